Background: an optimization exercise with open tools, aiming at small area and a short achievable clock period. Do not read the settings as production practice. At most, simulation tests tie the RTL to the original design; equivalence was not proved. The runs stand in the order in which they began. Some may have run side by side, so a run need not build on the results above it, and the first need not be the original design. Some runs may be left out. An edit can pass the tests and still lose a function that they never use. The RTL of runs 2 to 8, 10, 15, 18 and 21 was laid out without a check of its function. Power and IR drop assume default switching activity.

==> flow/design.v <==
module MAC_opt #(
    parameter DATA_WIDTH = 8,
    parameter ACC_WIDTH  = 24
)
(
    input                      clk,
    input                      control,
    input                      reset,
    input  [ACC_WIDTH-1:0]     acc_in,
    input  [DATA_WIDTH-1:0]    data_in,
    input  [DATA_WIDTH-1:0]    wt_path_in,
    output reg [ACC_WIDTH-1:0] acc_out,
    output [DATA_WIDTH-1:0]    data_out,
    output [DATA_WIDTH-1:0]    wt_path_out
);
    assign data_out    = data_in;
    assign wt_path_out = wt_path_in;
    always @(posedge clk) begin
        if (reset)
            acc_out <= {ACC_WIDTH{1'b0}};
        else if (control)
            acc_out <= acc_in + (data_in * wt_path_in);
        else
            acc_out <= acc_in;
    end
endmodule
`timescale 1ns/1ps
module TPU_optimized #(
    parameter DEPTH     = 4,
    parameter BIT_WIDTH = 8,
    parameter ACC_WIDTH = 24
)
(
    input clk,
    input control, 
    input [(BIT_WIDTH*DEPTH)-1:0] data_arr,
    input [(BIT_WIDTH*DEPTH)-1:0] wt_arr,
    output reg [(ACC_WIDTH*DEPTH)-1:0] acc_out
);
    wire [BIT_WIDTH-1:0] data_out [0:DEPTH-1][0:DEPTH-1];
    wire [BIT_WIDTH-1:0] wt_out   [0:DEPTH-1][0:DEPTH-1];
    wire [ACC_WIDTH-1:0] acc_temp [0:DEPTH-1][0:DEPTH-1];
    genvar j;
    generate
        for (j = 0; j < DEPTH; j = j + 1) begin : top_row
            if(j == 0) begin : cell_0_0
                MAC_opt #(BIT_WIDTH, ACC_WIDTH) mac_inst (
                    .clk(clk),
                    .control(control),
                    .reset(1'b0),
                    .acc_in({ACC_WIDTH{1'b0}}),
                    .data_in(data_arr[0*BIT_WIDTH +: BIT_WIDTH]),
                    .wt_path_in(wt_arr[0*BIT_WIDTH +: BIT_WIDTH]),
                    .acc_out(acc_temp[0][0]),
                    .data_out(data_out[0][0]),
                    .wt_path_out(wt_out[0][0])
                );
            end else begin : cell_0_j
                MAC_opt #(BIT_WIDTH, ACC_WIDTH) mac_inst (
                    .clk(clk),
                    .control(control),
                    .reset(1'b0),
                    .acc_in({ACC_WIDTH{1'b0}}),
                    .data_in(data_out[0][j-1]),
                    .wt_path_in(wt_arr[j*BIT_WIDTH +: BIT_WIDTH]),
                    .acc_out(acc_temp[0][j]),
                    .data_out(data_out[0][j]),
                    .wt_path_out(wt_out[0][j])
                );
            end
        end
    endgenerate
    genvar i, k;
    generate
        for (i = 1; i < DEPTH; i = i + 1) begin : other_rows
            for (k = 0; k < DEPTH; k = k + 1) begin : col_gen
                if(k == 0) begin : cell_i_0
                    MAC_opt #(BIT_WIDTH, ACC_WIDTH) mac_inst (
                        .clk(clk),
                        .control(control),
                        .reset(1'b0),
                        .acc_in(acc_temp[i-1][0]),
                        .data_in(data_arr[i*BIT_WIDTH +: BIT_WIDTH]),
                        .wt_path_in(wt_out[i-1][0]),
                        .acc_out(acc_temp[i][0]),
                        .data_out(data_out[i][0]),
                        .wt_path_out(wt_out[i][0])
                    );
                end else begin : cell_i_k
                    MAC_opt #(BIT_WIDTH, ACC_WIDTH) mac_inst (
                        .clk(clk),
                        .control(control),
                        .reset(1'b0),
                        .acc_in(acc_temp[i-1][k]),
                        .data_in(data_out[i][k-1]),
                        .wt_path_in(wt_out[i-1][k]),
                        .acc_out(acc_temp[i][k]),
                        .data_out(data_out[i][k]),
                        .wt_path_out(wt_out[i][k])
                    );
                end
            end
        end
    endgenerate
    genvar col;
    generate
        for(col = 0; col < DEPTH; col = col + 1) begin : output_gen
            always @(posedge clk) begin
                acc_out[col*ACC_WIDTH +: ACC_WIDTH] <= acc_temp[DEPTH-1][col];
            end
        end
    endgenerate
endmodule 
==> flow/run.sh <==
#!/bin/bash
# synth_recipe.tcl (not shown) runs the flow's synth.tcl, then flattens the netlist and writes it again
# the make line also repeats each setting of config.mk as NAME=value (left out here)
make -C /OpenROAD-flow-scripts/flow DESIGN_CONFIG=/design/flow/config.mk WORK_HOME=/design/flow/orfs CLKGATE_MAP_FILE= SYNTH_SCRIPT=/design/flow/synth_recipe.tcl finish
==> flow/config.mk <==
export PLATFORM = sky130hd
export DESIGN_NAME = TPU_optimized
export DESIGN_NICKNAME = TPU_optimized
export VERILOG_FILES = /design/flow/design.v
export SDC_FILE = /design/flow/constraint.sdc
export NUM_CORES = 4
export LEC_CHECK = 0
export CAP_MARGIN = 20
export CORE_MARGIN = 2
export CORE_UTILIZATION = 40
export SLEW_MARGIN = 20
==> flow/constraint.sdc <==
create_clock -name core_clock -period 7.5 [get_ports {clk}]
set_input_delay 1.5000 -clock core_clock [delete_from_list [all_inputs] [get_ports {clk}]]
set_output_delay 1.5000 -clock core_clock [all_outputs]
set_load 0.01 [all_outputs]
==> impl_metrics.yaml, run 1 <==
clock_tree:
  cts.path.max_buffers: 3
  cts_tree: "yes"
  htree_levels: 2
  post_cts_buffers: 0
  insertion_delay_ps: 600
  post_cts_resized: 0
  hold_buffers: 0
  clock_sinks: 356
  numCtsBuffers: 45
  cts_root_buf: "clkbuf_16"
  clk_pin_slew_worst_paths_ps: 60
global_routing:
  grt_pass1_vias: 40600
  grt.overflow.total: 0
  antenna_found_initial: 8
  grt_pass1_wl_um: 210000
  track_usage_pct: 19.0
  grt_max_degree: 180
die:
  ioPinCount: 162
  die_x_um: 366
  core_area_sq_um: 130000
  die_h_um: 366
  dieArea_sq_um: 134000
  row_count: 132
  initial_core_util_pct: 40.4
placed_design:
  routabilityCongestion: 0.859
  place_ws_ps: -30.6
  place_area_sq_um: 57300
  place.port_buffers: 141
  dpl.hpwl_um: 99800
synthesis:
  ys_ff_latch: 356
  synth_edf_count: 0
  ys_types: 91
  synth_seq_area_share_pct: 13.6
  netlist_top_cells_count: "inv_1, and2_1, ha_1"
  yosysMostFrequentCell: "inv_1"
  synth-warning-count: 2
  synth.avg_cell_area_sq_um: 8.77
  yosys-top-cells-area: "fa_1, ha_1, dfxtp_1, and2_1, inv_1"
  syn_inst: 5970
  synth_area_leader_cell: "fa_1"
  ys.flop_type: "dfxtp_1"
  synth_area_sq_um: 52400
  async_flop_share_pct: 0
  yosysTopAreaCellShare_pct: 22.5
timing:
  slew_viol_final: 0
  fmaxAchievable_mhz: 144
  whs_ps: 323
  finalHoldViolCount: 0
  fin_crit_sh_pct: 92.5
  min_period_ps: 6930
  slew-limit-headroom_pct: 41.1
  rsz0062_at_grt: "no"
  setup_viol: 0
  finClkSkew_ps: 17.5
  finalWorstSetupSlack_ps: 565
  tightest_slew_ps: 883
  finalSetupTns_ps: 0
route:
  via_per_inst: 5.02
  route.detailed.drc: 0
  wl_per_cell_um: 16.0
  routed_wl_um: 126000
  drtPass1Iterations: 5
  ant_nets: 0
  vias: 39700
  drtIter0Drc: 2005
finish:
  final_cell_area_sq_um: 59000
  syn2layout_area_growth_pct: 12.5
  diodes: 0
  drive_above_1_share_pct: 7.70
  final_nets: 7557
power_and_ir_drop:
  p_per_area_nw_per_um2: 406
  vdd_ir_drop_max_v: 0.000243
  leakage_uw: 0.0292
worst_hold_path:
  hp-class: "register to register"
job:
  maxCapViolCount: 0
worst_setup_path:
  setup.worst_path.start_class: "input port"
  startpoint: "wt_arr[26]"
  cpLargestDelayFamily: "adder cells"
  cp.required_ps: 8020
  worstSetupPathType: "input port to register"
  crit_fanout: 17
  cp_slowest_cell: "clkdlybuf4s50_1"
  path_depth: 23
  path_buf_inv: 6
  slowest_delay_ps: 680
  end_kind: "register"
  reg2regPathDepth: 8
  worstPathArrival_ps: 7460
  rrSetupSlack_ps: 4530
  path_cells: "clkdlybuf4s50_1 > buf_4 > nand2_1 > fa_1 > fa_1 > inv_1 > fa_1 > inv_1 > fa_1 > inv_1 > ha_1 > inv_1 > o21a_1 > nor3_1 > a21oi_1 > xnor2_1 > ha_1 > a21oi_1 > a21oi_1 > o22ai_1 > o21ai_1 > o211ai_1 > xnor2_1"
status:
  outcome: "finished clean"
==> worst min path at each step <==
stage	startpoint	endpoint	slack (ps)	cells after the start
2_1_floorplan	register	acc_out[0]	310	0
3_5_place_dp	register	acc_out[73]	310	0
5_1_grt	register	acc_out[56]	330	0
6_report	register	acc_out[76]	320	0
4_1_cts	register	acc_out[76]	320	0
3_3_place_gp	register	acc_out[18]	310	0
==> state kept, by name (all words and copies together) (netlist names) <==
| register | cells |
|---|---|
| acc_out | 76 |
| other_rows.col_gen.cell_i_k.mac_inst.acc_out | 162 |
| top_row.cell_0_j.mac_inst.acc_out | 48 |
| top_row.cell_0_0.mac_inst.acc_out | 16 |
| other_rows.col_gen.cell_i_0.mac_inst.acc_out | 54 |
==> power by group <==
group          total (uW)  switching (uW)  internal [uW]
Clock                2480             933           1540
Combinational       18200            9630           8580
Sequential           3260             494           2770
==> kinds of logic after synthesis <==
kind of cell	Yosys count	share of synthesized area [%]
other	1	0.00716
buffers and inverters	1206	8.83
muxes	137	2.95
and+or+nand+nor	1780	17.9
adders and majority gates	1360	40.9
AOI/OAI and AO/OA	819	10.6
DFF	356	13.6
xor gates and xnor gates	311	5.20
==> cell type report <==
class,instances,area (sq um)
Clock buffer,59,1310
Clock inverter,23,373
Fill cell,12600,70900
Inverter,942,3540
Multi-Input combinational cell,4427,40700
Sequential cell,356,7130
Tap cell,1742,2180
Timing Repair Buffer,359,3720
==> cells in the final DEF (no fill, tap or decap), drive strengths merged, types with 10 or more instances in the layout <==
cell type      instances
nand3                 65
a21o                  87
ha                   772
o21ai                134
nand2b                21
nor4b                 11
o31ai                 26
nor2b                 24
and2                 783
a31oi                 28
buf                  219
clkdlybuf4s50        140
nor2                 239
fa                   588
inv                  947
nor4                  13
clkbuf                59
a211oi                30
a211o                 10
xor2                  92
xnor2                219
a21oi                246
nand4                 23
o41ai                 16
o211ai                31
a2111oi               29
and3                  25
or3                   20
o21a                  36
dfxtp                356
mux2                 132
nor3                 105
o21bai                52
nand2                411
conb                  20
==> per-layer routing <==
layer | track usage (%) | wire length, um
met5 | 0 | 70
met4 | 4.20 | 2600
met3 | 2.33 | 6220
met2 | 30.6 | 55600
met1 | 27.1 | 61800
==> metrics by stage <==
stage,util [%],total power [uW],instances
after floorplan,-,17000,5989
after global placement,44.1,21100,7826
after detailed placement,44.1,21300,7826
after CTS,45.4,24000,7908
after global routing,45.4,26600,7908
final,45.4,23900,7908
==> run 2, diff against run 1 <==
==> flow/design.v (replaced) <==
module MAC_opt #(
    parameter IN_WIDTH  = 16,
    parameter OUT_WIDTH = 17
)
(
    input  [11:0]          sel,
    input  [7:0]           w1,
    input  [9:0]           w3,
    input  [IN_WIDTH-1:0]  acc_in,
    output [OUT_WIDTH-1:0] acc_out
);
    wire [9:0] m1 = {2'b00, w1};
    wire [9:0] m2 = {1'b0, w1, 1'b0};
    wire [9:0] pp [0:3];
    genvar j;
    generate
        for (j = 0; j < 4; j = j + 1) begin : digit
            assign pp[j] = ({10{sel[3*j]}}   & m1) |
                           ({10{sel[3*j+1]}} & m2) |
                           ({10{sel[3*j+2]}} & w3);
        end
    endgenerate
    assign acc_out = acc_in + pp[0] + (pp[1] << 2) + (pp[2] << 4) + (pp[3] << 6);
endmodule
`timescale 1ns/1ps
module TPU_optimized #(
    parameter DEPTH     = 4,
    parameter BIT_WIDTH = 8,
    parameter ACC_WIDTH = 24
)
(
    input clk,
    input control,
    input [(BIT_WIDTH*DEPTH)-1:0] data_arr,
    input [(BIT_WIDTH*DEPTH)-1:0] wt_arr,
    output [(ACC_WIDTH*DEPTH)-1:0] acc_out
);
    reg [11:0] sel_r [0:3];
    reg [7:0]  w1_r  [0:3];
    reg [9:0]  w3_r  [0:3];
    genvar i, j, k;
    generate
        for (i = 0; i < 4; i = i + 1) begin : row_in
            wire [7:0] d = data_arr[8*i +: 8];
            wire [11:0] sel_d;
            for (j = 0; j < 4; j = j + 1) begin : dig
                wire [1:0] b = d[2*j +: 2];
                assign sel_d[3*j]   = control &  b[0] & ~b[1];
                assign sel_d[3*j+1] = control & ~b[0] &  b[1];
                assign sel_d[3*j+2] = control &  b[0] &  b[1];
            end
            always @(posedge clk) sel_r[i] <= sel_d;
        end
        for (k = 0; k < 4; k = k + 1) begin : col_in
            wire [7:0] w = wt_arr[8*k +: 8];
            always @(posedge clk) begin
                w1_r[k] <= w;
                w3_r[k] <= {2'b00, w} + {1'b0, w, 1'b0};
            end
        end
    endgenerate
    generate
        for (k = 0; k < 4; k = k + 1) begin : col
            reg  [15:0] s1;
            reg  [16:0] s2;
            reg  [17:0] s3;
            reg  [17:0] o;
            wire [15:0] n1;
            wire [16:0] n2;
            wire [17:0] n3, no;
            MAC_opt #(1, 16)  m0 (.sel(sel_r[0]), .w1(w1_r[k]), .w3(w3_r[k]), .acc_in(1'b0), .acc_out(n1));
            MAC_opt #(16, 17) m1 (.sel(sel_r[1]), .w1(w1_r[k]), .w3(w3_r[k]), .acc_in(s1),   .acc_out(n2));
            MAC_opt #(17, 18) m2 (.sel(sel_r[2]), .w1(w1_r[k]), .w3(w3_r[k]), .acc_in(s2),   .acc_out(n3));
            MAC_opt #(18, 18) m3 (.sel(sel_r[3]), .w1(w1_r[k]), .w3(w3_r[k]), .acc_in(s3),   .acc_out(no));
            always @(posedge clk) begin
                s1 <= n1;
                s2 <= n2;
                s3 <= n3;
                o  <= no;
            end
            assign acc_out[ACC_WIDTH*k +: ACC_WIDTH] = {{(ACC_WIDTH-18){1'b0}}, o};
        end
    endgenerate
endmodule
--- a/flow/config.mk
+++ b/flow/config.mk
@@ -5,6 +5,7 @@
 export SDC_FILE = /design/flow/constraint.sdc
 export NUM_CORES = 4
 export LEC_CHECK = 0
+export ABC_CLOCK_PERIOD_IN_PS = 2500
 export CAP_MARGIN = 20
 export CORE_MARGIN = 2
 export CORE_UTILIZATION = 40
==> run 2 against run 1 <==
Effect of this change:
- still clean on timing, DRC and antenna
- global-route usage increased by 1.6 points
- die area is 26% lower
- synthesized cell count decreased by 30%
- sequential cell count rose by 36
- setup slack better by 1900 ps
- final cell count down 30%
- power decreased by 38%
- clock-buffer cell count grew 8
- register-to-register slack worse by 2000 ps
- largest cell class unchanged
==> impl_metrics.yaml, run 2 <==
status:
  outcome: "finished clean"
global_routing:
  grt.overflow.total: 0
  track_usage_pct: 20.6
  grt_max_degree: 49
  grt_pass1_wl_um: 168000
  grt_pass1_vias: 31000
  antenna_found_initial: 1
clock_tree:
  cts_tree: "yes"
  post_cts_buffers: 0
  numCtsBuffers: 47
  insertion_delay_ps: 620
  hold_buffers: 0
  clk_pin_slew_worst_paths_ps: 60
  htree_levels: 2
  clock_sinks: 392
  cts_root_buf: "clkbuf_16"
  cts.path.max_buffers: 3
  post_cts_resized: 0
synthesis:
  yosys-top-cells-area: "dfxtp_1, fa_1, ha_1, a222oi_1, inv_1"
  yosysTopAreaCellShare_pct: 20.2
  ys_types: 63
  synth_edf_count: 0
  synth_area_sq_um: 38800
  async_flop_share_pct: 0
  synth_area_leader_cell: "dfxtp_1"
  synth-warning-count: 11
  ys_ff_latch: 392
  syn_inst: 4208
  synth.avg_cell_area_sq_um: 9.22
  synth_seq_area_share_pct: 20.2
  yosysMostFrequentCell: "inv_1"
  ys.flop_type: "dfxtp_1"
  netlist_top_cells_count: "inv_1, ha_1, a222oi_1"
route:
  ant_nets: 0
  via_per_inst: 5.66
  wl_per_cell_um: 18.9
  drtPass1Iterations: 12
  vias: 31100
  route.detailed.drc: 0
  routed_wl_um: 104000
  drtIter0Drc: 5090
finish:
  fillCellCount: 9420
  diodes: 0
  reg_top3: "col.o (72), col.s3 (72), col.s2 (68)"
  syn2layout_area_growth_pct: 10.4
  ff_latch_area_sq_um: 7850
  final_common_cell: "inv_1"
  drive_above_1_share_pct: 4.57
  multi_input_area_sq_um: 26800
  final_cell_mix: "inv_1, ha_1, a222oi_1"
  final_nets: 5139
  final_cell_count_no_fill: 5501
power_and_ir_drop:
  leakage_uw: 0.0222
  vdd_ir_drop_max_v: 0.000180
  p_per_area_nw_per_um2: 345
worst_setup_path:
  worstSetupPathType: "register to register"
  timing.rr.start: "sel_r[0][0]"
  crit_fanout: 17
  end_kind: "register"
  reg2regPathDepth: 17
  worstPathArrival_ps: 5550
  startpoint: "sel_r[0][0]"
  setup.worst_path.start_class: "register"
  cp.required_ps: 8050
timing:
  finalSetupTns_ps: 0
  finClkSkew_ps: 26.7
  fmaxAchievable_mhz: 200
  slew_viol_final: 0
  slew-limit-headroom_pct: 24.8
  min_period_ps: 5010
  setup_viol: 0
  tightest_slew_ps: 1130
  fin_crit_sh_pct: 66.7
  rsz0062_at_grt: "no"
  finalHoldViolCount: 0
placed_design:
  place.port_buffers: 137
  routabilityCongestion: 0.858
  dp_cells: 5416
  dpl.hpwl_um: 74900
worst_hold_path:
  holdCritStartpoint: "col[2].s1[0]"
  hp-class: "register to register"
  whs_path_depth: 1
die:
  die_x_um: 315
  die_h_um: 315
  dieArea_sq_um: 99500
  core_area_sq_um: 96400
  ioPinCount: 162
  row_count: 114
  initial_core_util_pct: 40.2
job:
  maxCapViolCount: 0
run 2: cell types whose count changed after synthesis, sizes merged, moves of 54 or more:
cell    before  now
a222oi       0  448
inv        942  767
and2       783   35
xnor2      219  162
nor2       239  178
a21oi      246  153
fa         588  348
clkbuf     225  279
mux2       132    0
ha         772  536
nand2      411  132
run 2: power breakdown:
group | internal, uW | leakage (uW) | total [uW] | switching (uW)
combinational | 4090 | 0.0182 | 9180 | 5090
sequential | 2860 | 0.00328 | 3280 | 412
clock | 1340 | 0.000762 | 2300 | 961
total | 8290 | 0.0222 | 14800 | 6460
run 2: layout make-up:
class	instances	share of cell area (%)
Multi-Input combinational cell	2743	62.7
Sequential cell	392	18.3
Inverter	767	6.72
Timing Repair Buffer	238	4.97
Tap cell	1276	3.73
Clock buffer	67	3.20
Clock inverter	18	0.391
run 2: stage by stage:
| step | hold WS (ps) | cell area (sq um) | util [%] | total power [uW] | setup WS [ps] |
|---|---|---|---|---|---|
| 2_1_floorplan | 432 | 38900 | - | 10100 | 2990 |
| 3_5_place_dp | 452 | 41300 | 42.8 | 12400 | 2520 |
| 6_report | 466 | 42800 | 44.4 | 14800 | 2490 |
| 3_3_place_gp | 447 | 41300 | 42.8 | 12300 | 2550 |
| 5_1_grt | 477 | 42800 | 44.4 | 16300 | 2130 |
| 4_1_cts | 453 | 42800 | 44.4 | 14800 | 2520 |
run 2: per-layer routing:
layer	up-vias	GRT usage, %	wire [um]
met5	-	0	13
met1	14800	28.3	46200
met3	132	3.09	8820
met4	2	5.51	2040
li1	14900	-	-
met2	1304	33.9	46900
run 2: worst paths after layout:
check	to	slack, ps
worst max-delay path	col[0].s1[15]	2490
worst min-delay path	col[2].s2[0]	470
worst max register to register	col[0].s1[15]	2490
worst min register to register	col[2].s2[0]	470
run 2: cell families after synthesis:
logic type	share of synthesized area [%]
fa+ha+maj	35.2
flops	20.2
buf+inv	10.8
simple gates	7.04
other cells	0.00966
xor+xnor	5.15
compound gates	21.5
run 2: worst max-delay path: stages (launching register included):
cell	delay, ps
dfxtp_1	470
buf_4	290
a222oi_1	320
inv_1	80
ha_1	220
fa_1	470
a21o_1	180
a21oi_1	200
o21ai_0	160
o41ai_1	440
xor2_1	230
fa_1	440
ha_1	330
o21a_1	120
o31a_1	110
or4_1	430
a2111o_1	380
o211ai_1	90
==> run 3, diff against run 2 <==
--- a/flow/config.mk
+++ b/flow/config.mk
@@ -5,7 +5,6 @@
 export SDC_FILE = /design/flow/constraint.sdc
 export NUM_CORES = 4
 export LEC_CHECK = 0
-export ABC_CLOCK_PERIOD_IN_PS = 2500
 export CAP_MARGIN = 20
 export CORE_MARGIN = 2
 export CORE_UTILIZATION = 40
==> run 3 against run 2 <==
Effect of this change:
- still clean
- clock-buffer cell count unchanged
- wire length unchanged
- area after synthesis unchanged
- largest power group unchanged
==> impl_metrics.yaml, run 3 <==
status:
  outcome: "finished clean"
job:
  maxCapViolCount: 0
synthesis:
  synth_xor_area_share_pct: 5.15
  yosys-top-cells-area: "dfxtp_1, fa_1, ha_1, a222oi_1, inv_1"
  synth_area_sq_um: 38800
  synth-warning-count: 11
  synth_top_family_by_area: "adder cells"
  synthAdderAreaFrac_pct: 35.2
  synth_edf_count: 0
  synth-simple-area-share_pct: 7.04
  ys_ff_latch: 392
  yosysMostFrequentCell: "inv_1"
  ys_types: 63
  synth_seq_area_share_pct: 20.2
  syn_inst: 4208
  muxShareOfSynthArea_pct: 0
  ys.flop_type: "dfxtp_1"
  synth_area_leader_cell: "dfxtp_1"
  netlist_top_cells_count: "inv_1, ha_1, a222oi_1"
  synth_compound_area_share_pct: 21.5
  synth.avg_cell_area_sq_um: 9.22
  yosysTopAreaCellShare_pct: 20.2
  async_flop_share_pct: 0
finish:
  reg_top3: "col.o (72), col.s3 (72), col.s2 (68)"
  final_cell_count_no_fill: 5501
  drive_above_1_share_pct: 4.57
  fillCellCount: 9420
  diodes: 0
  syn2layout_area_growth_pct: 10.4
  final_cell_area_sq_um: 42800
  ff_latch_area_sq_um: 7850
  final_nets: 5139
  final_common_cell: "inv_1"
  final_cell_mix: "inv_1, ha_1, a222oi_1"
  multi_input_area_sq_um: 26800
  finish.utilization_pct: 44.4
clock_tree:
  post_cts_resized: 0
  cts.path.max_buffers: 3
  post_cts_buffers: 0
  numCtsBuffers: 47
  cts_root_buf: "clkbuf_16"
  cts_tree: "yes"
  hold_buffers: 0
  htree_levels: 2
  insertion_delay_ps: 620
  clock_sinks: 392
  clk_pin_slew_worst_paths_ps: 60
die:
  ioPinCount: 162
  die_x_um: 315
  row_count: 114
  initial_core_util_pct: 40.2
  dieArea_sq_um: 99500
  die_h_um: 315
  core_area_sq_um: 96400
power_and_ir_drop:
  p_int_uw: 8290
  vdd_ir_drop_max_v: 0.000180
  pwr-share-clk_pct: 15.6
  switchingPower_uw: 6460
  leakage_uw: 0.0222
  swShare_pct: 43.8
  p_per_area_nw_per_um2: 345
  pwr-share-comb_pct: 62.2
  p_seq_share_pct: 22.2
global_routing:
  track_usage_pct: 20.6
  grt_pass1_vias: 31000
  grt_pass1_wl_um: 168000
  grt.overflow.total: 0
  antenna_found_initial: 1
  grt_max_degree: 49
placed_design:
  routabilityCongestion: 0.858
  dpl.hpwl_um: 74900
  dp_cells: 5416
  place_area_sq_um: 41300
  place.port_buffers: 137
timing:
  slew-limit-headroom_pct: 24.8
  fmaxAchievable_mhz: 200
  fin_crit_sh_pct: 66.7
  rsz0062_at_grt: "no"
  slew_viol_final: 0
  setup_viol: 0
  tightest_slew_ps: 1130
  finClkSkew_ps: 26.7
  whs_ps: 466
  finalHoldViolCount: 0
  finalSetupTns_ps: 0
  min_period_ps: 5010
route:
  routed_wl_um: 104000
  wl_met2_um: 46900
  wl_per_cell_um: 18.9
  wl_met1_um: 46200
  vias: 31100
  wl_met3_um: 8820
  drtPass1Iterations: 12
  top_layer: "met5"
  route.detailed.drc: 0
  ant_nets: 0
  via_per_inst: 5.66
  drtIter0Drc: 5090
worst_setup_path:
  startpoint: "sel_r[0][0]"
  setup.worst_path.start_class: "register"
  timing.rr.start: "sel_r[0][0]"
  crit_fanout: 17
  end_kind: "register"
  cp.required_ps: 8050
  rrSetupSlack_ps: 2490
  worstPathArrival_ps: 5550
  worstSetupPathType: "register to register"
worst_hold_path:
  hp-class: "register to register"
  holdCritStartpoint: "col[2].s1[0]"
## run 3: cell counts after synthesis
Identical to the previous run, type by type.
## run 3: worst paths after layout
path | to | depth (start not counted)
max | col[0].s1[15] | 17
min | col[2].s2[0] | 1
max reg2reg | col[0].s1[15] | 17
min reg2reg | col[2].s2[0] | 1
## run 3: cells by family after synthesis
group,after synthesis
other cells,1
compound gates,1035
xor+xnor,228
buf+inv,1096
fa+ha+maj,884
flops,392
simple gates,572
## run 3: power by group through the flow
stage / combinational [uW] / sequential [uW] / clock (uW)
6_report: 9180 / 3280 / 2300
5_1_grt: 10500 / 3340 / 2440
4_1_cts: 9200 / 3280 / 2360
3_5_place_dp: 9080 / 3320 / 0
3_3_place_gp: 9020 / 3310 / 0
2_1_floorplan: 6860 / 3270 / 0
## run 3: cell type report
cell class	instances	share of cell area [%]
flip-flops and latches	392	18.3
well taps	1276	3.73
clock buffers	67	3.20
repair buffers	238	4.97
inverters	767	6.72
multi-input cells	2743	62.7
clock inverters	18	0.391
## run 3: critical path: stages, from the launching register on
cell,delay (ps)
dfxtp_1,470
buf_4,290
a222oi_1,320
inv_1,80
ha_1,220
fa_1,470
a21o_1,180
a21oi_1,200
o21ai_0,160
o41ai_1,440
xor2_1,230
fa_1,440
ha_1,330
o21a_1,120
o31a_1,110
or4_1,430
a2111o_1,380
o211ai_1,90
## run 3: metrics by stage
step           setup slack [ps]  power [uW]
6_report                   2490       14800
5_1_grt                    2130       16300
4_1_cts                    2520       14800
2_1_floorplan              2990       10100
3_3_place_gp               2550       12300
3_5_place_dp               2520       12400
## run 3: layer usage
| metal | vias up | global-route usage (%) |
|---|---|---|
| met2 | 1304 | 33.9 |
| li1 | 14900 | - |
| met5 | - | 0 |
| met4 | 2 | 5.51 |
| met1 | 14800 | 28.3 |
| met3 | 132 | 3.09 |
==> run 4: too many edits to list; what changed since run 3 <==
flow/design.v: 84 -> 2349 lines; modules unchanged: 0
  TPU_optimized: edited, 59 -> 2348 lines, shown in part
  removed: MAC_opt
==> module TPU_optimized as of run 4, first 62 of 2348 lines <==
module TPU_optimized #(
    parameter DEPTH     = 4,
    parameter BIT_WIDTH = 8,
    parameter ACC_WIDTH = 24
)
(
    input clk,
    input control,
    input [(BIT_WIDTH*DEPTH)-1:0] data_arr,
    input [(BIT_WIDTH*DEPTH)-1:0] wt_arr,
    output [(ACC_WIDTH*DEPTH)-1:0] acc_out
);
    reg [11:0] sel0;
    reg [11:0] sel1;
    reg [11:0] sel2;
    reg [7:0] wr0;
    reg [9:0] w3r0;
    reg [7:0] wr1;
    reg [9:0] w3r1;
    reg [7:0] wr2;
    reg [9:0] w3r2;
    reg [7:0] wr3;
    reg [9:0] w3r3;
    reg [15:0] p3_0_0;
    reg [15:0] p3_0_1;
    reg [15:0] p3_1_0;
    reg [15:0] p3_1_1;
    reg [15:0] p3_2_0;
    reg [15:0] p3_2_1;
    reg [15:0] p3_3_0;
    reg [15:0] p3_3_1;
    reg [15:0] s1_0_0;
    reg [15:0] s1_0_1;
    reg [16:0] s2_0_0;
    reg [16:0] s2_0_1;
    reg [17:0] s3_0_0;
    reg [17:0] s3_0_1;
    reg [17:0] o0;
    reg [15:0] s1_1_0;
    reg [15:0] s1_1_1;
    reg [16:0] s2_1_0;
    reg [16:0] s2_1_1;
    reg [17:0] s3_1_0;
    reg [17:0] s3_1_1;
    reg [17:0] o1;
    reg [15:0] s1_2_0;
    reg [15:0] s1_2_1;
    reg [16:0] s2_2_0;
    reg [16:0] s2_2_1;
    reg [17:0] s3_2_0;
    reg [17:0] s3_2_1;
    reg [17:0] o2;
    reg [15:0] s1_3_0;
    reg [15:0] s1_3_1;
    reg [16:0] s2_3_0;
    reg [16:0] s2_3_1;
    reg [17:0] s3_3_0;
    reg [17:0] s3_3_1;
    reg [17:0] o3;
    wire [7:0] d0 = data_arr[7:0];
    wire [11:0] sel0_d = {control & d0[6] & d0[7], control & ~d0[6] & d0[7], control & d0[6] & ~d0[7], control & d0[4] & d0[5], control & ~d0[4] & d0[5], control & d0[4] & ~d0[5], control & d0[2] & d0[3], control & ~d0[2] & d0[3], control & d0[2] & ~d0[3], control & d0[0] & d0[1], control & ~d0[0] & d0[1], control & d0[0] & ~d0[1]};
    wire [7:0] d1 = data_arr[15:8];
==> run 4 against run 3 <==
Effect of this change:
- wire length rose by 12%
- non-clock buffer count fell by 39
- sequential cell count rose by 288
- power rose by 16%
- maximum frequency rose by 11%
==> impl_metrics.yaml, run 4 <==
status:
  outcome: "finished clean"
route:
  drtIter0Drc: 4204
  wl_per_cell_um: 20.4
  via_per_inst: 5.26
  route.detailed.drc: 0
  vias: 30000
  drtPass1Iterations: 17
  ant_nets: 0
  routed_wl_um: 116000
finish:
  diodes: 0
  ff_latch_area_sq_um: 13600
  syn2layout_area_growth_pct: 12.0
  final_nets: 5135
  final_cell_mix: "inv_1, dfxtp_1, fa_1"
  drive_above_1_share_pct: 4.91
  multi_input_area_sq_um: 24300
  fillCellCount: 10200
  final_cell_count_no_fill: 5700
  final_common_cell: "inv_1"
power_and_ir_drop:
  p_seq_share_pct: 29.9
  p_per_area_nw_per_um2: 352
  switchingPower_uw: 6680
  pwr-share-comb_pct: 46.5
  pwr-share-clk_pct: 23.6
  leakage_uw: 0.0235
  p_int_uw: 10400
  swShare_pct: 39.2
  vdd_ir_drop_max_v: 0.000256
synthesis:
  synth_edf_count: 0
  synth_area_leader_cell: "dfxtp_1"
  netlist_top_cells_count: "inv_1, dfxtp_1, fa_1"
  ys.flop_type: "dfxtp_1"
  syn_inst: 4229
  synth-warning-count: 1
  yosysTopAreaCellShare_pct: 31.5
  yosysMostFrequentCell: "inv_1"
  ys_ff_latch: 680
  synth.avg_cell_area_sq_um: 10.2
  yosys-top-cells-area: "dfxtp_1, fa_1, inv_1, a222oi_1, ha_1"
  synth_area_sq_um: 43200
  async_flop_share_pct: 0
  synth_seq_area_share_pct: 31.5
  ys_types: 62
die:
  row_count: 120
  initial_core_util_pct: 40.3
  die_x_um: 333
  dieArea_sq_um: 111000
  die_h_um: 333
  ioPinCount: 162
  core_area_sq_um: 107000
worst_setup_path:
  cp.required_ps: 8030
  worstSetupPathType: "input port to register"
  setup.worst_path.start_class: "input port"
  worstPathArrival_ps: 5050
  end_kind: "register"
  crit_fanout: 15
global_routing:
  track_usage_pct: 21.2
  grt.overflow.total: 0
  grt_pass1_wl_um: 184000
  grt_pass1_vias: 31300
  grt_max_degree: 83
  antenna_found_initial: 5
timing:
  finalSetupTns_ps: 0
  fmaxAchievable_mhz: 221
  rsz0062_at_grt: "no"
  slew-limit-headroom_pct: 20.2
  slew_viol_final: 0
  fin_crit_sh_pct: 60.2
  finalHoldViolCount: 0
  min_period_ps: 4520
  finClkSkew_ps: 28.5
  tightest_slew_ps: 1200
  setup_viol: 0
clock_tree:
  numCtsBuffers: 80
  clock_sinks: 680
  cts.path.max_buffers: 3
  htree_levels: 3
  post_cts_resized: 0
  post_cts_buffers: 0
  clk_pin_slew_worst_paths_ps: 60
  insertion_delay_ps: 650
  hold_buffers: 0
  cts_tree: "yes"
  cts_root_buf: "clkbuf_16"
placed_design:
  routabilityCongestion: 0.807
  dp_cells: 5562
  dpl.hpwl_um: 76200
  place.port_buffers: 137
worst_hold_path:
  hp-class: "register to register"
job:
  maxCapViolCount: 0
run 4: cell type report:
type	instances	share of cell area [%]
flip-flops and latches	680	28.1
repair buffers	199	3.79
well taps	1403	3.63
inverters	1131	8.77
clock buffers	102	4.64
multi-input cells	2149	50.1
clock inverters	36	0.910
run 4: worst paths after layout:
| kind | slack [ps] | from | to | depth (start not counted) |
|---|---|---|---|---|
| max | 2980 | data_arr[24] | p3_1_1[8] | 8 |
| min | 330 | s1_0_0[0] | s2_0_0[0] | 0 |
| max reg2reg | 3600 | p3_0_0[2] | o0[16] | 12 |
| min reg2reg | 330 | s1_0_0[0] | s2_0_0[0] | 0 |
run 4: critical path: stages:
cell and delay (ps):
clkdlybuf4s50_1 990, and2_1 460, fa_1 470, fa_1 460, fa_1 540, inv_1 50
fa_1 530, nor2b_1 40
run 4: power by group through the flow:
stage / clock [uW] / sequential, uW / combinational, uW
detailed placement: 0 / 5170 / 7970
global route: 4270 / 5180 / 9090
finish: 4020 / 5100 / 7930
CTS: 4130 / 5090 / 8020
floorplan: 0 / 4970 / 5670
global placement: 0 / 5160 / 7860
run 4: metal layers:
metal / global-route usage (%) / wire, um / up-vias
li1: - / - / 13400
met1: 29.8 / 50300 / 15000
met2: 32.8 / 51900 / 1395
met3: 4.03 / 11100 / 178
met4: 6.62 / 2830 / 10
met5: 0 / 56 / -
run 4: through the flow:
| stage | worst slack (ps) | util [%] | instance area, sq um | power, uW | hold WS (ps) |
|---|---|---|---|---|---|
| after floorplan | 3480 | - | 43300 | 10600 | 310 |
| after global placement | 2360 | 42.7 | 45700 | 13000 | 311 |
| after detailed placement | 2340 | 42.7 | 45700 | 13100 | 313 |
| after CTS | 3030 | 45.2 | 48400 | 17300 | 325 |
| after global routing | 2880 | 45.2 | 48400 | 18500 | 331 |
| final | 2980 | 45.2 | 48400 | 17100 | 325 |
run 4: cells by family after synthesis:
kind of cell             Yosys count  synth area share (%)
other                              1               0.00867
multiplexers                       2                0.0463
XOR/XNOR                          78                  1.58
adder cells (fa/ha/maj)          828                  34.4
AO/OA/AOI/OAI                    582                  11.7
buffers and inverters           1423                  12.6
flip-flops                       680                  31.5
AND/OR/NAND/NOR                  635                  8.18
--- run 5: outline of the changes from run 4 ---
flow/design.v: 2349 -> 2361 lines; modules unchanged: 0
  TPU_optimized: edited, 2348 -> 2360 lines, shown in part
==> module TPU_optimized, changes in run 5, first 44 of 4209 lines <==
@@ -23,12 +23,16 @@
     reg [9:0] w3r3;
     reg [15:0] p3_0_0;
     reg [15:0] p3_0_1;
+    reg [15:0] p3_0_2;
     reg [15:0] p3_1_0;
     reg [15:0] p3_1_1;
+    reg [15:0] p3_1_2;
     reg [15:0] p3_2_0;
     reg [15:0] p3_2_1;
+    reg [15:0] p3_2_2;
     reg [15:0] p3_3_0;
     reg [15:0] p3_3_1;
+    reg [15:0] p3_3_2;
     reg [15:0] s1_0_0;
     reg [15:0] s1_0_1;
     reg [16:0] s2_0_0;
@@ -204,2096 +208,2100 @@
     wire fc122 = (pp61 & fc100) | (pp61 & fs103) | (fc100 & fs103);
     wire fs123 = pp48 ^ pp55 ^ pp62;
     wire fc124 = (pp48 & pp55) | (pp48 & pp62) | (pp55 & pp62);
-    wire hs125 = pp10 ^ pp17;
-    wire hc126 = pp10 & pp17;
-    wire fs127 = pp25 ^ pp4 ^ hs105;
-    wire fc128 = (pp25 & pp4) | (pp25 & hs105) | (pp4 & hs105);
-    wire fs129 = hc106 ^ hs77 ^ fs107;
-    wire fc130 = (hc106 & hs77) | (hc106 & fs107) | (hs77 & fs107);
-    wire fs131 = fc108 ^ fs79 ^ fs109;
-    wire fc132 = (fc108 & fs79) | (fc108 & fs109) | (fs79 & fs109);
-    wire fs133 = fc110 ^ fs85 ^ fs111;
-    wire fc134 = (fc110 & fs85) | (fc110 & fs111) | (fs85 & fs111);
-    wire fs135 = fc112 ^ fs89 ^ fs113;
-    wire fc136 = (fc112 & fs89) | (fc112 & fs113) | (fs89 & fs113);
-    wire fs137 = fs93 ^ fc114 ^ fs115;
-    wire fc138 = (fs93 & fc114) | (fs93 & fs115) | (fc114 & fs115);
-    wire fs139 = fs97 ^ fc116 ^ fs117;
-    wire fc140 = (fs97 & fc116) | (fs97 & fs117) | (fc116 & fs117);
-    wire fs141 = fs101 ^ fc118 ^ fs119;
-    wire fc142 = (fs101 & fc118) | (fs101 & fs119) | (fc118 & fs119);
-    wire fs143 = fc102 ^ fs121 ^ fc120;
-    wire fc144 = (fc102 & fs121) | (fc102 & fc120) | (fs121 & fc120);
-    wire fs145 = fc104 ^ fs123 ^ fc122;
-    wire fc146 = (fc104 & fs123) | (fc104 & fc122) | (fs123 & fc122);
-    wire fs147 = pp56 ^ pp63 ^ fc124;
==> run 5 against run 4 <==
Effect of this change:
- clock skew up 6.8 ps
- clock power increased by 4%
- critical path depth increased by 4
- sequential cell count rose by 44
- register-to-register slack improved by 160 ps
- worst hold slack about the same
- combinational power increased by 0.6%
- area after synthesis rose by 3.0%
- setup slack better by 780 ps
- first-iteration DRC count fell by 14%
- critical path type is now register to register
- largest cell class unchanged
==> impl_metrics.yaml, run 5 <==
synthesis:
  synth-warning-count: 1
  async_flop_share_pct: 0
  synth_area_leader_cell: "dfxtp_1"
  synth_seq_area_share_pct: 32.5
  ys_types: 66
  yosysMostFrequentCell: "inv_1"
  ys_ff_latch: 724
  syn_inst: 4318
  synth_area_sq_um: 44500
  synth_edf_count: 0
  yosysTopAreaCellShare_pct: 32.5
  ys.flop_type: "dfxtp_1"
  synth.avg_cell_area_sq_um: 10.3
  netlist_top_cells_count: "inv_1, dfxtp_1, fa_1"
  yosys-top-cells-area: "dfxtp_1, fa_1, inv_1, a222oi_1, ha_1"
placed_design:
  dp_cells: 5725
  place.port_buffers: 137
  place_ws_ps: 3210
  dpl.hpwl_um: 74600
  routabilityCongestion: 0.790
timing:
  tightest_slew_ps: 1190
  rsz0062_at_grt: "no"
  fmaxAchievable_mhz: 267
  finalWorstSetupSlack_ps: 3760
  finalSetupTns_ps: 0
  finalHoldViolCount: 0
  min_period_ps: 3740
  fin_crit_sh_pct: 49.9
  slew-limit-headroom_pct: 20.4
  setup_viol: 0
  slew_viol_final: 0
  finClkSkew_ps: 35.3
clock_tree:
  post_cts_resized: 0
  cts_root_buf: "clkbuf_16"
  cts.path.max_buffers: 3
  cts_tree: "yes"
  hold_buffers: 0
  clk_pin_slew_worst_paths_ps: 60
  numCtsBuffers: 81
  post_cts_buffers: 0
  htree_levels: 3
  clock_sinks: 724
  insertion_delay_ps: 660
global_routing:
  grt.overflow.total: 0
  antenna_found_initial: 11
  use_met2_pct: 35.1
  grt_max_degree: 108
  grt_pass1_vias: 32500
  grtUsageMet1_pct: 26.2
  grt_pass1_wl_um: 184000
  track_usage_pct: 20.8
  met3_usage_pct: 3.85
  top_usage_layer: "met2"
route:
  routed_wl_um: 117000
  drtIter0Drc: 3606
  ant_nets: 0
  wl_per_cell_um: 19.9
  via_per_inst: 5.18
  route.detailed.drc: 0
  drtPass1Iterations: 13
  vias: 30400
finish:
  drive_above_1_share_pct: 4.75
  fillCellCount: 10400
  syn2layout_area_growth_pct: 11.9
  finish.utilization_pct: 45.1
  final_nets: 5214
  final_common_cell: "inv_1"
  final_cell_mix: "inv_1, dfxtp_1, fa_1"
  final_cell_count_no_fill: 5873
worst_hold_path:
  hp-class: "register to register"
  holdCritStartpoint: "s1_0_0[0]"
  hold_end: "s2_0_0[0]"
  whs_path_depth: 0
worst_setup_path:
  slowest_delay_ps: 500
  timing.rr.start: "p3_1_0[5]"
  rrSetupSlack_ps: 3760
  cp.required_ps: 8020
  cp_slowest_cell: "fa_1"
  worstPathArrival_ps: 4260
  crit_fanout: 6
  worstSetupPathType: "register to register"
  r2r-end: "o1[17]"
  path_cells: "inv_1 > fa_1 > fa_1 > inv_1 > fa_1 > ha_1 > a2111oi_0 > a21oi_1 > o2111a_1 > a31oi_1 > mux2i_1 > o211ai_1"
  reg2regPathDepth: 12
  setup.worst_path.start_class: "register"
  crit_top_cell: "fa_1"
  end_kind: "register"
job:
  maxCapViolCount: 0
status:
  outcome: "finished clean"
die:
  ioPinCount: 162
  die_x_um: 338
  core_area_sq_um: 111000
  initial_core_util_pct: 40.3
  die_h_um: 338
  row_count: 122
  dieArea_sq_um: 114000
power_and_ir_drop:
  p_per_area_nw_per_um2: 350
  leakage_uw: 0.0243
  vdd_ir_drop_max_v: 0.000231
  power_uw: 17500
==> run 5: changes by cell type in the layout (fill, tap and decap cells not counted), moves of 13 or more <==
cell,before,now
inv_1,1131,1113
nor2_1,53,72
and3_1,39,61
and2_1,210,291
a21o_1,33,46
nand2_1,128,70
nor2b_1,129,110
dfxtp_1,674,714
==> run 5: worst max path at each step <==
stage,start,endpoint,slack (ps)
floorplan,data_arr[27],p3_1_2[9],4010
global placement,wt_arr[15],p3_1_2[9],3250
detailed placement,wt_arr[22],p3_2_2[9],3210
CTS,p3_1_0[5],o1[17],3760
global route,p3_1_0[5],o1[17],3500
finish,p3_1_0[5],o1[17],3760
==> run 5: layout make-up <==
cell class                 count  area [sq um]  share of cell area (%)
tap                         1488          1860                    3.73
inverter                    1113          4180                    8.38
clock buffer                 116          2390                    4.80
multi-input combinational   2210         24800                    49.7
antenna                        3          7.51                  0.0151
timing repair buffer         190          1750                    3.50
sequential                   724         14500                    29.1
clock inverter                29           399                   0.801
==> run 5: per-stage QoR <==
step | area (sq um) | hold slack (ps)
6_report | 49900 | 325
5_1_grt | 49900 | 332
4_1_cts | 49900 | 327
3_5_place_dp | 47100 | 314
3_3_place_gp | 47100 | 312
2_1_floorplan | 44600 | 310
==> run 5: routing by layer <==
layer | part of all wire, % | vias up
met5 | 0.062 | -
met1 | 40 | 15200
met4 | 3.2 | 12
li1 | - | 13700
met2 | 48 | 1246
met3 | 8.3 | 210
==> run 5: cells by family after synthesis <==
family          Yosys count  share of synthesized area, %
buf+inv                1407                          12.1
fa+ha+maj               828                          33.4
flops                   724                          32.5
simple gates            667                          8.61
compound gates          612                          11.9
xor+xnor                 77                          1.51
mux                       2                        0.0449
other cells               1                       0.00842
==> run 5: report_power, final <==
part           switching [uW]  total (uW)  internal (uW)
Combinational            4560        7980           3420
Sequential                484        5290           4810
Clock                    1650        4180           2520
==> run 5: critical path, delay by kind of cell (launching register included) <==
| family | cells | cell delay [ps] |
|---|---|---|
| fa+ha+maj | 4 | 1820 |
| compound gates | 5 | 1180 |
| mux | 1 | 220 |
| buf+inv | 2 | 110 |
| flops | 1 | 300 |
==> run 6, diff against run 5 <==
--- a/flow/config.mk
+++ b/flow/config.mk
@@ -8,4 +8,5 @@
 export CAP_MARGIN = 20
 export CORE_MARGIN = 2
 export CORE_UTILIZATION = 40
+export SETUP_SLACK_MARGIN = 4.3
 export SLEW_MARGIN = 20
==> run 6 against run 5 <==
Effect of this change:
- still clean
- first-iteration DRC count rose by 3.5%
- area after synthesis did not move
- clock power rose by 4%
- die area did not move
- register-to-register slack improved by 320 ps
- final cell count rose by 1.1%
- wire length rose by 2.6%
- worst hold slack got worse by 12 ps
- via count rose by 1.7%
- utilization rose by 1.7 points
- critical path type unchanged
- largest cell class unchanged
==> impl_metrics.yaml, run 6 <==
global_routing:
  track_usage_pct: 21.2
  grt_pass1_wl_um: 188000
  grt_pass1_vias: 32900
  grt.overflow.total: 0
  grt_max_degree: 112
  antenna_found_initial: 15
worst_setup_path:
  cp.required_ps: 8070
  rrSetupSlack_ps: 4080
  cpLargestDelayFamily: "adder cells"
  setup.worst_path.start_class: "register"
  timing.rr.start: "p3_3_0[6]"
  startpoint: "p3_3_0[6]"
  end_kind: "register"
  path_depth: 12
  path_cells: "inv_2 > fa_2 > fa_1 > inv_2 > fa_1 > ha_4 > a211oi_4 > o211ai_2 > a311oi_4 > o31ai_4 > or4b_1 > nand3_1"
  worstPathArrival_ps: 3990
  r2r-end: "o3[14]"
  reg2regPathDepth: 12
  crit_end: "o3[14]"
  cp_slowest_cell: "fa_1"
  worstSetupPathType: "register to register"
  crit_fanout: 3
  slowest_delay_ps: 510
  path_buf_inv: 2
die:
  die_h_um: 338
  ioPinCount: 162
  die_x_um: 338
  initial_core_util_pct: 40.3
  core_area_sq_um: 111000
  dieArea_sq_um: 114000
  row_count: 122
synthesis:
  synth_area_sq_um: 44500
  ys_types: 66
  netlist_top_cells_count: "inv_1, dfxtp_1, fa_1"
  yosys-top-cells-area: "dfxtp_1, fa_1, inv_1, a222oi_1, ha_1"
  yosysTopAreaCellShare_pct: 32.5
  synth_area_leader_cell: "dfxtp_1"
  synth_edf_count: 0
  synth-warning-count: 1
  syn_inst: 4318
  synth.avg_cell_area_sq_um: 10.3
  yosysMostFrequentCell: "inv_1"
  ys.flop_type: "dfxtp_1"
  ys_ff_latch: 724
  async_flop_share_pct: 0
  synth_seq_area_share_pct: 32.5
timing:
  finalWorstSetupSlack_ps: 4080
  setup_viol: 0
  fin_crit_sh_pct: 45.6
  slew-limit-headroom_pct: 23.2
  fmaxAchievable_mhz: 292
  finalHoldViolCount: 0
  rsz0062_at_grt: "yes"
  finClkSkew_ps: 32.9
  finalSetupTns_ps: 0
  tightest_slew_ps: 1150
  min_period_ps: 3420
  slew_viol_final: 0
worst_hold_path:
  hp-class: "register to register"
finish:
  final_common_cell: "inv_1"
  finish.utilization_pct: 46.9
  final_nets: 5270
  drive_above_1_share_pct: 11.6
  final_cell_mix: "inv_1, dfxtp_1, fa_1"
  syn2layout_area_growth_pct: 16.3
  final_cell_count_no_fill: 5939
route:
  ant_nets: 0
  wl_per_cell_um: 20.1
  via_per_inst: 5.21
  vias: 30900
  drtPass1Iterations: 12
  drtIter0Drc: 3732
  routed_wl_um: 120000
  route.detailed.drc: 0
clock_tree:
  cts_tree: "yes"
  htree_levels: 3
  insertion_delay_ps: 650
  clock_sinks: 724
  numCtsBuffers: 82
  clk_pin_slew_worst_paths_ps: 70
  cts.path.max_buffers: 3
  cts_root_buf: "clkbuf_16"
placed_design:
  dp_cells: 5731
  dpl.hpwl_um: 74700
  place_ws_ps: 2810
  routabilityCongestion: 0.800
  place.port_buffers: 137
status:
  outcome: "finished clean"
power_and_ir_drop:
  p_per_area_nw_per_um2: 393
  power_uw: 20400
  vdd_ir_drop_max_v: 0.000286
  leakage_uw: 0.0249
job:
  maxCapViolCount: 0
run 6: cells by family (layout without fill, tap and decap cells):
kind of cell               count (synthesis)  in the layout  synth area share, %
xor gates and xnor gates                  77             77                 1.51
DFF                                      724            724                 32.5
AOI/OAI and AO/OA                        612            612                 11.9
other                                      1             33              0.00842
adders and majority gates                828            828                 33.4
and+or+nand+nor                          667            667                 8.61
buffers and inverters                   1407           1508                 12.1
muxes                                      2              2               0.0449
run 6: worst register-to-register path: stages, from the launching register on:
cell and delay, ps:
dfxtp_2 320, inv_2 40, fa_2 390, fa_1 500, inv_2 40, fa_1 510, ha_4 220, a211oi_4 190
o211ai_2 150, a311oi_4 290, o31ai_4 120, or4b_1 460, nand3_1 110
run 6: per-layer routing:
layer	up-vias	part of all wire, %	global-route usage, %
li1	13900	-	-
met1	15500	39	26.2
met2	1307	49	36.5
met3	265	8.5	4.17
met4	20	3.4	8.27
met5	-	0.096	0.170
run 6: worst min-delay path by stage:
stage | to | startpoint | cells after the start
2_1_floorplan | s2_0_0[0] | s1_0_0[0] | 0
3_3_place_gp | s2_3_0[0] | s1_3_0[0] | 0
3_5_place_dp | s2_2_0[0] | s1_2_0[0] | 0
4_1_cts | s2_3_0[0] | s1_3_0[0] | 0
5_1_grt | s2_3_0[0] | s1_3_0[0] | 0
6_report | s2_3_0[0] | s1_3_0[0] | 0
run 6: repair_timing:
item / in CTS / in global routing
buffers inserted: 30 / 18
hold buffers: 0 / 0
pin swaps: 65 / 100
cloned: 1 / 0
setup endpoints to repair: 99 / 55
gates resized for setup: 163 / 146
run 6: layout make-up:
cell class	count	area (sq um)
antenna	9	22.5
clock buffer	114	2460
tap	1488	1860
timing repair buffer	245	2230
clock inverter	36	462
fill	10300	58700
multi-input combinational	2210	26000
sequential	724	14500
inverter	1113	4180
run 6: where the power goes:
group          total (uW)  internal (uW)  switching, uW
logic               10800           5160           5610
clock network        4330           2630           1690
registers            5280           4810            475
total               20400          12600           7780
run 6: metrics by stage:
stage          hold slack (ps)  instance area, sq um
3_3_place_gp               311                 47300
2_1_floorplan              310                 44900
6_report                   314                 51800
4_1_cts                    319                 51100
5_1_grt                    329                 51800
3_5_place_dp               312                 47300
==> run 7, diff against run 6 <==
--- a/flow/config.mk
+++ b/flow/config.mk
@@ -8,5 +8,6 @@
 export CAP_MARGIN = 20
 export CORE_MARGIN = 2
 export CORE_UTILIZATION = 40
-export SETUP_SLACK_MARGIN = 4.3
+export CTS_BUF_LIST = sky130_fd_sc_hd__clkbuf_4 sky130_fd_sc_hd__clkbuf_8
+export SETUP_SLACK_MARGIN = 3.9
 export SLEW_MARGIN = 20
==> run 7 against run 6 <==
Effect of this change:
- final cell count rose by 0.27%
- synthesized cell count did not move
- critical path depth did not move
- setup slack got worse by 120 ps
- sequential power barely moved
- still clean
- critical path type unchanged
==> impl_metrics.yaml, run 7 <==
placed_design:
  place.port_buffers: 137
  dp_cells: 5725
  routabilityCongestion: 0.790
  dpl.hpwl_um: 74600
timing:
  rsz0062_at_grt: "yes"
  slew-limit-headroom_pct: 22.5
  slew_viol_final: 0
  finalSetupTns_ps: 0
  tightest_slew_ps: 1160
  fin_crit_sh_pct: 47.2
  finalHoldViolCount: 0
  setup_viol: 0
  min_period_ps: 3540
  fmaxAchievable_mhz: 283
  finClkSkew_ps: 31.2
die:
  die_x_um: 338
  dieArea_sq_um: 114000
  row_count: 122
  core_area_sq_um: 111000
  initial_core_util_pct: 40.3
  ioPinCount: 162
  die_h_um: 338
clock_tree:
  htree_levels: 3
  clock_sinks: 724
  cts_tree: "yes"
  numCtsBuffers: 121
  cts_root_buf: "clkbuf_8"
  cts.path.max_buffers: 3
  insertion_delay_ps: 780
  clk_pin_slew_worst_paths_ps: 70
  hold_buffers: 0
global_routing:
  grt.overflow.total: 0
  track_usage_pct: 20.9
  grt_pass1_vias: 32900
  grt_max_degree: 108
  antenna_found_initial: 14
  grt_pass1_wl_um: 185000
synthesis:
  synth.avg_cell_area_sq_um: 10.3
  synth_area_leader_cell: "dfxtp_1"
  synth-warning-count: 1
  yosys-top-cells-area: "dfxtp_1, fa_1, inv_1, a222oi_1, ha_1"
  netlist_top_cells_count: "inv_1, dfxtp_1, fa_1"
  yosysMostFrequentCell: "inv_1"
  ys_types: 66
  synth_edf_count: 0
  ys_ff_latch: 724
  syn_inst: 4318
  synth_area_sq_um: 44500
  yosysTopAreaCellShare_pct: 32.5
  synth_seq_area_share_pct: 32.5
  async_flop_share_pct: 0
  ys.flop_type: "dfxtp_1"
finish:
  drive_above_1_share_pct: 7.44
  final_cell_count_no_fill: 5955
  final_common_cell: "inv_1"
  final_cell_mix: "inv_1, dfxtp_1, fa_1"
  final_nets: 5257
  syn2layout_area_growth_pct: 12.1
route:
  drtPass1Iterations: 17
  wl_per_cell_um: 19.8
  via_per_inst: 5.18
  routed_wl_um: 118000
  ant_nets: 0
  route.detailed.drc: 0
  vias: 30800
  drtIter0Drc: 3769
worst_hold_path:
  hp-class: "register to register"
worst_setup_path:
  setup.worst_path.start_class: "register"
  path_cells: "inv_1 > fa_1 > fa_1 > inv_1 > fa_1 > ha_2 > o21a_1 > o21ai_0 > a2bb2oi_2 > a31o_2 > a211oi_1 > xnor2_1"
  crit_fanout: 6
  end_kind: "register"
  worstPathArrival_ps: 4220
  cp.required_ps: 8180
  path_buf_inv: 2
  worstSetupPathType: "register to register"
  slowest_delay_ps: 550
  crit_top_cell: "fa_1"
  cp_slowest_cell: "fa_1"
  cpLargestDelayFamily: "adder cells"
power_and_ir_drop:
  swShare_pct: 39.4
  p_int_uw: 10600
  pwr-share-clk_pct: 21.9
  pwr-share-comb_pct: 47.8
  p_per_area_nw_per_um2: 349
  vdd_ir_drop_max_v: 0.000233
  switchingPower_uw: 6870
  leakage_uw: 0.0244
  p_seq_share_pct: 30.4
status:
  outcome: "finished clean"
job:
  maxCapViolCount: 0
run 7: changes by cell type in the layout (fill, tap and decap cells not counted), sizes merged:
cell           before  now
buf               110   61
bufbuf              1    0
clkinvlp            5    2
diode               9    6
clkinv             18   24
clkdlybuf4s50      98  132
dlygate4sd2        24    0
clkbuf            118  189
bufinv             10    3
dlymetal6s2s        8    0
run 7: cell families after synthesis:
kind of cell             Yosys count  share of synthesized area (%)
buffers and inverters           1407                           12.1
other                              1                        0.00842
XOR/XNOR                          77                           1.51
adder cells (fa/ha/maj)          828                           33.4
AND/OR/NAND/NOR                  667                           8.61
multiplexers                       2                         0.0449
AO/OA/AOI/OAI                    612                           11.9
flip-flops                       724                           32.5
run 7: worst paths after layout:
| check | startpoint | to | slack, ps | cells after the start |
|---|---|---|---|---|
| setup / recovery | p3_2_0[4] | o2[15] | 3960 | 12 |
| hold reg to reg | s1_3_0[0] | s2_3_0[0] | 310 | 0 |
| hold / removal | s1_3_0[0] | s2_3_0[0] | 310 | 0 |
| setup reg to reg | p3_2_0[4] | o2[15] | 3960 | 12 |
run 7: through the flow:
step / utilization (%) / instance area, sq um / total power (uW) / hold WS [ps] / setup WS (ps)
final: 45.2 / 49900 / 17400 / 314 / 3960
after global routing: 45.2 / 49900 / 19000 / 326 / 3840
after detailed placement: 42.6 / 47100 / 13500 / 314 / 3210
after floorplan: - / 44600 / 11100 / 310 / 4010
after CTS: 45.0 / 49800 / 17400 / 313 / 3900
after global placement: 42.6 / 47100 / 13300 / 312 / 3250
run 7: repair_timing:
item                       CTS  global route
setup endpoints to repair    7            13
gates resized for setup     10            27
setup buffers                0             3
pin swaps                    2            10
run 7: metal layers:
metal  vias up  share of wire [%]  GRT usage (%)
li1      13900                  -              -
met1     15400                 40           26.2
met2      1286                 48           35.3
met3       248                8.5           4.19
met4        14                3.1           8.02
met5         -              0.068              0
run 7: final cells by class:
class                      count  area, sq um
clock buffer                 189         2410
sequential                   724        14500
fill                       10500        60600
inverter                    1113         4180
tap                         1488         1860
antenna                        6         15.0
multi-input combinational   2210        24900
timing repair buffer         193         1770
clock inverter                32          254
run 7: power by group through the flow:
stage / sequential, uW / combinational [uW] / clock [uW]
after global routing: 5360 / 9530 / 4100
after global placement: 5370 / 7960 / 0
after floorplan: 5190 / 5900 / 0
after detailed placement: 5370 / 8080 / 0
after CTS: 5290 / 8200 / 3930
final: 5290 / 8330 / 3820
run 7: worst register-to-register path, delay by kind of cell (launching register included):
| kind | cells | cell delay, ps |
|---|---|---|
| DFF | 1 | 310 |
| adders and majority gates | 4 | 1790 |
| buffers and inverters | 2 | 100 |
| AOI/OAI and AO/OA | 5 | 1090 |
| xor gates and xnor gates | 1 | 160 |
==> run 8, diff against run 7 <==
==> flow/design.v: back to that of run 4 <==
==> run 8 against run 7 <==
Effect of this change:
- still clean on timing, DRC and antenna
- area after synthesis down 2.9%
- sequential power decreased by 4.0%
- non-clock buffer count up 11
- critical path depth increased by 1
- first-iteration DRC count grew 4.1%
- via count decreased by 1.5%
- critical endpoint is now o0[17]
==> impl_metrics.yaml, run 8 <==
global_routing:
  antenna_found_initial: 12
  grt_max_degree: 92
  track_usage_pct: 21.1
  grt_pass1_vias: 32200
  grt.overflow.total: 0
  grt_pass1_wl_um: 184000
power_and_ir_drop:
  swShare_pct: 39.8
  vdd_ir_drop_max_v: 0.000260
  p_per_area_nw_per_um2: 352
  leakage_uw: 0.0239
  pwr-share-clk_pct: 22.8
  pwr-share-comb_pct: 47.7
  switchingPower_uw: 6850
  p_int_uw: 10300
  p_seq_share_pct: 29.5
clock_tree:
  cts_tree: "yes"
  clock_sinks: 680
  cts_root_buf: "clkbuf_8"
  hold_buffers: 0
  htree_levels: 3
  clk_pin_slew_worst_paths_ps: 70
  numCtsBuffers: 119
  insertion_delay_ps: 780
  cts.path.max_buffers: 3
worst_setup_path:
  path_cells: "inv_1 > fa_2 > fa_1 > inv_1 > ha_2 > o21ai_2 > o21ai_2 > a21oi_4 > buf_6 > a2bb2oi_4 > a21oi_4 > or4_1 > and3_1"
  cp_slowest_cell: "fa_2"
  crit_fanout: 4
  worstSetupPathType: "register to register"
  cp.required_ps: 8160
  end_kind: "register"
  slowest_delay_ps: 620
  worstPathArrival_ps: 4230
  path_buf_inv: 3
  setup.worst_path.start_class: "register"
  cpLargestDelayFamily: "adder cells"
synthesis:
  synth-warning-count: 1
  ys_ff_latch: 680
  synth_area_leader_cell: "dfxtp_1"
  synth_edf_count: 0
  synth_area_sq_um: 43200
  yosysMostFrequentCell: "inv_1"
  synth_seq_area_share_pct: 31.5
  async_flop_share_pct: 0
  yosys-top-cells-area: "dfxtp_1, fa_1, inv_1, a222oi_1, ha_1"
  synth.avg_cell_area_sq_um: 10.2
  ys.flop_type: "dfxtp_1"
  ys_types: 62
  syn_inst: 4229
  netlist_top_cells_count: "inv_1, dfxtp_1, fa_1"
  yosysTopAreaCellShare_pct: 31.5
worst_hold_path:
  hp-class: "register to register"
status:
  outcome: "finished clean"
finish:
  final_nets: 5179
  final_common_cell: "inv_1"
  drive_above_1_share_pct: 8.31
  fillCellCount: 10200
  final_cell_mix: "inv_1, dfxtp_1, fa_1"
  syn2layout_area_growth_pct: 13.1
die:
  ioPinCount: 162
  row_count: 120
  dieArea_sq_um: 111000
  die_x_um: 333
  core_area_sq_um: 107000
  initial_core_util_pct: 40.3
  die_h_um: 333
placed_design:
  routabilityCongestion: 0.810
  dpl.hpwl_um: 74700
  place.port_buffers: 137
timing:
  slew_viol_final: 0
  tightest_slew_ps: 1140
  fin_crit_sh_pct: 47.5
  setup_viol: 0
  whs_ps: 320
  finalSetupTns_ps: 0
  rsz0062_at_grt: "yes"
  fmaxAchievable_mhz: 281
  finClkSkew_ps: 42.9
  slew-limit-headroom_pct: 23.6
  finalHoldViolCount: 0
  min_period_ps: 3560
route:
  route.detailed.drc: 0
  vias: 30300
  drtIter0Drc: 3922
  routed_wl_um: 118000
  drtPass1Iterations: 17
  wl_met2_um: 54200
  wl_per_cell_um: 20.4
  wl_met1_um: 48500
  via_per_inst: 5.24
  wl_met3_um: 11300
  ant_nets: 0
  top_layer: "met5"
job:
  maxCapViolCount: 0
run 8: cell types whose count changed in the layout (fill, tap and decap cells not counted), sizes merged, moves of 22 or more:
cell,change
and3,-22
nand2,+58
and2,-81
clkdlybuf4s50,-28
dfxtp,-44
run 8: cells by family after synthesis:
group,after synthesis,share of synthesized area (%)
multiplexers,2,0.0463
other,1,0.00867
buffers and inverters,1423,12.6
AND/OR/NAND/NOR,635,8.18
XOR/XNOR,78,1.58
adder cells (fa/ha/maj),828,34.4
AO/OA/AOI/OAI,582,11.7
flip-flops,680,31.5
run 8: path summary, 6_finish.rpt:
path / depth (start not counted) / startpoint / slack, ps / to
hold / removal: 0 / s1_0_0[0] / 320 / s2_0_0[0]
setup reg to reg: 13 / s3_0_0[2] / 3940 / o0[17]
hold reg to reg: 0 / s1_0_0[0] / 320 / s2_0_0[0]
setup / recovery: 13 / s3_0_0[2] / 3940 / o0[17]
run 8: worst register-to-register path: cells and delay by family (launching register included):
family | cells | cell delay, ps
AOI/OAI and AO/OA | 5 | 860
adders and majority gates | 3 | 1370
buffers and inverters | 3 | 300
DFF | 1 | 310
and+or+nand+nor | 2 | 630
run 8: timing repair:
action,4_1_cts,5_1_grt
gates cloned,0,4
gates resized for setup,41,49
buffers inserted,1,2
pin swaps,1,10
setup endpoints to repair,52,48
run 8: cell type report:
type	instances	area (sq um)	area share, %
multi-input cells	2149	24500	50.0
flip-flops and latches	680	13600	27.8
inverters	1131	4250	8.68
clock buffers	178	2310	4.71
repair buffers	204	2030	4.15
well taps	1403	1760	3.59
clock inverters	40	467	0.954
diodes	3	7.51	0.0153
run 8: power by group through the flow:
stage	Combinational (uW)	Clock (uW)	Sequential, uW
after floorplan	5680	0	4970
after global placement	7930	0	5150
after detailed placement	8040	0	5150
after CTS	8130	4030	5070
after global routing	9430	4200	5150
final	8200	3930	5080
run 8: routing by layer:
metal  vias up  track usage, %
met5         -               0
met4        16            7.96
met3       240            4.44
met2      1444            34.2
met1     15100            27.8
li1      13500               -
run 8: stage by stage:
step                      instances  instance area [sq um]  power [uW]  setup WS, ps  utilization (%)
after CTS                      5779                  48700       17200          3900             45.4
after floorplan                4252                  43500       10600          3760                -
after global routing           5786                  48900       18800          3880             45.6
final                          5788                  48900       17200          3940             45.6
after global placement         5560                  45800       13100          2820             42.7
after detailed placement       5560                  45800       13200          2760             42.7
==> run 9: too many edits to list; what changed since run 8 <==
flow/design.v: 2349 -> 2361 lines; modules unchanged: 0
  TPU_optimized: edited, 2348 -> 2360 lines, shown in part
==> module TPU_optimized, changes in run 9, first 44 of 4234 lines <==
@@ -23,12 +23,16 @@
     reg [9:0] w3r3;
     reg [15:0] p3_0_0;
     reg [15:0] p3_0_1;
+    reg [15:0] p3_0_2;
     reg [15:0] p3_1_0;
     reg [15:0] p3_1_1;
+    reg [15:0] p3_1_2;
     reg [15:0] p3_2_0;
     reg [15:0] p3_2_1;
+    reg [15:0] p3_2_2;
     reg [15:0] p3_3_0;
     reg [15:0] p3_3_1;
+    reg [15:0] p3_3_2;
     reg [15:0] s1_0_0;
     reg [15:0] s1_0_1;
     reg [16:0] s2_0_0;
@@ -64,20 +68,20 @@
     wire [7:0] d2 = data_arr[23:16];
     wire [11:0] sel2_d = {control & d2[6] & d2[7], control & ~d2[6] & d2[7], control & d2[6] & ~d2[7], control & d2[4] & d2[5], control & ~d2[4] & d2[5], control & d2[4] & ~d2[5], control & d2[2] & d2[3], control & ~d2[2] & d2[3], control & d2[2] & ~d2[3], control & d2[0] & d2[1], control & ~d2[0] & d2[1], control & d2[0] & ~d2[1]};
     wire [7:0] w0 = wt_arr[7:0];
-    wire [9:0] w3_0 = {2'b00, w0} + {1'b0, w0, 1'b0};
     wire [7:0] wr0_d = w0;
+    wire [9:0] w3_0 = {2'b00, w0} + {1'b0, w0, 1'b0};
     wire [9:0] w3r0_d = w3_0;
     wire [7:0] w1 = wt_arr[15:8];
-    wire [9:0] w3_1 = {2'b00, w1} + {1'b0, w1, 1'b0};
     wire [7:0] wr1_d = w1;
+    wire [9:0] w3_1 = {2'b00, w1} + {1'b0, w1, 1'b0};
     wire [9:0] w3r1_d = w3_1;
     wire [7:0] w2 = wt_arr[23:16];
-    wire [9:0] w3_2 = {2'b00, w2} + {1'b0, w2, 1'b0};
     wire [7:0] wr2_d = w2;
+    wire [9:0] w3_2 = {2'b00, w2} + {1'b0, w2, 1'b0};
     wire [9:0] w3r2_d = w3_2;
     wire [7:0] w3 = wt_arr[31:24];
-    wire [9:0] w3_3 = {2'b00, w3} + {1'b0, w3, 1'b0};
     wire [7:0] wr3_d = w3;
+    wire [9:0] w3_3 = {2'b00, w3} + {1'b0, w3, 1'b0};
     wire [9:0] w3r3_d = w3_3;
     wire [7:0] d3g = data_arr[31:24];
     wire pp1 = d3g[0] & w0[0];
@@ -204,2096 +208,2100 @@
     wire fc122 = (pp61 & fc100) | (pp61 & fs103) | (fc100 & fs103);
--- a/flow/config.mk
+++ b/flow/config.mk
@@ -8,6 +8,5 @@
 export CAP_MARGIN = 20
 export CORE_MARGIN = 2
 export CORE_UTILIZATION = 40
-export CTS_BUF_LIST = sky130_fd_sc_hd__clkbuf_4 sky130_fd_sc_hd__clkbuf_8
-export SETUP_SLACK_MARGIN = 3.9
+export SETUP_SLACK_MARGIN = 4.3
 export SLEW_MARGIN = 20
==> run 9 against run 8 <==
Effect of this change:
- maximum frequency rose by 4.2%
- still clean on timing, DRC and antenna
- largest cell class unchanged
- clock skew shrank 9.9 ps
- largest power group unchanged
- wire length increased by 1.4%
- first-iteration DRC count is 4.8% lower
- area after synthesis is 3.0% higher
- final cell count grew 2.6%
- critical endpoint is now o3[14]
- die area grew 3.0%
- global-route usage rose by 0.10 points
- non-clock buffer count up 41
- register-to-register slack improved by 140 ps
- sequential power up 4%
==> impl_metrics.yaml, run 9 <==
finish:
  syn2layout_area_growth_pct: 16.3
  final_cell_mix: "inv_1, dfxtp_1, fa_1"
  drive_above_1_share_pct: 11.6
  finish.utilization_pct: 46.9
  final_common_cell: "inv_1"
  final_nets: 5270
  fillCellCount: 10300
synthesis:
  ys.flop_type: "dfxtp_1"
  ys_ff_latch: 724
  synth_area_sq_um: 44500
  syn_inst: 4318
  synth_compound_area_share_pct: 11.9
  synth.avg_cell_area_sq_um: 10.3
  yosysTopAreaCellShare_pct: 32.5
  synth_top_family_by_area: "adder cells"
  synth_edf_count: 0
  muxShareOfSynthArea_pct: 0.0449
  yosysMostFrequentCell: "inv_1"
  yosys-top-cells-area: "dfxtp_1, fa_1, inv_1, a222oi_1, ha_1"
  synth-warning-count: 1
  synthAdderAreaFrac_pct: 33.4
  ys_types: 66
  synth_xor_area_share_pct: 1.51
  async_flop_share_pct: 0
  netlist_top_cells_count: "inv_1, dfxtp_1, fa_1"
  synth_area_leader_cell: "dfxtp_1"
  synth_seq_area_share_pct: 32.5
  synth-simple-area-share_pct: 8.61
worst_setup_path:
  startpoint: "p3_3_0[6]"
  slowest_delay_ps: 510
  r2r-end: "o3[14]"
  path_cells: "inv_2 > fa_2 > fa_1 > inv_2 > fa_1 > ha_4 > a211oi_4 > o211ai_2 > a311oi_4 > o31ai_4 > or4b_1 > nand3_1"
  cp_slowest_cell: "fa_1"
  setup.worst_path.start_class: "register"
  cp.required_ps: 8070
  crit_fanout: 3
  reg2regPathDepth: 12
  end_kind: "register"
  worstSetupPathType: "register to register"
  timing.rr.start: "p3_3_0[6]"
  crit_end: "o3[14]"
  rrSetupSlack_ps: 4080
  worstPathArrival_ps: 3990
worst_hold_path:
  hp-class: "register to register"
  whs_path_depth: 0
  holdCritStartpoint: "s1_3_0[0]"
placed_design:
  place.port_buffers: 137
  dpl.hpwl_um: 74700
  routabilityCongestion: 0.800
  place_ws_ps: 2810
timing:
  fmaxAchievable_mhz: 292
  finalWorstSetupSlack_ps: 4080
  finalHoldViolCount: 0
  slew_viol_final: 0
  slew-limit-headroom_pct: 23.2
  finalSetupTns_ps: 0
  min_period_ps: 3420
  setup_viol: 0
  tightest_slew_ps: 1150
  rsz0062_at_grt: "yes"
  finClkSkew_ps: 32.9
  fin_crit_sh_pct: 45.6
clock_tree:
  cts_tree: "yes"
  insertion_delay_ps: 650
  cts.path.max_buffers: 3
  numCtsBuffers: 82
  hold_buffers: 0
  cts_root_buf: "clkbuf_16"
  clk_pin_slew_worst_paths_ps: 70
  clock_sinks: 724
  htree_levels: 3
global_routing:
  track_usage_pct: 21.2
  grt_pass1_wl_um: 188000
  grt_max_degree: 112
  grt.overflow.total: 0
  antenna_found_initial: 15
  grt_pass1_vias: 32900
power_and_ir_drop:
  p_int_uw: 12600
  vdd_ir_drop_max_v: 0.000286
  pwr-share-comb_pct: 52.8
  leakage_uw: 0.0249
  switchingPower_uw: 7780
  swShare_pct: 38.2
  pwr-share-clk_pct: 21.2
  p_seq_share_pct: 25.9
  p_per_area_nw_per_um2: 393
die:
  ioPinCount: 162
  core_area_sq_um: 111000
  dieArea_sq_um: 114000
  die_h_um: 338
  die_x_um: 338
  row_count: 122
  initial_core_util_pct: 40.3
route:
  route.detailed.drc: 0
  wl_per_cell_um: 20.1
  routed_wl_um: 120000
  drtPass1Iterations: 12
  via_per_inst: 5.21
  ant_nets: 0
  drtIter0Drc: 3732
  vias: 30900
status:
  outcome: "finished clean"
job:
  maxCapViolCount: 0
-- run 9: cell types whose count changed after synthesis, moves of 10 or more --
cell / change
o21ai_0: +10
and3_1: +22
a211oi_1: +10
nor2_1: +19
dfxtp_1: +44
and2_1: +81
nor2b_1: -19
inv_1: -18
a21o_1: +13
nand2_1: -58
-- run 9: final cells by class --
cell class / count / area, sq um / share of cell area, %
tap: 1488 / 1860 / 3.60
multi-input combinational: 2210 / 26000 / 50.3
clock inverter: 36 / 462 / 0.892
clock buffer: 114 / 2460 / 4.74
antenna: 9 / 22.5 / 0.0435
sequential: 724 / 14500 / 28.0
inverter: 1113 / 4180 / 8.07
timing repair buffer: 245 / 2230 / 4.32
-- run 9: power by group through the flow --
stage	Sequential (uW)	Combinational [uW]	Clock, uW
finish	5280	10800	4330
floorplan	5190	6100	0
global placement	5350	8190	0
CTS	5280	9740	4420
detailed placement	5360	8290	0
global route	5350	12100	4580
-- run 9: metrics by stage --
step	hold slack (ps)	power [uW]	std cells	cell area, sq um
after floorplan	310	11300	4341	44900
after global placement	311	13500	5731	47300
after detailed placement	312	13700	5731	47300
after CTS	319	19400	5912	51100
after global routing	329	22000	5932	51800
final	314	20400	5939	51800
-- run 9: metal layers --
layer,global-route usage (%),up-vias,part of all wire (%)
li1,-,13900,-
met1,26.2,15500,39
met2,36.5,1307,49
met3,4.17,265,8.5
met4,8.27,20,3.4
met5,0.170,-,0.096
-- run 9: how the worst min path moves through the flow --
stage / endpoint / slack, ps
finish: s2_3_0[0] / 310
global route: s2_3_0[0] / 330
CTS: s2_3_0[0] / 320
detailed placement: s2_2_0[0] / 310
global placement: s2_3_0[0] / 310
floorplan: s2_0_0[0] / 310
-- run 9: worst max-delay path: cells and delay by family (launching register included) --
| family | cells | cell delay, ps |
|---|---|---|
| and+or+nand+nor | 2 | 570 |
| buffers and inverters | 2 | 80 |
| AOI/OAI and AO/OA | 4 | 750 |
| DFF | 1 | 320 |
| adders and majority gates | 4 | 1620 |
-- run 9: timing repair --
item                       CTS  global route
gates cloned                 1             0
setup buffers               30            18
setup endpoints to repair   99            55
gates resized for setup    163           146
pin swaps                   65           100
-- run 9: logic make-up (layout without fill, tap and decap cells) --
group,count (synthesis),after routing
adders and majority gates,828,828
buffers and inverters,1407,1508
and+or+nand+nor,667,667
DFF,724,724
xor gates and xnor gates,77,77
muxes,2,2
other,1,33
AOI/OAI and AO/OA,612,612
--- run 10: outline of the changes from run 9 ---
flow/design.v: 2361 -> 2312 lines; modules unchanged: 0
  TPU_optimized: edited, 2360 -> 2311 lines, shown in part
==> module TPU_optimized, changes in run 10, first 69 of 4255 lines <==
@@ -21,41 +21,38 @@
     reg [9:0] w3r2;
     reg [7:0] wr3;
     reg [9:0] w3r3;
+    reg [11:0] sel0d;
+    reg [7:0] wrd0;
+    reg [9:0] w3rd0;
+    reg [7:0] wrd1;
+    reg [9:0] w3rd1;
+    reg [7:0] wrd2;
+    reg [9:0] w3rd2;
+    reg [7:0] wrd3;
+    reg [9:0] w3rd3;
     reg [15:0] p3_0_0;
     reg [15:0] p3_0_1;
-    reg [15:0] p3_0_2;
     reg [15:0] p3_1_0;
     reg [15:0] p3_1_1;
-    reg [15:0] p3_1_2;
     reg [15:0] p3_2_0;
     reg [15:0] p3_2_1;
-    reg [15:0] p3_2_2;
     reg [15:0] p3_3_0;
     reg [15:0] p3_3_1;
-    reg [15:0] p3_3_2;
-    reg [15:0] s1_0_0;
-    reg [15:0] s1_0_1;
     reg [16:0] s2_0_0;
     reg [16:0] s2_0_1;
     reg [17:0] s3_0_0;
     reg [17:0] s3_0_1;
     reg [17:0] o0;
-    reg [15:0] s1_1_0;
-    reg [15:0] s1_1_1;
     reg [16:0] s2_1_0;
     reg [16:0] s2_1_1;
     reg [17:0] s3_1_0;
     reg [17:0] s3_1_1;
     reg [17:0] o1;
-    reg [15:0] s1_2_0;
-    reg [15:0] s1_2_1;
     reg [16:0] s2_2_0;
     reg [16:0] s2_2_1;
     reg [17:0] s3_2_0;
     reg [17:0] s3_2_1;
     reg [17:0] o2;
-    reg [15:0] s1_3_0;
-    reg [15:0] s1_3_1;
     reg [16:0] s2_3_0;
     reg [16:0] s2_3_1;
     reg [17:0] s3_3_0;
@@ -83,6 +80,15 @@
     wire [7:0] wr3_d = w3;
     wire [9:0] w3_3 = {2'b00, w3} + {1'b0, w3, 1'b0};
     wire [9:0] w3r3_d = w3_3;
+    wire [11:0] sel0d_d = sel0;
+    wire [7:0] wrd0_d = wr0;
+    wire [9:0] w3rd0_d = w3r0;
+    wire [7:0] wrd1_d = wr1;
+    wire [9:0] w3rd1_d = w3r1;
+    wire [7:0] wrd2_d = wr2;
+    wire [9:0] w3rd2_d = w3r2;
+    wire [7:0] wrd3_d = wr3;
+    wire [9:0] w3rd3_d = w3r3;
     wire [7:0] d3g = data_arr[31:24];
     wire pp1 = d3g[0] & w0[0];
     wire pp2 = d3g[0] & w0[1];
@@ -208,2100 +214,2048 @@
     wire fc122 = (pp61 & fc100) | (pp61 & fs103) | (fc100 & fs103);
--- a/flow/config.mk
+++ b/flow/config.mk
@@ -8,5 +8,6 @@
 export CAP_MARGIN = 20
 export CORE_MARGIN = 2
 export CORE_UTILIZATION = 40
-export SETUP_SLACK_MARGIN = 4.3
+export CTS_BUF_LIST = sky130_fd_sc_hd__clkbuf_4 sky130_fd_sc_hd__clkbuf_8
+export SETUP_SLACK_MARGIN = 3.9
 export SLEW_MARGIN = 20
==> run 10 against run 9 <==
Effect of this change:
- still clean on timing, DRC and antenna
- power shrank 18%
- wire length shrank 2.6%
- clock power shrank 11%
- maximum frequency shrank 3.2%
- final area shrank 7.6%
- sequential share of layout area shrank 1.1 points
- register-to-register slack lost 80 ps
- largest power group unchanged
==> impl_metrics.yaml, run 10 <==
status:
  outcome: "finished clean"
timing:
  finClkSkew_ps: 44.9
  tightest_slew_ps: 1080
  slew-limit-headroom_pct: 27.5
  rsz0062_at_grt: "no"
  finalHoldViolCount: 0
  finalSetupTns_ps: 0
  fin_crit_sh_pct: 47.1
  min_period_ps: 3530
  slew_viol_final: 0
  setup_viol: 0
  finalWorstSetupSlack_ps: 3970
  fmaxAchievable_mhz: 283
die:
  die_x_um: 330
  ioPinCount: 162
  die_h_um: 330
  core_area_sq_um: 105000
  row_count: 119
  dieArea_sq_um: 109000
  initial_core_util_pct: 40.3
power_and_ir_drop:
  pwr-share-comb_pct: 48.1
  p_int_uw: 10100
  p_per_area_nw_per_um2: 351
  power_uw: 16800
  switchingPower_uw: 6670
  pwr-share-clk_pct: 23.0
  leakage_uw: 0.0234
  vdd_ir_drop_max_v: 0.000242
  p_seq_share_pct: 28.9
  swShare_pct: 39.8
worst_hold_path:
  hold_end: "sel0d[9]"
  holdCritStartpoint: "sel0[9]"
  hp-class: "register to register"
  whs_path_depth: 0
global_routing:
  track_usage_pct: 21.5
  antenna_found_initial: 9
  grt_pass1_vias: 32000
  grt_pass1_wl_um: 181000
  grt.overflow.total: 0
  grt_max_degree: 95
placed_design:
  routabilityCongestion: 0.868
  place.port_buffers: 137
  place_area_sq_um: 44900
  place_ws_ps: 2660
  dp_cells: 5513
  dpl.hpwl_um: 76700
route:
  vias: 30300
  drtPass1Iterations: 14
  drtIter0Drc: 4527
  routed_wl_um: 116000
  ant_nets: 0
  via_per_inst: 5.28
  wl_per_cell_um: 20.3
  route.detailed.drc: 0
synthesis:
  netlist_top_cells_count: "inv_1, dfxtp_1, fa_1"
  ys.flop_type: "dfxtp_1"
  yosys-top-cells-area: "dfxtp_1, fa_1, inv_1, a222oi_1, ha_1"
  yosysMostFrequentCell: "inv_1"
  synth.avg_cell_area_sq_um: 10.1
  yosysTopAreaCellShare_pct: 30.4
  synth_area_sq_um: 42400
  syn_inst: 4201
  synth_area_leader_cell: "dfxtp_1"
  async_flop_share_pct: 0
  ys_types: 61
  synth-warning-count: 1
  synth_seq_area_share_pct: 30.4
  synth_edf_count: 0
  ys_ff_latch: 644
worst_setup_path:
  reg2regPathDepth: 8
  slowest_delay_ps: 490
  r2r-end: "s2_0_1[11]"
  end_kind: "register"
  path_cells: "dlymetal6s2s_1 > buf_12 > and2_1 > fa_1 > fa_2 > fa_1 > inv_1 > fa_1 > nor2b_1"
  cp.required_ps: 8140
  rrSetupSlack_ps: 4000
  worstPathArrival_ps: 4170
  timing.rr.start: "sel1[9]"
  cp_slowest_cell: "fa_1"
  crit_fanout: 16
  crit_top_cell: "fa_1"
  worstSetupPathType: "input port to register"
  setup.worst_path.start_class: "input port"
finish:
  final_cell_mix: "inv_1, dfxtp_1, fa_1"
  multi_input_area_sq_um: 24300
  final_common_cell: "inv_1"
  final_cell_area_sq_um: 47800
  final_nets: 5115
  final_cell_count_no_fill: 5733
  syn2layout_area_growth_pct: 12.9
  drive_above_1_share_pct: 7.65
  fillCellCount: 10000
  ff_latch_area_sq_um: 12900
clock_tree:
  cts_tree: "yes"
  numCtsBuffers: 113
  hold_buffers: 0
  post_cts_buffers: 0
  insertion_delay_ps: 770
  cts_root_buf: "clkbuf_8"
  clk_pin_slew_worst_paths_ps: 60
  htree_levels: 3
  cts.path.max_buffers: 3
  clock_sinks: 644
job:
  maxCapViolCount: 0
## run 10: changes by cell type after synthesis, sizes merged, moves of 6 or more
cell    change
nand2      +78
buf        +27
and3       -27
a21o        -6
nor2        -6
ha         -20
inv        +10
and2       -94
a21oi      +10
nor2b      +28
dfxtp      -80
clkbuf     -34
xnor2      +10
## run 10: cell families (layout without fill, tap and decap cells)
logic type	after synthesis	after routing	synth area share [%]
compound gates	614	614	12.4
xor+xnor	82	82	1.69
fa+ha+maj	808	808	34.5
buf+inv	1410	1526	12.7
flops	644	644	30.4
mux	1	1	0.0266
other cells	1	26	0.00885
simple gates	641	641	8.26
## run 10: power by group through the flow
stage | clock, uW | sequential, uW | combinational [uW]
floorplan | 0 | 4740 | 5790
global placement | 0 | 4910 | 7940
detailed placement | 0 | 4920 | 8030
CTS | 3970 | 4840 | 8110
global route | 4120 | 4920 | 9230
finish | 3860 | 4840 | 8070
## run 10: how the worst max path moves through the flow
stage,from,endpoint,slack [ps],depth (start not counted)
after floorplan,wt_arr[15],p3_1_1[8],3760,8
after global placement,data_arr[29],p3_0_1[8],2730,11
after detailed placement,data_arr[29],p3_0_1[8],2660,11
after CTS,wt_arr[2],p3_0_1[8],3840,10
after global routing,sel1[9],s2_0_1[11],3910,8
final,data_arr[26],p3_1_1[8],3970,9
## run 10: repair_timing
item / CTS / global route
gates cloned: 1 / 3
pin swaps: 0 / 1
gates resized for setup: 39 / 41
setup endpoints to repair: 65 / 38
## run 10: stage by stage
stage / hold WS [ps] / utilization, %
3_3_place_gp: 311 / 42.7
5_1_grt: 328 / 45.5
4_1_cts: 321 / 45.4
3_5_place_dp: 312 / 42.7
6_report: 322 / 45.5
2_1_floorplan: 310 / -
## run 10: cell type report
class	count	share of cell area [%]
repair buffers	189	4.03
multi-input cells	2170	50.8
flip-flops and latches	644	27.0
clock inverters	47	1.26
diodes	2	0.0105
inverters	1123	8.81
clock buffers	167	4.44
well taps	1391	3.64
## run 10: critical path, delay by kind of cell
family | cells | cell delay (ps)
fa+ha+maj | 4 | 1760
buf+inv | 3 | 680
simple gates | 2 | 210
## run 10: per-layer routing
metal / vias to the layer above / track usage (%) / wire (um)
li1: 13400 / - / -
met1: 15100 / 27.3 / 45500
met2: 1449 / 35.8 / 55400
met3: 230 / 4.44 / 10800
met4: 10 / 8.46 / 4800
met5: - / 0 / 72
--- run 11: outline of the changes from run 10 ---
flow/design.v: 2312 -> 2792 lines; modules unchanged: 0
  TPU_optimized: edited, 2311 -> 2791 lines, shown in part
==> module TPU_optimized, changes in run 11, first 31 of 2838 lines <==
@@ -1080,1183 +1080,1663 @@
     wire hc976 = s3_0_0[16] & s3_0_1[16];
     wire [17:0] o0_a = {s3_0_0[17], hs975, fc972, fc970, fc968, fc966, fc964, fc962, fc960, fc958, fc956, fc954, fc952, fc950, fc948, fc946, hc944, s3_0_1[0]};
     wire [17:0] o0_b = {hc976, fc974, fs973, fs971, fs969, fs967, fs965, fs963, fs961, fs959, fs957, fs955, fs953, fs951, fs949, fs947, fs945, hs943};
-    wire [17:0] o0_d = o0_a + o0_b;
+    wire [17:0] o0_d_p = o0_a ^ o0_b;
+    wire [17:0] o0_d_g = o0_a & o0_b;
+    wire o0_d_G977 = o0_d_g[1] | (o0_d_p[1] & o0_d_g[0]);
+    wire o0_d_P978 = o0_d_p[1] & o0_d_p[0];
+    wire o0_d_G979 = o0_d_g[2] | (o0_d_p[2] & o0_d_g[1]);
+    wire o0_d_P980 = o0_d_p[2] & o0_d_p[1];
+    wire o0_d_G981 = o0_d_g[3] | (o0_d_p[3] & o0_d_g[2]);
+    wire o0_d_P982 = o0_d_p[3] & o0_d_p[2];
+    wire o0_d_G983 = o0_d_g[4] | (o0_d_p[4] & o0_d_g[3]);
+    wire o0_d_P984 = o0_d_p[4] & o0_d_p[3];
+    wire o0_d_G985 = o0_d_g[5] | (o0_d_p[5] & o0_d_g[4]);
+    wire o0_d_P986 = o0_d_p[5] & o0_d_p[4];
+    wire o0_d_G987 = o0_d_g[6] | (o0_d_p[6] & o0_d_g[5]);
+    wire o0_d_P988 = o0_d_p[6] & o0_d_p[5];
+    wire o0_d_G989 = o0_d_g[7] | (o0_d_p[7] & o0_d_g[6]);
+    wire o0_d_P990 = o0_d_p[7] & o0_d_p[6];
+    wire o0_d_G991 = o0_d_g[8] | (o0_d_p[8] & o0_d_g[7]);
+    wire o0_d_P992 = o0_d_p[8] & o0_d_p[7];
+    wire o0_d_G993 = o0_d_g[9] | (o0_d_p[9] & o0_d_g[8]);
+    wire o0_d_P994 = o0_d_p[9] & o0_d_p[8];
+    wire o0_d_G995 = o0_d_g[10] | (o0_d_p[10] & o0_d_g[9]);
+    wire o0_d_P996 = o0_d_p[10] & o0_d_p[9];
+    wire o0_d_G997 = o0_d_g[11] | (o0_d_p[11] & o0_d_g[10]);
+    wire o0_d_P998 = o0_d_p[11] & o0_d_p[10];
+    wire o0_d_G999 = o0_d_g[12] | (o0_d_p[12] & o0_d_g[11]);
+    wire o0_d_P1000 = o0_d_p[12] & o0_d_p[11];
==> run 11 against run 10 <==
Effect of this change:
- final cell count is 6.5% lower
- clock power barely moved
- die area fell by 3.0%
==> impl_metrics.yaml, run 11 <==
synthesis:
  synth-simple-area-share_pct: 8.38
  synth_seq_area_share_pct: 31.4
  synth_area_sq_um: 41100
  syn_inst: 3858
  synth_top_family_by_area: "adder cells"
  synth_area_leader_cell: "dfxtp_1"
  synth-warning-count: 1
  synth.avg_cell_area_sq_um: 10.7
  synth_edf_count: 0
  synth_compound_area_share_pct: 12.6
  yosysMostFrequentCell: "inv_1"
  yosysTopAreaCellShare_pct: 31.4
  muxShareOfSynthArea_pct: 0.0761
  yosys-top-cells-area: "dfxtp_1, fa_1, a222oi_1, inv_1, ha_1"
  async_flop_share_pct: 0
  synthAdderAreaFrac_pct: 35.6
  ys.flop_type: "dfxtp_1"
  netlist_top_cells_count: "inv_1, dfxtp_1, fa_1"
  ys_ff_latch: 644
  synth_xor_area_share_pct: 1.73
  ys_types: 68
route:
  wl_per_cell_um: 21.0
  vias: 29000
  ant_nets: 0
  drtPass1Iterations: 17
  via_per_inst: 5.41
  route.detailed.drc: 0
  drtIter0Drc: 4446
  routed_wl_um: 113000
clock_tree:
  cts.path.max_buffers: 3
  cts_tree: "yes"
  insertion_delay_ps: 770
  htree_levels: 3
  cts_root_buf: "clkbuf_8"
  clk_pin_slew_worst_paths_ps: 60
  clock_sinks: 644
  numCtsBuffers: 114
job:
  maxCapViolCount: 0
finish:
  final_common_cell: "inv_1"
  final_cell_mix: "inv_1, dfxtp_1, fa_1"
  final_nets: 4765
  syn2layout_area_growth_pct: 13.1
  drive_above_1_share_pct: 7.95
placed_design:
  routabilityCongestion: 0.856
  dpl.hpwl_um: 71500
  place.port_buffers: 137
timing:
  setup_viol: 0
  min_period_ps: 3550
  whs_ps: 321
  slew_viol_final: 0
  finalHoldViolCount: 0
  fmaxAchievable_mhz: 282
  finalSetupTns_ps: 0
  rsz0062_at_grt: "yes"
  finClkSkew_ps: 41.5
  slew-limit-headroom_pct: 31.0
  fin_crit_sh_pct: 47.3
  tightest_slew_ps: 1030
die:
  core_area_sq_um: 102000
  dieArea_sq_um: 105000
  initial_core_util_pct: 40.3
  ioPinCount: 162
  die_x_um: 325
  row_count: 117
  die_h_um: 325
worst_setup_path:
  path_cells: "clkdlybuf4s50_1 > nand2_1 > fa_1 > inv_1 > fa_1 > inv_1 > fa_1 > nor2b_1"
  worstPathArrival_ps: 4190
  worstSetupPathType: "input port to register"
  timing.rr.start: "sel1[6]"
  reg2regPathDepth: 6
  end_kind: "register"
  cp.required_ps: 8140
  r2r-end: "s2_3_1[9]"
  startpoint: "wt_arr[25]"
  crit_fanout: 12
  crit_top_cell: "fa_1"
  slowest_delay_ps: 830
  cp_slowest_cell: "clkdlybuf4s50_1"
  rrSetupSlack_ps: 4020
  setup.worst_path.start_class: "input port"
worst_hold_path:
  holdCritStartpoint: "sel0[9]"
  whs_path_depth: 0
  hold_end: "sel0d[9]"
  hp-class: "register to register"
global_routing:
  grt_pass1_vias: 30400
  grt_pass1_wl_um: 173000
  track_usage_pct: 20.9
  grt.overflow.total: 0
  antenna_found_initial: 10
  grt_max_degree: 95
power_and_ir_drop:
  vdd_ir_drop_max_v: 0.000234
  power_uw: 16000
  leakage_uw: 0.0225
  p_per_area_nw_per_um2: 345
status:
  outcome: "finished clean"
## run 11: cell count changes after synthesis, moves of 5 or more
| cell | change |
|---|---|
| inv_1 | -314 |
| a21oi_1 | -15 |
| nand2_1 | -11 |
| o21bai_1 | +8 |
| xnor2_1 | -7 |
| clkbuf_1 | +6 |
| xor2_1 | +6 |
| buf_1 | -5 |
| nor2_1 | -5 |
## run 11: area by class of cell
cell class | count | area, sq um
Inverter | 809 | 3040
Multi-Input combinational cell | 2141 | 24200
Fill cell | 9618 | 55400
Sequential cell | 644 | 12900
Clock inverter | 41 | 554
Clock buffer | 170 | 2190
Antenna cell | 8 | 20.0
Timing Repair Buffer | 181 | 1870
Tap cell | 1368 | 1710
## run 11: metal layers
metal	part of all wire (%)	global-route usage, %
met2	46	33.6
met4	3.6	9.01
met1	41	27.3
met5	0.065	0
met3	9.1	4.36
## run 11: worst max path at each step
stage	endpoint	slack, ps	depth (start not counted)
6_report	p3_3_1[7]	3950	8
5_1_grt	p3_3_1[10]	3900	9
4_1_cts	p3_1_1[8]	3900	9
3_5_place_dp	p3_3_1[10]	2840	10
3_3_place_gp	p3_0_1[8]	2870	9
2_1_floorplan	p3_0_1[8]	3760	8
## run 11: logic make-up after synthesis
family	after synthesis
other	1
AOI/OAI and AO/OA	598
and+or+nand+nor	627
muxes	3
buffers and inverters	1096
xor gates and xnor gates	81
adders and majority gates	808
DFF	644
## run 11: what timing repair did
action,4_1_cts,5_1_grt
pin swaps,0,1
resized for setup,35,30
hold buffers,0,0
setup endpoints to repair,34,30
setup buffers,0,0
gates cloned,2,3
## run 11: per-stage QoR
| step | cells | utilization, % | cell area (sq um) | worst slack, ps |
|---|---|---|---|---|
| after floorplan | 3881 | - | 41500 | 3760 |
| final | 5362 | 45.6 | 46500 | 3950 |
| after CTS | 5351 | 45.5 | 46300 | 3900 |
| after global routing | 5355 | 45.6 | 46500 | 3900 |
| after global placement | 5138 | 42.7 | 43500 | 2870 |
| after detailed placement | 5138 | 42.7 | 43500 | 2840 |
## run 11: power by group
part / internal [uW] / total (uW) / switching (uW)
sequential: 4360 / 5000 / 640
combinational: 3210 / 7130 / 3930
clock: 2320 / 3890 / 1570
total: 9890 / 16000 / 6130
## run 11: worst max-delay path: cells and delay by family
kind                     cells  cell delay (ps)
adder cells (fa/ha/maj)      3             1550
buffers and inverters        3              940
AND/OR/NAND/NOR              2              190
==> run 12, diff against run 11 <==
==> flow/flow/run.sh (new file) <==
#!/bin/bash
# Layout flow: the standard ORFS flow (standard.sh, unchanged synthesis), with
# the port buffers that placement inserts on every input and output made
# sky130_fd_sc_hd__buf_4 instead of the resizer's default delay-buffer choice.
# Each tool's full output stays in orfs/logs/; make's own output goes to
# flow_make.log in the work folder.
set -euo pipefail
export BUFFER_PORTS_ARGS="-buffer_cell sky130_fd_sc_hd__buf_4"
bash standard.sh > flow_make.log 2>&1
==> flow/standard.sh (new file) <==
#!/bin/bash
# synth_recipe.tcl (not shown) runs the flow's synth.tcl, then flattens the netlist and writes it again
# the make line also repeats each setting of config.mk as NAME=value (left out here)
make -C /OpenROAD-flow-scripts/flow DESIGN_CONFIG=/design/flow/config.mk WORK_HOME=/design/flow/orfs CLKGATE_MAP_FILE= SYNTH_SCRIPT=/design/flow/synth_recipe.tcl "${@:-finish}"
--- a/flow/config.mk
+++ b/flow/config.mk
@@ -8,6 +8,7 @@
 export CAP_MARGIN = 20
 export CORE_MARGIN = 2
 export CORE_UTILIZATION = 40
-export CTS_BUF_LIST = sky130_fd_sc_hd__clkbuf_4 sky130_fd_sc_hd__clkbuf_8
-export SETUP_SLACK_MARGIN = 3.9
+export CTS_CLUSTER_DIAMETER = 100
+export CTS_CLUSTER_SIZE = 30
+export SETUP_SLACK_MARGIN = 4.1
 export SLEW_MARGIN = 20
removed: flow/run.sh
==> run 12 against run 11 <==
Effect of this change:
- utilization fell by 1.9 points
- via count shrank 3.4%
- worst hold slack better by 14 ps
- first-iteration DRC count is 1.8% higher
- sequential power is essentially flat
- critical endpoint is now p3_1_1[10]
==> impl_metrics.yaml, run 12 <==
timing:
  finalHoldViolCount: 0
  fmaxAchievable_mhz: 300
  slew-limit-headroom_pct: 35.9
  finalSetupTns_ps: 0
  slew_viol_final: 0
  rsz0062_at_grt: "yes"
  fin_crit_sh_pct: 44.4
  finalWorstSetupSlack_ps: 4170
  setup_viol: 0
  whs_ps: 335
  tightest_slew_ps: 957
  min_period_ps: 3330
  finClkSkew_ps: 36.9
global_routing:
  grt_max_degree: 95
  top_usage_layer: "met2"
  use_met2_pct: 33.7
  grtUsageMet1_pct: 27.1
  antenna_found_initial: 2
  grt_pass1_wl_um: 170000
  grt.overflow.total: 0
  met3_usage_pct: 3.30
  track_usage_pct: 20.3
  grt_pass1_vias: 29600
synthesis:
  netlist_top_cells_count: "inv_1, dfxtp_1, fa_1"
  yosysMostFrequentCell: "inv_1"
  async_flop_share_pct: 0
  yosys-top-cells-area: "dfxtp_1, fa_1, a222oi_1, inv_1, ha_1"
  synth_area_leader_cell: "dfxtp_1"
  ys.flop_type: "dfxtp_1"
  synth.avg_cell_area_sq_um: 10.7
  yosysTopAreaCellShare_pct: 31.4
  ys_types: 68
  syn_inst: 3858
  synth_edf_count: 0
  synth-warning-count: 1
  synth_area_sq_um: 41100
  synth_seq_area_share_pct: 31.4
  ys_ff_latch: 644
clock_tree:
  cts_root_buf: "clkbuf_16"
  clk_pin_slew_worst_paths_ps: 110
  cts.path.max_buffers: 3
  numCtsBuffers: 31
  clock_sinks: 644
  insertion_delay_ps: 660
  cts_tree: "yes"
  htree_levels: 1
finish:
  syn2layout_area_growth_pct: 8.33
  finish.utilization_pct: 43.7
  final_nets: 4677
  final_common_cell: "inv_1"
  drive_above_1_share_pct: 8.76
  final_cell_mix: "inv_1, dfxtp_1, fa_1"
  final_cell_area_sq_um: 44500
worst_setup_path:
  end_kind: "register"
  cpLargestDelayFamily: "adder cells"
  worstPathArrival_ps: 3870
  slowest_delay_ps: 530
  cp.required_ps: 8040
  crit_top_cell: "fa_2"
  path_buf_inv: 3
  path_cells: "buf_8 > nand2_1 > fa_1 > inv_1 > fa_2 > inv_2 > fa_2 > fa_2 > nor2b_1"
  worstSetupPathType: "input port to register"
  cp_slowest_cell: "fa_2"
  setup.worst_path.start_class: "input port"
  crit_fanout: 32
power_and_ir_drop:
  p_seq_share_pct: 34.8
  vdd_ir_drop_max_v: 0.000201
  pwr-share-clk_pct: 15.2
  leakage_uw: 0.0215
  swShare_pct: 41.1
  p_int_uw: 8420
  switchingPower_uw: 5880
  p_per_area_nw_per_um2: 321
  pwr-share-comb_pct: 50.0
route:
  via_per_inst: 5.39
  routed_wl_um: 108000
  ant_nets: 0
  wl_per_cell_um: 20.7
  route.detailed.drc: 0
  drtIter0Drc: 4528
  vias: 28000
  drtPass1Iterations: 13
placed_design:
  place_ws_ps: 3300
  place_area_sq_um: 43200
  place.port_buffers: 137
  dpl.hpwl_um: 71900
  routabilityCongestion: 0.844
worst_hold_path:
  hp-class: "register to register"
die:
  row_count: 117
  initial_core_util_pct: 40.3
  die_x_um: 325
  ioPinCount: 162
  dieArea_sq_um: 105000
  core_area_sq_um: 102000
  die_h_um: 325
job:
  maxCapViolCount: 0
status:
  outcome: "finished clean"
==> run 12: cell types whose count changed in the layout (fill, tap and decap cells not counted), moves of 9 or more <==
cell,previous run,this run
dfxtp_1,635,626
clkdlybuf4s50_1,102,0
clkbuf_4,25,0
bufinv_16,13,2
clkbuf_8,146,3
inv_2,8,18
dlygate4sd2_1,14,0
fa_2,12,25
fa_1,588,575
inv_1,801,791
clkbuf_16,3,31
clkinv_2,23,0
dlymetal6s2s_1,13,0
buf_4,35,164
==> run 12: what timing repair did <==
| action | CTS | global route |
|---|---|---|
| setup buffers | 1 | 0 |
| pin swaps | 1 | 7 |
| endpoints found under the setup margin | 32 | 43 |
| gates resized for setup | 6 | 43 |
| hold buffers | 0 | 0 |
==> run 12: cell families (layout without fill, tap and decap cells) <==
group                    after synthesis  count (layout)  synth area share, %
multiplexers                           3               3               0.0761
other                                  1              28              0.00913
buffers and inverters               1096            1038                 10.2
flip-flops                           644             644                 31.4
XOR/XNOR                              81              81                 1.73
adder cells (fa/ha/maj)              808             808                 35.6
AND/OR/NAND/NOR                      627             627                 8.38
AO/OA/AOI/OAI                        598             598                 12.6
==> run 12: cell type report <==
class / count / area, sq um
multi-input combinational: 2141 / 24400
tap: 1368 / 1710
timing repair buffer: 176 / 1380
clock buffer: 36 / 815
fill: 9792 / 57400
clock inverter: 17 / 273
antenna: 4 / 10.0
sequential: 644 / 12900
inverter: 809 / 3040
==> run 12: path summary, 6_finish.rpt <==
| kind | end | slack, ps | from | cells after the start |
|---|---|---|---|---|
| worst min register to register | sel0d[7] | 330 | sel0[7] | 0 |
| worst max-delay path | p3_1_1[10] | 4170 | data_arr[27] | 9 |
| worst min-delay path | sel0d[7] | 330 | sel0[7] | 0 |
| worst max register to register | s2_3_1[7] | 4180 | wr3[2] | 8 |
==> run 12: power by group through the flow <==
| stage | logic [uW] | clock network [uW] | registers, uW |
|---|---|---|---|
| 2_1_floorplan | 5230 | 0 | 4820 |
| 3_3_place_gp | 7020 | 0 | 5070 |
| 3_5_place_dp | 7110 | 0 | 5070 |
| 4_1_cts | 7170 | 2250 | 4980 |
| 5_1_grt | 8220 | 2360 | 5060 |
| 6_report | 7160 | 2170 | 4980 |
==> run 12: layer usage <==
layer / part of all wire (%) / vias up
li1: - / 12400
met1: 42 / 14200
met2: 48 / 1207
met3: 8.0 / 133
met4: 2.7 / 4
met5: 0.023 / -
==> run 12: stage by stage <==
step | instances | total power, uW
2_1_floorplan | 3881 | 10100
3_3_place_gp | 5137 | 12100
3_5_place_dp | 5137 | 12200
4_1_cts | 5191 | 14400
5_1_grt | 5191 | 15600
6_report | 5195 | 14300
==> run 12: worst reg2reg max path, cell delays in order, from the launching register on <==
cell and delay, ps:
dfxtp_1 900, a222oi_1 310, fa_1 580, inv_1 60, fa_1 410, inv_1 90, fa_1 380, inv_1 100
fa_1 380
==> run 13, diff against run 12 <==
--- a/flow/config.mk
+++ b/flow/config.mk
@@ -8,7 +8,5 @@
 export CAP_MARGIN = 20
 export CORE_MARGIN = 2
 export CORE_UTILIZATION = 40
-export CTS_CLUSTER_DIAMETER = 100
-export CTS_CLUSTER_SIZE = 30
 export SETUP_SLACK_MARGIN = 4.1
 export SLEW_MARGIN = 20
==> run 13 against run 12 <==
Effect of this change:
- still clean
- combinational power hardly changed
- sequential power hardly changed
- sequential share of layout area is 0.98 points lower
- utilization is 1.5 points higher
- setup slack worse by 6.3 ps
- sequential cell count stayed put
- register-to-register slack worse by 20 ps
- power is 12% higher
- synthesized cell count stayed put
- critical endpoint is now s2_3_1[9]
- largest cell class unchanged
- highest routed layer unchanged
==> impl_metrics.yaml, run 13 <==
synthesis:
  syn_inst: 3858
  synth_edf_count: 0
  async_flop_share_pct: 0
  yosysMostFrequentCell: "inv_1"
  yosys-top-cells-area: "dfxtp_1, fa_1, a222oi_1, inv_1, ha_1"
  synth_area_leader_cell: "dfxtp_1"
  synth-warning-count: 1
  netlist_top_cells_count: "inv_1, dfxtp_1, fa_1"
  synth_seq_area_share_pct: 31.4
  synth_area_sq_um: 41100
  ys_ff_latch: 644
  ys_types: 68
  ys.flop_type: "dfxtp_1"
  yosysTopAreaCellShare_pct: 31.4
  synth.avg_cell_area_sq_um: 10.7
route:
  ant_nets: 0
  route.detailed.drc: 0
  wl_per_cell_um: 20.6
  vias: 28400
  routed_wl_um: 109000
  drtIter0Drc: 4489
  via_per_inst: 5.37
  drtPass1Iterations: 17
die:
  core_area_sq_um: 102000
  ioPinCount: 162
  dieArea_sq_um: 105000
  die_h_um: 325
  die_x_um: 325
  row_count: 117
  initial_core_util_pct: 40.3
timing:
  slew_viol_final: 0
  slew-limit-headroom_pct: 37.8
  setup_viol: 0
  min_period_ps: 3340
  tightest_slew_ps: 933
  fin_crit_sh_pct: 44.5
  rsz0062_at_grt: "yes"
  finalSetupTns_ps: 0
  finalHoldViolCount: 0
  finClkSkew_ps: 30.5
  finalWorstSetupSlack_ps: 4160
  fmaxAchievable_mhz: 300
finish:
  finish.utilization_pct: 45.2
  final_common_cell: "inv_1"
  final_nets: 4722
  final_cell_count_no_fill: 5280
  final_cell_mix: "inv_1, dfxtp_1, fa_1"
  syn2layout_area_growth_pct: 12.1
  drive_above_1_share_pct: 10.5
  fillCellCount: 9652
worst_setup_path:
  setup.worst_path.start_class: "register"
  startpoint: "wr3[4]"
  cp.required_ps: 8020
  worstPathArrival_ps: 3850
  worstSetupPathType: "register to register"
  path_cells: "a222oi_1 > fa_1 > fa_1 > fa_1 > inv_1 > fa_1"
  crit_top_cell: "fa_1"
  slowest_delay_ps: 850
  path_depth: 6
  crit_fanout: 17
  reg2regPathDepth: 6
  end_kind: "register"
  timing.rr.start: "wr3[4]"
  cp_slowest_cell: "dfxtp_1"
  path_buf_inv: 1
  cpLargestDelayFamily: "adder cells"
global_routing:
  grt_pass1_vias: 30100
  antenna_found_initial: 2
  grt.overflow.total: 0
  track_usage_pct: 20.7
  grt_pass1_wl_um: 172000
  grt_max_degree: 95
power_and_ir_drop:
  vdd_ir_drop_max_v: 0.000195
  p_per_area_nw_per_um2: 348
  leakage_uw: 0.0223
placed_design:
  place.port_buffers: 137
  place_ws_ps: 3300
  routabilityCongestion: 0.844
  dpl.hpwl_um: 71900
  dp_cells: 5137
job:
  maxCapViolCount: 0
worst_hold_path:
  hp-class: "register to register"
  whs_path_depth: 0
  holdCritStartpoint: "sel0[4]"
clock_tree:
  clk_pin_slew_worst_paths_ps: 60
  cts_root_buf: "clkbuf_16"
  htree_levels: 3
  clock_sinks: 644
  numCtsBuffers: 76
  cts_tree: "yes"
  insertion_delay_ps: 640
  cts.path.max_buffers: 3
status:
  outcome: "finished clean"
==> run 13: cell counts after synthesis <==
Identical to the previous run, type by type.
==> run 13: path summary, 6_finish.rpt <==
path               endpoint  slack (ps)
setup / recovery  s2_3_1[9]        4160
hold / removal     sel0d[4]         330
setup reg to reg  s2_3_1[9]        4160
hold reg to reg    sel0d[4]         330
==> run 13: logic make-up after synthesis <==
logic type | after synthesis | share of synthesized area, %
buf+inv | 1096 | 10.2
fa+ha+maj | 808 | 35.6
flops | 644 | 31.4
simple gates | 627 | 8.38
compound gates | 598 | 12.6
xor+xnor | 81 | 1.73
mux | 3 | 0.0761
other cells | 1 | 0.00913
==> run 13: through the flow <==
stage	instance area (sq um)	hold WS, ps	power [uW]
2_1_floorplan	41600	310	10100
3_3_place_gp	43200	312	12100
3_5_place_dp	43200	312	12200
4_1_cts	45900	327	16100
5_1_grt	46000	332	17400
6_report	46100	326	16000
==> run 13: per-layer routing <==
layer	share of wire (%)	global-route usage [%]	up-vias
met5	0.0073	0	-
met4	2.6	7.44	2
met3	8.5	3.96	185
met2	48	34.0	1284
met1	41	27.3	14300
li1	-	-	12600
==> run 13: timing repair <==
action	in CTS	in global routing
setup buffers	1	0
setup endpoints to repair	34	45
pin swaps	1	7
resized for setup	7	40
hold buffers	0	0
endpoints found under the hold margin	0	0
==> run 13: final cells by class <==
| type | instances | area, sq um | area share (%) |
|---|---|---|---|
| Clock inverter | 41 | 498 | 1.08 |
| Multi-Input combinational cell | 2141 | 24400 | 52.9 |
| Clock buffer | 97 | 2130 | 4.62 |
| Tap cell | 1368 | 1710 | 3.72 |
| Inverter | 809 | 3040 | 6.59 |
| Timing Repair Buffer | 176 | 1390 | 3.01 |
| Sequential cell | 644 | 12900 | 28.0 |
| Antenna cell | 4 | 10.0 | 0.0217 |
==> run 13: power by group <==
| group | leakage (uW) | switching, uW | total (uW) | internal [uW] |
|---|---|---|---|---|
| clock | 0.00127 | 1540 | 3870 | 2330 |
| sequential | 0.00536 | 623 | 4980 | 4360 |
| combinational | 0.0156 | 4000 | 7160 | 3160 |
| total | 0.0223 | 6160 | 16000 | 9860 |
==> run 14, diff against run 13 <==
--- a/flow/config.mk
+++ b/flow/config.mk
@@ -8,5 +8,5 @@
 export CAP_MARGIN = 20
 export CORE_MARGIN = 2
 export CORE_UTILIZATION = 40
-export SETUP_SLACK_MARGIN = 4.1
+export SETUP_SLACK_MARGIN = 4.4
 export SLEW_MARGIN = 20
==> run 14 against run 13 <==
Effect of this change:
- combinational power grew 13%
- final cell count rose by 1.4%
- critical path depth grew 4
- largest cell class unchanged
- die area stayed put
- synthesized cell count stayed put
- global-route usage rose by 1.0 points
- critical path type is now input port to register
- via count grew 3.1%
- final area grew 4.7%
- register-to-register slack gained 170 ps
- sequential power barely moved
==> impl_metrics.yaml, run 14 <==
finish:
  final_nets: 4797
  syn2layout_area_growth_pct: 17.3
  fillCellCount: 9364
  final_cell_area_sq_um: 48200
  drive_above_1_share_pct: 17.1
  final_cell_mix: "inv_1, dfxtp_1, fa_1"
  final_cell_count_no_fill: 5356
  final_common_cell: "inv_1"
worst_setup_path:
  path_cells: "buf_16 > and2_4 > fa_2 > inv_2 > fa_2 > inv_2 > fa_1 > inv_2 > fa_2 > nor2b_1"
  setup.worst_path.start_class: "input port"
  cp.required_ps: 8070
  crit_fanout: 8
  timing.rr.start: "sel1[9]"
  slowest_delay_ps: 560
  worstSetupPathType: "input port to register"
  worstPathArrival_ps: 3810
  rrSetupSlack_ps: 4330
  reg2regPathDepth: 11
  end_kind: "register"
  r2r-end: "s2_1_1[9]"
  cp_slowest_cell: "fa_2"
worst_hold_path:
  hold_end: "sel0d[8]"
  holdCritStartpoint: "sel0[8]"
  whs_path_depth: 0
  hp-class: "register to register"
placed_design:
  place_area_sq_um: 43400
  dp_cells: 5134
  place.port_buffers: 137
  dpl.hpwl_um: 72300
  routabilityCongestion: 0.844
power_and_ir_drop:
  swShare_pct: 38.3
  p_seq_share_pct: 29.1
  switchingPower_uw: 6570
  pwr-share-comb_pct: 47.0
  leakage_uw: 0.0230
  vdd_ir_drop_max_v: 0.000246
  p_int_uw: 10600
  pwr-share-clk_pct: 23.9
  p_per_area_nw_per_um2: 356
route:
  drtPass1Iterations: 15
  ant_nets: 0
  route.detailed.drc: 0
  routed_wl_um: 119000
  via_per_inst: 5.46
  vias: 29200
  drtIter0Drc: 4568
  wl_per_cell_um: 22.3
synthesis:
  synth_area_sq_um: 41100
  ys_ff_latch: 644
  yosysMostFrequentCell: "inv_1"
  synth_area_leader_cell: "dfxtp_1"
  syn_inst: 3858
  yosys-top-cells-area: "dfxtp_1, fa_1, a222oi_1, inv_1, ha_1"
  synth_seq_area_share_pct: 31.4
  async_flop_share_pct: 0
  synth-warning-count: 1
  synth.avg_cell_area_sq_um: 10.7
  ys.flop_type: "dfxtp_1"
  netlist_top_cells_count: "inv_1, dfxtp_1, fa_1"
  synth_edf_count: 0
  ys_types: 68
  yosysTopAreaCellShare_pct: 31.4
timing:
  min_period_ps: 3240
  rsz0062_at_grt: "yes"
  finalSetupTns_ps: 0
  setup_viol: 0
  fin_crit_sh_pct: 43.3
  tightest_slew_ps: 902
  fmaxAchievable_mhz: 308
  whs_ps: 325
  finClkSkew_ps: 40.3
  slew-limit-headroom_pct: 39.8
  finalHoldViolCount: 0
  slew_viol_final: 0
clock_tree:
  cts.path.max_buffers: 3
  numCtsBuffers: 76
  cts_tree: "yes"
  insertion_delay_ps: 640
  hold_buffers: 0
  cts_root_buf: "clkbuf_16"
  clk_pin_slew_worst_paths_ps: 60
  clock_sinks: 644
  htree_levels: 3
die:
  initial_core_util_pct: 40.3
  ioPinCount: 162
  die_h_um: 325
  core_area_sq_um: 102000
  dieArea_sq_um: 105000
  die_x_um: 325
  row_count: 117
global_routing:
  grt_pass1_vias: 30600
  grt_max_degree: 95
  antenna_found_initial: 4
  grt.overflow.total: 0
  grt_pass1_wl_um: 179000
  track_usage_pct: 21.8
status:
  outcome: "finished clean"
job:
  maxCapViolCount: 0
## run 14: per-layer routing
layer  part of all wire (%)  wire length (um)  GRT usage (%)
met4                    4.7              5630           9.45
met3                    9.7             11600           4.89
met1                     40             47500           28.4
met5                  0.013                16              0
met2                     46             54500           34.7
## run 14: cell families (layout without fill, tap and decap cells)
logic type / Yosys count / in the layout / share of synthesized area, %
and+or+nand+nor: 627 / 627 / 8.38
adders and majority gates: 808 / 808 / 35.6
xor gates and xnor gates: 81 / 81 / 1.73
buffers and inverters: 1096 / 1201 / 10.2
other: 1 / 26 / 0.00913
AOI/OAI and AO/OA: 598 / 598 / 12.6
DFF: 644 / 644 / 31.4
muxes: 3 / 3 / 0.0761
## run 14: critical path: cells and delay by family
| kind | cells | cell delay [ps] |
|---|---|---|
| buf+inv | 4 | 320 |
| simple gates | 2 | 250 |
| fa+ha+maj | 4 | 1720 |
## run 14: worst max-delay path by stage
stage / slack (ps) / to / cells after the start / start
after floorplan: 3760 / p3_0_1[8] / 8 / data_arr[25]
after global placement: 3300 / p3_3_1[10] / 9 / data_arr[27]
after detailed placement: 3270 / p3_1_1[10] / 9 / data_arr[27]
after CTS: 4280 / p3_2_1[9] / 10 / data_arr[26]
after global routing: 4200 / p3_0_1[9] / 10 / data_arr[27]
final: 4260 / p3_2_1[9] / 10 / data_arr[25]
## run 14: area by class of cell
cell class,count,area (sq um),share of cell area (%)
timing repair buffer,251,2730,5.65
inverter,809,3040,6.30
clock buffer,94,2110,4.38
clock inverter,47,683,1.42
sequential,644,13000,26.9
antenna,2,5.00,0.0104
multi-input combinational,2141,25000,51.8
tap,1368,1710,3.55
## run 14: through the flow
step | utilization (%) | worst slack [ps] | total power [uW]
detailed placement | 42.6 | 3270 | 12200
floorplan | - | 3760 | 10100
finish | 47.3 | 4260 | 17200
global placement | 42.6 | 3300 | 12100
global route | 47.3 | 4200 | 18500
CTS | 46.4 | 4280 | 16800
## run 14: power by group through the flow
stage                     clock network (uW)  logic [uW]  registers [uW]
after floorplan                            0        5250            4820
after global placement                     0        7050            5070
after detailed placement                   0        7160            5070
after CTS                               4200        7610            4990
after global routing                    4340        9110            5070
final                                   4110        8070            4990
## run 14: what timing repair did
action,4_1_cts,5_1_grt
setup buffers,40,25
gates resized for setup,143,158
endpoints found under the setup margin,135,99
gates cloned,6,8
pin swaps,47,129
--- run 15: outline of the changes from run 14 ---
flow/design.v: 2792 -> 2552 lines; modules unchanged: 0
  TPU_optimized: edited, 2791 -> 2551 lines, shown in part
==> module TPU_optimized as of run 15, first 63 of 2551 lines <==
module TPU_optimized #(
    parameter DEPTH     = 4,
    parameter BIT_WIDTH = 8,
    parameter ACC_WIDTH = 24
)
(
    input clk,
    input control,
    input [(BIT_WIDTH*DEPTH)-1:0] data_arr,
    input [(BIT_WIDTH*DEPTH)-1:0] wt_arr,
    output [(ACC_WIDTH*DEPTH)-1:0] acc_out
);
    reg [11:0] sel0;
    reg [11:0] sel1;
    reg [11:0] sel2;
    reg [7:0] wr0;
    reg [9:0] w3r0;
    reg [7:0] wr1;
    reg [9:0] w3r1;
    reg [7:0] wr2;
    reg [9:0] w3r2;
    reg [7:0] wr3;
    reg [9:0] w3r3;
    reg [11:0] sel0d;
    reg [7:0] wrd0;
    reg [9:0] w3rd0;
    reg [7:0] wrd1;
    reg [9:0] w3rd1;
    reg [7:0] wrd2;
    reg [9:0] w3rd2;
    reg [7:0] wrd3;
    reg [9:0] w3rd3;
    reg [15:0] p3_0_0;
    reg [15:0] p3_0_1;
    reg [15:0] p3_1_0;
    reg [15:0] p3_1_1;
    reg [15:0] p3_2_0;
    reg [15:0] p3_2_1;
    reg [15:0] p3_3_0;
    reg [15:0] p3_3_1;
    reg [16:0] s2_0_0;
    reg [16:0] s2_0_1;
    reg [17:0] s3_0_0;
    reg [17:0] s3_0_1;
    reg [17:0] o0;
    reg [16:0] s2_1_0;
    reg [16:0] s2_1_1;
    reg [17:0] s3_1_0;
    reg [17:0] s3_1_1;
    reg [17:0] o1;
    reg [16:0] s2_2_0;
    reg [16:0] s2_2_1;
    reg [17:0] s3_2_0;
    reg [17:0] s3_2_1;
    reg [17:0] o2;
    reg [16:0] s2_3_0;
    reg [16:0] s2_3_1;
    reg [17:0] s3_3_0;
    reg [17:0] s3_3_1;
    reg [17:0] o3;
    wire [7:0] d0 = data_arr[7:0];
    wire [11:0] sel0_d = {control & d0[6] & d0[7], control & ~d0[6] & d0[7], control & d0[6] & ~d0[7], control & d0[4] & d0[5], control & ~d0[4] & d0[5], control & d0[4] & ~d0[5], control & d0[2] & d0[3], control & ~d0[2] & d0[3], control & d0[2] & ~d0[3], control & d0[0] & d0[1], control & ~d0[0] & d0[1], control & d0[0] & ~d0[1]};
    wire [7:0] d1 = data_arr[15:8];
--- a/flow/config.mk
+++ b/flow/config.mk
@@ -8,5 +8,7 @@
 export CAP_MARGIN = 20
 export CORE_MARGIN = 2
 export CORE_UTILIZATION = 40
-export SETUP_SLACK_MARGIN = 4.4
+export CTS_CLUSTER_DIAMETER = 100
+export CTS_CLUSTER_SIZE = 30
+export SETUP_SLACK_MARGIN = 4.1
 export SLEW_MARGIN = 20
==> run 15 against run 14 <==
Effect of this change:
- clock-buffer cell count fell by 60
- largest cell class unchanged
- worst hold slack improved by 7.6 ps
- highest routed layer unchanged
- maximum frequency fell by 11%
==> impl_metrics.yaml, run 15 <==
worst_setup_path:
  worstSetupPathType: "register to register"
  crit_fanout: 2
  worstPathArrival_ps: 4190
  end_kind: "register"
  setup.worst_path.start_class: "register"
  cp.required_ps: 8050
timing:
  slew_viol_final: 0
  rsz0062_at_grt: "yes"
  finClkSkew_ps: 29.1
  slew-limit-headroom_pct: 29.8
  finalWorstSetupSlack_ps: 3850
  min_period_ps: 3650
  tightest_slew_ps: 1050
  whs_ps: 333
  finalSetupTns_ps: 0
  setup_viol: 0
  fin_crit_sh_pct: 48.6
  finalHoldViolCount: 0
  fmaxAchievable_mhz: 274
die:
  initial_core_util_pct: 40.2
  row_count: 117
  ioPinCount: 162
  core_area_sq_um: 101000
  dieArea_sq_um: 104000
  die_x_um: 323
  die_h_um: 323
route:
  routed_wl_um: 105000
  via_per_inst: 5.31
  route.detailed.drc: 0
  ant_nets: 0
  drtIter0Drc: 3982
  vias: 27200
  wl_per_cell_um: 20.5
  drtPass1Iterations: 12
finish:
  ff_latch_area_sq_um: 13000
  fillCellCount: 9576
  drive_above_1_share_pct: 10.9
  final_cell_mix: "inv_1, dfxtp_1, fa_1"
  final_common_cell: "inv_1"
  multi_input_area_sq_um: 24100
  final_nets: 4639
  syn2layout_area_growth_pct: 9.20
synthesis:
  synth_area_sq_um: 40800
  ys.flop_type: "dfxtp_1"
  yosysTopAreaCellShare_pct: 31.6
  async_flop_share_pct: 0
  synth.avg_cell_area_sq_um: 10.8
  netlist_top_cells_count: "inv_1, dfxtp_1, fa_1"
  yosys-top-cells-area: "dfxtp_1, fa_1, a222oi_1, inv_1, ha_1"
  synth_seq_area_share_pct: 31.6
  synth_area_leader_cell: "dfxtp_1"
  ys_types: 48
  syn_inst: 3780
  synth-warning-count: 1
  yosysMostFrequentCell: "inv_1"
  synth_edf_count: 0
  ys_ff_latch: 644
clock_tree:
  cts_root_buf: "clkbuf_16"
  numCtsBuffers: 31
  hold_buffers: 0
  insertion_delay_ps: 670
  cts_tree: "yes"
  clk_pin_slew_worst_paths_ps: 110
  htree_levels: 1
  cts.path.max_buffers: 3
  clock_sinks: 644
power_and_ir_drop:
  power_uw: 13700
  vdd_ir_drop_max_v: 0.000205
  p_per_area_nw_per_um2: 308
  leakage_uw: 0.0211
global_routing:
  track_usage_pct: 20.5
  antenna_found_initial: 2
  grt_pass1_wl_um: 168000
  grt_pass1_vias: 29300
  grt_max_degree: 94
  grt.overflow.total: 0
placed_design:
  place_ws_ps: 3350
  place.port_buffers: 137
  dpl.hpwl_um: 70500
  routabilityCongestion: 0.829
status:
  outcome: "finished clean"
job:
  maxCapViolCount: 0
worst_hold_path:
  hp-class: "register to register"
run 15: cell count changes after synthesis, moves of 15 or more:
cell,delta
xnor2_1,-20
o21bai_1,-15
a21o_1,-26
fa_1,+32
a21oi_1,-24
inv_1,+49
run 15: worst max-delay path: stages, from the launching register on:
cell and delay (ps):
dfxtp_2 340, fa_1 530, inv_1 50, fa_2 560
inv_2 50, ha_4 210, a21o_1 160, or4_4 420
o21ai_4 230, buf_6 130, buf_6 80, a21oi_2 40
a211o_1 250, fa_2 340, xor2_1 140
run 15: report_power, final:
part	switching, uW	total (uW)	internal, uW	leakage, uW
Clock	1280	2150	872	0.000511
Combinational	3620	6610	3000	0.0152
Sequential	613	4970	4360	0.00537
Total	5500	13700	8220	0.0211
run 15: logic make-up (layout without fill, tap and decap cells):
logic type | Yosys count | count (layout) | share of synthesized area (%)
buffers and inverters | 1136 | 1094 | 10.7
adder cells (fa/ha/maj) | 832 | 832 | 37.2
flip-flops | 644 | 644 | 31.6
AND/OR/NAND/NOR | 600 | 600 | 8.14
AO/OA/AOI/OAI | 515 | 515 | 11.2
XOR/XNOR | 52 | 52 | 1.12
other | 1 | 26 | 0.00920
run 15: routing by layer:
layer / share of wire [%] / up-vias / track usage (%)
met4: 3.1 / 2 / 6.57
li1: - / 12000 / -
met2: 49 / 1164 / 34.7
met3: 8.0 / 157 / 3.42
met1: 40 / 13900 / 26.8
met5: 0.011 / - / 0
run 15: area by class of cell:
cell class                 count  area share (%)
clock inverter                19           0.582
clock buffer                  34            1.81
tap                         1368            3.85
inverter                     858            7.24
timing repair buffer         183            3.21
sequential                   644            29.1
multi-input combinational   2023            54.2
antenna                        2          0.0112
run 15: timing repair:
action | CTS | global route
pin swaps | 28 | 37
resized for setup | 49 | 68
buffers inserted | 5 | 9
setup endpoints to repair | 65 | 60
run 15: stage by stage:
| step | cells | utilization (%) | instance area [sq um] |
|---|---|---|---|
| CTS | 5120 | 43.6 | 44200 |
| finish | 5131 | 43.9 | 44500 |
| floorplan | 3803 | - | 41200 |
| global placement | 5062 | 42.3 | 42900 |
| global route | 5129 | 43.9 | 44500 |
| detailed placement | 5062 | 42.3 | 42900 |
run 15: worst paths after layout:
path                            startpoint        to  slack [ps]  cells after the start
worst max-delay path             p3_0_0[4]    o0[13]        3850                     14
worst min-delay path               sel0[8]  sel0d[8]         330                      0
worst max register to register   p3_0_0[4]    o0[13]        3850                     14
worst min register to register     sel0[8]  sel0d[8]         330                      0
==> run 16, diff against run 15 <==
==> flow/design.v: back to that of run 11 <==
--- a/flow/config.mk
+++ b/flow/config.mk
@@ -8,7 +8,7 @@
 export CAP_MARGIN = 20
 export CORE_MARGIN = 2
 export CORE_UTILIZATION = 40
-export CTS_CLUSTER_DIAMETER = 100
-export CTS_CLUSTER_SIZE = 30
+export CTS_CLUSTER_DIAMETER = 80
+export CTS_CLUSTER_SIZE = 24
 export SETUP_SLACK_MARGIN = 4.1
 export SLEW_MARGIN = 20
==> run 16 against run 15 <==
Effect of this change:
- synthesized cell count is 2.1% higher
- sequential share of layout area is 0.37 points lower
- largest cell class unchanged
- critical path type is now input port to register
- final cell count is 1.7% higher
==> impl_metrics.yaml, run 16 <==
finish:
  final_cell_area_sq_um: 44900
  final_common_cell: "inv_1"
  drive_above_1_share_pct: 9.29
  syn2layout_area_growth_pct: 9.39
  final_cell_mix: "inv_1, dfxtp_1, fa_1"
  final_nets: 4690
power_and_ir_drop:
  p_per_area_nw_per_um2: 329
  leakage_uw: 0.0217
  vdd_ir_drop_max_v: 0.000234
worst_setup_path:
  setup.worst_path.start_class: "input port"
  crit_fanout: 32
  r2r-end: "s2_0_1[9]"
  reg2regPathDepth: 6
  cp.required_ps: 8000
  end_kind: "register"
  worstPathArrival_ps: 3820
  rrSetupSlack_ps: 4180
  timing.rr.start: "wr0[6]"
  worstSetupPathType: "input port to register"
global_routing:
  grt_pass1_vias: 29600
  antenna_found_initial: 2
  grt_max_degree: 95
  track_usage_pct: 20.5
  grt_pass1_wl_um: 171000
  grt.overflow.total: 0
clock_tree:
  numCtsBuffers: 43
  cts_tree: "yes"
  cts_root_buf: "clkbuf_16"
  clk_pin_slew_worst_paths_ps: 90
  insertion_delay_ps: 630
  cts.path.max_buffers: 3
  hold_buffers: 0
  htree_levels: 2
  clock_sinks: 644
synthesis:
  ys_types: 68
  ys.flop_type: "dfxtp_1"
  synthAdderAreaFrac_pct: 35.6
  async_flop_share_pct: 0
  syn_inst: 3858
  synth-simple-area-share_pct: 8.38
  synth_top_family_by_area: "adder cells"
  yosysTopAreaCellShare_pct: 31.4
  ys_ff_latch: 644
  synth_seq_area_share_pct: 31.4
  netlist_top_cells_count: "inv_1, dfxtp_1, fa_1"
  synth_xor_area_share_pct: 1.73
  synth_area_sq_um: 41100
  synth_edf_count: 0
  synth_area_leader_cell: "dfxtp_1"
  yosysMostFrequentCell: "inv_1"
  yosys-top-cells-area: "dfxtp_1, fa_1, a222oi_1, inv_1, ha_1"
  synth.avg_cell_area_sq_um: 10.7
  muxShareOfSynthArea_pct: 0.0761
  synth-warning-count: 1
  synth_compound_area_share_pct: 12.6
timing:
  fmaxAchievable_mhz: 301
  finalHoldViolCount: 0
  slew-limit-headroom_pct: 37.3
  finClkSkew_ps: 35.9
  tightest_slew_ps: 937
  finalSetupTns_ps: 0
  slew_viol_final: 0
  rsz0062_at_grt: "yes"
  min_period_ps: 3330
  fin_crit_sh_pct: 44.3
  setup_viol: 0
worst_hold_path:
  hp-class: "register to register"
  holdCritStartpoint: "sel0[4]"
  whs_path_depth: 0
  hold_end: "sel0d[4]"
die:
  core_area_sq_um: 102000
  die_x_um: 325
  initial_core_util_pct: 40.3
  die_h_um: 325
  ioPinCount: 162
  row_count: 117
  dieArea_sq_um: 105000
route:
  route.detailed.drc: 0
  drtIter0Drc: 4306
  wl_per_cell_um: 20.7
  ant_nets: 0
  routed_wl_um: 108000
  drtPass1Iterations: 13
  via_per_inst: 5.38
  vias: 28100
placed_design:
  place_area_sq_um: 43200
  dpl.hpwl_um: 71900
  routabilityCongestion: 0.844
  place.port_buffers: 137
job:
  maxCapViolCount: 0
status:
  outcome: "finished clean"
[run 16: logic make-up after synthesis]
logic type,count (synthesis)
flops,644
simple gates,627
compound gates,598
mux,3
fa+ha+maj,808
xor+xnor,81
buf+inv,1096
other cells,1
[run 16: area by class of cell]
class | count | area, sq um
Fill cell | 9738 | 56900
Multi-Input combinational cell | 2141 | 24400
Sequential cell | 644 | 12900
Inverter | 809 | 3040
Tap cell | 1368 | 1710
Timing Repair Buffer | 177 | 1400
Clock buffer | 46 | 1110
Clock inverter | 27 | 395
Antenna cell | 6 | 15.0
[run 16: timing repair]
action	4_1_cts	5_1_grt
buffers inserted	1	1
endpoints found under the setup margin	33	44
gates resized for setup	8	44
pin swaps	1	8
[run 16: per-layer routing]
layer | GRT usage, % | routed length [um] | vias to the layer above
met2 | 33.8 | 51000 | 1261
met4 | 6.83 | 3300 | 2
met1 | 27.2 | 44200 | 14200
li1 | - | - | 12500
met5 | 0 | 12 | -
met3 | 3.74 | 9540 | 170
[run 16: worst max-delay path, cell delays in order]
cell and delay (ps):
buf_8 250, nand2_4 70, fa_1 540, inv_1 50, fa_2 330, inv_2 60, fa_1 430, fa_2 540
nor2b_1 40
[run 16: how the worst max path moves through the flow]
stage | start | end | slack, ps | cells past startpoint
2_1_floorplan | data_arr[25] | p3_0_1[8] | 3760 | 8
4_1_cts | sel1[3] | s2_3_1[9] | 4100 | 6
6_report | data_arr[26] | p3_3_1[10] | 4170 | 9
3_3_place_gp | data_arr[27] | p3_3_1[10] | 3330 | 9
3_5_place_dp | data_arr[27] | p3_2_1[10] | 3300 | 9
5_1_grt | p3_2_0[2] | o2[16] | 4020 | 11
[run 16: stage by stage]
step / setup WS, ps / hold WS [ps] / instances / total power (uW) / util, %
5_1_grt: 4020 / 340 / 5212 / 16100 / 44.1
3_3_place_gp: 3330 / 312 / 5137 / 12100 / 42.4
2_1_floorplan: 3760 / 310 / 3881 / 10100 / -
6_report: 4170 / 332 / 5218 / 14800 / 44.1
4_1_cts: 4100 / 333 / 5211 / 14900 / 44.0
3_5_place_dp: 3300 / 312 / 5137 / 12200 / 42.4
[run 16: where the power goes]
group | internal (uW) | switching (uW)
registers | 4350 | 625
logic | 3160 | 3990
clock network | 1250 | 1410
total | 8770 | 6030
==> run 17, diff against run 16 <==
--- a/flow/config.mk
+++ b/flow/config.mk
@@ -10,5 +10,6 @@
 export CORE_UTILIZATION = 40
 export CTS_CLUSTER_DIAMETER = 80
 export CTS_CLUSTER_SIZE = 24
+export PLACE_DENSITY = 0.72
 export SETUP_SLACK_MARGIN = 4.1
 export SLEW_MARGIN = 20
==> run 17 against run 16 <==
Effect of this change:
- worst hold slack about the same
- utilization decreased by 0.060 points
- critical endpoint is now s2_3_1[9]
- register-to-register slack got worse by 50 ps
- combinational power increased by 1%
- area after synthesis unchanged
- clock power decreased by 3%
- still clean
==> impl_metrics.yaml, run 17 <==
status:
  outcome: "finished clean"
clock_tree:
  cts_root_buf: "clkbuf_16"
  numCtsBuffers: 42
  htree_levels: 2
  clock_sinks: 644
  hold_buffers: 0
  clk_pin_slew_worst_paths_ps: 90
  cts_tree: "yes"
  insertion_delay_ps: 640
  cts.path.max_buffers: 3
route:
  drtPass1Iterations: 14
  routed_wl_um: 106000
  via_per_inst: 5.51
  ant_nets: 0
  drtIter0Drc: 4948
  route.detailed.drc: 0
  wl_per_cell_um: 20.4
  vias: 28700
global_routing:
  track_usage_pct: 20.2
  grt_pass1_wl_um: 170000
  grt_max_degree: 95
  grt.overflow.total: 0
  grt_pass1_vias: 30300
  antenna_found_initial: 0
job:
  maxCapViolCount: 0
worst_setup_path:
  worstPathArrival_ps: 3950
  setup.worst_path.start_class: "register"
  worstSetupPathType: "register to register"
  r2r-end: "s2_3_1[9]"
  crit_end: "s2_3_1[9]"
  cp.required_ps: 8080
  startpoint: "wr3[4]"
  crit_fanout: 17
  end_kind: "register"
  rrSetupSlack_ps: 4130
  reg2regPathDepth: 6
  timing.rr.start: "wr3[4]"
timing:
  finalHoldViolCount: 0
  fmaxAchievable_mhz: 296
  slew-limit-headroom_pct: 33.4
  min_period_ps: 3370
  finClkSkew_ps: 42.6
  rsz0062_at_grt: "yes"
  tightest_slew_ps: 999
  finalSetupTns_ps: 0
  slew_viol_final: 0
  fin_crit_sh_pct: 45.0
  setup_viol: 0
synthesis:
  synth_area_sq_um: 41100
  synth_area_leader_cell: "dfxtp_1"
  ys_ff_latch: 644
  synth-warning-count: 1
  synth_seq_area_share_pct: 31.4
  yosys-top-cells-area: "dfxtp_1, fa_1, a222oi_1, inv_1, ha_1"
  ys.flop_type: "dfxtp_1"
  synth.avg_cell_area_sq_um: 10.7
  netlist_top_cells_count: "inv_1, dfxtp_1, fa_1"
  yosysMostFrequentCell: "inv_1"
  synth_edf_count: 0
  yosysTopAreaCellShare_pct: 31.4
  syn_inst: 3858
  ys_types: 68
  async_flop_share_pct: 0
finish:
  final_nets: 4684
  final_common_cell: "inv_1"
  drive_above_1_share_pct: 9.25
  fillCellCount: 9561
  finish.utilization_pct: 44.1
  final_cell_mix: "inv_1, dfxtp_1, fa_1"
  syn2layout_area_growth_pct: 9.24
die:
  ioPinCount: 162
  initial_core_util_pct: 40.3
  core_area_sq_um: 102000
  die_x_um: 325
  dieArea_sq_um: 105000
  die_h_um: 325
  row_count: 117
placed_design:
  routabilityCongestion: 0.859
  place.port_buffers: 137
  dpl.hpwl_um: 71200
worst_hold_path:
  hp-class: "register to register"
power_and_ir_drop:
  switchingPower_uw: 6060
  swShare_pct: 40.9
  p_int_uw: 8740
  leakage_uw: 0.0217
  pwr-share-comb_pct: 49.0
  p_seq_share_pct: 33.6
  vdd_ir_drop_max_v: 0.000190
  pwr-share-clk_pct: 17.4
  p_per_area_nw_per_um2: 330
-- run 17: cell count changes in the layout (fill, tap and decap cells not counted), moves of 2 or more --
cell        change
o21ai_1         -2
clkinvlp_4      +6
diode_2         -4
o21ai_0         +2
inv_12          -3
dfxtp_4         +4
dfxtp_2         -3
buf_4           -3
a211oi_1        -3
clkbuf_8        +2
inv_8           -2
clkinv_16       +2
a211oi_2        +3
-- run 17: critical path, cell delays in order (launching register included) --
cell and delay [ps]:
dfxtp_1 880, a222oi_1 290, fa_1 500, fa_1 520, fa_1 540, inv_1 50
fa_1 520
-- run 17: power by group through the flow --
stage	Sequential, uW	Clock (uW)	Combinational, uW
finish	4970	2570	7250
CTS	4970	2650	7270
detailed placement	5050	0	7190
global route	5050	2770	8300
floorplan	4820	0	5230
global placement	5040	0	7000
-- run 17: worst min-delay path by stage --
stage | from | endpoint | cells after the start
global placement | sel0[5] | sel0d[5] | 0
finish | sel0[11] | sel0d[11] | 0
floorplan | sel0[0] | sel0d[0] | 0
detailed placement | sel0[11] | sel0d[11] | 0
global route | sel0[0] | sel0d[0] | 0
CTS | sel0[11] | sel0d[11] | 0
-- run 17: what timing repair did --
| item | in CTS | in global routing |
|---|---|---|
| gates resized for setup | 14 | 38 |
| gates cloned | 0 | 0 |
| endpoints found under the setup margin | 44 | 36 |
| pin swaps | 2 | 5 |
| buffers inserted | 1 | 0 |
-- run 17: cell type report --
class | count | area (sq um) | area share, %
clock buffers | 47 | 1110 | 2.47
multi-input cells | 2141 | 24400 | 54.3
well taps | 1368 | 1710 | 3.81
inverters | 809 | 3040 | 6.77
clock inverters | 26 | 365 | 0.814
diodes | 2 | 5.00 | 0.0111
flip-flops and latches | 644 | 12900 | 28.8
repair buffers | 172 | 1350 | 3.02
-- run 17: routing by layer --
layer	vias to the layer above	global-route usage, %	share of wire, %
met5	-	0	0
met4	0	6.83	3.3
met3	231	3.80	10
met2	1594	33.6	48
met1	14400	26.3	39
li1	12500	-	-
-- run 17: cells by family after synthesis --
| kind of cell | synth area share [%] |
|---|---|
| adder cells (fa/ha/maj) | 35.6 |
| other | 0.00913 |
| flip-flops | 31.4 |
| AND/OR/NAND/NOR | 8.38 |
| XOR/XNOR | 1.73 |
| AO/OA/AOI/OAI | 12.6 |
| buffers and inverters | 10.2 |
| multiplexers | 0.0761 |
-- run 17: metrics by stage --
| step | setup WS [ps] | hold WS, ps | cell area (sq um) | cells | power (uW) |
|---|---|---|---|---|---|
| finish | 4130 | 333 | 44900 | 5209 | 14800 |
| global route | 4010 | 339 | 44900 | 5207 | 16100 |
| CTS | 4100 | 331 | 44800 | 5207 | 14900 |
| global placement | 3350 | 312 | 43200 | 5133 | 12000 |
| detailed placement | 3300 | 312 | 43200 | 5133 | 12200 |
| floorplan | 3760 | 310 | 41600 | 3881 | 10100 |
## Run 18: large edit since run 17, in outline
flow/design.v: 2792 -> 2829 lines; modules unchanged: 0
  TPU_optimized: edited, 2791 -> 2828 lines, shown in part
==> module TPU_optimized, changes in run 18, first 64 of 4173 lines <==
@@ -21,15 +21,6 @@
     reg [9:0] w3r2;
     reg [7:0] wr3;
     reg [9:0] w3r3;
-    reg [11:0] sel0d;
-    reg [7:0] wrd0;
-    reg [9:0] w3rd0;
-    reg [7:0] wrd1;
-    reg [9:0] w3rd1;
-    reg [7:0] wrd2;
-    reg [9:0] w3rd2;
-    reg [7:0] wrd3;
-    reg [9:0] w3rd3;
     reg [15:0] p3_0_0;
     reg [15:0] p3_0_1;
     reg [15:0] p3_1_0;
@@ -38,21 +29,29 @@
     reg [15:0] p3_2_1;
     reg [15:0] p3_3_0;
     reg [15:0] p3_3_1;
+    reg [15:0] s1_0_0;
+    reg [15:0] s1_0_1;
     reg [16:0] s2_0_0;
     reg [16:0] s2_0_1;
     reg [17:0] s3_0_0;
     reg [17:0] s3_0_1;
     reg [17:0] o0;
+    reg [15:0] s1_1_0;
+    reg [15:0] s1_1_1;
     reg [16:0] s2_1_0;
     reg [16:0] s2_1_1;
     reg [17:0] s3_1_0;
     reg [17:0] s3_1_1;
     reg [17:0] o1;
+    reg [15:0] s1_2_0;
+    reg [15:0] s1_2_1;
     reg [16:0] s2_2_0;
     reg [16:0] s2_2_1;
     reg [17:0] s3_2_0;
     reg [17:0] s3_2_1;
     reg [17:0] o2;
+    reg [15:0] s1_3_0;
+    reg [15:0] s1_3_1;
     reg [16:0] s2_3_0;
     reg [16:0] s2_3_1;
     reg [17:0] s3_3_0;
@@ -80,15 +79,6 @@
     wire [7:0] wr3_d = w3;
     wire [9:0] w3_3 = {2'b00, w3} + {1'b0, w3, 1'b0};
     wire [9:0] w3r3_d = w3_3;
-    wire [11:0] sel0d_d = sel0;
-    wire [7:0] wrd0_d = wr0;
-    wire [9:0] w3rd0_d = w3r0;
-    wire [7:0] wrd1_d = wr1;
-    wire [9:0] w3rd1_d = w3r1;
-    wire [7:0] wrd2_d = wr2;
-    wire [9:0] w3rd2_d = w3r2;
-    wire [7:0] wrd3_d = wr3;
-    wire [9:0] w3rd3_d = w3r3;
     wire [7:0] d3g = data_arr[31:24];
     wire pp1 = d3g[0] & w0[0];
     wire pp2 = d3g[0] & w0[1];
@@ -690,444 +680,446 @@
     wire fc592 = (pp500 & pp507) | (pp500 & fc568) | (pp507 & fc568);
--- a/flow/config.mk
+++ b/flow/config.mk
@@ -10,6 +10,5 @@
 export CORE_UTILIZATION = 40
 export CTS_CLUSTER_DIAMETER = 80
 export CTS_CLUSTER_SIZE = 24
-export PLACE_DENSITY = 0.72
 export SETUP_SLACK_MARGIN = 4.1
 export SLEW_MARGIN = 20
==> run 18 against run 17 <==
Effect of this change:
- still clean on timing, DRC and antenna
- die area increased by 2.4%
- clock-buffer cell count increased by 1
- worst hold slack about the same
- largest power group unchanged
- highest routed layer is now met5
==> impl_metrics.yaml, run 18 <==
power_and_ir_drop:
  power_uw: 15800
  p_per_area_nw_per_um2: 342
  vdd_ir_drop_max_v: 0.000280
  leakage_uw: 0.0224
die:
  die_h_um: 328
  ioPinCount: 162
  row_count: 118
  dieArea_sq_um: 108000
  initial_core_util_pct: 40.5
  die_x_um: 328
  core_area_sq_um: 104000
route:
  vias: 28900
  wl_per_cell_um: 21.8
  routed_wl_um: 116000
  route.detailed.drc: 0
  ant_nets: 0
  drtPass1Iterations: 17
  drtIter0Drc: 4056
  via_per_inst: 5.43
worst_setup_path:
  worstSetupPathType: "register to register"
  cp.required_ps: 8000
  setup.worst_path.start_class: "register"
  crit_fanout: 4
  path_buf_inv: 0
  path_cells: "fa_1 > fa_1 > ha_4 > and4_4 > and3_4 > a21o_1 > o41ai_4 > a21oi_2 > a311o_1"
  cpLargestDelayFamily: "adder cells"
  end_kind: "register"
  slowest_delay_ps: 580
  crit_top_cell: "fa_1"
  worstPathArrival_ps: 3820
  cp_slowest_cell: "fa_1"
placed_design:
  routabilityCongestion: 0.849
  place.port_buffers: 137
  place_area_sq_um: 44400
  dpl.hpwl_um: 75000
finish:
  final_common_cell: "inv_1"
  multi_input_area_sq_um: 24700
  final_cell_mix: "inv_1, dfxtp_1, fa_1"
  final_cell_area_sq_um: 46300
  finish.utilization_pct: 44.5
  ff_latch_area_sq_um: 13600
  drive_above_1_share_pct: 10.3
  fillCellCount: 9736
  final_nets: 4806
  syn2layout_area_growth_pct: 9.95
clock_tree:
  clk_pin_slew_worst_paths_ps: 90
  cts_root_buf: "clkbuf_16"
  clock_sinks: 680
  insertion_delay_ps: 630
  cts_tree: "yes"
  cts.path.max_buffers: 3
  htree_levels: 2
  numCtsBuffers: 42
global_routing:
  grt_max_degree: 92
  track_usage_pct: 21.5
  antenna_found_initial: 8
  grt_pass1_vias: 30200
  grt.overflow.total: 0
  grt_pass1_wl_um: 180000
timing:
  slew-limit-headroom_pct: 21.3
  rsz0062_at_grt: "yes"
  slew_viol_final: 0
  min_period_ps: 3320
  fin_crit_sh_pct: 44.2
  tightest_slew_ps: 1180
  finalSetupTns_ps: 0
  finalHoldViolCount: 0
  finClkSkew_ps: 36.1
  setup_viol: 0
  fmaxAchievable_mhz: 301
synthesis:
  yosysMostFrequentCell: "inv_1"
  ys_ff_latch: 680
  ys_types: 58
  netlist_top_cells_count: "inv_1, dfxtp_1, fa_1"
  synth.avg_cell_area_sq_um: 10.7
  yosys-top-cells-area: "dfxtp_1, fa_1, a222oi_1, inv_1, ha_1"
  yosysTopAreaCellShare_pct: 32.4
  syn_inst: 3931
  synth_edf_count: 0
  synth_area_sq_um: 42100
  async_flop_share_pct: 0
  ys.flop_type: "dfxtp_1"
  synth_area_leader_cell: "dfxtp_1"
  synth_seq_area_share_pct: 32.4
  synth-warning-count: 1
status:
  outcome: "finished clean"
job:
  maxCapViolCount: 0
worst_hold_path:
  hp-class: "register to register"
==> run 18: cell count changes after synthesis, moves of 5 or more <==
cell,change
o21ai_0,-8
inv_1,+24
ha_1,+20
clkbuf_1,+24
dfxtp_1,+36
buf_1,-18
a21oi_1,+9
nor2_1,-5
nor2b_1,-9
and2_1,+10
a211oi_1,-7
==> run 18: cell type report <==
cell class / count / area share, %
timing repair buffer: 207 / 3.48
multi-input combinational: 2148 / 53.4
clock buffer: 48 / 2.43
tap: 1380 / 3.73
antenna: 2 / 0.0108
inverter: 833 / 6.76
sequential: 680 / 29.5
clock inverter: 25 / 0.725
==> run 18: cell families after synthesis <==
logic type	after synthesis	synth area share (%)
AND/OR/NAND/NOR	625	8.15
AO/OA/AOI/OAI	585	12.1
adder cells (fa/ha/maj)	828	35.3
flip-flops	680	32.4
other	1	0.00891
XOR/XNOR	85	1.77
buffers and inverters	1126	10.3
multiplexers	1	0.0268
==> run 18: final timing paths <==
path             start   endpoint  slack [ps]  depth (start not counted)
max          s3_3_0[8]     o3[15]        4180                          9
min          s1_0_0[1]  s2_0_0[1]         330                          0
max reg2reg  s3_3_0[8]     o3[15]        4180                          9
min reg2reg  s1_0_0[1]  s2_0_0[1]         330                          0
==> run 18: per-layer routing <==
| metal | share of wire (%) | up-vias | wire (um) | global-route usage, % |
|---|---|---|---|---|
| met5 | 0.050 | - | 58 | 0 |
| met4 | 2.8 | 10 | 3200 | 6.35 |
| met3 | 9.7 | 183 | 11200 | 4.10 |
| met2 | 46 | 1420 | 53700 | 34.7 |
| met1 | 41 | 14600 | 47800 | 29.4 |
| li1 | - | 12700 | - | - |
==> run 18: report_power, final <==
group / internal, uW / leakage, uW / total, uW / switching, uW
Combinational: 3500 / 0.0161 / 7990 / 4490
Clock: 1210 / 0.000713 / 2650 / 1440
Sequential: 4590 / 0.00565 / 5180 / 592
==> run 18: repair_timing <==
item                       CTS  global route
buffers inserted             3             6
pin swaps                    4            20
gates resized for setup     12            51
hold buffers                 0             0
setup endpoints to repair   24            25
==> run 18: stage by stage <==
| step | hold slack, ps | worst slack [ps] | cells |
|---|---|---|---|
| finish | 333 | 4180 | 5323 |
| detailed placement | 312 | 3300 | 5239 |
| global route | 339 | 4050 | 5321 |
| floorplan | 310 | 3760 | 3954 |
| global placement | 311 | 3320 | 5239 |
| CTS | 333 | 4000 | 5315 |
==> run 19, diff against run 18 <==
==> flow/design.v: back to that of run 11 <==
--- a/flow/config.mk
+++ b/flow/config.mk
@@ -10,5 +10,5 @@
 export CORE_UTILIZATION = 40
 export CTS_CLUSTER_DIAMETER = 80
 export CTS_CLUSTER_SIZE = 24
-export SETUP_SLACK_MARGIN = 4.1
+export SETUP_SLACK_MARGIN = 3.95
 export SLEW_MARGIN = 20
==> run 19 against run 18 <==
Effect of this change:
- still clean
- via count shrank 2.4%
- clock power shrank 4%
- final area shrank 3.6%
- sequential cell count shrank 36
- utilization shrank 0.74 points
- first-iteration DRC count grew 11%
- critical path type is now input port to register
- critical endpoint is now p3_1_1[8]
- largest power group unchanged
==> impl_metrics.yaml, run 19 <==
status:
  outcome: "finished clean"
worst_setup_path:
  end_kind: "register"
  worstSetupPathType: "input port to register"
  setup.worst_path.start_class: "input port"
  cp.required_ps: 8020
  crit_fanout: 32
  worstPathArrival_ps: 3970
clock_tree:
  numCtsBuffers: 42
  insertion_delay_ps: 630
  cts.path.max_buffers: 3
  clock_sinks: 644
  cts_tree: "yes"
  htree_levels: 2
  cts_root_buf: "clkbuf_16"
  hold_buffers: 0
  clk_pin_slew_worst_paths_ps: 90
synthesis:
  synth_area_sq_um: 41100
  synth_seq_area_share_pct: 31.4
  yosys-top-cells-area: "dfxtp_1, fa_1, a222oi_1, inv_1, ha_1"
  yosysTopAreaCellShare_pct: 31.4
  ys.flop_type: "dfxtp_1"
  yosysMostFrequentCell: "inv_1"
  synth.avg_cell_area_sq_um: 10.7
  synth_edf_count: 0
  ys_types: 68
  ys_ff_latch: 644
  async_flop_share_pct: 0
  synth-warning-count: 1
  syn_inst: 3858
  synth_area_leader_cell: "dfxtp_1"
  netlist_top_cells_count: "inv_1, dfxtp_1, fa_1"
timing:
  slew-limit-headroom_pct: 35.6
  fmaxAchievable_mhz: 290
  rsz0062_at_grt: "no"
  finalHoldViolCount: 0
  slew_viol_final: 0
  fin_crit_sh_pct: 46.0
  min_period_ps: 3450
  finalSetupTns_ps: 0
  tightest_slew_ps: 966
  setup_viol: 0
  finClkSkew_ps: 40.0
  finalWorstSetupSlack_ps: 4050
finish:
  final_common_cell: "inv_1"
  fillCellCount: 9729
  drive_above_1_share_pct: 8.11
  final_cell_mix: "inv_1, dfxtp_1, fa_1"
  finish.utilization_pct: 43.8
  syn2layout_area_growth_pct: 8.52
  final_nets: 4682
route:
  drtPass1Iterations: 20
  drtIter0Drc: 4515
  vias: 28200
  wl_per_cell_um: 20.6
  via_per_inst: 5.42
  route.detailed.drc: 0
  ant_nets: 0
  routed_wl_um: 107000
power_and_ir_drop:
  leakage_uw: 0.0216
  p_seq_share_pct: 34.1
  p_int_uw: 8650
  p_per_area_nw_per_um2: 328
  pwr-share-clk_pct: 17.3
  pwr-share-comb_pct: 48.6
  switchingPower_uw: 5980
  vdd_ir_drop_max_v: 0.000229
  power_uw: 14600
  swShare_pct: 40.9
die:
  initial_core_util_pct: 40.3
  row_count: 117
  die_h_um: 325
  dieArea_sq_um: 105000
  ioPinCount: 162
  core_area_sq_um: 102000
  die_x_um: 325
global_routing:
  track_usage_pct: 20.4
  grt.overflow.total: 0
  grt_pass1_vias: 29200
  antenna_found_initial: 1
  grt_max_degree: 95
  grt_pass1_wl_um: 170000
job:
  maxCapViolCount: 0
placed_design:
  dpl.hpwl_um: 71600
  place.port_buffers: 137
  routabilityCongestion: 0.847
  place_ws_ps: 3300
worst_hold_path:
  hp-class: "register to register"
## run 19: layout make-up
cell class	count	area [sq um]	area share (%)
Clock inverter	26	293	0.657
Inverter	809	3040	6.81
Antenna cell	3	7.51	0.0168
Clock buffer	46	1110	2.48
Timing Repair Buffer	170	1290	2.90
Multi-Input combinational cell	2141	24200	54.4
Sequential cell	644	12900	28.9
Tap cell	1368	1710	3.84
## run 19: power groups by stage
stage          logic (uW)  registers [uW]  clock network [uW]
2_1_floorplan        5230            4820                   0
3_3_place_gp         7060            5060                   0
3_5_place_dp         7140            5070                   0
4_1_cts              7190            4990                2630
5_1_grt              8170            5080                2760
6_report             7110            4980                2540
## run 19: logic make-up (layout without fill, tap and decap cells)
kind of cell | count (synthesis) | in the layout | share of synthesized area, %
adder cells (fa/ha/maj) | 808 | 808 | 35.6
AND/OR/NAND/NOR | 627 | 627 | 8.38
AO/OA/AOI/OAI | 598 | 598 | 12.6
XOR/XNOR | 81 | 81 | 1.73
other | 1 | 27 | 0.00913
buffers and inverters | 1096 | 1051 | 10.2
flip-flops | 644 | 644 | 31.4
multiplexers | 3 | 3 | 0.0761
## run 19: path summary, 6_finish.rpt
path	from	endpoint	slack, ps	depth (start not counted)
setup / recovery	data_arr[25]	p3_1_1[8]	4050	8
hold / removal	sel0[0]	sel0d[0]	330	0
setup reg to reg	sel1[3]	s2_1_1[9]	4060	6
hold reg to reg	sel0[0]	sel0d[0]	330	0
## run 19: critical path, cell delays in order
cell and delay (ps):
buf_4 370, and2_1 220, fa_1 440, fa_2 370
fa_1 480, inv_1 50, fa_1 480, nor2b_1 50
## run 19: what timing repair did
action / in CTS / in global routing
endpoints found under the setup margin: 2 / 38
resized for setup: 1 / 10
pin swaps: 0 / 2
buffers inserted: 0 / 2
## run 19: routing by layer
layer | global-route usage [%] | share of wire (%) | wire (um)
met5 | 0 | 0 | 0
met4 | 6.22 | 2.5 | 2720
met3 | 3.90 | 9.3 | 10000
met2 | 33.1 | 47 | 50400
met1 | 27.5 | 41 | 44000
## run 19: metrics by stage
step | hold slack [ps] | instance area [sq um] | instances
2_1_floorplan | 310 | 41500 | 3881
6_report | 328 | 44600 | 5207
4_1_cts | 333 | 44500 | 5202
5_1_grt | 339 | 44600 | 5204
3_3_place_gp | 311 | 43100 | 5130
3_5_place_dp | 312 | 43100 | 5130
==> run 20, diff against run 19 <==
--- a/flow/config.mk
+++ b/flow/config.mk
@@ -10,5 +10,6 @@
 export CORE_UTILIZATION = 40
 export CTS_CLUSTER_DIAMETER = 80
 export CTS_CLUSTER_SIZE = 24
-export SETUP_SLACK_MARGIN = 3.95
+export SETUP_SLACK_MARGIN = 4.1
 export SLEW_MARGIN = 20
+export TNS_END_PERCENT = 5
==> run 20 against run 19 <==
Effect of this change:
- clock skew up 2.2 ps
- non-clock buffer count is 2 higher
- wire length is 1.0% higher
- first-iteration DRC count shrank 2.7%
- sequential share of layout area about the same
- final area rose by 0.12%
- critical endpoint unchanged
- sequential cell count did not move
- combinational power is 0.6% higher
==> impl_metrics.yaml, run 20 <==
status:
  outcome: "finished clean"
finish:
  syn2layout_area_growth_pct: 8.65
  final_common_cell: "inv_1"
  final_nets: 4685
  fillCellCount: 9759
  final_cell_area_sq_um: 44600
  drive_above_1_share_pct: 8.02
  final_cell_mix: "inv_1, dfxtp_1, fa_1"
timing:
  fmaxAchievable_mhz: 290
  finClkSkew_ps: 42.2
  min_period_ps: 3440
  rsz0062_at_grt: "yes"
  slew-limit-headroom_pct: 34.3
  finalWorstSetupSlack_ps: 4060
  slew_viol_final: 0
  fin_crit_sh_pct: 45.9
  finalHoldViolCount: 0
  finalSetupTns_ps: 0
  setup_viol: 0
  tightest_slew_ps: 986
job:
  maxCapViolCount: 0
global_routing:
  track_usage_pct: 20.5
  grt_pass1_wl_um: 171000
  grt_max_degree: 89
  antenna_found_initial: 3
  grt_pass1_vias: 29900
  grt.overflow.total: 0
route:
  vias: 28300
  drtPass1Iterations: 17
  routed_wl_um: 108000
  drtIter0Drc: 4395
  route.detailed.drc: 0
  via_per_inst: 5.42
  wl_per_cell_um: 20.8
  ant_nets: 0
clock_tree:
  cts_tree: "yes"
  hold_buffers: 0
  htree_levels: 2
  clk_pin_slew_worst_paths_ps: 90
  insertion_delay_ps: 650
  numCtsBuffers: 43
  cts_root_buf: "clkbuf_16"
  cts.path.max_buffers: 3
  clock_sinks: 644
die:
  dieArea_sq_um: 105000
  die_h_um: 325
  row_count: 117
  ioPinCount: 162
  core_area_sq_um: 102000
  die_x_um: 325
  initial_core_util_pct: 40.3
worst_setup_path:
  timing.rr.start: "wr0[5]"
  crit_fanout: 32
  end_kind: "register"
  cp.required_ps: 8020
  setup.worst_path.start_class: "input port"
  worstSetupPathType: "input port to register"
  startpoint: "data_arr[25]"
  r2r-end: "s2_0_1[10]"
  worstPathArrival_ps: 3970
  rrSetupSlack_ps: 4080
  reg2regPathDepth: 6
synthesis:
  ys.flop_type: "dfxtp_1"
  async_flop_share_pct: 0
  synth_area_leader_cell: "dfxtp_1"
  ys_ff_latch: 644
  synth_seq_area_share_pct: 31.4
  yosysMostFrequentCell: "inv_1"
  synth_area_sq_um: 41100
  synth_edf_count: 0
  syn_inst: 3858
  synth-warning-count: 1
  ys_types: 68
  yosysTopAreaCellShare_pct: 31.4
  yosys-top-cells-area: "dfxtp_1, fa_1, a222oi_1, inv_1, ha_1"
  synth.avg_cell_area_sq_um: 10.7
  netlist_top_cells_count: "inv_1, dfxtp_1, fa_1"
placed_design:
  place.port_buffers: 137
  routabilityCongestion: 0.841
  dpl.hpwl_um: 72600
  place_ws_ps: 3300
  place_area_sq_um: 43100
power_and_ir_drop:
  p_per_area_nw_per_um2: 330
  vdd_ir_drop_max_v: 0.000214
  leakage_uw: 0.0216
  power_uw: 14700
worst_hold_path:
  hold_end: "sel0d[3]"
  hp-class: "register to register"
  holdCritStartpoint: "sel0[3]"
  whs_path_depth: 0
run 20: layout make-up:
class	count	area [sq um]	share of cell area, %
multi-input combinational	2141	24200	54.2
sequential	644	12900	28.9
inverter	809	3040	6.80
tap	1368	1710	3.83
timing repair buffer	172	1310	2.93
clock buffer	50	1160	2.60
clock inverter	26	317	0.709
antenna	3	7.51	0.0168
run 20: critical path: stages:
cell and delay [ps]:
buf_4 370, and2_1 220, fa_1 450, fa_2 370, fa_1 480, inv_1 50, fa_1 470, nor2b_1 40
run 20: stage by stage:
stage          hold WS [ps]  util, %  std cells
3_5_place_dp            312     42.3       5133
5_1_grt                 334     43.8       5210
3_3_place_gp            310     42.3       5133
4_1_cts                 334     43.7       5209
2_1_floorplan           310        -       3881
6_report                332     43.8       5213
run 20: worst max path at each step:
| stage | endpoint | slack [ps] | cells after the start |
|---|---|---|---|
| CTS | p3_3_1[10] | 3980 | 9 |
| finish | p3_1_1[8] | 4060 | 8 |
| global route | o1[14] | 3980 | 11 |
| detailed placement | p3_2_1[10] | 3300 | 9 |
| floorplan | p3_0_1[8] | 3760 | 8 |
| global placement | p3_3_1[10] | 3360 | 9 |
run 20: what timing repair did:
item | 4_1_cts | 5_1_grt
hold endpoints to repair | 0 | 0
pin swaps | 0 | 3
gates resized for setup | 1 | 18
endpoints found under the setup margin | 35 | 71
setup buffers | 0 | 1
run 20: power by group:
| part | leakage (uW) | internal (uW) | switching [uW] |
|---|---|---|---|
| clock network | 0.000729 | 1200 | 1420 |
| logic | 0.0155 | 3160 | 3990 |
| registers | 0.00536 | 4350 | 620 |
| total | 0.0216 | 8710 | 6030 |
run 20: layer usage:
layer,GRT usage [%],wire (um),share of wire [%]
met5,0,48,0.044
met4,7.35,3340,3.1
met3,3.73,8980,8.3
met2,33.8,51600,48
met1,27.1,44300,41
run 20: logic make-up (layout without fill, tap and decap cells):
kind of cell               Yosys count  after routing  synth area share [%]
AOI/OAI and AO/OA                  598            598                  12.6
xor gates and xnor gates            81             81                  1.73
adders and majority gates          808            808                  35.6
buffers and inverters             1096           1057                  10.2
DFF                                644            644                  31.4
muxes                                3              3                0.0761
other                                1             27               0.00913
and+or+nand+nor                    627            627                  8.38
==> run 21, diff against run 20 <==
--- a/flow/design.v
+++ b/flow/design.v
@@ -91,70 +91,70 @@
     wire [7:0] wrd3_d = wr3;
     wire [9:0] w3rd3_d = w3r3;
     wire [7:0] d3g = data_arr[31:24];
-    wire pp1 = d3g[0] & w0[0];
-    wire pp2 = d3g[0] & w0[1];
-    wire pp3 = d3g[0] & w0[2];
-    wire pp4 = d3g[0] & w0[3];
-    wire pp5 = d3g[0] & w0[4];
-    wire pp6 = d3g[0] & w0[5];
-    wire pp7 = d3g[0] & w0[6];
-    wire pp8 = d3g[0] & w0[7];
-    wire pp9 = d3g[1] & w0[0];
-    wire pp10 = d3g[1] & w0[1];
-    wire pp11 = d3g[1] & w0[2];
-    wire pp12 = d3g[1] & w0[3];
-    wire pp13 = d3g[1] & w0[4];
-    wire pp14 = d3g[1] & w0[5];
-    wire pp15 = d3g[1] & w0[6];
-    wire pp16 = d3g[1] & w0[7];
-    wire pp17 = d3g[2] & w0[0];
-    wire pp18 = d3g[2] & w0[1];
-    wire pp19 = d3g[2] & w0[2];
-    wire pp20 = d3g[2] & w0[3];
-    wire pp21 = d3g[2] & w0[4];
-    wire pp22 = d3g[2] & w0[5];
-    wire pp23 = d3g[2] & w0[6];
-    wire pp24 = d3g[2] & w0[7];
-    wire pp25 = d3g[3] & w0[0];
-    wire pp26 = d3g[3] & w0[1];
-    wire pp27 = d3g[3] & w0[2];
-    wire pp28 = d3g[3] & w0[3];
-    wire pp29 = d3g[3] & w0[4];
-    wire pp30 = d3g[3] & w0[5];
-    wire pp31 = d3g[3] & w0[6];
-    wire pp32 = d3g[3] & w0[7];
-    wire pp33 = d3g[4] & w0[0];
-    wire pp34 = d3g[4] & w0[1];
-    wire pp35 = d3g[4] & w0[2];
-    wire pp36 = d3g[4] & w0[3];
-    wire pp37 = d3g[4] & w0[4];
-    wire pp38 = d3g[4] & w0[5];
-    wire pp39 = d3g[4] & w0[6];
-    wire pp40 = d3g[4] & w0[7];
-    wire pp41 = d3g[5] & w0[0];
-    wire pp42 = d3g[5] & w0[1];
-    wire pp43 = d3g[5] & w0[2];
-    wire pp44 = d3g[5] & w0[3];
-    wire pp45 = d3g[5] & w0[4];
-    wire pp46 = d3g[5] & w0[5];
-    wire pp47 = d3g[5] & w0[6];
-    wire pp48 = d3g[5] & w0[7];
-    wire pp49 = d3g[6] & w0[0];
-    wire pp50 = d3g[6] & w0[1];
-    wire pp51 = d3g[6] & w0[2];
-    wire pp52 = d3g[6] & w0[3];
-    wire pp53 = d3g[6] & w0[4];
-    wire pp54 = d3g[6] & w0[5];
-    wire pp55 = d3g[6] & w0[6];
-    wire pp56 = d3g[6] & w0[7];
-    wire pp57 = d3g[7] & w0[0];
-    wire pp58 = d3g[7] & w0[1];
-    wire pp59 = d3g[7] & w0[2];
-    wire pp60 = d3g[7] & w0[3];
-    wire pp61 = d3g[7] & w0[4];
-    wire pp62 = d3g[7] & w0[5];
-    wire pp63 = d3g[7] & w0[6];
-    wire pp64 = d3g[7] & w0[7];
+    wire pp1 = d3g[0] & w0[0] & control;
+    wire pp2 = d3g[0] & w0[1] & control;
+    wire pp3 = d3g[0] & w0[2] & control;
+    wire pp4 = d3g[0] & w0[3] & control;
+    wire pp5 = d3g[0] & w0[4] & control;
+    wire pp6 = d3g[0] & w0[5] & control;
+    wire pp7 = d3g[0] & w0[6] & control;
+    wire pp8 = d3g[0] & w0[7] & control;
+    wire pp9 = d3g[1] & w0[0] & control;
+    wire pp10 = d3g[1] & w0[1] & control;
+    wire pp11 = d3g[1] & w0[2] & control;
+    wire pp12 = d3g[1] & w0[3] & control;
+    wire pp13 = d3g[1] & w0[4] & control;
+    wire pp14 = d3g[1] & w0[5] & control;
+    wire pp15 = d3g[1] & w0[6] & control;
+    wire pp16 = d3g[1] & w0[7] & control;
+    wire pp17 = d3g[2] & w0[0] & control;
+    wire pp18 = d3g[2] & w0[1] & control;
+    wire pp19 = d3g[2] & w0[2] & control;
+    wire pp20 = d3g[2] & w0[3] & control;
+    wire pp21 = d3g[2] & w0[4] & control;
+    wire pp22 = d3g[2] & w0[5] & control;
+    wire pp23 = d3g[2] & w0[6] & control;
+    wire pp24 = d3g[2] & w0[7] & control;
+    wire pp25 = d3g[3] & w0[0] & control;
+    wire pp26 = d3g[3] & w0[1] & control;
+    wire pp27 = d3g[3] & w0[2] & control;
+    wire pp28 = d3g[3] & w0[3] & control;
+    wire pp29 = d3g[3] & w0[4] & control;
+    wire pp30 = d3g[3] & w0[5] & control;
+    wire pp31 = d3g[3] & w0[6] & control;
+    wire pp32 = d3g[3] & w0[7] & control;
+    wire pp33 = d3g[4] & w0[0] & control;
+    wire pp34 = d3g[4] & w0[1] & control;
+    wire pp35 = d3g[4] & w0[2] & control;
+    wire pp36 = d3g[4] & w0[3] & control;
+    wire pp37 = d3g[4] & w0[4] & control;
+    wire pp38 = d3g[4] & w0[5] & control;
+    wire pp39 = d3g[4] & w0[6] & control;
+    wire pp40 = d3g[4] & w0[7] & control;
+    wire pp41 = d3g[5] & w0[0] & control;
+    wire pp42 = d3g[5] & w0[1] & control;
+    wire pp43 = d3g[5] & w0[2] & control;
+    wire pp44 = d3g[5] & w0[3] & control;
+    wire pp45 = d3g[5] & w0[4] & control;
+    wire pp46 = d3g[5] & w0[5] & control;
+    wire pp47 = d3g[5] & w0[6] & control;
+    wire pp48 = d3g[5] & w0[7] & control;
+    wire pp49 = d3g[6] & w0[0] & control;
+    wire pp50 = d3g[6] & w0[1] & control;
+    wire pp51 = d3g[6] & w0[2] & control;
+    wire pp52 = d3g[6] & w0[3] & control;
+    wire pp53 = d3g[6] & w0[4] & control;
+    wire pp54 = d3g[6] & w0[5] & control;
+    wire pp55 = d3g[6] & w0[6] & control;
+    wire pp56 = d3g[6] & w0[7] & control;
+    wire pp57 = d3g[7] & w0[0] & control;
+    wire pp58 = d3g[7] & w0[1] & control;
+    wire pp59 = d3g[7] & w0[2] & control;
+    wire pp60 = d3g[7] & w0[3] & control;
+    wire pp61 = d3g[7] & w0[4] & control;
+    wire pp62 = d3g[7] & w0[5] & control;
+    wire pp63 = d3g[7] & w0[6] & control;
+    wire pp64 = d3g[7] & w0[7] & control;
     wire hs65 = pp14 ^ pp21;
     wire hc66 = pp14 & pp21;
     wire fs67 = pp15 ^ pp22 ^ pp29;
@@ -239,72 +239,72 @@
     wire fc146 = (fc104 & fs123) | (fc104 & fc122) | (fs123 & fc122);
     wire fs147 = pp56 ^ pp63 ^ fc124;
     wire fc148 = (pp56 & pp63) | (pp56 & fc124) | (pp63 & fc124);
-    wire [15:0] p3_0_0_d = {1'b0, pp64, fs147, fs145, fs143, fc140, fc138, fc136, fc134, fc132, fc130, fc128, hc126, pp3, pp2, pp1} & {16{control}};
-    wire [15:0] p3_0_1_d = {1'b0, fc148, fc146, fc144, fc142, fs141, fs139, fs137, fs135, fs133, fs131, fs129, fs127, hs125, pp9, 1'b0} & {16{control}};
-    wire pp149 = d3g[0] & w1[0];
-    wire pp150 = d3g[0] & w1[1];
-    wire pp151 = d3g[0] & w1[2];
-    wire pp152 = d3g[0] & w1[3];
-    wire pp153 = d3g[0] & w1[4];
-    wire pp154 = d3g[0] & w1[5];
-    wire pp155 = d3g[0] & w1[6];
-    wire pp156 = d3g[0] & w1[7];
-    wire pp157 = d3g[1] & w1[0];
-    wire pp158 = d3g[1] & w1[1];
-    wire pp159 = d3g[1] & w1[2];
-    wire pp160 = d3g[1] & w1[3];
-    wire pp161 = d3g[1] & w1[4];
-    wire pp162 = d3g[1] & w1[5];
-    wire pp163 = d3g[1] & w1[6];
-    wire pp164 = d3g[1] & w1[7];
-    wire pp165 = d3g[2] & w1[0];
-    wire pp166 = d3g[2] & w1[1];
-    wire pp167 = d3g[2] & w1[2];
-    wire pp168 = d3g[2] & w1[3];
-    wire pp169 = d3g[2] & w1[4];
-    wire pp170 = d3g[2] & w1[5];
-    wire pp171 = d3g[2] & w1[6];
-    wire pp172 = d3g[2] & w1[7];
-    wire pp173 = d3g[3] & w1[0];
-    wire pp174 = d3g[3] & w1[1];
-    wire pp175 = d3g[3] & w1[2];
-    wire pp176 = d3g[3] & w1[3];
-    wire pp177 = d3g[3] & w1[4];
-    wire pp178 = d3g[3] & w1[5];
-    wire pp179 = d3g[3] & w1[6];
-    wire pp180 = d3g[3] & w1[7];
-    wire pp181 = d3g[4] & w1[0];
-    wire pp182 = d3g[4] & w1[1];
-    wire pp183 = d3g[4] & w1[2];
-    wire pp184 = d3g[4] & w1[3];
-    wire pp185 = d3g[4] & w1[4];
-    wire pp186 = d3g[4] & w1[5];
-    wire pp187 = d3g[4] & w1[6];
-    wire pp188 = d3g[4] & w1[7];
-    wire pp189 = d3g[5] & w1[0];
-    wire pp190 = d3g[5] & w1[1];
-    wire pp191 = d3g[5] & w1[2];
-    wire pp192 = d3g[5] & w1[3];
-    wire pp193 = d3g[5] & w1[4];
-    wire pp194 = d3g[5] & w1[5];
-    wire pp195 = d3g[5] & w1[6];
-    wire pp196 = d3g[5] & w1[7];
-    wire pp197 = d3g[6] & w1[0];
-    wire pp198 = d3g[6] & w1[1];
-    wire pp199 = d3g[6] & w1[2];
-    wire pp200 = d3g[6] & w1[3];
-    wire pp201 = d3g[6] & w1[4];
-    wire pp202 = d3g[6] & w1[5];
-    wire pp203 = d3g[6] & w1[6];
-    wire pp204 = d3g[6] & w1[7];
-    wire pp205 = d3g[7] & w1[0];
-    wire pp206 = d3g[7] & w1[1];
-    wire pp207 = d3g[7] & w1[2];
-    wire pp208 = d3g[7] & w1[3];
-    wire pp209 = d3g[7] & w1[4];
-    wire pp210 = d3g[7] & w1[5];
-    wire pp211 = d3g[7] & w1[6];
-    wire pp212 = d3g[7] & w1[7];
+    wire [15:0] p3_0_0_d = {1'b0, pp64, fs147, fs145, fs143, fc140, fc138, fc136, fc134, fc132, fc130, fc128, hc126, pp3, pp2, pp1};
+    wire [15:0] p3_0_1_d = {1'b0, fc148, fc146, fc144, fc142, fs141, fs139, fs137, fs135, fs133, fs131, fs129, fs127, hs125, pp9, 1'b0};
+    wire pp149 = d3g[0] & w1[0] & control;
+    wire pp150 = d3g[0] & w1[1] & control;
+    wire pp151 = d3g[0] & w1[2] & control;
+    wire pp152 = d3g[0] & w1[3] & control;
+    wire pp153 = d3g[0] & w1[4] & control;
+    wire pp154 = d3g[0] & w1[5] & control;
+    wire pp155 = d3g[0] & w1[6] & control;
+    wire pp156 = d3g[0] & w1[7] & control;
+    wire pp157 = d3g[1] & w1[0] & control;
+    wire pp158 = d3g[1] & w1[1] & control;
+    wire pp159 = d3g[1] & w1[2] & control;
+    wire pp160 = d3g[1] & w1[3] & control;
+    wire pp161 = d3g[1] & w1[4] & control;
+    wire pp162 = d3g[1] & w1[5] & control;
+    wire pp163 = d3g[1] & w1[6] & control;
+    wire pp164 = d3g[1] & w1[7] & control;
+    wire pp165 = d3g[2] & w1[0] & control;
+    wire pp166 = d3g[2] & w1[1] & control;
+    wire pp167 = d3g[2] & w1[2] & control;
+    wire pp168 = d3g[2] & w1[3] & control;
+    wire pp169 = d3g[2] & w1[4] & control;
+    wire pp170 = d3g[2] & w1[5] & control;
+    wire pp171 = d3g[2] & w1[6] & control;
+    wire pp172 = d3g[2] & w1[7] & control;
+    wire pp173 = d3g[3] & w1[0] & control;
+    wire pp174 = d3g[3] & w1[1] & control;
+    wire pp175 = d3g[3] & w1[2] & control;
+    wire pp176 = d3g[3] & w1[3] & control;
+    wire pp177 = d3g[3] & w1[4] & control;
+    wire pp178 = d3g[3] & w1[5] & control;
+    wire pp179 = d3g[3] & w1[6] & control;
+    wire pp180 = d3g[3] & w1[7] & control;
+    wire pp181 = d3g[4] & w1[0] & control;
+    wire pp182 = d3g[4] & w1[1] & control;
+    wire pp183 = d3g[4] & w1[2] & control;
+    wire pp184 = d3g[4] & w1[3] & control;
+    wire pp185 = d3g[4] & w1[4] & control;
+    wire pp186 = d3g[4] & w1[5] & control;
+    wire pp187 = d3g[4] & w1[6] & control;
+    wire pp188 = d3g[4] & w1[7] & control;
+    wire pp189 = d3g[5] & w1[0] & control;
+    wire pp190 = d3g[5] & w1[1] & control;
+    wire pp191 = d3g[5] & w1[2] & control;
+    wire pp192 = d3g[5] & w1[3] & control;
+    wire pp193 = d3g[5] & w1[4] & control;
+    wire pp194 = d3g[5] & w1[5] & control;
+    wire pp195 = d3g[5] & w1[6] & control;
+    wire pp196 = d3g[5] & w1[7] & control;
+    wire pp197 = d3g[6] & w1[0] & control;
+    wire pp198 = d3g[6] & w1[1] & control;
+    wire pp199 = d3g[6] & w1[2] & control;
+    wire pp200 = d3g[6] & w1[3] & control;
+    wire pp201 = d3g[6] & w1[4] & control;
+    wire pp202 = d3g[6] & w1[5] & control;
+    wire pp203 = d3g[6] & w1[6] & control;
+    wire pp204 = d3g[6] & w1[7] & control;
+    wire pp205 = d3g[7] & w1[0] & control;
+    wire pp206 = d3g[7] & w1[1] & control;
+    wire pp207 = d3g[7] & w1[2] & control;
+    wire pp208 = d3g[7] & w1[3] & control;
+    wire pp209 = d3g[7] & w1[4] & control;
+    wire pp210 = d3g[7] & w1[5] & control;
+    wire pp211 = d3g[7] & w1[6] & control;
+    wire pp212 = d3g[7] & w1[7] & control;
     wire hs213 = pp155 ^ pp162;
     wire hc214 = pp155 & pp162;
     wire fs215 = pp156 ^ pp163 ^ pp170;
@@ -389,72 +389,72 @@
     wire fc294 = (fc252 & fs271) | (fc252 & fc270) | (fs271 & fc270);
     wire fs295 = pp204 ^ pp211 ^ fc272;
     wire fc296 = (pp204 & pp211) | (pp204 & fc272) | (pp211 & fc272);
-    wire [15:0] p3_1_0_d = {1'b0, pp212, fs295, fs293, fs291, fc288, fc286, fc284, fc282, fc280, fc278, fc276, hc274, pp165, pp150, pp149} & {16{control}};
-    wire [15:0] p3_1_1_d = {1'b0, fc296, fc294, fc292, fc290, fs289, fs287, fs285, fs283, fs281, fs279, fs277, fs275, hs273, pp157, 1'b0} & {16{control}};
-    wire pp297 = d3g[0] & w2[0];
-    wire pp298 = d3g[0] & w2[1];
-    wire pp299 = d3g[0] & w2[2];
-    wire pp300 = d3g[0] & w2[3];
-    wire pp301 = d3g[0] & w2[4];
-    wire pp302 = d3g[0] & w2[5];
-    wire pp303 = d3g[0] & w2[6];
-    wire pp304 = d3g[0] & w2[7];
-    wire pp305 = d3g[1] & w2[0];
-    wire pp306 = d3g[1] & w2[1];
-    wire pp307 = d3g[1] & w2[2];
-    wire pp308 = d3g[1] & w2[3];
-    wire pp309 = d3g[1] & w2[4];
-    wire pp310 = d3g[1] & w2[5];
-    wire pp311 = d3g[1] & w2[6];
-    wire pp312 = d3g[1] & w2[7];
-    wire pp313 = d3g[2] & w2[0];
-    wire pp314 = d3g[2] & w2[1];
-    wire pp315 = d3g[2] & w2[2];
-    wire pp316 = d3g[2] & w2[3];
-    wire pp317 = d3g[2] & w2[4];
-    wire pp318 = d3g[2] & w2[5];
-    wire pp319 = d3g[2] & w2[6];
-    wire pp320 = d3g[2] & w2[7];
-    wire pp321 = d3g[3] & w2[0];
-    wire pp322 = d3g[3] & w2[1];
-    wire pp323 = d3g[3] & w2[2];
-    wire pp324 = d3g[3] & w2[3];
-    wire pp325 = d3g[3] & w2[4];
-    wire pp326 = d3g[3] & w2[5];
-    wire pp327 = d3g[3] & w2[6];
-    wire pp328 = d3g[3] & w2[7];
-    wire pp329 = d3g[4] & w2[0];
-    wire pp330 = d3g[4] & w2[1];
-    wire pp331 = d3g[4] & w2[2];
-    wire pp332 = d3g[4] & w2[3];
-    wire pp333 = d3g[4] & w2[4];
-    wire pp334 = d3g[4] & w2[5];
-    wire pp335 = d3g[4] & w2[6];
-    wire pp336 = d3g[4] & w2[7];
-    wire pp337 = d3g[5] & w2[0];
-    wire pp338 = d3g[5] & w2[1];
-    wire pp339 = d3g[5] & w2[2];
-    wire pp340 = d3g[5] & w2[3];
-    wire pp341 = d3g[5] & w2[4];
-    wire pp342 = d3g[5] & w2[5];
-    wire pp343 = d3g[5] & w2[6];
-    wire pp344 = d3g[5] & w2[7];
-    wire pp345 = d3g[6] & w2[0];
-    wire pp346 = d3g[6] & w2[1];
-    wire pp347 = d3g[6] & w2[2];
-    wire pp348 = d3g[6] & w2[3];
-    wire pp349 = d3g[6] & w2[4];
-    wire pp350 = d3g[6] & w2[5];
-    wire pp351 = d3g[6] & w2[6];
-    wire pp352 = d3g[6] & w2[7];
-    wire pp353 = d3g[7] & w2[0];
-    wire pp354 = d3g[7] & w2[1];
-    wire pp355 = d3g[7] & w2[2];
-    wire pp356 = d3g[7] & w2[3];
-    wire pp357 = d3g[7] & w2[4];
-    wire pp358 = d3g[7] & w2[5];
-    wire pp359 = d3g[7] & w2[6];
-    wire pp360 = d3g[7] & w2[7];
+    wire [15:0] p3_1_0_d = {1'b0, pp212, fs295, fs293, fs291, fc288, fc286, fc284, fc282, fc280, fc278, fc276, hc274, pp165, pp150, pp149};
+    wire [15:0] p3_1_1_d = {1'b0, fc296, fc294, fc292, fc290, fs289, fs287, fs285, fs283, fs281, fs279, fs277, fs275, hs273, pp157, 1'b0};
+    wire pp297 = d3g[0] & w2[0] & control;
+    wire pp298 = d3g[0] & w2[1] & control;
+    wire pp299 = d3g[0] & w2[2] & control;
+    wire pp300 = d3g[0] & w2[3] & control;
+    wire pp301 = d3g[0] & w2[4] & control;
+    wire pp302 = d3g[0] & w2[5] & control;
+    wire pp303 = d3g[0] & w2[6] & control;
+    wire pp304 = d3g[0] & w2[7] & control;
+    wire pp305 = d3g[1] & w2[0] & control;
+    wire pp306 = d3g[1] & w2[1] & control;
+    wire pp307 = d3g[1] & w2[2] & control;
+    wire pp308 = d3g[1] & w2[3] & control;
+    wire pp309 = d3g[1] & w2[4] & control;
+    wire pp310 = d3g[1] & w2[5] & control;
+    wire pp311 = d3g[1] & w2[6] & control;
+    wire pp312 = d3g[1] & w2[7] & control;
+    wire pp313 = d3g[2] & w2[0] & control;
+    wire pp314 = d3g[2] & w2[1] & control;
+    wire pp315 = d3g[2] & w2[2] & control;
+    wire pp316 = d3g[2] & w2[3] & control;
+    wire pp317 = d3g[2] & w2[4] & control;
+    wire pp318 = d3g[2] & w2[5] & control;
+    wire pp319 = d3g[2] & w2[6] & control;
+    wire pp320 = d3g[2] & w2[7] & control;
+    wire pp321 = d3g[3] & w2[0] & control;
+    wire pp322 = d3g[3] & w2[1] & control;
+    wire pp323 = d3g[3] & w2[2] & control;
+    wire pp324 = d3g[3] & w2[3] & control;
+    wire pp325 = d3g[3] & w2[4] & control;
+    wire pp326 = d3g[3] & w2[5] & control;
+    wire pp327 = d3g[3] & w2[6] & control;
+    wire pp328 = d3g[3] & w2[7] & control;
+    wire pp329 = d3g[4] & w2[0] & control;
+    wire pp330 = d3g[4] & w2[1] & control;
+    wire pp331 = d3g[4] & w2[2] & control;
+    wire pp332 = d3g[4] & w2[3] & control;
+    wire pp333 = d3g[4] & w2[4] & control;
+    wire pp334 = d3g[4] & w2[5] & control;
+    wire pp335 = d3g[4] & w2[6] & control;
+    wire pp336 = d3g[4] & w2[7] & control;
+    wire pp337 = d3g[5] & w2[0] & control;
+    wire pp338 = d3g[5] & w2[1] & control;
+    wire pp339 = d3g[5] & w2[2] & control;
+    wire pp340 = d3g[5] & w2[3] & control;
+    wire pp341 = d3g[5] & w2[4] & control;
+    wire pp342 = d3g[5] & w2[5] & control;
+    wire pp343 = d3g[5] & w2[6] & control;
+    wire pp344 = d3g[5] & w2[7] & control;
+    wire pp345 = d3g[6] & w2[0] & control;
+    wire pp346 = d3g[6] & w2[1] & control;
+    wire pp347 = d3g[6] & w2[2] & control;
+    wire pp348 = d3g[6] & w2[3] & control;
+    wire pp349 = d3g[6] & w2[4] & control;
+    wire pp350 = d3g[6] & w2[5] & control;
+    wire pp351 = d3g[6] & w2[6] & control;
+    wire pp352 = d3g[6] & w2[7] & control;
+    wire pp353 = d3g[7] & w2[0] & control;
+    wire pp354 = d3g[7] & w2[1] & control;
+    wire pp355 = d3g[7] & w2[2] & control;
+    wire pp356 = d3g[7] & w2[3] & control;
+    wire pp357 = d3g[7] & w2[4] & control;
+    wire pp358 = d3g[7] & w2[5] & control;
+    wire pp359 = d3g[7] & w2[6] & control;
+    wire pp360 = d3g[7] & w2[7] & control;
     wire hs361 = pp303 ^ pp310;
     wire hc362 = pp303 & pp310;
     wire fs363 = pp304 ^ pp311 ^ pp318;
@@ -539,72 +539,72 @@
     wire fc442 = (fc400 & fs419) | (fc400 & fc418) | (fs419 & fc418);
     wire fs443 = pp352 ^ pp359 ^ fc420;
     wire fc444 = (pp352 & pp359) | (pp352 & fc420) | (pp359 & fc420);
-    wire [15:0] p3_2_0_d = {1'b0, pp360, fs443, fs441, fs439, fc436, fc434, fc432, fc430, fc428, fc426, fc424, hc422, pp313, pp298, pp297} & {16{control}};
-    wire [15:0] p3_2_1_d = {1'b0, fc444, fc442, fc440, fc438, fs437, fs435, fs433, fs431, fs429, fs427, fs425, fs423, hs421, pp305, 1'b0} & {16{control}};
-    wire pp445 = d3g[0] & w3[0];
-    wire pp446 = d3g[0] & w3[1];
-    wire pp447 = d3g[0] & w3[2];
-    wire pp448 = d3g[0] & w3[3];
-    wire pp449 = d3g[0] & w3[4];
-    wire pp450 = d3g[0] & w3[5];
-    wire pp451 = d3g[0] & w3[6];
-    wire pp452 = d3g[0] & w3[7];
-    wire pp453 = d3g[1] & w3[0];
-    wire pp454 = d3g[1] & w3[1];
-    wire pp455 = d3g[1] & w3[2];
-    wire pp456 = d3g[1] & w3[3];
-    wire pp457 = d3g[1] & w3[4];
-    wire pp458 = d3g[1] & w3[5];
-    wire pp459 = d3g[1] & w3[6];
-    wire pp460 = d3g[1] & w3[7];
-    wire pp461 = d3g[2] & w3[0];
-    wire pp462 = d3g[2] & w3[1];
-    wire pp463 = d3g[2] & w3[2];
-    wire pp464 = d3g[2] & w3[3];
-    wire pp465 = d3g[2] & w3[4];
-    wire pp466 = d3g[2] & w3[5];
-    wire pp467 = d3g[2] & w3[6];
-    wire pp468 = d3g[2] & w3[7];
-    wire pp469 = d3g[3] & w3[0];
-    wire pp470 = d3g[3] & w3[1];
-    wire pp471 = d3g[3] & w3[2];
-    wire pp472 = d3g[3] & w3[3];
-    wire pp473 = d3g[3] & w3[4];
-    wire pp474 = d3g[3] & w3[5];
-    wire pp475 = d3g[3] & w3[6];
-    wire pp476 = d3g[3] & w3[7];
-    wire pp477 = d3g[4] & w3[0];
-    wire pp478 = d3g[4] & w3[1];
-    wire pp479 = d3g[4] & w3[2];
-    wire pp480 = d3g[4] & w3[3];
-    wire pp481 = d3g[4] & w3[4];
-    wire pp482 = d3g[4] & w3[5];
-    wire pp483 = d3g[4] & w3[6];
-    wire pp484 = d3g[4] & w3[7];
-    wire pp485 = d3g[5] & w3[0];
-    wire pp486 = d3g[5] & w3[1];
-    wire pp487 = d3g[5] & w3[2];
-    wire pp488 = d3g[5] & w3[3];
-    wire pp489 = d3g[5] & w3[4];
-    wire pp490 = d3g[5] & w3[5];
-    wire pp491 = d3g[5] & w3[6];
-    wire pp492 = d3g[5] & w3[7];
-    wire pp493 = d3g[6] & w3[0];
-    wire pp494 = d3g[6] & w3[1];
-    wire pp495 = d3g[6] & w3[2];
-    wire pp496 = d3g[6] & w3[3];
-    wire pp497 = d3g[6] & w3[4];
-    wire pp498 = d3g[6] & w3[5];
-    wire pp499 = d3g[6] & w3[6];
-    wire pp500 = d3g[6] & w3[7];
-    wire pp501 = d3g[7] & w3[0];
-    wire pp502 = d3g[7] & w3[1];
-    wire pp503 = d3g[7] & w3[2];
-    wire pp504 = d3g[7] & w3[3];
-    wire pp505 = d3g[7] & w3[4];
-    wire pp506 = d3g[7] & w3[5];
-    wire pp507 = d3g[7] & w3[6];
-    wire pp508 = d3g[7] & w3[7];
+    wire [15:0] p3_2_0_d = {1'b0, pp360, fs443, fs441, fs439, fc436, fc434, fc432, fc430, fc428, fc426, fc424, hc422, pp313, pp298, pp297};
+    wire [15:0] p3_2_1_d = {1'b0, fc444, fc442, fc440, fc438, fs437, fs435, fs433, fs431, fs429, fs427, fs425, fs423, hs421, pp305, 1'b0};
+    wire pp445 = d3g[0] & w3[0] & control;
+    wire pp446 = d3g[0] & w3[1] & control;
+    wire pp447 = d3g[0] & w3[2] & control;
+    wire pp448 = d3g[0] & w3[3] & control;
+    wire pp449 = d3g[0] & w3[4] & control;
+    wire pp450 = d3g[0] & w3[5] & control;
+    wire pp451 = d3g[0] & w3[6] & control;
+    wire pp452 = d3g[0] & w3[7] & control;
+    wire pp453 = d3g[1] & w3[0] & control;
+    wire pp454 = d3g[1] & w3[1] & control;
+    wire pp455 = d3g[1] & w3[2] & control;
+    wire pp456 = d3g[1] & w3[3] & control;
+    wire pp457 = d3g[1] & w3[4] & control;
+    wire pp458 = d3g[1] & w3[5] & control;
+    wire pp459 = d3g[1] & w3[6] & control;
+    wire pp460 = d3g[1] & w3[7] & control;
+    wire pp461 = d3g[2] & w3[0] & control;
+    wire pp462 = d3g[2] & w3[1] & control;
+    wire pp463 = d3g[2] & w3[2] & control;
+    wire pp464 = d3g[2] & w3[3] & control;
+    wire pp465 = d3g[2] & w3[4] & control;
+    wire pp466 = d3g[2] & w3[5] & control;
+    wire pp467 = d3g[2] & w3[6] & control;
+    wire pp468 = d3g[2] & w3[7] & control;
+    wire pp469 = d3g[3] & w3[0] & control;
+    wire pp470 = d3g[3] & w3[1] & control;
+    wire pp471 = d3g[3] & w3[2] & control;
+    wire pp472 = d3g[3] & w3[3] & control;
+    wire pp473 = d3g[3] & w3[4] & control;
+    wire pp474 = d3g[3] & w3[5] & control;
+    wire pp475 = d3g[3] & w3[6] & control;
+    wire pp476 = d3g[3] & w3[7] & control;
+    wire pp477 = d3g[4] & w3[0] & control;
+    wire pp478 = d3g[4] & w3[1] & control;
+    wire pp479 = d3g[4] & w3[2] & control;
+    wire pp480 = d3g[4] & w3[3] & control;
+    wire pp481 = d3g[4] & w3[4] & control;
+    wire pp482 = d3g[4] & w3[5] & control;
+    wire pp483 = d3g[4] & w3[6] & control;
+    wire pp484 = d3g[4] & w3[7] & control;
+    wire pp485 = d3g[5] & w3[0] & control;
+    wire pp486 = d3g[5] & w3[1] & control;
+    wire pp487 = d3g[5] & w3[2] & control;
+    wire pp488 = d3g[5] & w3[3] & control;
+    wire pp489 = d3g[5] & w3[4] & control;
+    wire pp490 = d3g[5] & w3[5] & control;
+    wire pp491 = d3g[5] & w3[6] & control;
+    wire pp492 = d3g[5] & w3[7] & control;
+    wire pp493 = d3g[6] & w3[0] & control;
+    wire pp494 = d3g[6] & w3[1] & control;
+    wire pp495 = d3g[6] & w3[2] & control;
+    wire pp496 = d3g[6] & w3[3] & control;
+    wire pp497 = d3g[6] & w3[4] & control;
+    wire pp498 = d3g[6] & w3[5] & control;
+    wire pp499 = d3g[6] & w3[6] & control;
+    wire pp500 = d3g[6] & w3[7] & control;
+    wire pp501 = d3g[7] & w3[0] & control;
+    wire pp502 = d3g[7] & w3[1] & control;
+    wire pp503 = d3g[7] & w3[2] & control;
+    wire pp504 = d3g[7] & w3[3] & control;
+    wire pp505 = d3g[7] & w3[4] & control;
+    wire pp506 = d3g[7] & w3[5] & control;
+    wire pp507 = d3g[7] & w3[6] & control;
+    wire pp508 = d3g[7] & w3[7] & control;
     wire hs509 = pp451 ^ pp458;
     wire hc510 = pp451 & pp458;
     wire fs511 = pp452 ^ pp459 ^ pp466;
@@ -689,8 +689,8 @@
     wire fc590 = (fc548 & fs567) | (fc548 & fc566) | (fs567 & fc566);
     wire fs591 = pp500 ^ pp507 ^ fc568;
     wire fc592 = (pp500 & pp507) | (pp500 & fc568) | (pp507 & fc568);
-    wire [15:0] p3_3_0_d = {1'b0, pp508, fs591, fs589, fs587, fc584, fc582, fc580, fc578, fc576, fc574, fc572, hc570, pp461, pp446, pp445} & {16{control}};
-    wire [15:0] p3_3_1_d = {1'b0, fc592, fc590, fc588, fc586, fs585, fs583, fs581, fs579, fs577, fs575, fs573, fs571, hs569, pp453, 1'b0} & {16{control}};
+    wire [15:0] p3_3_0_d = {1'b0, pp508, fs591, fs589, fs587, fc584, fc582, fc580, fc578, fc576, fc574, fc572, hc570, pp461, pp446, pp445};
+    wire [15:0] p3_3_1_d = {1'b0, fc592, fc590, fc588, fc586, fs585, fs583, fs581, fs579, fs577, fs575, fs573, fs571, hs569, pp453, 1'b0};
     wire pp593 = (sel1[0] & wr0[0]) | (sel1[2] & w3r0[0]);
     wire pp594 = (sel1[0] & wr0[1]) | (sel1[1] & wr0[0]) | (sel1[2] & w3r0[1]);
     wire pp595 = (sel1[0] & wr0[2]) | (sel1[1] & wr0[1]) | (sel1[2] & w3r0[2]);
--- a/flow/config.mk
+++ b/flow/config.mk
@@ -12,4 +12,3 @@
 export CTS_CLUSTER_SIZE = 24
 export SETUP_SLACK_MARGIN = 4.1
 export SLEW_MARGIN = 20
-export TNS_END_PERCENT = 5
==> run 21 against run 20 <==
Effect of this change:
- still clean on timing, DRC and antenna
- clock skew is 2.6 ps lower
- final area up 0.77%
- critical path depth up 1
- combinational power is 8.4% higher
- critical path type unchanged
- critical endpoint is now p3_2_1[9]
- largest cell class unchanged
- highest routed layer unchanged
==> impl_metrics.yaml, run 21 <==
global_routing:
  grt_pass1_wl_um: 180000
  grtUsageMet1_pct: 30.2
  grt_max_degree: 82
  track_usage_pct: 22.6
  use_met2_pct: 36.3
  met3_usage_pct: 4.15
  antenna_found_initial: 3
  grt.overflow.total: 0
  top_usage_layer: "met2"
  grt_pass1_vias: 30000
clock_tree:
  cts_root_buf: "clkbuf_16"
  insertion_delay_ps: 630
  clock_sinks: 644
  cts_tree: "yes"
  htree_levels: 2
  numCtsBuffers: 42
  cts.path.max_buffers: 3
  clk_pin_slew_worst_paths_ps: 90
timing:
  fmaxAchievable_mhz: 286
  whs_ps: 330
  finalWorstSetupSlack_ps: 4010
  min_period_ps: 3490
  finalSetupTns_ps: 0
  finClkSkew_ps: 39.7
  finalHoldViolCount: 0
  rsz0062_at_grt: "yes"
  slew_viol_final: 0
  setup_viol: 0
  slew-limit-headroom_pct: 33.2
  fin_crit_sh_pct: 46.6
  tightest_slew_ps: 1000
synthesis:
  async_flop_share_pct: 0
  synth-simple-area-share_pct: 6.65
  yosys-top-cells-area: "dfxtp_1, fa_1, a222oi_1, inv_1, ha_1"
  ys.flop_type: "dfxtp_1"
  synth_area_sq_um: 40400
  synth-warning-count: 1
  synth_compound_area_share_pct: 12.8
  synth_top_family_by_area: "adder cells"
  synth.avg_cell_area_sq_um: 10.7
  synth_xor_area_share_pct: 1.86
  synth_area_leader_cell: "dfxtp_1"
  synth_edf_count: 0
  ys_ff_latch: 644
  syn_inst: 3769
  netlist_top_cells_count: "inv_1, dfxtp_1, fa_1"
  yosysMostFrequentCell: "inv_1"
  ys_types: 60
  yosysTopAreaCellShare_pct: 31.9
  muxShareOfSynthArea_pct: 0
  synthAdderAreaFrac_pct: 36.2
  synth_seq_area_share_pct: 31.9
worst_setup_path:
  crit_fanout: 6
  reg2regPathDepth: 9
  worstPathArrival_ps: 4030
  startpoint: "control"
  r2r-end: "s2_2_1[10]"
  rrSetupSlack_ps: 4160
  end_kind: "register"
  setup.worst_path.start_class: "input port"
  cp.required_ps: 8040
  timing.rr.start: "sel0d[3]"
  worstSetupPathType: "input port to register"
worst_hold_path:
  hp-class: "register to register"
  whs_path_depth: 0
  holdCritStartpoint: "sel0[1]"
  hold_end: "sel0d[1]"
finish:
  finish.utilization_pct: 44.9
  multi_input_area_sq_um: 23800
  fillCellCount: 9275
  final_common_cell: "inv_1"
  final_nets: 4641
  final_cell_area_sq_um: 45000
  drive_above_1_share_pct: 11.7
  final_cell_mix: "inv_1, dfxtp_1, fa_1"
  syn2layout_area_growth_pct: 11.3
  ff_latch_area_sq_um: 12900
route:
  drtPass1Iterations: 17
  drtIter0Drc: 5047
  ant_nets: 0
  wl_per_cell_um: 22.9
  route.detailed.drc: 0
  vias: 28500
  routed_wl_um: 117000
  via_per_inst: 5.60
die:
  die_x_um: 322
  initial_core_util_pct: 40.3
  die_h_um: 322
  core_area_sq_um: 100000
  dieArea_sq_um: 104000
  ioPinCount: 162
  row_count: 116
placed_design:
  routabilityCongestion: 0.872
  place_ws_ps: 2400
  place.port_buffers: 137
  place_area_sq_um: 42500
  dpl.hpwl_um: 77000
power_and_ir_drop:
  vdd_ir_drop_max_v: 0.000208
  p_per_area_nw_per_um2: 339
  leakage_uw: 0.0224
status:
  outcome: "finished clean"
job:
  maxCapViolCount: 0
run 21: cell type report:
| cell class | count | area share [%] |
|---|---|---|
| Sequential cell | 644 | 28.7 |
| Tap cell | 1298 | 3.61 |
| Antenna cell | 3 | 0.0167 |
| Multi-Input combinational cell | 2030 | 52.8 |
| Clock buffer | 44 | 2.38 |
| Timing Repair Buffer | 225 | 4.78 |
| Inverter | 824 | 6.88 |
| Clock inverter | 29 | 0.801 |
run 21: power by group:
group,internal (uW),switching [uW],total [uW]
registers,4360,584,4940
logic,3460,4290,7750
clock network,1150,1400,2550
total,8970,6280,15200
run 21: cells by family (layout without fill, tap and decap cells):
group,Yosys count,after routing
buffers and inverters,1118,1122
adders and majority gates,808,808
DFF,644,644
AOI/OAI and AO/OA,596,596
and+or+nand+nor,516,516
xor gates and xnor gates,86,86
other,1,27
run 21: timing repair:
item                                    CTS  global route
gates cloned                              5             1
endpoints found under the hold margin     0             0
endpoints found under the setup margin   83            56
hold buffers                              0             0
buffers inserted                         26            11
gates resized for setup                  77            56
pin swaps                                22            40
run 21: how the worst max path moves through the flow:
stage               cells past startpoint  slack, ps         to
global route                            9       3980  p3_2_1[9]
detailed placement                     10       2400  p3_0_1[8]
floorplan                              12       3490  p3_1_1[8]
CTS                                     9       4060  p3_2_1[9]
global placement                       10       2450  p3_0_1[8]
finish                                  9       4010  p3_2_1[9]
run 21: routing by layer:
metal | wire length [um] | vias up | share of wire [%]
met5 | 16 | - | 0.014
met4 | 4930 | 2 | 4.2
met3 | 11500 | 218 | 9.8
met2 | 53900 | 1555 | 46
met1 | 46600 | 14400 | 40
li1 | - | 12400 | -
run 21: through the flow:
stage | power, uW | cells
after floorplan | 10100 | 3792
after global placement | 12400 | 4978
after detailed placement | 12500 | 4978
after CTS | 15200 | 5082
after global routing | 16500 | 5095
final | 15200 | 5097
run 21: critical path: stages:
cell	delay, ps
buf_16	120
and2_4	180
buf_12	130
nand2_1	80
fa_1	500
fa_2	360
fa_1	540
inv_1	60
fa_2	540

==> static timing again, ports no longer ideal <==
The results above use ideal ports. As a check the final layouts listed here were re-extracted and re-timed, cells and wires unchanged.
Step 1 (the two cells are an assumption about what drives the block):
set clk [get_ports {clk}]
set_driving_cell -lib_cell sky130_fd_sc_hd__clkbuf_16 $clk
set_driving_cell -lib_cell sky130_fd_sc_hd__buf_2 [delete_from_list [all_inputs] $clk]
Step 2 also shifts input and output timing later by t, the mid clock arrival at the registers, as if the neighbouring blocks saw the same clock.
a / b / c = ideal / step 1 / step 2; a / b = the first two.
run	t, ns	setup slack, ns	worst setup path after step 2	slew at the worst register clock pin (ns)
run 1	0.648	0.565 / 0.507 / -0.141	input to register	0.07 / 0.07
run 2	0.680	2.495 / 2.495 / 2.495	register to register	0.07 / 0.07
run 3	0.680	2.495 / 2.495 / 2.495	register to register	0.07 / 0.07
run 4	0.700	2.984 / 2.992 / 2.292	input to register	0.07 / 0.07
run 5	0.708	3.759 / 3.759 / 3.219	input to register	0.06 / 0.06
run 6	0.705	4.081 / 4.081 / 3.684	input to register	0.07 / 0.07
run 7	0.834	3.963 / 3.963 / 3.238	input to register	0.07 / 0.07
run 8	0.824	3.936 / 3.936 / 3.155	input to register	0.07 / 0.07
run 9	0.705	4.081 / 4.081 / 3.684	input to register	0.07 / 0.07
run 10	0.818	3.967 / 4.005 / 3.195	input to register	0.07 / 0.07
run 11	0.811	3.953 / 3.981 / 3.169	input to register	0.07 / 0.07
run 12	0.715	4.170 / 4.181 / 3.467	input to register	0.12 / 0.12
run 13	0.694	4.164 / 4.164 / 3.472	input to register	0.06 / 0.06
run 14	0.688	4.256 / 4.030 / 3.342	input to register	0.07 / 0.07
run 15	0.724	3.853 / 3.853 / 3.441	input to register	0.12 / 0.12
run 16	0.680	4.174 / 4.159 / 3.479	input to register	0.10 / 0.10
run 17	0.685	4.127 / 4.127 / 3.473	input to register	0.10 / 0.10
run 18	0.681	4.183 / 4.114 / 3.432	input to register	0.10 / 0.10
run 19	0.679	4.051 / 4.058 / 3.401	input to register	0.10 / 0.10
run 20	0.702	4.057 / 4.076 / 3.374	input to register	0.10 / 0.10
run 21	0.680	4.007 / 3.727 / 3.046	input to register	0.10 / 0.10
With both steps, setup timing fails in run 1, where it was met with ideal ports. For run 21, which loses most, drivers alone change the setup slack by -0.280 ns; drivers and shift together by -0.961 ns.
